What follows belongs to an exercise in optimizing a design on an open flow for small area and a short achievable clock period; a production flow would make more cautious choices.
Function was checked by simulation only, so behaviour that the tests miss may differ from the original.
Order is by start time. A run may have started before the one above it ended, and the first run may already hold edits.
Not every run is shown, and edits may drop behaviour that the tests do not exercise.
Power and IR drop assume default switching activity.

## design/flow/run.sh

```bash
#!/bin/bash
# synth_recipe.tcl (not shown) runs the flow's synth.tcl, then flattens the netlist and writes it again
# the make line also repeats each setting of config.mk as NAME=value (left out here)
make -C /OpenROAD-flow-scripts/flow DESIGN_CONFIG=/design/flow/config.mk WORK_HOME=/design/flow/orfs CLKGATE_MAP_FILE= SYNTH_SCRIPT=/design/flow/synth_recipe.tcl finish
```

## design/flow/design.v

```verilog
module processor( input         clk, reset,
                  output [31:0] PC,
                  input  [31:0] instruction,
                  output        WE,
                  output [31:0] address_to_mem,
                  output [31:0] data_to_mem,
                  input  [31:0] data_from_mem
                );
    wire beq, blt, jal, jalr, reg_write, mem_to_reg, mem_write, alu_src;
    wire [2:0] imm_control;
    wire [2:0] alu_control;
    wire [31:0] wd3, rs1, rs2;
    wire [31:0] imm;
    wire [31:0] src_a, src_b;
    assign src_a = rs1;
    wire [31:0] alu_out;
    wire alu_zero, alu_lt;
    wire [31:0] branch_sum_data, branch_target;
    assign address_to_mem = alu_out;
    assign data_to_mem = rs2;
    assign WE = mem_write;
    wire [31:0] pc_in, pc_plus_4, jalx_mux_out;
    wire jalx;
    assign jalx = jal || jalr;
    wire branch_outcome;
    assign branch_outcome = (alu_lt && blt) || (beq && alu_zero) || jalx;
    control_unit control_unit(instruction, beq, blt, jal, jalr, reg_write, mem_to_reg, mem_write, alu_src, imm_control, alu_control);
    registers registers(reg_write, clk, reset, instruction[19:15], instruction[24:20], instruction[11:7], wd3, rs1, rs2);
    imm_decode imm_decoder (instruction [31:7], imm_control, imm );
    mux alu_mux(rs2, imm, alu_src, src_b);
    alu alu(src_a, src_b, alu_control, alu_out, alu_zero, alu_lt);
    register pc_reg(pc_in, clk, reset, PC);
    sum pc_inc(PC, 4, pc_plus_4);
    sum branch_sum(imm, PC, branch_sum_data);
    mux branch_target_mux(branch_sum_data, alu_out, jalr, branch_target);
    mux jalx_mux(alu_out, pc_plus_4, jalx, jalx_mux_out);
    mux reg_write_mux(jalx_mux_out, data_from_mem, mem_to_reg, wd3);
    mux pc_next_mux(pc_plus_4, branch_target, branch_outcome, pc_in);
endmodule
module register(input [31:0] in, input clk, input reset, output [31:0] out);
    reg [31:0] data;
    assign out = data;
    always @(posedge clk) begin
        data = in;
        if (reset) data = 0;
    end
endmodule
module sum (input [31:0] a, b, output [31:0] res);
    assign res = a + b;
endmodule
module mux (input [31:0] a, b, input select, output reg [31:0] out);
    always @(*) begin
        if (!select) out = a;
        else out = b;
    end
endmodule
module alu (input [31:0] a, b, input [2:0] alu_control, output reg [31:0] out, output reg zero, output reg lt);
    localparam [2:0] ALU_ADD = 0;
    localparam [2:0] ALU_SUB = 1;
    localparam [2:0] ALU_AND = 2;
    localparam [2:0] ALU_SRL = 3;
    localparam [2:0] ALU_LOG = 4;
    reg [7:0] exp;
    always @(*) begin
        exp = a[30:23];
        out = 0;
        case (alu_control)
            ALU_ADD: out = a + b;
            ALU_SUB: out = a - b;
            ALU_AND: out = a & b;
            ALU_SRL: out = a >> b;
            ALU_LOG: begin
                out = exp - 127;
            end
        endcase
        zero = (out == 0);
        lt = out[31];
    end
endmodule
module imm_decode ( input [31:7] instruction, input [2:0] imm_control, output reg [31:0] imm );
    localparam [2:0] IMM_I = 1;
    localparam [2:0] IMM_S = 2;
    localparam [2:0] IMM_B = 3;
    localparam [2:0] IMM_U = 4;
    localparam [2:0] IMM_J = 5;
    always @(*) begin
        imm[31:0] = {32{1'b0}};
        case (imm_control)
            IMM_I: imm = {{20{instruction[31]}}, instruction[31:20]};
            IMM_S: imm = {{20{instruction[31]}}, instruction[31:25], instruction[11:7]};
            IMM_B: imm = {{19{instruction[31]}}, instruction[31], instruction[7], instruction[30:25], instruction[11:8], 1'b0};
            IMM_U: imm[31:12] = instruction[31:12];
            IMM_J: imm = {{11{instruction[31]}}, instruction[31], instruction[19:12], instruction[20], instruction[30:21], 1'b0};
        endcase
    end
endmodule
module registers ( input we3, clk, reset, input [4:0] a1, a2, a3, input [31:0] wd3, output [31:0] rd1, rd2);
    reg [31:0] data [31:0];
    assign rd1 = data[a1];
    assign rd2 = data[a2];
    integer i;
    always @(posedge clk) begin
        data[0] <= 0;
        if (we3 && a3 != 0) data[a3] = wd3;
        if (reset) begin
            for (i = 0; i < 32; i = i + 1) begin
               data[i] <= 0;
            end
        end
    end
endmodule
module control_unit ( input [31:0] instruction,
                      output reg beq, blt, jal, jalr, reg_write, mem_to_reg, mem_write, alu_src,
                      output reg [2:0] imm_control,
                      output reg [2:0] alu_control);
    localparam [2:0] ALU_ADD = 0;
    localparam [2:0] ALU_SUB = 1;
    localparam [2:0] ALU_AND = 2;
    localparam [2:0] ALU_SRL = 3;
    localparam [2:0] ALU_LOG = 4;
    localparam [2:0] IMM_OFF = 0;
    localparam [2:0] IMM_I = 1;
    localparam [2:0] IMM_S = 2;
    localparam [2:0] IMM_B = 3;
    localparam [2:0] IMM_U = 4;
    localparam [2:0] IMM_J = 5;
    always @(*) begin
        beq = 0;
        blt = 0;
        jal = 0;
        jalr = 0;
        reg_write = 0;
        mem_to_reg = 0;
        mem_write = 0;
        alu_src = 0;
        imm_control = IMM_OFF;
        alu_control = ALU_ADD;
        case (instruction[6:0])
            7'b0110011: begin  
                reg_write = 1;
                if (instruction[14:12] == 3'b111) alu_control = ALU_AND;
                else if (instruction[14:12] == 3'b101) alu_control = ALU_SRL;
                else if (instruction[31:25] == 7'b0000000) alu_control = ALU_ADD;
                else if (instruction[31:25] == 7'b0100000) alu_control = ALU_SUB;
            end
            7'b0010011: begin  
                reg_write = 1;
                alu_src = 1;
                imm_control = IMM_I;
            end
            7'b1100011: begin  
                alu_control = ALU_SUB;
                imm_control = IMM_B;
                if (instruction[14:12] == 3'b000) beq = 1;
                else blt = 1;
            end
            7'b0000011: begin  
                reg_write = 1;
                mem_to_reg = 1;
                alu_src = 1;
                imm_control = IMM_I;
            end
            7'b0100011: begin  
                mem_write = 1;
                alu_src = 1;
                imm_control = IMM_S;
            end
            7'b0110111: begin  
                reg_write = 1;
                alu_src = 1;
                imm_control = IMM_U;
            end
            7'b1101111: begin  
                jal = 1;
                reg_write = 1;
                imm_control = IMM_J;
            end
            7'b1100111: begin  
                jalr = 1;
                reg_write = 1;
                alu_src = 1;
                imm_control = IMM_I;
            end
            7'b0001011: begin  
                reg_write = 1;
                alu_control = ALU_LOG;
                alu_src = 1;
                imm_control = IMM_I;
            end
        endcase
    end
endmodule
```

## design/flow/constraint.sdc

```tcl
create_clock -name core_clock -period 11.0 [get_ports {clk}]
set_input_delay 2.2000 -clock core_clock [delete_from_list [all_inputs] [get_ports {clk}]]
set_output_delay 2.2000 -clock core_clock [all_outputs]
set_load 0.01 [all_outputs]
```

## design/flow/config.mk

```make
export PLATFORM = sky130hd
export DESIGN_NAME = processor
export DESIGN_NICKNAME = processor
export VERILOG_FILES = /design/flow/design.v
export SDC_FILE = /design/flow/constraint.sdc
export NUM_CORES = 4
export LEC_CHECK = 0
export CAP_MARGIN = 20
export CORE_MARGIN = 2
export CORE_UTILIZATION = 40
export SLEW_MARGIN = 20
```

==> run_results.csv, run 1 <==
group,metric,value,unit
yosys,synth_top_area_share,24.8,%
yosys,synth_edf_count,512,
placed_design,post-place-ws,-270,ps
job,maxCapViolations,0,
yosys,yosysMostFrequentCell,"nor2_1",
yosys,ys_ff_latch,1056,
yosys,synthTopCellsByArea,"edfxtp_1 25%, dfxtp_1 18%, mux4_2 11%",
yosys,yosysWarnings,6,
sta,max_slew.worst_pin.slew,1230,ps
finish,syn2layout_area_growth,17.1,%
worst_setup_path,worstPathArrival,8610,ps
placed_design,hpwl,190,mm
power_and_ir_drop,power.leakage,0.0269,µW
floorplanning,core-area,154000,µm²
clock_tree,cts_tree,"built",
power_and_ir_drop,switching_power,3930,µW
global_routing,grt_overflow,0,
floorplanning,io_pins,163,
power_and_ir_drop,cell_internal_pwr,7450,µW
worst_setup_path,max_stage_delay,560,ps
placed_design,gp_congestion,1.06,
sta,max_slew_margin,18.1,%
clock_tree,cts_buffers,111,
global_routing,antenna_found_initial,9,
sta,period_share,98.3,%
sta,fmax,0.0925,GHz
detailed_routing,drt_iter0_markers,7837,
finish,nNetsFinal,6534,
worst_setup_path,cp_slowest_cell,"clkdlybuf4s50_1",
global_routing,grt_pass1_vias,53200,
detailed_routing,ant_nets,0,
clock_tree,clock_latency,750,ps
worst_hold_path,hold-path-cell-count,2,
worst_setup_path,crit_top_cell,"buf_4",
yosys,synth_seq_area_share,42.4,%
yosys,yosysTopAreaCell,"edfxtp_1",
detailed_routing,wl,284,mm
detailed_routing,num_vias,56000,
floorplanning,rows,144,
yosys,synth.distinct_cells,107,
yosys,synth.cells.most_frequent,"1,173 x nor2_1, 544 x dfxtp_1, 515 x a211oi_1",
worst_setup_path,worstRegToRegCells,34,
clock_tree,htreeDepth,3,
sta,fin_ws,188,ps
yosys,synthCells,6107,
placed_design,io_buffers,162,
sta,setup-violations-final,0,
clock_tree,clk_pin_slew_worst_paths,60,ps
global_routing,grt_max_degree,100,
power_and_ir_drop,p_comb_share,28.6,%
sta,period_minus_slack,10810,ps
yosys,async_reset_ff_share,0,%
worst_setup_path,worstSetupStartpointType,"primary input",
clock_tree,cts.sinks,1056,
power_and_ir_drop,pwr-share-seq,37.2,%
sta,rsz0062_at_grt,"false",
yosys,syn_area,61900,µm²
yosys,ys.flop_type,"dfxtp_1",
status,outcome,"complete, no violations",
power_and_ir_drop,clkPwrFrac,34.1,%
finish,drive_above_1_share,20.0,%
power_and_ir_drop,irDropWorstVdd,0.150,mV
detailed_routing,first_pass_iters,6,
worst_setup_path,critPathMaxFanout,33,
floorplanning,dieArea,158000,µm²
sta,hold_viol_final,0,
sta,finalMaxSlewViolations,0,
detailed_routing,viasPerCell,6.55,
power_and_ir_drop,power,11400,µW
detailed_routing,wl_per_cell,33.3,µm
clock_tree,cts_max_path_buffers,3,
detailed_routing,drcViolationCount,0,
power_and_ir_drop,swShare,34.5,%
yosys,syn_area_per_cell,10.1,µm²
floorplanning,die_w,397,µm
clock_tree,cts_hold_buffers,0,
global_routing,grt_usage,35.0,%
floorplanning,initial_core_util,40.2,%
clock_tree,root_buffer,"clkbuf_16",
global_routing,grt_first_pass_wirelength,397,mm
worst_setup_path,cp-end-kind,"output pin",
sta,fin_skew,45.0,ps
worst_hold_path,hold_class,"reg -> reg",
floorplanning,die_y,397,µm
worst_setup_path,criticalPathCategory,"in -> out",
worst_setup_path,required,8800,ps
power_and_ir_drop,p_per_area,157,nW/µm²
-- final timing paths --
kind	startpoint	end	slack, ps
worst max-delay path	instruction[24]	address_to_mem[31]	190
worst min-delay path	registers.data[22][30]	registers.data[22][30]	510
worst max register to register	registers.data[14][1]	pc_reg.data[5]	3180
worst min register to register	registers.data[22][30]	registers.data[22][30]	510
-- layout make-up --
| type | count | area (µm²) |
|---|---|---|
| fill | 14300 | 81300 |
| multi-input combinational | 4428 | 33400 |
| sequential | 1056 | 26300 |
| timing repair buffer | 748 | 6380 |
| clock buffer | 158 | 3170 |
| tap | 2044 | 2560 |
| clock inverter | 50 | 514 |
| inverter | 53 | 199 |
| antenna | 2 | 5.00 |
-- cells in the final DEF (no fill, tap or decap), drive strengths merged, types with 138 or more instances in the layout --
master / instances
nor2: 1176
buf: 594
dfxtp: 544
a211oi: 515
mux2i: 513
edfxtp: 512
nand2: 310
mux4: 290
a22oi: 239
clkbuf: 159
nand3: 154
o21ai: 154
clkdlybuf4s50: 151
a21oi: 138
-- worst max-delay path: cells and delay by family --
kind | cells | cell delay, ps
simple gates | 7 | 1870
buf+inv | 9 | 2020
compound gates | 9 | 2040
fa+ha+maj | 1 | 270
xor+xnor | 1 | 160
-- metrics by stage --
stage / cell area (µm²) / setup TNS, ps / hold WS, ps / utilization (%) / instances
2_1_floorplan: 62000 / 0 / 484 / - / 6138
3_3_place_gp: 68700 / -1610 / 493 / 44.6 / 8323
3_5_place_dp: 68700 / -913 / 504 / 44.6 / 8324
4_1_cts: 72400 / 0 / 511 / 47.0 / 8533
5_1_grt: 72500 / 0 / 529 / 47.1 / 8537
6_report: 72500 / 0 / 510 / 47.1 / 8539
-- cell families (layout without fill, tap and decap cells) --
kind of cell / after synthesis / count (layout) / share of synthesized area (%)
flip-flops: 1056 / 1056 / 42.4
multiplexers: 865 / 865 / 20.1
AND/OR/NAND/NOR: 1997 / 1997 / 14.0
XOR/XNOR: 115 / 115 / 1.63
other: 1 / 34 / 0.00606
buffers and inverters: 654 / 1009 / 4.79
AO/OA/AOI/OAI: 1349 / 1349 / 15.6
adder cells (fa/ha/maj): 70 / 70 / 1.44
-- sequential cells by signal (all words and copies together) (netlist names) --
signal	flops
registers.data	1024
pc_reg.data	32
-- power by group through the flow --
| stage | sequential, µW | clock [µW] | combinational (µW) |
|---|---|---|---|
| 2_1_floorplan | 4300 | 0 | 1560 |
| 3_3_place_gp | 4310 | 0 | 3100 |
| 3_5_place_dp | 4320 | 0 | 3100 |
| 4_1_cts | 4230 | 3900 | 3110 |
| 5_1_grt | 4240 | 4050 | 3330 |
| 6_report | 4240 | 3880 | 3260 |
-- metal layers --
layer | GRT usage, % | vias up | routed length, µm
li1 | - | 23500 | -
met1 | 43.2 | 27500 | 103000
met2 | 54.1 | 3931 | 126000
met3 | 7.93 | 1000 | 32000
met4 | 24.8 | 12 | 23500
met5 | 0 | - | 91
-- repair_timing --
| item | 4_1_cts | 5_1_grt |
|---|---|---|
| setup buffers | 1 | 2 |
| gates resized for setup | 10 | 18 |
| setup endpoints to repair | 5 | 9 |
| hold endpoints to repair | 0 | 0 |
| pin swaps | 3 | 5 |
==> run 2: changes to the inputs <==
==> design/flow/design.v (replaced) <==
module processor( input         clk, reset,
                  output [31:0] PC,
                  input  [31:0] instruction,
                  output        WE,
                  output [31:0] address_to_mem,
                  output [31:0] data_to_mem,
                  input  [31:0] data_from_mem
                );
    wire [6:0] op = instruction[6:0];
    wire [2:0] f3 = instruction[14:12];
    wire [4:0] a1 = instruction[19:15];
    wire [4:0] a2 = instruction[24:20];
    wire [4:0] a3 = instruction[11:7];
    wire is_store = ~op[6] &  op[5] & ~op[4];
    wire is_lui   = ~op[6] &  op[4] &  op[2];
    wire is_rtype = ~op[6] &  op[5] &  op[4] & ~op[2];
    wire is_addi  = ~op[6] & ~op[5] &  op[4];
    wire is_flog  = ~op[6] & ~op[4] &  op[3];
    wire is_load  = ~op[6] & ~op[5] & ~op[4] & ~op[3];
    wire is_br    =  op[6] & ~op[2];
    wire is_jal   =  op[6] &  op[2] &  op[3];
    wire is_jalr  =  op[6] &  op[2] & ~op[3];
    wire reg_write = ~is_store & ~is_br;
    wire [31:0] imm_i = {{20{instruction[31]}}, instruction[31:20]};
    wire [31:0] imm_s = {{20{instruction[31]}}, instruction[31:25], instruction[11:7]};
    wire [31:0] imm_u = {instruction[31:12], 12'b0};
    wire [31:0] imm_b = {{20{instruction[31]}}, instruction[7], instruction[30:25], instruction[11:8], 1'b0};
    wire [31:0] imm_j = {{12{instruction[31]}}, instruction[19:12], instruction[20], instruction[30:21], 1'b0};
    reg  [31:0] rf [1:31];
    wire [31:0] wd;
    wire [31:0] rs1, rs2;
    wire [31:0] wd_r = wd & {32{~reset}};
    wire [31:0] sel1, sel2;
    wire [31:0] en, en_n;
    genvar gi, gb;
    generate
        for (gi = 0; gi < 32; gi = gi + 1) begin : dec
            assign sel1[gi] = (a1 == gi);
            assign sel2[gi] = (a2 == gi);
            assign en[gi]   = reset | (reg_write & (a3 == gi));
            assign en_n[gi] = ~en[gi];
        end
        for (gi = 1; gi < 32; gi = gi + 1) begin : wr
            wire [31:0] d;
            for (gb = 0; gb < 32; gb = gb + 1) begin : b
                rf_wmux m (.q(rf[gi][gb]), .hold(en_n[gi]), .d(wd_r[gb]), .load(en[gi]), .y(d[gb]));
            end
            always @(posedge clk) rf[gi] <= d;
        end
        for (gb = 0; gb < 32; gb = gb + 1) begin : rd
            rf_rdbit r1 (.q01(rf[1][gb]),  .q02(rf[2][gb]),  .q03(rf[3][gb]),  .q04(rf[4][gb]),
                         .q05(rf[5][gb]),  .q06(rf[6][gb]),  .q07(rf[7][gb]),  .q08(rf[8][gb]),
                         .q09(rf[9][gb]),  .q10(rf[10][gb]), .q11(rf[11][gb]), .q12(rf[12][gb]),
                         .q13(rf[13][gb]), .q14(rf[14][gb]), .q15(rf[15][gb]), .q16(rf[16][gb]),
                         .q17(rf[17][gb]), .q18(rf[18][gb]), .q19(rf[19][gb]), .q20(rf[20][gb]),
                         .q21(rf[21][gb]), .q22(rf[22][gb]), .q23(rf[23][gb]), .q24(rf[24][gb]),
                         .q25(rf[25][gb]), .q26(rf[26][gb]), .q27(rf[27][gb]), .q28(rf[28][gb]),
                         .q29(rf[29][gb]), .q30(rf[30][gb]), .q31(rf[31][gb]),
                         .sel(sel1[31:1]), .y(rs1[gb]));
            rf_rdbit r2 (.q01(rf[1][gb]),  .q02(rf[2][gb]),  .q03(rf[3][gb]),  .q04(rf[4][gb]),
                         .q05(rf[5][gb]),  .q06(rf[6][gb]),  .q07(rf[7][gb]),  .q08(rf[8][gb]),
                         .q09(rf[9][gb]),  .q10(rf[10][gb]), .q11(rf[11][gb]), .q12(rf[12][gb]),
                         .q13(rf[13][gb]), .q14(rf[14][gb]), .q15(rf[15][gb]), .q16(rf[16][gb]),
                         .q17(rf[17][gb]), .q18(rf[18][gb]), .q19(rf[19][gb]), .q20(rf[20][gb]),
                         .q21(rf[21][gb]), .q22(rf[22][gb]), .q23(rf[23][gb]), .q24(rf[24][gb]),
                         .q25(rf[25][gb]), .q26(rf[26][gb]), .q27(rf[27][gb]), .q28(rf[28][gb]),
                         .q29(rf[29][gb]), .q30(rf[30][gb]), .q31(rf[31][gb]),
                         .sel(sel2[31:1]), .y(rs2[gb]));
        end
    endgenerate
    wire [31:0] imm_a = is_store ? imm_s : (is_lui ? imm_u : imm_i);
    wire [31:0] agu = rs1 + imm_a;
    assign address_to_mem = agu;
    assign data_to_mem = rs2;
    reg  [7:0] armed_key;
    always @(posedge clk) if (reset) armed_key <= 8'hA5;
    assign WE = is_store & (armed_key == 8'hA5);
    wire        sub = is_br | instruction[30];
    wire [31:0] addsub = sub ? rs1 - rs2 : rs1 + rs2;
    wire        eq = (rs1 == rs2);
    wire        lt = addsub[31];
    wire [31:0] andv = rs1 & rs2;
    wire [31:0] srlv = (|rs2[31:5]) ? 32'b0 : (rs1 >> rs2[4:0]);
    wire [8:0]  fl = {1'b0, rs1[30:23]} - 9'd127;
    wire [31:0] flog = {{23{fl[8]}}, fl};
    reg  [31:0] pc_q;
    assign PC = pc_q;
    wire [31:0] pc4 = pc_q + 32'd4;
    wire [31:0] pcimm = pc_q + (op[2] ? imm_j : imm_b);
    wire taken = is_br & (f3[2] ? lt : eq);
    wire [31:0] pc_next = is_jalr ? agu : ((is_jal | taken) ? pcimm : pc4);
    always @(posedge clk) pc_q <= reset ? 32'b0 : pc_next;
    reg [31:0] wdr;
    always @(*) begin
        if (is_rtype)
            wdr = f3[2] ? (f3[1] ? andv : srlv) : addsub;
        else if (is_load)
            wdr = data_from_mem;
        else if (is_flog)
            wdr = flog;
        else if (op[6])
            wdr = pc4;
        else
            wdr = agu;
    end
    assign wd = wdr;
endmodule
module rf_wmux (input q, hold, d, load, output y);
    assign y = (q & hold) | (d & load);
endmodule
module rf_aoi3 (input a0, s0, a1, s1, a2, s2, output y);
    assign y = ~((a0 & s0) | (a1 & s1) | (a2 & s2));
endmodule
module rf_nand2 (input a, b, output y);
    assign y = ~(a & b);
endmodule
module rf_nand3 (input a, b, c, output y);
    assign y = ~(a & b & c);
endmodule
module rf_nand4 (input a, b, c, d, output y);
    assign y = ~(a & b & c & d);
endmodule
module rf_or3 (input a, b, c, output y);
    assign y = a | b | c;
endmodule
module rf_rdbit (input q01, q02, q03, q04, q05, q06, q07, q08, q09, q10,
                       q11, q12, q13, q14, q15, q16, q17, q18, q19, q20,
                       q21, q22, q23, q24, q25, q26, q27, q28, q29, q30, q31,
                 input [31:1] sel, output y);
    wire [10:0] n;
    wire [2:0] m;
    rf_aoi3 g0 (q01, sel[1],  q02, sel[2],  q03, sel[3],  n[0]);
    rf_aoi3 g1 (q04, sel[4],  q05, sel[5],  q06, sel[6],  n[1]);
    rf_aoi3 g2 (q07, sel[7],  q08, sel[8],  q09, sel[9],  n[2]);
    rf_aoi3 g3 (q10, sel[10], q11, sel[11], q12, sel[12], n[3]);
    rf_aoi3 g4 (q13, sel[13], q14, sel[14], q15, sel[15], n[4]);
    rf_aoi3 g5 (q16, sel[16], q17, sel[17], q18, sel[18], n[5]);
    rf_aoi3 g6 (q19, sel[19], q20, sel[20], q21, sel[21], n[6]);
    rf_aoi3 g7 (q22, sel[22], q23, sel[23], q24, sel[24], n[7]);
    rf_aoi3 g8 (q25, sel[25], q26, sel[26], q27, sel[27], n[8]);
    rf_aoi3 g9 (q28, sel[28], q29, sel[29], q30, sel[30], n[9]);
    rf_nand2 g10 (q31, sel[31], n[10]);
    rf_nand4 h0 (n[0], n[1], n[2], n[3], m[0]);
    rf_nand4 h1 (n[4], n[5], n[6], n[7], m[1]);
    rf_nand3 h2 (n[8], n[9], n[10], m[2]);
    rf_or3 o (m[0], m[1], m[2], y);
endmodule
--- a/design/flow/config.mk
+++ b/design/flow/config.mk
@@ -9,3 +9,4 @@
 export CORE_MARGIN = 2
 export CORE_UTILIZATION = 40
 export SLEW_MARGIN = 20
+export SYNTH_HIERARCHICAL = 1
==> run 2 against run 1 <==
Against the previous run: critical endpoint is now address_to_mem[28]; utilization is 1.1 points higher; the layout now fails its checks (setup timing); register-to-register slack improved by 1500 ps; non-clock buffer count down 310; synthesized area shrank 20%; critical path type unchanged; combinational power is about 30% higher; largest cell class unchanged; clock power barely moved; die area shrank 20%; fmax fell by 1.9%; cell count down 17%.
==> run_results.csv, run 2 <==
group,metric,value,unit
status,outcome,"complete, but fails checks",
status,violations,"setup timing",
detailed_routing,ant_nets,0,
worst_setup_path,critPathMaxFanout,28,
finish,top_register,"rf",
worst_setup_path,cp-end-kind,"output pin",
worst_setup_path,r2r_slack,4650,ps
yosys,synth_seq_area_share,41.2,%
floorplanning,initial_core_util,40.3,%
worst_hold_path,hold_class,"reg -> reg",
sta,max_slew.worst_pin.slew,1240,ps
power_and_ir_drop,power.leakage,0.0235,µW
detailed_routing,first_pass_iters,12,
yosys,synth.cells.most_frequent,"1,024 x dfxtp_1, 1,001 x a22o_1, 642 x a222oi_1",
floorplanning,rows,129,
power_and_ir_drop,p_per_area,220,nW/µm²
worst_setup_path,worstSetupStartpointType,"primary input",
clock_tree,cts_tree,"built",
job,maxCapViolations,0,
global_routing,grt_max_degree,44,
sta,setup-violations-final,1,
detailed_routing,wl_per_cell,36.3,µm
yosys,yosysWarnings,9,
clock_tree,cts.sinks,1024,
sta,fmax,0.0907,GHz
clock_tree,clock_latency,760,ps
clock_tree,cts_buffers,105,
worst_setup_path,cp_slowest_cell,"clkdlybuf4s50_1",
power_and_ir_drop,pwr-share-seq,37.9,%
sta,rsz0062_at_grt,"false",
floorplanning,die_y,357,µm
global_routing,grt_usage,38.3,%
floorplanning,die_w,357,µm
detailed_routing,wl,257,mm
yosys,synthCells,4929,
worst_setup_path,criticalPathCategory,"in -> out",
floorplanning,io_pins,163,
placed_design,hpwl,169,mm
finish,nNetsFinal,5543,
floorplanning,core-area,123000,µm²
clock_tree,cts_max_path_buffers,3,
clock_tree,htreeDepth,3,
yosys,synth.distinct_cells,87,
placed_design,gp_congestion,1.01,
global_routing,grt_overflow,0,
power_and_ir_drop,switching_power,4870,µW
global_routing,antenna_found_initial,25,
detailed_routing,num_vias,53400,
yosys,synth_edf_count,0,
yosys,ys.flop_type,"dfxtp_1",
floorplanning,dieArea,127000,µm²
worst_setup_path,crit_path_cell_trace,"clkdlybuf4s50_1 -> nand2b_1 -> buf_4 -> nor3_2 -> buf_4 -> a222oi_1 -> nand4_1 -> or3_1 -> ha_1 -> a41oi_1 -> o21ai_0 -> a221o_1 -> a31o_2 -> a221oi_1 -> o21ai_1 -> a311oi_1 -> xnor2_1 -> clkdlybuf4s50_1",
sta,finalMaxSlewViolations,0,
finish,syn2layout_area_growth,19.8,%
detailed_routing,drt_iter0_markers,12800,
detailed_routing,viasPerCell,7.54,
global_routing,grt_pass1_vias,49200,
yosys,async_reset_ff_share,0,%
clock_tree,cts_hold_buffers,0,
finish,reg_top3,"rf x992, pc_q x32",
sta,fin_skew,49.4,ps
yosys,ys_ff_latch,1024,
power_and_ir_drop,irDropWorstVdd,0.132,mV
yosys,yosysTopAreaCell,"dfxtp_1",
finish,largest_register_ffs,992,
placed_design,place_area,55800,µm²
finish,mostFrequentLayoutCell,"dfxtp_1",
clock_tree,clk_pin_slew_worst_paths,60,ps
clock_tree,root_buffer,"clkbuf_16",
sta,fin_ws,-26.4,ps
sta,timing.setup.tns,-26.4,ps
worst_setup_path,max_stage_delay,650,ps
worst_setup_path,worstPathArrival,8830,ps
placed_design,io_buffers,160,
finish,final_cell_mix,"1,024 x dfxtp_1, 1,001 x a22o_1, 642 x a222oi_1",
yosys,yosysMostFrequentCell,"dfxtp_1",
sta,period_minus_slack,11030,ps
power_and_ir_drop,clkPwrFrac,29.7,%
power_and_ir_drop,cell_internal_pwr,8240,µW
yosys,syn_area,49700,µm²
global_routing,grt_first_pass_wirelength,359,mm
sta,hold_viol_final,0,
finish,drive_above_1_share,11.8,%
power_and_ir_drop,swShare,37.1,%
yosys,synthTopCellsByArea,"dfxtp_1 41%, a22o_1 18%, a222oi_1 13%",
finish,finalInstanceArea,59600,µm²
sta,max_slew_margin,17.7,%
sta,period_share,100,%
yosys,syn_area_per_cell,10.1,µm²
worst_setup_path,required,8800,ps
yosys,synth_top_area_share,41.2,%
detailed_routing,drcViolationCount,0,
power_and_ir_drop,p_comb_share,32.4,%
==> run 2: cell types whose count changed after synthesis, sizes merged, moves of 472 or more <==
cell | previous run | this run
nor2 | 1176 | 171
mux2i | 513 | 29
dfxtp | 544 | 1024
a222oi | 2 | 642
edfxtp | 512 | 0
a211oi | 515 | 43
a22o | 19 | 1001
==> run 2: kinds of logic (layout without fill, tap and decap cells) <==
family | after synthesis | count (layout) | synth area share (%)
fa+ha+maj | 134 | 134 | 3.43
simple gates | 1029 | 1030 | 10.3
buf+inv | 254 | 752 | 1.99
flops | 1024 | 1024 | 41.2
mux | 55 | 55 | 1.49
other cells | 0 | 15 | 0
compound gates | 2312 | 2312 | 39.5
xor+xnor | 121 | 121 | 2.13
==> run 2: power groups by stage <==
stage | logic [µW] | clock network (µW) | registers, µW
final | 4240 | 3890 | 4970
after global routing | 4390 | 4040 | 5040
after CTS | 4060 | 3890 | 4930
after detailed placement | 4040 | 0 | 5000
after global placement | 4020 | 0 | 4980
after floorplan | 2380 | 0 | 4870
==> run 2: cell type report <==
type | count | area, µm²
multi-input cells | 3652 | 29100
diodes | 15 | 37.5
clock inverters | 42 | 561
flip-flops and latches | 1024 | 20500
fillers | 11500 | 63900
inverters | 122 | 458
well taps | 1637 | 2050
repair buffers | 438 | 3790
clock buffers | 150 | 3140
==> run 2: timing repair <==
action                                  CTS  global route
resized for setup                         0             4
setup buffers                             0             0
endpoints found under the setup margin    0             2
==> run 2: per-layer routing <==
layer / part of all wire [%] / GRT usage [%]
met3: 14 / 11.0
met5: 0.049 / 0
met2: 42 / 56.5
met1: 36 / 47.4
met4: 8.3 / 27.8
==> run 2: through the flow <==
stage	hold slack (ps)	total power (µW)	cells	utilization [%]	setup slack, ps
3_3_place_gp	487	9000	6871	45.2	78.0
6_report	512	13100	7080	48.3	-26.4
3_5_place_dp	493	9040	6871	45.2	55.6
4_1_cts	509	12900	7063	48.2	44.4
2_1_floorplan	477	7250	4929	-	122
5_1_grt	524	13500	7068	48.2	6.58
==> run 2: final timing paths <==
kind | startpoint | endpoint | depth (start not counted)
worst max-delay path | instruction[15] | address_to_mem[28] | 18
worst min-delay path | rf[31][6] | rf[31][6] | 1
worst max register to register | rf[16][7] | rf[24][24] | 18
worst min register to register | rf[31][6] | rf[31][6] | 1
==> run 2: modules after synthesis, one instance, submodules excluded, a selection <==
module	flops+latches	times used	area [µm²]	cells
rf_or3	0	64	6.26	1
processor	1024	1	32900	2977
rf_wmux	0	992	8.76	1
rf_nand4	0	128	6.26	1
rf_aoi3	0	640	10.0	1
rf_nand3	0	64	5.00	1
rf_nand2	0	64	3.75	1
==> run 2: worst max-delay path, delay by kind of cell <==
family,cells,cell delay (ps)
adder cells (fa/ha/maj),1,440
AND/OR/NAND/NOR,4,1390
buffers and inverters,4,1760
AO/OA/AOI/OAI,8,2700
XOR/XNOR,1,320
==> run 3: changes to the inputs <==
==> design/flow/design.v (replaced) <==
module processor( input         clk, reset,
                  output [31:0] PC,
                  input  [31:0] instruction,
                  output        WE,
                  output [31:0] address_to_mem,
                  output [31:0] data_to_mem,
                  input  [31:0] data_from_mem
                );
    wire [6:0] op = instruction[6:0];
    wire [2:0] f3 = instruction[14:12];
    wire [4:0] a1 = instruction[19:15];
    wire [4:0] a2 = instruction[24:20];
    wire [4:0] a3 = instruction[11:7];
    wire is_store = ~op[6] &  op[5] & ~op[4];
    wire is_lui   = ~op[6] &  op[4] &  op[2];
    wire is_rtype = ~op[6] &  op[5] &  op[4] & ~op[2];
    wire is_flog  = ~op[6] & ~op[4] &  op[3];
    wire is_load  = ~op[6] & ~op[5] & ~op[4] & ~op[3];
    wire is_br    =  op[6] & ~op[2];
    wire is_jal   =  op[6] &  op[2] &  op[3];
    wire is_jalr  =  op[6] &  op[2] & ~op[3];
    wire reg_write = ~is_store & ~is_br;
    wire [31:0] imm_i = {{20{instruction[31]}}, instruction[31:20]};
    wire [31:0] imm_s = {{20{instruction[31]}}, instruction[31:25], instruction[11:7]};
    wire [31:0] imm_u = {instruction[31:12], 12'b0};
    wire [31:0] imm_b = {{20{instruction[31]}}, instruction[7], instruction[30:25], instruction[11:8], 1'b0};
    wire [31:0] imm_j = {{12{instruction[31]}}, instruction[19:12], instruction[20], instruction[30:21], 1'b0};
    reg  [31:0] rf [1:31];
    wire [31:0] wd;
    wire [31:0] rs1, rs2;
    wire [31:0] wd_r = wd & {32{~reset}};
    wire [31:0] sel1, sel2, en, en_n;
    genvar gi, gb;
    generate
        for (gi = 0; gi < 32; gi = gi + 1) begin : dec
            assign sel1[gi] = (a1 == gi);
            assign sel2[gi] = (a2 == gi);
            assign en[gi]   = reset | (reg_write & (a3 == gi));
            assign en_n[gi] = ~en[gi];
        end
        for (gi = 1; gi < 32; gi = gi + 1) begin : wr
            wire [31:0] d;
            for (gb = 0; gb < 32; gb = gb + 1) begin : b
                k_a22o m (.a1(rf[gi][gb]), .a2(en_n[gi]), .b1(wd_r[gb]), .b2(en[gi]), .y(d[gb]));
            end
            always @(posedge clk) rf[gi] <= d;
        end
        for (gb = 0; gb < 32; gb = gb + 1) begin : rd
            wire [31:1] q;
            for (gi = 1; gi < 32; gi = gi + 1) begin : c
                assign q[gi] = rf[gi][gb];
            end
            rf_rdbit r1 (.q(q), .sel(sel1[31:1]), .y(rs1[gb]));
            rf_rdbit r2 (.q(q), .sel(sel2[31:1]), .y(rs2[gb]));
        end
    endgenerate
    wire [31:0] imm_a = is_store ? imm_s : (is_lui ? imm_u : imm_i);
    wire [31:0] agu;
    add_agu u_agu (.a(rs1), .b(imm_a), .s(agu));
    assign address_to_mem = agu;
    assign data_to_mem = rs2;
    reg  [7:0] armed_key;
    always @(posedge clk) if (reset) armed_key <= 8'hA5;
    assign WE = is_store & (armed_key == 8'hA5);
    wire        sub = is_br | instruction[30];
    wire [31:0] bx = rs2 ^ {32{sub}};
    wire [31:0] as_p = rs1 ^ bx;
    wire [31:0] as_g = rs1 & bx;
    wire [31:0] as_g0 = {as_g[31:1], as_g[0] | (as_p[0] & sub)};
    wire [31:0] addsub;
    add_as u_as (.g(as_g0), .p(as_p), .c0(sub), .s(addsub));
    wire        eq = &as_p;           
    wire        lt = addsub[31];
    wire [31:0] andv = rs1 & rs2;
    wire [31:0] srlv = (|rs2[31:5]) ? 32'b0 : (rs1 >> rs2[4:0]);
    wire [8:0]  fl = {1'b0, rs1[30:23]} - 9'd127;
    wire [31:0] flog = {{23{fl[8]}}, fl};
    reg  [31:0] pc_q;
    assign PC = pc_q;
    wire [31:0] pc4 = pc_q + 32'd4;
    wire [31:0] immbj = op[2] ? imm_j : imm_b;
    wire [31:0] pcimm;
    add_pc u_pc (.g(pc_q & immbj), .p(pc_q ^ immbj), .c0(1'b0), .s(pcimm));
    wire taken = is_br & (f3[2] ? lt : eq);
    wire [31:0] pc_next = is_jalr ? agu : ((is_jal | taken) ? pcimm : pc4);
    always @(posedge clk) pc_q <= reset ? 32'b0 : pc_next;
    reg [31:0] wdr;
    always @(*) begin
        if (is_rtype)
            wdr = f3[2] ? (f3[1] ? andv : srlv) : addsub;
        else if (is_load)
            wdr = data_from_mem;
        else if (is_flog)
            wdr = flog;
        else if (op[6])
            wdr = pc4;
        else
            wdr = agu;
    end
    assign wd = wdr;
endmodule
module rf_rdbit (input [31:1] q, input [31:1] sel, output y);
    wire [10:0] n;
    wire [2:0] m;
    k_a222oi g0 (q[1],  sel[1],  q[2],  sel[2],  q[3],  sel[3],  n[0]);
    k_a222oi g1 (q[4],  sel[4],  q[5],  sel[5],  q[6],  sel[6],  n[1]);
    k_a222oi g2 (q[7],  sel[7],  q[8],  sel[8],  q[9],  sel[9],  n[2]);
    k_a222oi g3 (q[10], sel[10], q[11], sel[11], q[12], sel[12], n[3]);
    k_a222oi g4 (q[13], sel[13], q[14], sel[14], q[15], sel[15], n[4]);
    k_a222oi g5 (q[16], sel[16], q[17], sel[17], q[18], sel[18], n[5]);
    k_a222oi g6 (q[19], sel[19], q[20], sel[20], q[21], sel[21], n[6]);
    k_a222oi g7 (q[22], sel[22], q[23], sel[23], q[24], sel[24], n[7]);
    k_a222oi g8 (q[25], sel[25], q[26], sel[26], q[27], sel[27], n[8]);
    k_a222oi g9 (q[28], sel[28], q[29], sel[29], q[30], sel[30], n[9]);
    k_nand2  g10 (q[31], sel[31], n[10]);
    k_nand4  h0 (n[0], n[1], n[2], n[3], m[0]);
    k_nand4  h1 (n[4], n[5], n[6], n[7], m[1]);
    k_nand3  h2 (n[8], n[9], n[10], m[2]);
    k_or3    o  (m[0], m[1], m[2], y);
endmodule
module k_inv (input a, output y);            assign y = ~a;                       endmodule
module k_nand2 (input a, b, output y);       assign y = ~(a & b);                 endmodule
module k_nor2 (input a, b, output y);        assign y = ~(a | b);                 endmodule
module k_nand3 (input a, b, c, output y);    assign y = ~(a & b & c);             endmodule
module k_or3 (input a, b, c, output y);      assign y = a | b | c;                endmodule
module k_nand4 (input a, b, c, d, output y); assign y = ~(a & b & c & d);         endmodule
module k_xor2 (input a, b, output y);        assign y = a ^ b;                    endmodule
module k_xnor2 (input a, b, output y);       assign y = ~(a ^ b);                 endmodule
module k_a21oi (input a1, a2, b1, output y); assign y = ~((a1 & a2) | b1);        endmodule
module k_o21ai (input a1, a2, b1, output y); assign y = ~((a1 | a2) & b1);        endmodule
module k_a22o (input a1, a2, b1, b2, output y); assign y = (a1 & a2) | (b1 & b2); endmodule
module k_a222oi (input a1, a2, b1, b2, c1, c2, output y);
    assign y = ~((a1 & a2) | (b1 & b2) | (c1 & c2));
endmodule
module add_agu (input [31:0] a, input [31:0] b, output [31:0] s);
    wire t1;
    k_nand2 c1 (a[0], b[0], t1);
    k_xor2 c2 (a[0], b[0], s[0]);
    wire t3;
    k_xnor2 c3 (a[0], b[0], t3);
    wire t4;
    k_nand2 c4 (a[1], b[1], t4);
    wire t5;
    k_xnor2 c5 (a[1], b[1], t5);
    wire t6;
    k_nand2 c6 (a[2], b[2], t6);
    wire t7;
    k_xnor2 c7 (a[2], b[2], t7);
    wire t8;
    k_nand2 c8 (a[3], b[3], t8);
    wire t9;
    k_xnor2 c9 (a[3], b[3], t9);
    wire t10;
    k_nand2 c10 (a[4], b[4], t10);
    wire t11;
    k_xnor2 c11 (a[4], b[4], t11);
    wire t12;
    k_nand2 c12 (a[5], b[5], t12);
    wire t13;
    k_xnor2 c13 (a[5], b[5], t13);
    wire t14;
    k_nand2 c14 (a[6], b[6], t14);
    wire t15;
    k_xnor2 c15 (a[6], b[6], t15);
    wire t16;
    k_nand2 c16 (a[7], b[7], t16);
    wire t17;
    k_xnor2 c17 (a[7], b[7], t17);
    wire t18;
    k_nand2 c18 (a[8], b[8], t18);
    wire t19;
    k_xnor2 c19 (a[8], b[8], t19);
    wire t20;
    k_nand2 c20 (a[9], b[9], t20);
    wire t21;
    k_xnor2 c21 (a[9], b[9], t21);
    wire t22;
    k_nand2 c22 (a[10], b[10], t22);
    wire t23;
    k_xnor2 c23 (a[10], b[10], t23);
    wire t24;
    k_nand2 c24 (a[11], b[11], t24);
    wire t25;
    k_xnor2 c25 (a[11], b[11], t25);
    wire t26;
    k_nand2 c26 (a[12], b[12], t26);
    wire t27;
    k_xnor2 c27 (a[12], b[12], t27);
    wire t28;
    k_nand2 c28 (a[13], b[13], t28);
    wire t29;
    k_xnor2 c29 (a[13], b[13], t29);
    wire t30;
    k_nand2 c30 (a[14], b[14], t30);
    wire t31;
    k_xnor2 c31 (a[14], b[14], t31);
    wire t32;
    k_nand2 c32 (a[15], b[15], t32);
    wire t33;
    k_xnor2 c33 (a[15], b[15], t33);
    wire t34;
    k_nand2 c34 (a[16], b[16], t34);
    wire t35;
    k_xnor2 c35 (a[16], b[16], t35);
    wire t36;
    k_nand2 c36 (a[17], b[17], t36);
    wire t37;
    k_xnor2 c37 (a[17], b[17], t37);
    wire t38;
    k_nand2 c38 (a[18], b[18], t38);
    wire t39;
    k_xnor2 c39 (a[18], b[18], t39);
    wire t40;
    k_nand2 c40 (a[19], b[19], t40);
    wire t41;
    k_xnor2 c41 (a[19], b[19], t41);
    wire t42;
    k_nand2 c42 (a[20], b[20], t42);
    wire t43;
    k_xnor2 c43 (a[20], b[20], t43);
    wire t44;
    k_nand2 c44 (a[21], b[21], t44);
    wire t45;
    k_xnor2 c45 (a[21], b[21], t45);
    wire t46;
    k_nand2 c46 (a[22], b[22], t46);
    wire t47;
    k_xnor2 c47 (a[22], b[22], t47);
    wire t48;
    k_nand2 c48 (a[23], b[23], t48);
    wire t49;
    k_xnor2 c49 (a[23], b[23], t49);
    wire t50;
    k_nand2 c50 (a[24], b[24], t50);
    wire t51;
    k_xnor2 c51 (a[24], b[24], t51);
    wire t52;
    k_nand2 c52 (a[25], b[25], t52);
    wire t53;
    k_xnor2 c53 (a[25], b[25], t53);
    wire t54;
    k_nand2 c54 (a[26], b[26], t54);
    wire t55;
    k_xnor2 c55 (a[26], b[26], t55);
    wire t56;
    k_nand2 c56 (a[27], b[27], t56);
    wire t57;
    k_xnor2 c57 (a[27], b[27], t57);
    wire t58;
    k_nand2 c58 (a[28], b[28], t58);
    wire t59;
    k_xnor2 c59 (a[28], b[28], t59);
    wire t60;
    k_nand2 c60 (a[29], b[29], t60);
    wire t61;
    k_xnor2 c61 (a[29], b[29], t61);
    wire t62;
    k_nand2 c62 (a[30], b[30], t62);
    wire t63;
    k_xnor2 c63 (a[30], b[30], t63);
    wire t64;
    k_nand2 c64 (a[31], b[31], t64);
    wire t65;
    k_xnor2 c65 (a[31], b[31], t65);
    wire t66;
    k_o21ai c66 (t5, t1, t4, t66);
    wire t67;
    k_o21ai c67 (t9, t6, t8, t67);
    wire t68;
    k_nor2 c68 (t9, t7, t68);
    wire t69;
    k_o21ai c69 (t13, t10, t12, t69);
    wire t70;
    k_nor2 c70 (t13, t11, t70);
    wire t71;
    k_o21ai c71 (t17, t14, t16, t71);
    wire t72;
    k_nor2 c72 (t17, t15, t72);
    wire t73;
    k_o21ai c73 (t21, t18, t20, t73);
    wire t74;
    k_nor2 c74 (t21, t19, t74);
    wire t75;
    k_o21ai c75 (t25, t22, t24, t75);
    wire t76;
    k_nor2 c76 (t25, t23, t76);
    wire t77;
    k_o21ai c77 (t29, t26, t28, t77);
    wire t78;
    k_nor2 c78 (t29, t27, t78);
    wire t79;
    k_o21ai c79 (t33, t30, t32, t79);
    wire t80;
    k_nor2 c80 (t33, t31, t80);
    wire t81;
    k_o21ai c81 (t37, t34, t36, t81);
    wire t82;
    k_nor2 c82 (t37, t35, t82);
    wire t83;
    k_o21ai c83 (t41, t38, t40, t83);
    wire t84;
    k_nor2 c84 (t41, t39, t84);
    wire t85;
    k_o21ai c85 (t45, t42, t44, t85);
    wire t86;
    k_nor2 c86 (t45, t43, t86);
    wire t87;
    k_o21ai c87 (t49, t46, t48, t87);
    wire t88;
    k_nor2 c88 (t49, t47, t88);
    wire t89;
    k_o21ai c89 (t53, t50, t52, t89);
    wire t90;
    k_nor2 c90 (t53, t51, t90);
    wire t91;
    k_o21ai c91 (t57, t54, t56, t91);
    wire t92;
    k_nor2 c92 (t57, t55, t92);
    wire t93;
    k_o21ai c93 (t61, t58, t60, t93);
    wire t94;
    k_nor2 c94 (t61, t59, t94);
    wire t95;
    k_o21ai c95 (t65, t62, t64, t95);
    wire t96;
    k_nor2 c96 (t65, t63, t96);
    wire t97;
    k_inv c97 (t66, t97);
    wire t98;
    k_o21ai c98 (t7, t97, t6, t98);
    wire t99;
    k_a21oi c99 (t68, t66, t67, t99);
    wire t100;
    k_inv c100 (t69, t100);
    wire t101;
    k_inv c101 (t70, t101);
    wire t102;
    k_o21ai c102 (t15, t100, t14, t102);
    wire t103;
    k_nor2 c103 (t15, t101, t103);
    wire t104;
    k_a21oi c104 (t72, t69, t71, t104);
    wire t105;
    k_nand2 c105 (t72, t70, t105);
    wire t106;
    k_inv c106 (t73, t106);
    wire t107;
    k_inv c107 (t74, t107);
    wire t108;
    k_o21ai c108 (t23, t106, t22, t108);
    wire t109;
    k_nor2 c109 (t23, t107, t109);
    wire t110;
    k_a21oi c110 (t76, t73, t75, t110);
    wire t111;
    k_nand2 c111 (t76, t74, t111);
    wire t112;
    k_inv c112 (t77, t112);
    wire t113;
    k_inv c113 (t78, t113);
    wire t114;
    k_o21ai c114 (t31, t112, t30, t114);
    wire t115;
    k_nor2 c115 (t31, t113, t115);
    wire t116;
    k_a21oi c116 (t80, t77, t79, t116);
    wire t117;
    k_nand2 c117 (t80, t78, t117);
    wire t118;
    k_inv c118 (t81, t118);
    wire t119;
    k_inv c119 (t82, t119);
    wire t120;
    k_o21ai c120 (t39, t118, t38, t120);
    wire t121;
    k_nor2 c121 (t39, t119, t121);
    wire t122;
    k_a21oi c122 (t84, t81, t83, t122);
    wire t123;
    k_nand2 c123 (t84, t82, t123);
    wire t124;
    k_inv c124 (t85, t124);
    wire t125;
    k_inv c125 (t86, t125);
    wire t126;
    k_o21ai c126 (t47, t124, t46, t126);
    wire t127;
    k_nor2 c127 (t47, t125, t127);
    wire t128;
    k_a21oi c128 (t88, t85, t87, t128);
    wire t129;
    k_nand2 c129 (t88, t86, t129);
    wire t130;
    k_inv c130 (t89, t130);
    wire t131;
    k_inv c131 (t90, t131);
    wire t132;
    k_o21ai c132 (t55, t130, t54, t132);
    wire t133;
    k_nor2 c133 (t55, t131, t133);
    wire t134;
    k_a21oi c134 (t92, t89, t91, t134);
    wire t135;
    k_nand2 c135 (t92, t90, t135);
    wire t136;
    k_inv c136 (t93, t136);
    wire t137;
    k_inv c137 (t94, t137);
    wire t138;
    k_o21ai c138 (t63, t136, t62, t138);
    wire t139;
    k_nor2 c139 (t63, t137, t139);
    wire t140;
    k_a21oi c140 (t96, t93, t95, t140);
    wire t141;
    k_nand2 c141 (t96, t94, t141);
    wire t142;
    k_o21ai c142 (t11, t99, t10, t142);
    wire t143;
    k_inv c143 (t99, t143);
    wire t144;
    k_a21oi c144 (t70, t143, t69, t144);
    wire t145;
    k_a21oi c145 (t103, t143, t102, t145);
    wire t146;
    k_o21ai c146 (t105, t99, t104, t146);
    wire t147;
    k_o21ai c147 (t27, t110, t26, t147);
    wire t148;
    k_nor2 c148 (t27, t111, t148);
    wire t149;
    k_inv c149 (t110, t149);
    wire t150;
    k_inv c150 (t111, t150);
    wire t151;
    k_a21oi c151 (t78, t149, t77, t151);
    wire t152;
    k_nand2 c152 (t78, t150, t152);
    wire t153;
    k_a21oi c153 (t115, t149, t114, t153);
    wire t154;
    k_nand2 c154 (t115, t150, t154);
    wire t155;
    k_o21ai c155 (t117, t110, t116, t155);
    wire t156;
    k_nor2 c156 (t117, t111, t156);
    wire t157;
    k_o21ai c157 (t43, t122, t42, t157);
    wire t158;
    k_nor2 c158 (t43, t123, t158);
    wire t159;
    k_inv c159 (t122, t159);
    wire t160;
    k_inv c160 (t123, t160);
    wire t161;
    k_a21oi c161 (t86, t159, t85, t161);
    wire t162;
    k_nand2 c162 (t86, t160, t162);
    wire t163;
    k_a21oi c163 (t127, t159, t126, t163);
    wire t164;
    k_nand2 c164 (t127, t160, t164);
    wire t165;
    k_o21ai c165 (t129, t122, t128, t165);
    wire t166;
    k_nor2 c166 (t129, t123, t166);
    wire t167;
    k_o21ai c167 (t59, t134, t58, t167);
    wire t168;
    k_nor2 c168 (t59, t135, t168);
    wire t169;
    k_inv c169 (t134, t169);
    wire t170;
    k_inv c170 (t135, t170);
    wire t171;
    k_a21oi c171 (t94, t169, t93, t171);
    wire t172;
    k_nand2 c172 (t94, t170, t172);
    wire t173;
    k_a21oi c173 (t139, t169, t138, t173);
    wire t174;
    k_nand2 c174 (t139, t170, t174);
    wire t175;
    k_o21ai c175 (t141, t134, t140, t175);
    wire t176;
    k_nor2 c176 (t141, t135, t176);
    wire t177;
    k_inv c177 (t146, t177);
    wire t178;
    k_o21ai c178 (t19, t177, t18, t178);
    wire t179;
    k_a21oi c179 (t74, t146, t73, t179);
    wire t180;
    k_a21oi c180 (t109, t146, t108, t180);
    wire t181;
    k_o21ai c181 (t111, t177, t110, t181);
    wire t182;
    k_a21oi c182 (t148, t146, t147, t182);
    wire t183;
    k_o21ai c183 (t152, t177, t151, t183);
    wire t184;
    k_o21ai c184 (t154, t177, t153, t184);
    wire t185;
    k_a21oi c185 (t156, t146, t155, t185);
    wire t186;
    k_inv c186 (t165, t186);
    wire t187;
    k_inv c187 (t166, t187);
    wire t188;
    k_o21ai c188 (t51, t186, t50, t188);
    wire t189;
    k_nor2 c189 (t51, t187, t189);
    wire t190;
    k_a21oi c190 (t90, t165, t89, t190);
    wire t191;
    k_nand2 c191 (t90, t166, t191);
    wire t192;
    k_a21oi c192 (t133, t165, t132, t192);
    wire t193;
    k_nand2 c193 (t133, t166, t193);
    wire t194;
    k_o21ai c194 (t135, t186, t134, t194);
    wire t195;
    k_nor2 c195 (t135, t187, t195);
    wire t196;
    k_a21oi c196 (t168, t165, t167, t196);
    wire t197;
    k_nand2 c197 (t168, t166, t197);
    wire t198;
    k_o21ai c198 (t172, t186, t171, t198);
    wire t199;
    k_nor2 c199 (t172, t187, t199);
    wire t200;
    k_o21ai c200 (t174, t186, t173, t200);
    wire t201;
    k_nor2 c201 (t174, t187, t201);
    wire t202;
    k_a21oi c202 (t176, t165, t175, t202);
    wire t203;
    k_nand2 c203 (t176, t166, t203);
    wire t204;
    k_o21ai c204 (t35, t185, t34, t204);
    wire t205;
    k_inv c205 (t185, t205);
    wire t206;
    k_a21oi c206 (t82, t205, t81, t206);
    wire t207;
    k_a21oi c207 (t121, t205, t120, t207);
    wire t208;
    k_o21ai c208 (t123, t185, t122, t208);
    wire t209;
    k_a21oi c209 (t158, t205, t157, t209);
    wire t210;
    k_o21ai c210 (t162, t185, t161, t210);
    wire t211;
    k_o21ai c211 (t164, t185, t163, t211);
    wire t212;
    k_a21oi c212 (t166, t205, t165, t212);
    wire t213;
    k_a21oi c213 (t189, t205, t188, t213);
    wire t214;
    k_o21ai c214 (t191, t185, t190, t214);
    wire t215;
    k_o21ai c215 (t193, t185, t192, t215);
    wire t216;
    k_a21oi c216 (t195, t205, t194, t216);
    wire t217;
    k_o21ai c217 (t197, t185, t196, t217);
    wire t218;
    k_a21oi c218 (t199, t205, t198, t218);
    wire t219;
    k_a21oi c219 (t201, t205, t200, t219);
    wire t220;
    k_o21ai c220 (t203, t185, t202, t220);
    k_xor2 c221 (t5, t1, s[1]);
    k_xnor2 c222 (t7, t66, s[2]);
    k_xnor2 c223 (t9, t98, s[3]);
    k_xor2 c224 (t11, t99, s[4]);
    k_xnor2 c225 (t13, t142, s[5]);
    k_xor2 c226 (t15, t144, s[6]);
    k_xor2 c227 (t17, t145, s[7]);
    k_xnor2 c228 (t19, t146, s[8]);
    k_xnor2 c229 (t21, t178, s[9]);
    k_xor2 c230 (t23, t179, s[10]);
    k_xor2 c231 (t25, t180, s[11]);
    k_xnor2 c232 (t27, t181, s[12]);
    k_xor2 c233 (t29, t182, s[13]);
    k_xnor2 c234 (t31, t183, s[14]);
    k_xnor2 c235 (t33, t184, s[15]);
    k_xor2 c236 (t35, t185, s[16]);
    k_xnor2 c237 (t37, t204, s[17]);
    k_xor2 c238 (t39, t206, s[18]);
    k_xor2 c239 (t41, t207, s[19]);
    k_xnor2 c240 (t43, t208, s[20]);
    k_xor2 c241 (t45, t209, s[21]);
    k_xnor2 c242 (t47, t210, s[22]);
    k_xnor2 c243 (t49, t211, s[23]);
    k_xor2 c244 (t51, t212, s[24]);
    k_xor2 c245 (t53, t213, s[25]);
    k_xnor2 c246 (t55, t214, s[26]);
    k_xnor2 c247 (t57, t215, s[27]);
    k_xor2 c248 (t59, t216, s[28]);
    k_xnor2 c249 (t61, t217, s[29]);
    k_xor2 c250 (t63, t218, s[30]);
    k_xor2 c251 (t65, t219, s[31]);
endmodule
module add_as (input [31:0] g, input [31:0] p, input c0, output [31:0] s);
    wire t1;
    k_a21oi c1 (p[1], g[0], g[1], t1);
    wire t2;
    k_a21oi c2 (p[3], g[2], g[3], t2);
    wire t3;
    k_nand2 c3 (p[3], p[2], t3);
    wire t4;
    k_a21oi c4 (p[5], g[4], g[5], t4);
    wire t5;
    k_nand2 c5 (p[5], p[4], t5);
    wire t6;
    k_a21oi c6 (p[7], g[6], g[7], t6);
    wire t7;
    k_nand2 c7 (p[7], p[6], t7);
    wire t8;
    k_a21oi c8 (p[9], g[8], g[9], t8);
    wire t9;
    k_nand2 c9 (p[9], p[8], t9);
    wire t10;
    k_a21oi c10 (p[11], g[10], g[11], t10);
    wire t11;
    k_nand2 c11 (p[11], p[10], t11);
    wire t12;
    k_a21oi c12 (p[13], g[12], g[13], t12);
    wire t13;
    k_nand2 c13 (p[13], p[12], t13);
    wire t14;
    k_a21oi c14 (p[15], g[14], g[15], t14);
    wire t15;
    k_nand2 c15 (p[15], p[14], t15);
    wire t16;
    k_a21oi c16 (p[17], g[16], g[17], t16);
    wire t17;
    k_nand2 c17 (p[17], p[16], t17);
    wire t18;
    k_a21oi c18 (p[19], g[18], g[19], t18);
    wire t19;
    k_nand2 c19 (p[19], p[18], t19);
    wire t20;
    k_a21oi c20 (p[21], g[20], g[21], t20);
    wire t21;
    k_nand2 c21 (p[21], p[20], t21);
    wire t22;
    k_a21oi c22 (p[23], g[22], g[23], t22);
    wire t23;
    k_nand2 c23 (p[23], p[22], t23);
    wire t24;
    k_a21oi c24 (p[25], g[24], g[25], t24);
    wire t25;
    k_nand2 c25 (p[25], p[24], t25);
    wire t26;
    k_a21oi c26 (p[27], g[26], g[27], t26);
    wire t27;
    k_nand2 c27 (p[27], p[26], t27);
    wire t28;
    k_a21oi c28 (p[29], g[28], g[29], t28);
    wire t29;
    k_nand2 c29 (p[29], p[28], t29);
    wire t30;
    k_a21oi c30 (p[31], g[30], g[31], t30);
    wire t31;
    k_nand2 c31 (p[31], p[30], t31);
    wire t32;
    k_inv c32 (t1, t32);
    wire t33;
    k_a21oi c33 (p[2], t32, g[2], t33);
    wire t34;
    k_o21ai c34 (t3, t1, t2, t34);
    wire t35;
    k_inv c35 (t4, t35);
    wire t36;
    k_inv c36 (t5, t36);
    wire t37;
    k_a21oi c37 (p[6], t35, g[6], t37);
    wire t38;
    k_nand2 c38 (p[6], t36, t38);
    wire t39;
    k_o21ai c39 (t7, t4, t6, t39);
    wire t40;
    k_nor2 c40 (t7, t5, t40);
    wire t41;
    k_inv c41 (t8, t41);
    wire t42;
    k_inv c42 (t9, t42);
    wire t43;
    k_a21oi c43 (p[10], t41, g[10], t43);
    wire t44;
    k_nand2 c44 (p[10], t42, t44);
    wire t45;
    k_o21ai c45 (t11, t8, t10, t45);
    wire t46;
    k_nor2 c46 (t11, t9, t46);
    wire t47;
    k_inv c47 (t12, t47);
    wire t48;
    k_inv c48 (t13, t48);
    wire t49;
    k_a21oi c49 (p[14], t47, g[14], t49);
    wire t50;
    k_nand2 c50 (p[14], t48, t50);
    wire t51;
    k_o21ai c51 (t15, t12, t14, t51);
    wire t52;
    k_nor2 c52 (t15, t13, t52);
    wire t53;
    k_inv c53 (t16, t53);
    wire t54;
    k_inv c54 (t17, t54);
    wire t55;
    k_a21oi c55 (p[18], t53, g[18], t55);
    wire t56;
    k_nand2 c56 (p[18], t54, t56);
    wire t57;
    k_o21ai c57 (t19, t16, t18, t57);
    wire t58;
    k_nor2 c58 (t19, t17, t58);
    wire t59;
    k_inv c59 (t20, t59);
    wire t60;
    k_inv c60 (t21, t60);
    wire t61;
    k_a21oi c61 (p[22], t59, g[22], t61);
    wire t62;
    k_nand2 c62 (p[22], t60, t62);
    wire t63;
    k_o21ai c63 (t23, t20, t22, t63);
    wire t64;
    k_nor2 c64 (t23, t21, t64);
    wire t65;
    k_inv c65 (t24, t65);
    wire t66;
    k_inv c66 (t25, t66);
    wire t67;
    k_a21oi c67 (p[26], t65, g[26], t67);
    wire t68;
    k_nand2 c68 (p[26], t66, t68);
    wire t69;
    k_o21ai c69 (t27, t24, t26, t69);
    wire t70;
    k_nor2 c70 (t27, t25, t70);
    wire t71;
    k_inv c71 (t28, t71);
    wire t72;
    k_inv c72 (t29, t72);
    wire t73;
    k_a21oi c73 (p[30], t71, g[30], t73);
    wire t74;
    k_nand2 c74 (p[30], t72, t74);
    wire t75;
    k_o21ai c75 (t31, t28, t30, t75);
    wire t76;
    k_nor2 c76 (t31, t29, t76);
    wire t77;
    k_a21oi c77 (p[4], t34, g[4], t77);
    wire t78;
    k_inv c78 (t34, t78);
    wire t79;
    k_o21ai c79 (t5, t78, t4, t79);
    wire t80;
    k_o21ai c80 (t38, t78, t37, t80);
    wire t81;
    k_a21oi c81 (t40, t34, t39, t81);
    wire t82;
    k_a21oi c82 (p[12], t45, g[12], t82);
    wire t83;
    k_nand2 c83 (p[12], t46, t83);
    wire t84;
    k_inv c84 (t45, t84);
    wire t85;
    k_inv c85 (t46, t85);
    wire t86;
    k_o21ai c86 (t13, t84, t12, t86);
    wire t87;
    k_nor2 c87 (t13, t85, t87);
    wire t88;
    k_o21ai c88 (t50, t84, t49, t88);
    wire t89;
    k_nor2 c89 (t50, t85, t89);
    wire t90;
    k_a21oi c90 (t52, t45, t51, t90);
    wire t91;
    k_nand2 c91 (t52, t46, t91);
    wire t92;
    k_a21oi c92 (p[20], t57, g[20], t92);
    wire t93;
    k_nand2 c93 (p[20], t58, t93);
    wire t94;
    k_inv c94 (t57, t94);
    wire t95;
    k_inv c95 (t58, t95);
    wire t96;
    k_o21ai c96 (t21, t94, t20, t96);
    wire t97;
    k_nor2 c97 (t21, t95, t97);
    wire t98;
    k_o21ai c98 (t62, t94, t61, t98);
    wire t99;
    k_nor2 c99 (t62, t95, t99);
    wire t100;
    k_a21oi c100 (t64, t57, t63, t100);
    wire t101;
    k_nand2 c101 (t64, t58, t101);
    wire t102;
    k_a21oi c102 (p[28], t69, g[28], t102);
    wire t103;
    k_nand2 c103 (p[28], t70, t103);
    wire t104;
    k_inv c104 (t69, t104);
    wire t105;
    k_inv c105 (t70, t105);
    wire t106;
    k_o21ai c106 (t29, t104, t28, t106);
    wire t107;
    k_nor2 c107 (t29, t105, t107);
    wire t108;
    k_o21ai c108 (t74, t104, t73, t108);
    wire t109;
    k_nor2 c109 (t74, t105, t109);
    wire t110;
    k_a21oi c110 (t76, t69, t75, t110);
    wire t111;
    k_nand2 c111 (t76, t70, t111);
    wire t112;
    k_inv c112 (t81, t112);
    wire t113;
    k_a21oi c113 (p[8], t112, g[8], t113);
    wire t114;
    k_o21ai c114 (t9, t81, t8, t114);
    wire t115;
    k_o21ai c115 (t44, t81, t43, t115);
    wire t116;
    k_a21oi c116 (t46, t112, t45, t116);
    wire t117;
    k_o21ai c117 (t83, t81, t82, t117);
    wire t118;
    k_a21oi c118 (t87, t112, t86, t118);
    wire t119;
    k_a21oi c119 (t89, t112, t88, t119);
    wire t120;
    k_o21ai c120 (t91, t81, t90, t120);
    wire t121;
    k_inv c121 (t100, t121);
    wire t122;
    k_inv c122 (t101, t122);
    wire t123;
    k_a21oi c123 (p[24], t121, g[24], t123);
    wire t124;
    k_nand2 c124 (p[24], t122, t124);
    wire t125;
    k_o21ai c125 (t25, t100, t24, t125);
    wire t126;
    k_nor2 c126 (t25, t101, t126);
    wire t127;
    k_o21ai c127 (t68, t100, t67, t127);
    wire t128;
    k_nor2 c128 (t68, t101, t128);
    wire t129;
    k_a21oi c129 (t70, t121, t69, t129);
    wire t130;
    k_nand2 c130 (t70, t122, t130);
    wire t131;
    k_o21ai c131 (t103, t100, t102, t131);
    wire t132;
    k_nor2 c132 (t103, t101, t132);
    wire t133;
    k_a21oi c133 (t107, t121, t106, t133);
    wire t134;
    k_nand2 c134 (t107, t122, t134);
    wire t135;
    k_a21oi c135 (t109, t121, t108, t135);
    wire t136;
    k_nand2 c136 (t109, t122, t136);
    wire t137;
    k_o21ai c137 (t111, t100, t110, t137);
    wire t138;
    k_nor2 c138 (t111, t101, t138);
    wire t139;
    k_a21oi c139 (p[16], t120, g[16], t139);
    wire t140;
    k_inv c140 (t120, t140);
    wire t141;
    k_o21ai c141 (t17, t140, t16, t141);
    wire t142;
    k_o21ai c142 (t56, t140, t55, t142);
    wire t143;
    k_a21oi c143 (t58, t120, t57, t143);
    wire t144;
    k_o21ai c144 (t93, t140, t92, t144);
    wire t145;
    k_a21oi c145 (t97, t120, t96, t145);
    wire t146;
    k_a21oi c146 (t99, t120, t98, t146);
    wire t147;
    k_o21ai c147 (t101, t140, t100, t147);
    wire t148;
    k_o21ai c148 (t124, t140, t123, t148);
    wire t149;
    k_a21oi c149 (t126, t120, t125, t149);
    wire t150;
    k_a21oi c150 (t128, t120, t127, t150);
    wire t151;
    k_o21ai c151 (t130, t140, t129, t151);
    wire t152;
    k_a21oi c152 (t132, t120, t131, t152);
    wire t153;
    k_o21ai c153 (t134, t140, t133, t153);
    wire t154;
    k_o21ai c154 (t136, t140, t135, t154);
    wire t155;
    k_a21oi c155 (t138, t120, t137, t155);
    k_xor2 c156 (p[0], c0, s[0]);
    k_xor2 c157 (p[1], g[0], s[1]);
    k_xnor2 c158 (p[2], t1, s[2]);
    k_xnor2 c159 (p[3], t33, s[3]);
    k_xor2 c160 (p[4], t34, s[4]);
    k_xnor2 c161 (p[5], t77, s[5]);
    k_xor2 c162 (p[6], t79, s[6]);
    k_xor2 c163 (p[7], t80, s[7]);
    k_xnor2 c164 (p[8], t81, s[8]);
    k_xnor2 c165 (p[9], t113, s[9]);
    k_xor2 c166 (p[10], t114, s[10]);
    k_xor2 c167 (p[11], t115, s[11]);
    k_xnor2 c168 (p[12], t116, s[12]);
    k_xor2 c169 (p[13], t117, s[13]);
    k_xnor2 c170 (p[14], t118, s[14]);
    k_xnor2 c171 (p[15], t119, s[15]);
    k_xor2 c172 (p[16], t120, s[16]);
    k_xnor2 c173 (p[17], t139, s[17]);
    k_xor2 c174 (p[18], t141, s[18]);
    k_xor2 c175 (p[19], t142, s[19]);
    k_xnor2 c176 (p[20], t143, s[20]);
    k_xor2 c177 (p[21], t144, s[21]);
    k_xnor2 c178 (p[22], t145, s[22]);
    k_xnor2 c179 (p[23], t146, s[23]);
    k_xor2 c180 (p[24], t147, s[24]);
    k_xor2 c181 (p[25], t148, s[25]);
    k_xnor2 c182 (p[26], t149, s[26]);
    k_xnor2 c183 (p[27], t150, s[27]);
    k_xor2 c184 (p[28], t151, s[28]);
    k_xnor2 c185 (p[29], t152, s[29]);
    k_xor2 c186 (p[30], t153, s[30]);
    k_xor2 c187 (p[31], t154, s[31]);
endmodule
module add_pc (input [31:0] g, input [31:0] p, input c0, output [31:0] s);
    wire t1;
    k_a21oi c1 (p[1], g[0], g[1], t1);
    wire t2;
    k_a21oi c2 (p[3], g[2], g[3], t2);
    wire t3;
    k_nand2 c3 (p[3], p[2], t3);
    wire t4;
    k_a21oi c4 (p[5], g[4], g[5], t4);
    wire t5;
    k_nand2 c5 (p[5], p[4], t5);
    wire t6;
    k_a21oi c6 (p[7], g[6], g[7], t6);
    wire t7;
    k_nand2 c7 (p[7], p[6], t7);
    wire t8;
    k_a21oi c8 (p[9], g[8], g[9], t8);
    wire t9;
    k_nand2 c9 (p[9], p[8], t9);
    wire t10;
    k_a21oi c10 (p[11], g[10], g[11], t10);
    wire t11;
    k_nand2 c11 (p[11], p[10], t11);
    wire t12;
    k_a21oi c12 (p[13], g[12], g[13], t12);
    wire t13;
    k_nand2 c13 (p[13], p[12], t13);
    wire t14;
    k_a21oi c14 (p[15], g[14], g[15], t14);
    wire t15;
    k_nand2 c15 (p[15], p[14], t15);
    wire t16;
    k_a21oi c16 (p[17], g[16], g[17], t16);
    wire t17;
    k_nand2 c17 (p[17], p[16], t17);
    wire t18;
    k_a21oi c18 (p[19], g[18], g[19], t18);
    wire t19;
    k_nand2 c19 (p[19], p[18], t19);
    wire t20;
    k_a21oi c20 (p[21], g[20], g[21], t20);
    wire t21;
    k_nand2 c21 (p[21], p[20], t21);
    wire t22;
    k_a21oi c22 (p[23], g[22], g[23], t22);
    wire t23;
    k_nand2 c23 (p[23], p[22], t23);
    wire t24;
    k_a21oi c24 (p[25], g[24], g[25], t24);
    wire t25;
    k_nand2 c25 (p[25], p[24], t25);
    wire t26;
    k_a21oi c26 (p[27], g[26], g[27], t26);
    wire t27;
    k_nand2 c27 (p[27], p[26], t27);
    wire t28;
    k_a21oi c28 (p[29], g[28], g[29], t28);
    wire t29;
    k_nand2 c29 (p[29], p[28], t29);
    wire t30;
    k_a21oi c30 (p[31], g[30], g[31], t30);
    wire t31;
    k_nand2 c31 (p[31], p[30], t31);
    wire t32;
    k_o21ai c32 (t3, t1, t2, t32);
    wire t33;
    k_o21ai c33 (t7, t4, t6, t33);
    wire t34;
    k_nor2 c34 (t7, t5, t34);
    wire t35;
    k_o21ai c35 (t11, t8, t10, t35);
    wire t36;
    k_nor2 c36 (t11, t9, t36);
    wire t37;
    k_o21ai c37 (t15, t12, t14, t37);
    wire t38;
    k_nor2 c38 (t15, t13, t38);
    wire t39;
    k_o21ai c39 (t19, t16, t18, t39);
    wire t40;
    k_nor2 c40 (t19, t17, t40);
    wire t41;
    k_o21ai c41 (t23, t20, t22, t41);
    wire t42;
    k_nor2 c42 (t23, t21, t42);
    wire t43;
    k_o21ai c43 (t27, t24, t26, t43);
    wire t44;
    k_nor2 c44 (t27, t25, t44);
    wire t45;
    k_o21ai c45 (t31, t28, t30, t45);
    wire t46;
    k_nor2 c46 (t31, t29, t46);
    wire t47;
    k_a21oi c47 (t34, t32, t33, t47);
    wire t48;
    k_a21oi c48 (t38, t35, t37, t48);
    wire t49;
    k_nand2 c49 (t38, t36, t49);
    wire t50;
    k_a21oi c50 (t42, t39, t41, t50);
    wire t51;
    k_nand2 c51 (t42, t40, t51);
    wire t52;
    k_a21oi c52 (t46, t43, t45, t52);
    wire t53;
    k_nand2 c53 (t46, t44, t53);
    wire t54;
    k_o21ai c54 (t49, t47, t48, t54);
    wire t55;
    k_o21ai c55 (t53, t50, t52, t55);
    wire t56;
    k_nor2 c56 (t53, t51, t56);
    wire t57;
    k_a21oi c57 (t56, t54, t55, t57);
    wire t58;
    k_inv c58 (t54, t58);
    wire t59;
    k_o21ai c59 (t51, t58, t50, t59);
    wire t60;
    k_inv c60 (t47, t60);
    wire t61;
    k_a21oi c61 (t36, t60, t35, t61);
    wire t62;
    k_a21oi c62 (t40, t54, t39, t62);
    wire t63;
    k_a21oi c63 (t44, t59, t43, t63);
    wire t64;
    k_inv c64 (t32, t64);
    wire t65;
    k_o21ai c65 (t5, t64, t4, t65);
    wire t66;
    k_o21ai c66 (t9, t47, t8, t66);
    wire t67;
    k_o21ai c67 (t13, t61, t12, t67);
    wire t68;
    k_o21ai c68 (t17, t58, t16, t68);
    wire t69;
    k_o21ai c69 (t21, t62, t20, t69);
    wire t70;
    k_inv c70 (t59, t70);
    wire t71;
    k_o21ai c71 (t25, t70, t24, t71);
    wire t72;
    k_o21ai c72 (t29, t63, t28, t72);
    wire t73;
    k_inv c73 (t1, t73);
    wire t74;
    k_a21oi c74 (p[2], t73, g[2], t74);
    wire t75;
    k_a21oi c75 (p[4], t32, g[4], t75);
    wire t76;
    k_a21oi c76 (p[6], t65, g[6], t76);
    wire t77;
    k_a21oi c77 (p[8], t60, g[8], t77);
    wire t78;
    k_a21oi c78 (p[10], t66, g[10], t78);
    wire t79;
    k_inv c79 (t61, t79);
    wire t80;
    k_a21oi c80 (p[12], t79, g[12], t80);
    wire t81;
    k_a21oi c81 (p[14], t67, g[14], t81);
    wire t82;
    k_a21oi c82 (p[16], t54, g[16], t82);
    wire t83;
    k_a21oi c83 (p[18], t68, g[18], t83);
    wire t84;
    k_inv c84 (t62, t84);
    wire t85;
    k_a21oi c85 (p[20], t84, g[20], t85);
    wire t86;
    k_a21oi c86 (p[22], t69, g[22], t86);
    wire t87;
    k_a21oi c87 (p[24], t59, g[24], t87);
    wire t88;
    k_a21oi c88 (p[26], t71, g[26], t88);
    wire t89;
    k_inv c89 (t63, t89);
    wire t90;
    k_a21oi c90 (p[28], t89, g[28], t90);
    wire t91;
    k_a21oi c91 (p[30], t72, g[30], t91);
    k_xor2 c92 (p[0], c0, s[0]);
    k_xor2 c93 (p[1], g[0], s[1]);
    k_xnor2 c94 (p[2], t1, s[2]);
    k_xnor2 c95 (p[3], t74, s[3]);
    k_xor2 c96 (p[4], t32, s[4]);
    k_xnor2 c97 (p[5], t75, s[5]);
    k_xor2 c98 (p[6], t65, s[6]);
    k_xnor2 c99 (p[7], t76, s[7]);
    k_xnor2 c100 (p[8], t47, s[8]);
    k_xnor2 c101 (p[9], t77, s[9]);
    k_xor2 c102 (p[10], t66, s[10]);
    k_xnor2 c103 (p[11], t78, s[11]);
    k_xnor2 c104 (p[12], t61, s[12]);
    k_xnor2 c105 (p[13], t80, s[13]);
    k_xor2 c106 (p[14], t67, s[14]);
    k_xnor2 c107 (p[15], t81, s[15]);
    k_xor2 c108 (p[16], t54, s[16]);
    k_xnor2 c109 (p[17], t82, s[17]);
    k_xor2 c110 (p[18], t68, s[18]);
    k_xnor2 c111 (p[19], t83, s[19]);
    k_xnor2 c112 (p[20], t62, s[20]);
    k_xnor2 c113 (p[21], t85, s[21]);
    k_xor2 c114 (p[22], t69, s[22]);
    k_xnor2 c115 (p[23], t86, s[23]);
    k_xor2 c116 (p[24], t59, s[24]);
    k_xnor2 c117 (p[25], t87, s[25]);
    k_xor2 c118 (p[26], t71, s[26]);
    k_xnor2 c119 (p[27], t88, s[27]);
    k_xnor2 c120 (p[28], t63, s[28]);
    k_xnor2 c121 (p[29], t90, s[29]);
    k_xor2 c122 (p[30], t72, s[30]);
    k_xnor2 c123 (p[31], t91, s[31]);
endmodule
--- a/design/flow/config.mk
+++ b/design/flow/config.mk
@@ -8,5 +8,6 @@
 export CAP_MARGIN = 20
 export CORE_MARGIN = 2
 export CORE_UTILIZATION = 40
+export SETUP_SLACK_MARGIN = 3.5
 export SLEW_MARGIN = 20
 export SYNTH_HIERARCHICAL = 1
==> run 3 against run 2 <==
Against the previous run: count of clock-buffer cells in the layout up 1; largest power group unchanged; via count fell by 1.3%; cell count fell by 1.2%; the run now finishes clean; sequential share of layout area decreased by 1.4 points; global-route usage up 3.1 points; critical path type unchanged; wire length is 4.2% higher; non-clock buffer count is 201 higher; combinational power about the same; critical path depth grew 3.
==> run_results.csv, run 3 <==
group,metric,value,unit
worst_setup_path,criticalPathCategory,"in -> out",
finish,mostFrequentLayoutCell,"dfxtp_1",
sta,setup-violations-final,0,
detailed_routing,num_vias,52700,
yosys,async_reset_ff_share,0,%
power_and_ir_drop,p_per_area,210,nW/µm²
clock_tree,cts_max_path_buffers,3,
finish,syn2layout_area_growth,28.7,%
worst_setup_path,crit_path_cell_trace,"buf_6 -> buf_12 -> nand3b_1 -> buf_12 -> nor2_4 -> buf_4 -> buf_16 -> a222oi_1 -> nand4_1 -> or3_4 -> xnor2_4 -> o21ai_2 -> a21oi_4 -> o21ai_4 -> buf_12 -> a21oi_4 -> buf_12 -> buf_6 -> o21ai_4 -> xnor2_2 -> buf_2",
clock_tree,cts.sinks,1024,
placed_design,gp_congestion,1.07,
finish,reg_top3,"rf x992, pc_q x32",
job,maxCapViolations,0,
yosys,syn_area_per_cell,10.4,µm²
sta,max_slew_margin,16.8,%
sta,fmax,0.117,GHz
global_routing,grt_max_degree,49,
global_routing,grt_overflow,0,
finish,final_cell_mix,"1,024 x dfxtp_1, 997 x a22o_1, 651 x a222oi_1",
worst_setup_path,path_delay_family,"simple AND/OR/NAND/NOR gates",
worst_setup_path,max_stage_delay,600,ps
yosys,yosysWarnings,9,
floorplanning,dieArea,123000,µm²
sta,period_share,77.9,%
sta,timing.setup.tns,0,ps
status,outcome,"complete, no violations",
clock_tree,clock_latency,780,ps
yosys,yosysTopAreaCell,"dfxtp_1",
finish,n_fill_cell,10800,
yosys,synthTopCellsByArea,"dfxtp_1 43%, a22o_1 18%, a222oi_1 14%",
clock_tree,cts_tree,"built",
finish,top_register,"rf",
clock_tree,clk_pin_slew_worst_paths,60,ps
yosys,synth.distinct_cells,75,
floorplanning,io_pins,163,
finish,largest_register_ffs,992,
finish,drive_above_1_share,21.9,%
sta,max_slew.worst_pin.slew,1240,ps
worst_setup_path,cp-end-kind,"output pin",
worst_setup_path,crit_top_cell,"buf_12",
yosys,synth_top_area_share,42.5,%
global_routing,grt_first_pass_wirelength,368,mm
power_and_ir_drop,irDropWorstVdd,0.134,mV
worst_setup_path,worstSetupStartpointType,"primary input",
detailed_routing,drt_iter0_markers,12100,
clock_tree,root_buffer,"clkbuf_16",
detailed_routing,viasPerCell,7.53,
global_routing,grt_usage,41.3,%
worst_setup_path,worstPathArrival,6370,ps
worst_setup_path,cp_slowest_cell,"or3_4",
yosys,synth_edf_count,0,
placed_design,hpwl,167,mm
power_and_ir_drop,power,13100,µW
global_routing,antenna_found_initial,14,
yosys,synthCells,4636,
sta,finalMaxSlewViolations,0,
finish,fin_util,51.8,%
placed_design,io_buffers,160,
sta,fin_skew,52.7,ps
worst_setup_path,critPathMaxFanout,7,
floorplanning,die_y,351,µm
detailed_routing,drcViolationCount,0,
floorplanning,die_w,351,µm
sta,period_minus_slack,8570,ps
clock_tree,cts_hold_buffers,0,
detailed_routing,first_pass_iters,14,
worst_setup_path,critPathBufInv,9,
detailed_routing,wl,268,mm
power_and_ir_drop,power.leakage,0.0240,µW
yosys,yosysMostFrequentCell,"dfxtp_1",
yosys,synth_seq_area_share,42.5,%
floorplanning,core-area,120000,µm²
sta,hold_viol_final,0,
clock_tree,htreeDepth,3,
yosys,ys_ff_latch,1024,
clock_tree,cts_buffers,107,
yosys,synth.cells.most_frequent,"1,024 x dfxtp_1, 997 x a22o_1, 651 x a222oi_1",
detailed_routing,ant_nets,0,
global_routing,grt_pass1_vias,48300,
floorplanning,rows,127,
detailed_routing,wl_per_cell,38.3,µm
floorplanning,initial_core_util,40.2,%
yosys,ys.flop_type,"dfxtp_1",
yosys,syn_area,48200,µm²
sta,rsz0062_at_grt,"true",
worst_setup_path,required,8800,ps
worst_hold_path,hold_class,"reg -> reg",
finish,nNetsFinal,5431,
run 3: cell count changes after synthesis, moves of 41 or more:
cell	before	now
ha_1	130	64
o21ai_0	123	43
nand2_1	304	243
a21oi_2	1	111
xor2_1	46	87
o21ai_1	3	92
a21oi_1	196	54
run 3: area by class of cell:
class / instances / area (µm²) / share of cell area, %
multi-input combinational: 3427 / 29600 / 47.7
sequential: 1024 / 20500 / 33.0
timing repair buffer: 639 / 5890 / 9.49
clock buffer: 151 / 3120 / 5.02
clock inverter: 37 / 548 / 0.883
antenna: 5 / 12.5 / 0.0202
inverter: 102 / 410 / 0.661
tap: 1612 / 2020 / 3.25
run 3: Yosys stat by module, one instance, submodules excluded, a selection:
module / area, µm² / cells
k_xor2: 8.76 / 1
k_a22o: 8.76 / 1
k_nand2: 3.75 / 1
k_a21oi: 8.76 / 1
k_a222oi: 10.0 / 1
k_o21ai: 5.00 / 1
k_xnor2: 8.76 / 1
k_inv: 3.75 / 1
k_nand3: 5.00 / 1
k_nor2: 3.75 / 1
k_nand4: 6.26 / 1
processor: 28100 / 2152
k_or3: 6.26 / 1
run 3: repair_timing:
item,4_1_cts,5_1_grt
pin swaps,182,61
setup buffers,166,29
endpoints found under the setup margin,1088,425
hold endpoints to repair,0,0
gates resized for setup,408,73
gates cloned,28,1
run 3: routing by layer:
layer / up-vias / part of all wire [%] / routed length, µm / global-route usage (%)
met5: - / 0.026 / 69 / 0.118
met4: 10 / 9.3 / 24800 / 32.8
met3: 941 / 15 / 40500 / 13.9
met2: 4574 / 39 / 105000 / 56.6
met1: 25800 / 36 / 97600 / 52.6
li1: 21400 / - / - / -
run 3: path summary, 6_finish.rpt:
| kind | depth (start not counted) | startpoint | slack, ps | to |
|---|---|---|---|---|
| max | 21 | instruction[19] | 2430 | address_to_mem[26] |
| min | 1 | rf[12][30] | 510 | rf[12][30] |
| max reg2reg | 20 | rf[10][4] | 5530 | rf[3][29] |
| min reg2reg | 1 | rf[12][30] | 510 | rf[12][30] |
run 3: per-stage QoR:
| stage | instance area (µm²) | hold slack, ps | cells | setup slack, ps |
|---|---|---|---|---|
| after floorplan | 49400 | 476 | 4638 | 3380 |
| after global placement | 54900 | 485 | 6578 | 885 |
| after detailed placement | 54900 | 492 | 6580 | 978 |
| after CTS | 61400 | 509 | 6962 | 2780 |
| after global routing | 62100 | 520 | 6992 | 2480 |
| final | 62100 | 511 | 6997 | 2430 |
run 3: where the power goes:
part / internal, µW / switching [µW]
clock: 2210 / 1650
sequential: 4370 / 563
combinational: 1730 / 2540
run 3: cells by family after synthesis:
group,Yosys count,share of synthesized area (%)
flops,1024,42.5
simple gates,920,9.46
other cells,1,0.00778
mux,75,2.23
xor+xnor,193,3.51
buf+inv,211,1.72
fa+ha+maj,64,1.66
compound gates,2148,38.9
==> run 4: changes to the inputs <==
--- a/design/flow/design.v
+++ b/design/flow/design.v
@@ -28,6 +28,7 @@
     reg  [31:0] rf [1:31];
     wire [31:0] wd;
     wire [31:0] rs1, rs2;
+    wire [2:0]  rs1_m [0:31];
     wire [31:0] wd_r = wd & {32{~reset}};
     wire [31:0] sel1, sel2, en, en_n;
     genvar gi, gb;
@@ -50,13 +51,22 @@
             for (gi = 1; gi < 32; gi = gi + 1) begin : c
                 assign q[gi] = rf[gi][gb];
             end
-            rf_rdbit r1 (.q(q), .sel(sel1[31:1]), .y(rs1[gb]));
+            rf_rdbit_m r1 (.q(q), .sel(sel1[31:1]), .m(rs1_m[gb]));
+            k_or3 o1 (rs1_m[gb][0], rs1_m[gb][1], rs1_m[gb][2], rs1[gb]);
             rf_rdbit r2 (.q(q), .sel(sel2[31:1]), .y(rs2[gb]));
         end
     endgenerate
     wire [31:0] imm_a = is_store ? imm_s : (is_lui ? imm_u : imm_i);
     wire [31:0] agu;
-    add_agu u_agu (.a(rs1), .b(imm_a), .s(agu));
+    wire [31:0] rs1_m0, rs1_m1, rs1_m2;
+    generate
+        for (gb = 0; gb < 32; gb = gb + 1) begin : rm
+            assign rs1_m0[gb] = rs1_m[gb][0];
+            assign rs1_m1[gb] = rs1_m[gb][1];
+            assign rs1_m2[gb] = rs1_m[gb][2];
+        end
+    endgenerate
+    add_agu u_agu (.m0(rs1_m0), .m1(rs1_m1), .m2(rs1_m2), .a(rs1), .b(imm_a), .s(agu));
     assign address_to_mem = agu;
     assign data_to_mem = rs2;
     reg  [7:0] armed_key;
@@ -118,6 +128,25 @@
     k_nand3  h2 (n[8], n[9], n[10], m[2]);
     k_or3    o  (m[0], m[1], m[2], y);
 endmodule
+module rf_rdbit_m (input [31:1] q, input [31:1] sel, output [2:0] m);
+    wire [10:0] n;
+    k_a222oi g0 (q[1],  sel[1],  q[2],  sel[2],  q[3],  sel[3],  n[0]);
+    k_a222oi g1 (q[4],  sel[4],  q[5],  sel[5],  q[6],  sel[6],  n[1]);
+    k_a222oi g2 (q[7],  sel[7],  q[8],  sel[8],  q[9],  sel[9],  n[2]);
+    k_a222oi g3 (q[10], sel[10], q[11], sel[11], q[12], sel[12], n[3]);
+    k_a222oi g4 (q[13], sel[13], q[14], sel[14], q[15], sel[15], n[4]);
+    k_a222oi g5 (q[16], sel[16], q[17], sel[17], q[18], sel[18], n[5]);
+    k_a222oi g6 (q[19], sel[19], q[20], sel[20], q[21], sel[21], n[6]);
+    k_a222oi g7 (q[22], sel[22], q[23], sel[23], q[24], sel[24], n[7]);
+    k_a222oi g8 (q[25], sel[25], q[26], sel[26], q[27], sel[27], n[8]);
+    k_a222oi g9 (q[28], sel[28], q[29], sel[29], q[30], sel[30], n[9]);
+    k_nand2  g10 (q[31], sel[31], n[10]);
+    k_nand4  h0 (n[0], n[1], n[2], n[3], m[0]);
+    k_nand4  h1 (n[4], n[5], n[6], n[7], m[1]);
+    k_nand3  h2 (n[8], n[9], n[10], m[2]);
+endmodule
+module k_o31ai (input a1, a2, a3, b1, output y); assign y = ~((a1 | a2 | a3) & b1); endmodule
+module k_nor4 (input a, b, c, d, output y);  assign y = ~(a | b | c | d);         endmodule
 module k_inv (input a, output y);            assign y = ~a;                       endmodule
 module k_nand2 (input a, b, output y);       assign y = ~(a & b);                 endmodule
 module k_nor2 (input a, b, output y);        assign y = ~(a | b);                 endmodule
@@ -132,477 +161,539 @@
 module k_a222oi (input a1, a2, b1, b2, c1, c2, output y);
     assign y = ~((a1 & a2) | (b1 & b2) | (c1 & c2));
 endmodule
-module add_agu (input [31:0] a, input [31:0] b, output [31:0] s);
+module add_agu (input [31:0] m0, m1, m2, input [31:0] a, input [31:0] b, output [31:0] s);
     wire t1;
-    k_nand2 c1 (a[0], b[0], t1);
-    k_xor2 c2 (a[0], b[0], s[0]);
-    wire t3;
-    k_xnor2 c3 (a[0], b[0], t3);
+    k_o31ai c1 (m0[0], m1[0], m2[0], b[0], t1);
+    wire t2;
+    k_nor4 c2 (m0[0], m1[0], m2[0], b[0], t2);
+    k_xor2 c3 (a[0], b[0], s[0]);
     wire t4;
-    k_nand2 c4 (a[1], b[1], t4);
+    k_o31ai c4 (m0[1], m1[1], m2[1], b[1], t4);
     wire t5;
-    k_xnor2 c5 (a[1], b[1], t5);
+    k_nor4 c5 (m0[1], m1[1], m2[1], b[1], t5);
     wire t6;
-    k_nand2 c6 (a[2], b[2], t6);
+    k_xnor2 c6 (a[1], b[1], t6);
     wire t7;
-    k_xnor2 c7 (a[2], b[2], t7);
+    k_o31ai c7 (m0[2], m1[2], m2[2], b[2], t7);
     wire t8;
-    k_nand2 c8 (a[3], b[3], t8);
+    k_nor4 c8 (m0[2], m1[2], m2[2], b[2], t8);
     wire t9;
-    k_xnor2 c9 (a[3], b[3], t9);
+    k_xnor2 c9 (a[2], b[2], t9);
     wire t10;
-    k_nand2 c10 (a[4], b[4], t10);
+    k_o31ai c10 (m0[3], m1[3], m2[3], b[3], t10);
     wire t11;
-    k_xnor2 c11 (a[4], b[4], t11);
+    k_nor4 c11 (m0[3], m1[3], m2[3], b[3], t11);
     wire t12;
-    k_nand2 c12 (a[5], b[5], t12);
+    k_xnor2 c12 (a[3], b[3], t12);
     wire t13;
-    k_xnor2 c13 (a[5], b[5], t13);
+    k_o31ai c13 (m0[4], m1[4], m2[4], b[4], t13);
     wire t14;
-    k_nand2 c14 (a[6], b[6], t14);
+    k_nor4 c14 (m0[4], m1[4], m2[4], b[4], t14);
     wire t15;
-    k_xnor2 c15 (a[6], b[6], t15);
+    k_xnor2 c15 (a[4], b[4], t15);
     wire t16;
-    k_nand2 c16 (a[7], b[7], t16);
+    k_o31ai c16 (m0[5], m1[5], m2[5], b[5], t16);
     wire t17;
-    k_xnor2 c17 (a[7], b[7], t17);
+    k_nor4 c17 (m0[5], m1[5], m2[5], b[5], t17);
     wire t18;
-    k_nand2 c18 (a[8], b[8], t18);
+    k_xnor2 c18 (a[5], b[5], t18);
     wire t19;
-    k_xnor2 c19 (a[8], b[8], t19);
+    k_o31ai c19 (m0[6], m1[6], m2[6], b[6], t19);
     wire t20;
-    k_nand2 c20 (a[9], b[9], t20);
+    k_nor4 c20 (m0[6], m1[6], m2[6], b[6], t20);
     wire t21;
-    k_xnor2 c21 (a[9], b[9], t21);
+    k_xnor2 c21 (a[6], b[6], t21);
     wire t22;
-    k_nand2 c22 (a[10], b[10], t22);
+    k_o31ai c22 (m0[7], m1[7], m2[7], b[7], t22);
     wire t23;
-    k_xnor2 c23 (a[10], b[10], t23);
+    k_nor4 c23 (m0[7], m1[7], m2[7], b[7], t23);
     wire t24;
-    k_nand2 c24 (a[11], b[11], t24);
+    k_xnor2 c24 (a[7], b[7], t24);
     wire t25;
-    k_xnor2 c25 (a[11], b[11], t25);
+    k_o31ai c25 (m0[8], m1[8], m2[8], b[8], t25);
     wire t26;
-    k_nand2 c26 (a[12], b[12], t26);
+    k_nor4 c26 (m0[8], m1[8], m2[8], b[8], t26);
     wire t27;
-    k_xnor2 c27 (a[12], b[12], t27);
+    k_xnor2 c27 (a[8], b[8], t27);
     wire t28;
-    k_nand2 c28 (a[13], b[13], t28);
+    k_o31ai c28 (m0[9], m1[9], m2[9], b[9], t28);
     wire t29;
-    k_xnor2 c29 (a[13], b[13], t29);
+    k_nor4 c29 (m0[9], m1[9], m2[9], b[9], t29);
     wire t30;
-    k_nand2 c30 (a[14], b[14], t30);
+    k_xnor2 c30 (a[9], b[9], t30);
     wire t31;
-    k_xnor2 c31 (a[14], b[14], t31);
+    k_o31ai c31 (m0[10], m1[10], m2[10], b[10], t31);
     wire t32;
-    k_nand2 c32 (a[15], b[15], t32);
+    k_nor4 c32 (m0[10], m1[10], m2[10], b[10], t32);
     wire t33;
-    k_xnor2 c33 (a[15], b[15], t33);
+    k_xnor2 c33 (a[10], b[10], t33);
     wire t34;
-    k_nand2 c34 (a[16], b[16], t34);
+    k_o31ai c34 (m0[11], m1[11], m2[11], b[11], t34);
     wire t35;
-    k_xnor2 c35 (a[16], b[16], t35);
+    k_nor4 c35 (m0[11], m1[11], m2[11], b[11], t35);
     wire t36;
-    k_nand2 c36 (a[17], b[17], t36);
+    k_xnor2 c36 (a[11], b[11], t36);
     wire t37;
-    k_xnor2 c37 (a[17], b[17], t37);
+    k_o31ai c37 (m0[12], m1[12], m2[12], b[12], t37);
     wire t38;
-    k_nand2 c38 (a[18], b[18], t38);
+    k_nor4 c38 (m0[12], m1[12], m2[12], b[12], t38);
     wire t39;
-    k_xnor2 c39 (a[18], b[18], t39);
+    k_xnor2 c39 (a[12], b[12], t39);
     wire t40;
-    k_nand2 c40 (a[19], b[19], t40);
+    k_o31ai c40 (m0[13], m1[13], m2[13], b[13], t40);
     wire t41;
-    k_xnor2 c41 (a[19], b[19], t41);
+    k_nor4 c41 (m0[13], m1[13], m2[13], b[13], t41);
     wire t42;
-    k_nand2 c42 (a[20], b[20], t42);
+    k_xnor2 c42 (a[13], b[13], t42);
     wire t43;
-    k_xnor2 c43 (a[20], b[20], t43);
+    k_o31ai c43 (m0[14], m1[14], m2[14], b[14], t43);
     wire t44;
-    k_nand2 c44 (a[21], b[21], t44);
+    k_nor4 c44 (m0[14], m1[14], m2[14], b[14], t44);
     wire t45;
-    k_xnor2 c45 (a[21], b[21], t45);
+    k_xnor2 c45 (a[14], b[14], t45);
     wire t46;
-    k_nand2 c46 (a[22], b[22], t46);
+    k_o31ai c46 (m0[15], m1[15], m2[15], b[15], t46);
     wire t47;
-    k_xnor2 c47 (a[22], b[22], t47);
+    k_nor4 c47 (m0[15], m1[15], m2[15], b[15], t47);
     wire t48;
-    k_nand2 c48 (a[23], b[23], t48);
+    k_xnor2 c48 (a[15], b[15], t48);
     wire t49;
-    k_xnor2 c49 (a[23], b[23], t49);
+    k_o31ai c49 (m0[16], m1[16], m2[16], b[16], t49);
     wire t50;
-    k_nand2 c50 (a[24], b[24], t50);
+    k_nor4 c50 (m0[16], m1[16], m2[16], b[16], t50);
     wire t51;
-    k_xnor2 c51 (a[24], b[24], t51);
+    k_xnor2 c51 (a[16], b[16], t51);
     wire t52;
-    k_nand2 c52 (a[25], b[25], t52);
+    k_o31ai c52 (m0[17], m1[17], m2[17], b[17], t52);
     wire t53;
-    k_xnor2 c53 (a[25], b[25], t53);
+    k_nor4 c53 (m0[17], m1[17], m2[17], b[17], t53);
     wire t54;
-    k_nand2 c54 (a[26], b[26], t54);
+    k_xnor2 c54 (a[17], b[17], t54);
     wire t55;
-    k_xnor2 c55 (a[26], b[26], t55);
+    k_o31ai c55 (m0[18], m1[18], m2[18], b[18], t55);
     wire t56;
-    k_nand2 c56 (a[27], b[27], t56);
+    k_nor4 c56 (m0[18], m1[18], m2[18], b[18], t56);
     wire t57;
-    k_xnor2 c57 (a[27], b[27], t57);
+    k_xnor2 c57 (a[18], b[18], t57);
     wire t58;
-    k_nand2 c58 (a[28], b[28], t58);
+    k_o31ai c58 (m0[19], m1[19], m2[19], b[19], t58);
     wire t59;
-    k_xnor2 c59 (a[28], b[28], t59);
+    k_nor4 c59 (m0[19], m1[19], m2[19], b[19], t59);
     wire t60;
-    k_nand2 c60 (a[29], b[29], t60);
+    k_xnor2 c60 (a[19], b[19], t60);
     wire t61;
-    k_xnor2 c61 (a[29], b[29], t61);
+    k_o31ai c61 (m0[20], m1[20], m2[20], b[20], t61);
     wire t62;
-    k_nand2 c62 (a[30], b[30], t62);
+    k_nor4 c62 (m0[20], m1[20], m2[20], b[20], t62);
     wire t63;
-    k_xnor2 c63 (a[30], b[30], t63);
+    k_xnor2 c63 (a[20], b[20], t63);
     wire t64;
-    k_nand2 c64 (a[31], b[31], t64);
+    k_o31ai c64 (m0[21], m1[21], m2[21], b[21], t64);
     wire t65;
-    k_xnor2 c65 (a[31], b[31], t65);
+    k_nor4 c65 (m0[21], m1[21], m2[21], b[21], t65);
     wire t66;
-    k_o21ai c66 (t5, t1, t4, t66);
+    k_xnor2 c66 (a[21], b[21], t66);
     wire t67;
-    k_o21ai c67 (t9, t6, t8, t67);
+    k_o31ai c67 (m0[22], m1[22], m2[22], b[22], t67);
     wire t68;
-    k_nor2 c68 (t9, t7, t68);
+    k_nor4 c68 (m0[22], m1[22], m2[22], b[22], t68);
     wire t69;
-    k_o21ai c69 (t13, t10, t12, t69);
+    k_xnor2 c69 (a[22], b[22], t69);
     wire t70;
-    k_nor2 c70 (t13, t11, t70);
+    k_o31ai c70 (m0[23], m1[23], m2[23], b[23], t70);
     wire t71;
-    k_o21ai c71 (t17, t14, t16, t71);
+    k_nor4 c71 (m0[23], m1[23], m2[23], b[23], t71);
     wire t72;
-    k_nor2 c72 (t17, t15, t72);
+    k_xnor2 c72 (a[23], b[23], t72);
     wire t73;
-    k_o21ai c73 (t21, t18, t20, t73);
+    k_o31ai c73 (m0[24], m1[24], m2[24], b[24], t73);
     wire t74;
-    k_nor2 c74 (t21, t19, t74);
+    k_nor4 c74 (m0[24], m1[24], m2[24], b[24], t74);
     wire t75;
-    k_o21ai c75 (t25, t22, t24, t75);
+    k_xnor2 c75 (a[24], b[24], t75);
     wire t76;
-    k_nor2 c76 (t25, t23, t76);
+    k_o31ai c76 (m0[25], m1[25], m2[25], b[25], t76);
     wire t77;
-    k_o21ai c77 (t29, t26, t28, t77);
+    k_nor4 c77 (m0[25], m1[25], m2[25], b[25], t77);
     wire t78;
-    k_nor2 c78 (t29, t27, t78);
+    k_xnor2 c78 (a[25], b[25], t78);
     wire t79;
-    k_o21ai c79 (t33, t30, t32, t79);
+    k_o31ai c79 (m0[26], m1[26], m2[26], b[26], t79);
     wire t80;
-    k_nor2 c80 (t33, t31, t80);
+    k_nor4 c80 (m0[26], m1[26], m2[26], b[26], t80);
     wire t81;
-    k_o21ai c81 (t37, t34, t36, t81);
+    k_xnor2 c81 (a[26], b[26], t81);
     wire t82;
-    k_nor2 c82 (t37, t35, t82);
+    k_o31ai c82 (m0[27], m1[27], m2[27], b[27], t82);
     wire t83;
-    k_o21ai c83 (t41, t38, t40, t83);
+    k_nor4 c83 (m0[27], m1[27], m2[27], b[27], t83);
     wire t84;
-    k_nor2 c84 (t41, t39, t84);
+    k_xnor2 c84 (a[27], b[27], t84);
     wire t85;
-    k_o21ai c85 (t45, t42, t44, t85);
+    k_o31ai c85 (m0[28], m1[28], m2[28], b[28], t85);
     wire t86;
-    k_nor2 c86 (t45, t43, t86);
+    k_nor4 c86 (m0[28], m1[28], m2[28], b[28], t86);
     wire t87;
-    k_o21ai c87 (t49, t46, t48, t87);
+    k_xnor2 c87 (a[28], b[28], t87);
     wire t88;
-    k_nor2 c88 (t49, t47, t88);
+    k_o31ai c88 (m0[29], m1[29], m2[29], b[29], t88);
     wire t89;
-    k_o21ai c89 (t53, t50, t52, t89);
+    k_nor4 c89 (m0[29], m1[29], m2[29], b[29], t89);
     wire t90;
-    k_nor2 c90 (t53, t51, t90);
+    k_xnor2 c90 (a[29], b[29], t90);
     wire t91;
-    k_o21ai c91 (t57, t54, t56, t91);
+    k_o31ai c91 (m0[30], m1[30], m2[30], b[30], t91);
     wire t92;
-    k_nor2 c92 (t57, t55, t92);
+    k_nor4 c92 (m0[30], m1[30], m2[30], b[30], t92);
     wire t93;
-    k_o21ai c93 (t61, t58, t60, t93);
+    k_xnor2 c93 (a[30], b[30], t93);
     wire t94;
-    k_nor2 c94 (t61, t59, t94);
+    k_o31ai c94 (m0[31], m1[31], m2[31], b[31], t94);
     wire t95;
-    k_o21ai c95 (t65, t62, t64, t95);
+    k_nor4 c95 (m0[31], m1[31], m2[31], b[31], t95);
     wire t96;
-    k_nor2 c96 (t65, t63, t96);
+    k_xnor2 c96 (a[31], b[31], t96);
     wire t97;
-    k_inv c97 (t66, t97);
+    k_o21ai c97 (t5, t1, t4, t97);
     wire t98;
-    k_o21ai c98 (t7, t97, t6, t98);
+    k_o21ai c98 (t11, t7, t10, t98);
     wire t99;
-    k_a21oi c99 (t68, t66, t67, t99);
+    k_nor2 c99 (t11, t8, t99);
     wire t100;
-    k_inv c100 (t69, t100);
+    k_o21ai c100 (t17, t13, t16, t100);
     wire t101;
-    k_inv c101 (t70, t101);
+    k_nor2 c101 (t17, t14, t101);
     wire t102;
-    k_o21ai c102 (t15, t100, t14, t102);
+    k_o21ai c102 (t23, t19, t22, t102);
     wire t103;
-    k_nor2 c103 (t15, t101, t103);
+    k_nor2 c103 (t23, t20, t103);
     wire t104;
-    k_a21oi c104 (t72, t69, t71, t104);
+    k_o21ai c104 (t29, t25, t28, t104);
     wire t105;
-    k_nand2 c105 (t72, t70, t105);
+    k_nor2 c105 (t29, t26, t105);
     wire t106;
-    k_inv c106 (t73, t106);
+    k_o21ai c106 (t35, t31, t34, t106);
     wire t107;
-    k_inv c107 (t74, t107);
+    k_nor2 c107 (t35, t32, t107);
     wire t108;
-    k_o21ai c108 (t23, t106, t22, t108);
+    k_o21ai c108 (t41, t37, t40, t108);
     wire t109;
-    k_nor2 c109 (t23, t107, t109);
+    k_nor2 c109 (t41, t38, t109);
     wire t110;
-    k_a21oi c110 (t76, t73, t75, t110);
+    k_o21ai c110 (t47, t43, t46, t110);
     wire t111;
-    k_nand2 c111 (t76, t74, t111);
+    k_nor2 c111 (t47, t44, t111);
     wire t112;
-    k_inv c112 (t77, t112);
+    k_o21ai c112 (t53, t49, t52, t112);
     wire t113;
-    k_inv c113 (t78, t113);
+    k_nor2 c113 (t53, t50, t113);
     wire t114;
-    k_o21ai c114 (t31, t112, t30, t114);
+    k_o21ai c114 (t59, t55, t58, t114);
     wire t115;
-    k_nor2 c115 (t31, t113, t115);
+    k_nor2 c115 (t59, t56, t115);
     wire t116;
-    k_a21oi c116 (t80, t77, t79, t116);
+    k_o21ai c116 (t65, t61, t64, t116);
     wire t117;
-    k_nand2 c117 (t80, t78, t117);
+    k_nor2 c117 (t65, t62, t117);
     wire t118;
-    k_inv c118 (t81, t118);
+    k_o21ai c118 (t71, t67, t70, t118);
     wire t119;
-    k_inv c119 (t82, t119);
+    k_nor2 c119 (t71, t68, t119);
     wire t120;
-    k_o21ai c120 (t39, t118, t38, t120);
+    k_o21ai c120 (t77, t73, t76, t120);
     wire t121;
-    k_nor2 c121 (t39, t119, t121);
+    k_nor2 c121 (t77, t74, t121);
     wire t122;
-    k_a21oi c122 (t84, t81, t83, t122);
+    k_o21ai c122 (t83, t79, t82, t122);
     wire t123;
-    k_nand2 c123 (t84, t82, t123);
+    k_nor2 c123 (t83, t80, t123);
     wire t124;
-    k_inv c124 (t85, t124);
+    k_o21ai c124 (t89, t85, t88, t124);
     wire t125;
-    k_inv c125 (t86, t125);
+    k_nor2 c125 (t89, t86, t125);
     wire t126;
-    k_o21ai c126 (t47, t124, t46, t126);
+    k_o21ai c126 (t95, t91, t94, t126);
     wire t127;
-    k_nor2 c127 (t47, t125, t127);
+    k_nor2 c127 (t95, t92, t127);
     wire t128;
-    k_a21oi c128 (t88, t85, t87, t128);
+    k_inv c128 (t97, t128);
     wire t129;
-    k_nand2 c129 (t88, t86, t129);
+    k_o21ai c129 (t8, t128, t7, t129);
     wire t130;
-    k_inv c130 (t89, t130);
+    k_a21oi c130 (t99, t97, t98, t130);
     wire t131;
-    k_inv c131 (t90, t131);
+    k_inv c131 (t100, t131);
     wire t132;
-    k_o21ai c132 (t55, t130, t54, t132);
+    k_inv c132 (t101, t132);
     wire t133;
-    k_nor2 c133 (t55, t131, t133);
+    k_o21ai c133 (t20, t131, t19, t133);
     wire t134;
-    k_a21oi c134 (t92, t89, t91, t134);
+    k_nor2 c134 (t20, t132, t134);
     wire t135;
-    k_nand2 c135 (t92, t90, t135);
+    k_a21oi c135 (t103, t100, t102, t135);
     wire t136;
-    k_inv c136 (t93, t136);
+    k_nand2 c136 (t103, t101, t136);
     wire t137;
-    k_inv c137 (t94, t137);
+    k_inv c137 (t104, t137);
     wire t138;
-    k_o21ai c138 (t63, t136, t62, t138);
+    k_inv c138 (t105, t138);
     wire t139;
-    k_nor2 c139 (t63, t137, t139);
+    k_o21ai c139 (t32, t137, t31, t139);
     wire t140;
-    k_a21oi c140 (t96, t93, t95, t140);
+    k_nor2 c140 (t32, t138, t140);
     wire t141;
-    k_nand2 c141 (t96, t94, t141);
+    k_a21oi c141 (t107, t104, t106, t141);
     wire t142;
-    k_o21ai c142 (t11, t99, t10, t142);
+    k_nand2 c142 (t107, t105, t142);
     wire t143;
-    k_inv c143 (t99, t143);
+    k_inv c143 (t108, t143);
     wire t144;
-    k_a21oi c144 (t70, t143, t69, t144);
+    k_inv c144 (t109, t144);
     wire t145;
-    k_a21oi c145 (t103, t143, t102, t145);
+    k_o21ai c145 (t44, t143, t43, t145);
     wire t146;
-    k_o21ai c146 (t105, t99, t104, t146);
+    k_nor2 c146 (t44, t144, t146);
     wire t147;
-    k_o21ai c147 (t27, t110, t26, t147);
+    k_a21oi c147 (t111, t108, t110, t147);
     wire t148;
-    k_nor2 c148 (t27, t111, t148);
+    k_nand2 c148 (t111, t109, t148);
     wire t149;
-    k_inv c149 (t110, t149);
+    k_inv c149 (t112, t149);
     wire t150;
-    k_inv c150 (t111, t150);
+    k_inv c150 (t113, t150);
     wire t151;
-    k_a21oi c151 (t78, t149, t77, t151);
+    k_o21ai c151 (t56, t149, t55, t151);
     wire t152;
-    k_nand2 c152 (t78, t150, t152);
+    k_nor2 c152 (t56, t150, t152);
     wire t153;
-    k_a21oi c153 (t115, t149, t114, t153);
+    k_a21oi c153 (t115, t112, t114, t153);
     wire t154;
-    k_nand2 c154 (t115, t150, t154);
+    k_nand2 c154 (t115, t113, t154);
     wire t155;
-    k_o21ai c155 (t117, t110, t116, t155);
+    k_inv c155 (t116, t155);
     wire t156;
-    k_nor2 c156 (t117, t111, t156);
+    k_inv c156 (t117, t156);
     wire t157;
-    k_o21ai c157 (t43, t122, t42, t157);
+    k_o21ai c157 (t68, t155, t67, t157);
     wire t158;
-    k_nor2 c158 (t43, t123, t158);
+    k_nor2 c158 (t68, t156, t158);
     wire t159;
-    k_inv c159 (t122, t159);
+    k_a21oi c159 (t119, t116, t118, t159);
     wire t160;
-    k_inv c160 (t123, t160);
+    k_nand2 c160 (t119, t117, t160);
     wire t161;
-    k_a21oi c161 (t86, t159, t85, t161);
+    k_inv c161 (t120, t161);
     wire t162;
-    k_nand2 c162 (t86, t160, t162);
+    k_inv c162 (t121, t162);
     wire t163;
-    k_a21oi c163 (t127, t159, t126, t163);
+    k_o21ai c163 (t80, t161, t79, t163);
     wire t164;
-    k_nand2 c164 (t127, t160, t164);
+    k_nor2 c164 (t80, t162, t164);
     wire t165;
-    k_o21ai c165 (t129, t122, t128, t165);
+    k_a21oi c165 (t123, t120, t122, t165);
     wire t166;
-    k_nor2 c166 (t129, t123, t166);
+    k_nand2 c166 (t123, t121, t166);
     wire t167;
-    k_o21ai c167 (t59, t134, t58, t167);
+    k_inv c167 (t124, t167);
     wire t168;
-    k_nor2 c168 (t59, t135, t168);
+    k_inv c168 (t125, t168);
     wire t169;
-    k_inv c169 (t134, t169);
+    k_o21ai c169 (t92, t167, t91, t169);
     wire t170;
-    k_inv c170 (t135, t170);
+    k_nor2 c170 (t92, t168, t170);
     wire t171;
-    k_a21oi c171 (t94, t169, t93, t171);
+    k_a21oi c171 (t127, t124, t126, t171);
     wire t172;
-    k_nand2 c172 (t94, t170, t172);
+    k_nand2 c172 (t127, t125, t172);
     wire t173;
-    k_a21oi c173 (t139, t169, t138, t173);
+    k_o21ai c173 (t14, t130, t13, t173);
     wire t174;
-    k_nand2 c174 (t139, t170, t174);
+    k_inv c174 (t130, t174);
     wire t175;
-    k_o21ai c175 (t141, t134, t140, t175);
+    k_a21oi c175 (t101, t174, t100, t175);
     wire t176;
-    k_nor2 c176 (t141, t135, t176);
+    k_a21oi c176 (t134, t174, t133, t176);
     wire t177;
-    k_inv c177 (t146, t177);
+    k_o21ai c177 (t136, t130, t135, t177);
     wire t178;
-    k_o21ai c178 (t19, t177, t18, t178);
+    k_o21ai c178 (t38, t141, t37, t178);
     wire t179;
-    k_a21oi c179 (t74, t146, t73, t179);
+    k_nor2 c179 (t38, t142, t179);
     wire t180;
-    k_a21oi c180 (t109, t146, t108, t180);
+    k_inv c180 (t141, t180);
     wire t181;
-    k_o21ai c181 (t111, t177, t110, t181);
+    k_inv c181 (t142, t181);
     wire t182;
-    k_a21oi c182 (t148, t146, t147, t182);
+    k_a21oi c182 (t109, t180, t108, t182);
     wire t183;
-    k_o21ai c183 (t152, t177, t151, t183);
+    k_nand2 c183 (t109, t181, t183);
     wire t184;
-    k_o21ai c184 (t154, t177, t153, t184);
+    k_a21oi c184 (t146, t180, t145, t184);
     wire t185;
-    k_a21oi c185 (t156, t146, t155, t185);
+    k_nand2 c185 (t146, t181, t185);
     wire t186;
-    k_inv c186 (t165, t186);
+    k_o21ai c186 (t148, t141, t147, t186);
     wire t187;
-    k_inv c187 (t166, t187);
+    k_nor2 c187 (t148, t142, t187);
     wire t188;
-    k_o21ai c188 (t51, t186, t50, t188);
+    k_o21ai c188 (t62, t153, t61, t188);
     wire t189;
-    k_nor2 c189 (t51, t187, t189);
+    k_nor2 c189 (t62, t154, t189);
     wire t190;
-    k_a21oi c190 (t90, t165, t89, t190);
+    k_inv c190 (t153, t190);
     wire t191;
-    k_nand2 c191 (t90, t166, t191);
+    k_inv c191 (t154, t191);
     wire t192;
-    k_a21oi c192 (t133, t165, t132, t192);
+    k_a21oi c192 (t117, t190, t116, t192);
     wire t193;
-    k_nand2 c193 (t133, t166, t193);
+    k_nand2 c193 (t117, t191, t193);
     wire t194;
-    k_o21ai c194 (t135, t186, t134, t194);
+    k_a21oi c194 (t158, t190, t157, t194);
     wire t195;
-    k_nor2 c195 (t135, t187, t195);
+    k_nand2 c195 (t158, t191, t195);
     wire t196;
-    k_a21oi c196 (t168, t165, t167, t196);
+    k_o21ai c196 (t160, t153, t159, t196);
     wire t197;
-    k_nand2 c197 (t168, t166, t197);
+    k_nor2 c197 (t160, t154, t197);
     wire t198;
-    k_o21ai c198 (t172, t186, t171, t198);
+    k_o21ai c198 (t86, t165, t85, t198);
     wire t199;
-    k_nor2 c199 (t172, t187, t199);
+    k_nor2 c199 (t86, t166, t199);
     wire t200;
-    k_o21ai c200 (t174, t186, t173, t200);
+    k_inv c200 (t165, t200);
     wire t201;
-    k_nor2 c201 (t174, t187, t201);
+    k_inv c201 (t166, t201);
     wire t202;
-    k_a21oi c202 (t176, t165, t175, t202);
+    k_a21oi c202 (t125, t200, t124, t202);
     wire t203;
-    k_nand2 c203 (t176, t166, t203);
+    k_nand2 c203 (t125, t201, t203);
     wire t204;
-    k_o21ai c204 (t35, t185, t34, t204);
+    k_a21oi c204 (t170, t200, t169, t204);
     wire t205;
-    k_inv c205 (t185, t205);
+    k_nand2 c205 (t170, t201, t205);
     wire t206;
-    k_a21oi c206 (t82, t205, t81, t206);
+    k_o21ai c206 (t172, t165, t171, t206);
     wire t207;
-    k_a21oi c207 (t121, t205, t120, t207);
+    k_nor2 c207 (t172, t166, t207);
     wire t208;
-    k_o21ai c208 (t123, t185, t122, t208);
+    k_inv c208 (t177, t208);
     wire t209;
-    k_a21oi c209 (t158, t205, t157, t209);
+    k_o21ai c209 (t26, t208, t25, t209);
     wire t210;
-    k_o21ai c210 (t162, t185, t161, t210);
+    k_a21oi c210 (t105, t177, t104, t210);
     wire t211;
-    k_o21ai c211 (t164, t185, t163, t211);
+    k_a21oi c211 (t140, t177, t139, t211);
     wire t212;
-    k_a21oi c212 (t166, t205, t165, t212);
+    k_o21ai c212 (t142, t208, t141, t212);
     wire t213;
-    k_a21oi c213 (t189, t205, t188, t213);
+    k_a21oi c213 (t179, t177, t178, t213);
     wire t214;
-    k_o21ai c214 (t191, t185, t190, t214);
+    k_o21ai c214 (t183, t208, t182, t214);
     wire t215;
-    k_o21ai c215 (t193, t185, t192, t215);
+    k_o21ai c215 (t185, t208, t184, t215);
     wire t216;
-    k_a21oi c216 (t195, t205, t194, t216);
+    k_a21oi c216 (t187, t177, t186, t216);
     wire t217;
-    k_o21ai c217 (t197, t185, t196, t217);
+    k_inv c217 (t196, t217);
     wire t218;
-    k_a21oi c218 (t199, t205, t198, t218);
+    k_inv c218 (t197, t218);
     wire t219;
-    k_a21oi c219 (t201, t205, t200, t219);
+    k_o21ai c219 (t74, t217, t73, t219);
     wire t220;
-    k_o21ai c220 (t203, t185, t202, t220);
-    k_xor2 c221 (t5, t1, s[1]);
-    k_xnor2 c222 (t7, t66, s[2]);
-    k_xnor2 c223 (t9, t98, s[3]);
-    k_xor2 c224 (t11, t99, s[4]);
-    k_xnor2 c225 (t13, t142, s[5]);
-    k_xor2 c226 (t15, t144, s[6]);
-    k_xor2 c227 (t17, t145, s[7]);
-    k_xnor2 c228 (t19, t146, s[8]);
-    k_xnor2 c229 (t21, t178, s[9]);
-    k_xor2 c230 (t23, t179, s[10]);
-    k_xor2 c231 (t25, t180, s[11]);
-    k_xnor2 c232 (t27, t181, s[12]);
-    k_xor2 c233 (t29, t182, s[13]);
-    k_xnor2 c234 (t31, t183, s[14]);
-    k_xnor2 c235 (t33, t184, s[15]);
-    k_xor2 c236 (t35, t185, s[16]);
-    k_xnor2 c237 (t37, t204, s[17]);
-    k_xor2 c238 (t39, t206, s[18]);
-    k_xor2 c239 (t41, t207, s[19]);
-    k_xnor2 c240 (t43, t208, s[20]);
-    k_xor2 c241 (t45, t209, s[21]);
-    k_xnor2 c242 (t47, t210, s[22]);
-    k_xnor2 c243 (t49, t211, s[23]);
-    k_xor2 c244 (t51, t212, s[24]);
-    k_xor2 c245 (t53, t213, s[25]);
-    k_xnor2 c246 (t55, t214, s[26]);
-    k_xnor2 c247 (t57, t215, s[27]);
-    k_xor2 c248 (t59, t216, s[28]);
-    k_xnor2 c249 (t61, t217, s[29]);
-    k_xor2 c250 (t63, t218, s[30]);
-    k_xor2 c251 (t65, t219, s[31]);
+    k_nor2 c220 (t74, t218, t220);
+    wire t221;
+    k_a21oi c221 (t121, t196, t120, t221);
+    wire t222;
+    k_nand2 c222 (t121, t197, t222);
+    wire t223;
+    k_a21oi c223 (t164, t196, t163, t223);
+    wire t224;
+    k_nand2 c224 (t164, t197, t224);
+    wire t225;
+    k_o21ai c225 (t166, t217, t165, t225);
+    wire t226;
+    k_nor2 c226 (t166, t218, t226);
+    wire t227;
+    k_a21oi c227 (t199, t196, t198, t227);
+    wire t228;
+    k_nand2 c228 (t199, t197, t228);
+    wire t229;
+    k_o21ai c229 (t203, t217, t202, t229);
+    wire t230;
+    k_nor2 c230 (t203, t218, t230);
+    wire t231;
+    k_o21ai c231 (t205, t217, t204, t231);
+    wire t232;
+    k_nor2 c232 (t205, t218, t232);
+    wire t233;
+    k_a21oi c233 (t207, t196, t206, t233);
+    wire t234;
+    k_nand2 c234 (t207, t197, t234);
+    wire t235;
+    k_o21ai c235 (t50, t216, t49, t235);
+    wire t236;
+    k_inv c236 (t216, t236);
+    wire t237;
+    k_a21oi c237 (t113, t236, t112, t237);
+    wire t238;
+    k_a21oi c238 (t152, t236, t151, t238);
+    wire t239;
+    k_o21ai c239 (t154, t216, t153, t239);
+    wire t240;
+    k_a21oi c240 (t189, t236, t188, t240);
+    wire t241;
+    k_o21ai c241 (t193, t216, t192, t241);
+    wire t242;
+    k_o21ai c242 (t195, t216, t194, t242);
+    wire t243;
+    k_a21oi c243 (t197, t236, t196, t243);
+    wire t244;
+    k_a21oi c244 (t220, t236, t219, t244);
+    wire t245;
+    k_o21ai c245 (t222, t216, t221, t245);
+    wire t246;
+    k_o21ai c246 (t224, t216, t223, t246);
+    wire t247;
+    k_a21oi c247 (t226, t236, t225, t247);
+    wire t248;
+    k_o21ai c248 (t228, t216, t227, t248);
+    wire t249;
+    k_a21oi c249 (t230, t236, t229, t249);
+    wire t250;
+    k_a21oi c250 (t232, t236, t231, t250);
+    wire t251;
+    k_o21ai c251 (t234, t216, t233, t251);
+    k_xor2 c252 (t6, t1, s[1]);
+    k_xnor2 c253 (t9, t97, s[2]);
+    k_xnor2 c254 (t12, t129, s[3]);
+    k_xor2 c255 (t15, t130, s[4]);
+    k_xnor2 c256 (t18, t173, s[5]);
+    k_xor2 c257 (t21, t175, s[6]);
+    k_xor2 c258 (t24, t176, s[7]);
+    k_xnor2 c259 (t27, t177, s[8]);
+    k_xnor2 c260 (t30, t209, s[9]);
+    k_xor2 c261 (t33, t210, s[10]);
+    k_xor2 c262 (t36, t211, s[11]);
+    k_xnor2 c263 (t39, t212, s[12]);
+    k_xor2 c264 (t42, t213, s[13]);
+    k_xnor2 c265 (t45, t214, s[14]);
+    k_xnor2 c266 (t48, t215, s[15]);
+    k_xor2 c267 (t51, t216, s[16]);
+    k_xnor2 c268 (t54, t235, s[17]);
+    k_xor2 c269 (t57, t237, s[18]);
+    k_xor2 c270 (t60, t238, s[19]);
+    k_xnor2 c271 (t63, t239, s[20]);
+    k_xor2 c272 (t66, t240, s[21]);
+    k_xnor2 c273 (t69, t241, s[22]);
+    k_xnor2 c274 (t72, t242, s[23]);
+    k_xor2 c275 (t75, t243, s[24]);
+    k_xor2 c276 (t78, t244, s[25]);
+    k_xnor2 c277 (t81, t245, s[26]);
+    k_xnor2 c278 (t84, t246, s[27]);
+    k_xor2 c279 (t87, t247, s[28]);
+    k_xnor2 c280 (t90, t248, s[29]);
+    k_xor2 c281 (t93, t249, s[30]);
+    k_xor2 c282 (t96, t250, s[31]);
 endmodule
 module add_as (input [31:0] g, input [31:0] p, input c0, output [31:0] s);
     wire t1;
==> run 4 against run 3 <==
Against the previous run: still clean on timing, DRC and antenna; clock skew fell by 14 ps; die area rose by 1.3%; flip-flop and latch count did not move; count of clock-buffer cells in the layout rose by 4; cell count rose by 1.7%; clock power barely moved; sequential share of layout area fell by 0.65 points; largest cell class unchanged.
==> run_results.csv, run 4 <==
group,metric,value,unit
floorplanning,core-area,122000,µm²
detailed_routing,num_vias,53800,
yosys,ys.flop_type,"dfxtp_1",
clock_tree,cts_hold_buffers,0,
yosys,synth_top_area_share,42.0,%
detailed_routing,first_pass_iters,15,
worst_setup_path,criticalPathCategory,"in -> out",
yosys,synth_seq_area_share,42.0,%
floorplanning,die_y,354,µm
yosys,yosysMostFrequentCell,"dfxtp_1",
sta,fin_skew,38.9,ps
sta,setup-violations-final,0,
floorplanning,initial_core_util,40.2,%
finish,mostFrequentLayoutCell,"dfxtp_1",
clock_tree,cts_buffers,107,
yosys,syn_area,48900,µm²
finish,n_fill_cell,10900,
detailed_routing,wl,267,mm
sta,max_slew.worst_pin.slew,1230,ps
worst_setup_path,worstPathArrival,5950,ps
yosys,ys_ff_latch,1024,
yosys,syn_area_per_cell,10.5,µm²
sta,period_share,74.1,%
sta,max_slew_margin,17.5,%
worst_setup_path,cp-end-kind,"output pin",
placed_design,gp_congestion,1.02,
floorplanning,io_pins,163,
worst_setup_path,critPathMaxFanout,10,
worst_setup_path,required,8800,ps
clock_tree,clk_pin_slew_worst_paths,60,ps
worst_setup_path,worstSetupStartpointType,"primary input",
sta,period_minus_slack,8150,ps
floorplanning,rows,128,
yosys,yosysWarnings,9,
global_routing,grt_overflow,0,
power_and_ir_drop,power.leakage,0.0246,µW
global_routing,antenna_found_initial,16,
finish,nNetsFinal,5523,
yosys,synth_edf_count,0,
clock_tree,root_buffer,"clkbuf_16",
finish,top_register,"rf",
status,outcome,"complete, no violations",
finish,reg_top3,"rf x992, pc_q x32",
sta,timing.setup.tns,0,ps
yosys,yosysTopAreaCell,"dfxtp_1",
yosys,synthCells,4666,
detailed_routing,viasPerCell,7.55,
finish,final_cell_mix,"1,024 x dfxtp_1, 997 x a22o_1, 651 x a222oi_1",
floorplanning,dieArea,125000,µm²
yosys,synth.cells.most_frequent,"1,024 x dfxtp_1, 997 x a22o_1, 651 x a222oi_1",
sta,fmax,0.123,GHz
worst_hold_path,hold_class,"reg -> reg",
job,maxCapViolations,0,
clock_tree,cts_max_path_buffers,3,
yosys,synthTopCellsByArea,"dfxtp_1 42%, a22o_1 18%, a222oi_1 13%",
detailed_routing,drt_iter0_markers,12900,
sta,rsz0062_at_grt,"true",
clock_tree,cts_tree,"built",
sta,finalMaxSlewViolations,0,
floorplanning,die_w,354,µm
worst_setup_path,r2r_slack,5450,ps
finish,syn2layout_area_growth,29.6,%
yosys,async_reset_ff_share,0,%
detailed_routing,drcViolationCount,0,
finish,drive_above_1_share,23.1,%
detailed_routing,wl_per_cell,37.6,µm
clock_tree,cts.sinks,1024,
global_routing,grt_max_degree,61,
power_and_ir_drop,irDropWorstVdd,0.176,mV
placed_design,io_buffers,160,
detailed_routing,ant_nets,0,
sta,hold_viol_final,0,
placed_design,dp.cells,6586,
clock_tree,clock_latency,740,ps
power_and_ir_drop,p_per_area,208,nW/µm²
finish,largest_register_ffs,992,
global_routing,grt_first_pass_wirelength,371,mm
global_routing,grt_usage,40.4,%
global_routing,grt_pass1_vias,49700,
yosys,synth.distinct_cells,76,
clock_tree,htreeDepth,3,
finish,stdcell_count,7117,
placed_design,hpwl,166,mm
[run 4: changes by cell type after synthesis, sizes merged]
cell   change
nand2     -31
nor4      +30
o31ai     +31
[run 4: power by group]
group / switching [µW] / total, µW / internal (µW)
clock: 1630 / 3830 / 2200
combinational: 2590 / 4390 / 1790
sequential: 567 / 4940 / 4370
total: 4790 / 13200 / 8360
[run 4: what timing repair did]
item	in CTS	in global routing
gates cloned	26	0
resized for setup	426	118
setup buffers	263	34
pin swaps	195	80
endpoints found under the setup margin	1088	448
[run 4: final timing paths]
kind                         from                  to  cells after the start
setup / recovery  instruction[19]  address_to_mem[27]                     21
hold / removal         rf[31][26]          rf[31][26]                      1
setup reg to reg        rf[1][25]          rf[21][31]                     18
hold reg to reg        rf[31][26]          rf[31][26]                      1
[run 4: cell type report]
type                    instances  area [µm²]  share of cell area, %
multi-input cells            3456       30000                   47.4
flip-flops and latches       1024       20500                   32.4
repair buffers                702        6650                   10.5
clock buffers                 155        3180                   5.02
well taps                    1625        2030                   3.21
clock inverters                42         512                  0.808
inverters                     102         413                  0.652
diodes                         11        27.5                 0.0435
[run 4: stage by stage]
stage | setup slack (ps) | area, µm² | hold slack (ps) | util [%] | power [µW]
2_1_floorplan | 3500 | 49800 | 475 | - | 7110
3_3_place_gp | 889 | 55000 | 487 | 45.2 | 8600
3_5_place_dp | 836 | 55000 | 493 | 45.2 | 8670
4_1_cts | 3010 | 62600 | 509 | 51.5 | 12800
5_1_grt | 2830 | 63300 | 522 | 52.1 | 13500
6_report | 2850 | 63300 | 513 | 52.1 | 13200
[run 4: cells by family after synthesis]
kind of cell	Yosys count	synth area share [%]
AND/OR/NAND/NOR	919	9.87
adder cells (fa/ha/maj)	64	1.64
buffers and inverters	211	1.70
AO/OA/AOI/OAI	2179	39.2
multiplexers	75	2.20
XOR/XNOR	193	3.46
flip-flops	1024	42.0
other	1	0.00767
[run 4: metal layers]
layer | part of all wire, % | vias to the layer above | wire (µm) | global-route usage, %
met5 | 0.050 | - | 135 | 0
met4 | 8.7 | 16 | 23200 | 28.6
met3 | 15 | 1076 | 40500 | 15.1
met2 | 41 | 4679 | 108000 | 57.8
met1 | 36 | 26200 | 95300 | 50.0
li1 | - | 21800 | - | -
[run 4: worst max-delay path, cell delays in order]
cell and delay, ps:
buf_6 220, buf_8 230, nor3_4 70, buf_12 130, buf_12 140, buf_8 130
a222oi_1 400, nand4_1 210, buf_6 190, nor4_4 340, o21ai_2 120, a21oi_4 250
o21ai_4 170, a21oi_4 200, buf_12 160, buf_8 120, buf_4 100, o21ai_2 50
xnor2_1 160, buf_4 190, buf_6 110
[run 4: modules after synthesis (local to each module, per instance), excerpt]
module   area, µm²  flops+latches  times used
k_nor4        12.5              0          30
k_o31ai       12.5              0          31
k_xnor2       8.76              0          81
k_a22o        8.76              0         992
k_a21oi       8.76              0         111
k_or3         6.26              0          64
k_o21ai       5.00              0          91
k_nand3       5.00              0          64
k_inv         3.75              0          60
==> run 5: changes to the inputs <==
--- a/design/flow/design.v
+++ b/design/flow/design.v
@@ -354,346 +354,506 @@
     wire t96;
     k_xnor2 c96 (a[31], b[31], t96);
     wire t97;
-    k_o21ai c97 (t5, t1, t4, t97);
+    k_o21ai c97 (t95, t91, t94, t97);
     wire t98;
-    k_o21ai c98 (t11, t7, t10, t98);
+    k_nor2 c98 (t95, t92, t98);
     wire t99;
-    k_nor2 c99 (t11, t8, t99);
+    k_o21ai c99 (t92, t88, t91, t99);
     wire t100;
-    k_o21ai c100 (t17, t13, t16, t100);
+    k_nor2 c100 (t92, t89, t100);
     wire t101;
-    k_nor2 c101 (t17, t14, t101);
+    k_o21ai c101 (t89, t85, t88, t101);
     wire t102;
-    k_o21ai c102 (t23, t19, t22, t102);
+    k_nor2 c102 (t89, t86, t102);
     wire t103;
-    k_nor2 c103 (t23, t20, t103);
+    k_o21ai c103 (t86, t82, t85, t103);
     wire t104;
-    k_o21ai c104 (t29, t25, t28, t104);
+    k_nor2 c104 (t86, t83, t104);
     wire t105;
-    k_nor2 c105 (t29, t26, t105);
+    k_o21ai c105 (t83, t79, t82, t105);
     wire t106;
-    k_o21ai c106 (t35, t31, t34, t106);
+    k_nor2 c106 (t83, t80, t106);
     wire t107;
-    k_nor2 c107 (t35, t32, t107);
+    k_o21ai c107 (t80, t76, t79, t107);
     wire t108;
-    k_o21ai c108 (t41, t37, t40, t108);
+    k_nor2 c108 (t80, t77, t108);
     wire t109;
-    k_nor2 c109 (t41, t38, t109);
+    k_o21ai c109 (t77, t73, t76, t109);
     wire t110;
-    k_o21ai c110 (t47, t43, t46, t110);
+    k_nor2 c110 (t77, t74, t110);
     wire t111;
-    k_nor2 c111 (t47, t44, t111);
+    k_o21ai c111 (t74, t70, t73, t111);
     wire t112;
-    k_o21ai c112 (t53, t49, t52, t112);
+    k_nor2 c112 (t74, t71, t112);
     wire t113;
-    k_nor2 c113 (t53, t50, t113);
+    k_o21ai c113 (t71, t67, t70, t113);
     wire t114;
-    k_o21ai c114 (t59, t55, t58, t114);
+    k_nor2 c114 (t71, t68, t114);
     wire t115;
-    k_nor2 c115 (t59, t56, t115);
+    k_o21ai c115 (t68, t64, t67, t115);
     wire t116;
-    k_o21ai c116 (t65, t61, t64, t116);
+    k_nor2 c116 (t68, t65, t116);
     wire t117;
-    k_nor2 c117 (t65, t62, t117);
+    k_o21ai c117 (t65, t61, t64, t117);
     wire t118;
-    k_o21ai c118 (t71, t67, t70, t118);
+    k_nor2 c118 (t65, t62, t118);
     wire t119;
-    k_nor2 c119 (t71, t68, t119);
+    k_o21ai c119 (t62, t58, t61, t119);
     wire t120;
-    k_o21ai c120 (t77, t73, t76, t120);
+    k_nor2 c120 (t62, t59, t120);
     wire t121;
-    k_nor2 c121 (t77, t74, t121);
+    k_o21ai c121 (t59, t55, t58, t121);
     wire t122;
-    k_o21ai c122 (t83, t79, t82, t122);
+    k_nor2 c122 (t59, t56, t122);
     wire t123;
-    k_nor2 c123 (t83, t80, t123);
+    k_o21ai c123 (t56, t52, t55, t123);
     wire t124;
-    k_o21ai c124 (t89, t85, t88, t124);
+    k_nor2 c124 (t56, t53, t124);
     wire t125;
-    k_nor2 c125 (t89, t86, t125);
+    k_o21ai c125 (t53, t49, t52, t125);
     wire t126;
-    k_o21ai c126 (t95, t91, t94, t126);
+    k_nor2 c126 (t53, t50, t126);
     wire t127;
-    k_nor2 c127 (t95, t92, t127);
+    k_o21ai c127 (t50, t46, t49, t127);
     wire t128;
-    k_inv c128 (t97, t128);
+    k_nor2 c128 (t50, t47, t128);
     wire t129;
-    k_o21ai c129 (t8, t128, t7, t129);
+    k_o21ai c129 (t47, t43, t46, t129);
     wire t130;
-    k_a21oi c130 (t99, t97, t98, t130);
+    k_nor2 c130 (t47, t44, t130);
     wire t131;
-    k_inv c131 (t100, t131);
+    k_o21ai c131 (t44, t40, t43, t131);
     wire t132;
-    k_inv c132 (t101, t132);
+    k_nor2 c132 (t44, t41, t132);
     wire t133;
-    k_o21ai c133 (t20, t131, t19, t133);
+    k_o21ai c133 (t41, t37, t40, t133);
     wire t134;
-    k_nor2 c134 (t20, t132, t134);
+    k_nor2 c134 (t41, t38, t134);
     wire t135;
-    k_a21oi c135 (t103, t100, t102, t135);
+    k_o21ai c135 (t38, t34, t37, t135);
     wire t136;
-    k_nand2 c136 (t103, t101, t136);
+    k_nor2 c136 (t38, t35, t136);
     wire t137;
-    k_inv c137 (t104, t137);
+    k_o21ai c137 (t35, t31, t34, t137);
     wire t138;
-    k_inv c138 (t105, t138);
+    k_nor2 c138 (t35, t32, t138);
     wire t139;
-    k_o21ai c139 (t32, t137, t31, t139);
+    k_o21ai c139 (t32, t28, t31, t139);
     wire t140;
-    k_nor2 c140 (t32, t138, t140);
+    k_nor2 c140 (t32, t29, t140);
     wire t141;
-    k_a21oi c141 (t107, t104, t106, t141);
+    k_o21ai c141 (t29, t25, t28, t141);
     wire t142;
-    k_nand2 c142 (t107, t105, t142);
+    k_nor2 c142 (t29, t26, t142);
     wire t143;
-    k_inv c143 (t108, t143);
+    k_o21ai c143 (t26, t22, t25, t143);
     wire t144;
-    k_inv c144 (t109, t144);
+    k_nor2 c144 (t26, t23, t144);
     wire t145;
-    k_o21ai c145 (t44, t143, t43, t145);
+    k_o21ai c145 (t23, t19, t22, t145);
     wire t146;
-    k_nor2 c146 (t44, t144, t146);
+    k_nor2 c146 (t23, t20, t146);
     wire t147;
-    k_a21oi c147 (t111, t108, t110, t147);
+    k_o21ai c147 (t20, t16, t19, t147);
     wire t148;
-    k_nand2 c148 (t111, t109, t148);
+    k_nor2 c148 (t20, t17, t148);
     wire t149;
-    k_inv c149 (t112, t149);
+    k_o21ai c149 (t17, t13, t16, t149);
     wire t150;
-    k_inv c150 (t113, t150);
+    k_nor2 c150 (t17, t14, t150);
     wire t151;
-    k_o21ai c151 (t56, t149, t55, t151);
+    k_o21ai c151 (t14, t10, t13, t151);
     wire t152;
-    k_nor2 c152 (t56, t150, t152);
+    k_nor2 c152 (t14, t11, t152);
     wire t153;
-    k_a21oi c153 (t115, t112, t114, t153);
+    k_o21ai c153 (t11, t7, t10, t153);
     wire t154;
-    k_nand2 c154 (t115, t113, t154);
+    k_nor2 c154 (t11, t8, t154);
     wire t155;
-    k_inv c155 (t116, t155);
+    k_o21ai c155 (t8, t4, t7, t155);
     wire t156;
-    k_inv c156 (t117, t156);
+    k_nor2 c156 (t8, t5, t156);
     wire t157;
-    k_o21ai c157 (t68, t155, t67, t157);
+    k_o21ai c157 (t5, t1, t4, t157);
     wire t158;
-    k_nor2 c158 (t68, t156, t158);
+    k_a21oi c158 (t98, t101, t97, t158);
     wire t159;
-    k_a21oi c159 (t119, t116, t118, t159);
+    k_nand2 c159 (t98, t102, t159);
     wire t160;
-    k_nand2 c160 (t119, t117, t160);
+    k_a21oi c160 (t100, t103, t99, t160);
     wire t161;
-    k_inv c161 (t120, t161);
+    k_nand2 c161 (t100, t104, t161);
     wire t162;
-    k_inv c162 (t121, t162);
+    k_a21oi c162 (t102, t105, t101, t162);
     wire t163;
-    k_o21ai c163 (t80, t161, t79, t163);
+    k_nand2 c163 (t102, t106, t163);
     wire t164;
-    k_nor2 c164 (t80, t162, t164);
+    k_a21oi c164 (t104, t107, t103, t164);
     wire t165;
-    k_a21oi c165 (t123, t120, t122, t165);
+    k_nand2 c165 (t104, t108, t165);
     wire t166;
-    k_nand2 c166 (t123, t121, t166);
+    k_a21oi c166 (t106, t109, t105, t166);
     wire t167;
-    k_inv c167 (t124, t167);
+    k_nand2 c167 (t106, t110, t167);
     wire t168;
-    k_inv c168 (t125, t168);
+    k_a21oi c168 (t108, t111, t107, t168);
     wire t169;
-    k_o21ai c169 (t92, t167, t91, t169);
+    k_nand2 c169 (t108, t112, t169);
     wire t170;
-    k_nor2 c170 (t92, t168, t170);
+    k_a21oi c170 (t110, t113, t109, t170);
     wire t171;
-    k_a21oi c171 (t127, t124, t126, t171);
+    k_nand2 c171 (t110, t114, t171);
     wire t172;
-    k_nand2 c172 (t127, t125, t172);
+    k_a21oi c172 (t112, t115, t111, t172);
     wire t173;
-    k_o21ai c173 (t14, t130, t13, t173);
+    k_nand2 c173 (t112, t116, t173);
     wire t174;
-    k_inv c174 (t130, t174);
+    k_a21oi c174 (t114, t117, t113, t174);
     wire t175;
-    k_a21oi c175 (t101, t174, t100, t175);
+    k_nand2 c175 (t114, t118, t175);
     wire t176;
-    k_a21oi c176 (t134, t174, t133, t176);
+    k_a21oi c176 (t116, t119, t115, t176);
     wire t177;
-    k_o21ai c177 (t136, t130, t135, t177);
+    k_nand2 c177 (t116, t120, t177);
     wire t178;
-    k_o21ai c178 (t38, t141, t37, t178);
+    k_a21oi c178 (t118, t121, t117, t178);
     wire t179;
-    k_nor2 c179 (t38, t142, t179);
+    k_nand2 c179 (t118, t122, t179);
     wire t180;
-    k_inv c180 (t141, t180);
+    k_a21oi c180 (t120, t123, t119, t180);
     wire t181;
-    k_inv c181 (t142, t181);
+    k_nand2 c181 (t120, t124, t181);
     wire t182;
-    k_a21oi c182 (t109, t180, t108, t182);
+    k_a21oi c182 (t122, t125, t121, t182);
     wire t183;
-    k_nand2 c183 (t109, t181, t183);
+    k_nand2 c183 (t122, t126, t183);
     wire t184;
-    k_a21oi c184 (t146, t180, t145, t184);
+    k_a21oi c184 (t124, t127, t123, t184);
     wire t185;
-    k_nand2 c185 (t146, t181, t185);
+    k_nand2 c185 (t124, t128, t185);
     wire t186;
-    k_o21ai c186 (t148, t141, t147, t186);
+    k_a21oi c186 (t126, t129, t125, t186);
     wire t187;
-    k_nor2 c187 (t148, t142, t187);
+    k_nand2 c187 (t126, t130, t187);
     wire t188;
-    k_o21ai c188 (t62, t153, t61, t188);
+    k_a21oi c188 (t128, t131, t127, t188);
     wire t189;
-    k_nor2 c189 (t62, t154, t189);
+    k_nand2 c189 (t128, t132, t189);
     wire t190;
-    k_inv c190 (t153, t190);
+    k_a21oi c190 (t130, t133, t129, t190);
     wire t191;
-    k_inv c191 (t154, t191);
+    k_nand2 c191 (t130, t134, t191);
     wire t192;
-    k_a21oi c192 (t117, t190, t116, t192);
+    k_a21oi c192 (t132, t135, t131, t192);
     wire t193;
-    k_nand2 c193 (t117, t191, t193);
+    k_nand2 c193 (t132, t136, t193);
     wire t194;
-    k_a21oi c194 (t158, t190, t157, t194);
+    k_a21oi c194 (t134, t137, t133, t194);
     wire t195;
-    k_nand2 c195 (t158, t191, t195);
+    k_nand2 c195 (t134, t138, t195);
     wire t196;
-    k_o21ai c196 (t160, t153, t159, t196);
+    k_a21oi c196 (t136, t139, t135, t196);
     wire t197;
-    k_nor2 c197 (t160, t154, t197);
+    k_nand2 c197 (t136, t140, t197);
     wire t198;
-    k_o21ai c198 (t86, t165, t85, t198);
+    k_a21oi c198 (t138, t141, t137, t198);
     wire t199;
-    k_nor2 c199 (t86, t166, t199);
+    k_nand2 c199 (t138, t142, t199);
     wire t200;
-    k_inv c200 (t165, t200);
+    k_a21oi c200 (t140, t143, t139, t200);
     wire t201;
-    k_inv c201 (t166, t201);
+    k_nand2 c201 (t140, t144, t201);
     wire t202;
-    k_a21oi c202 (t125, t200, t124, t202);
+    k_a21oi c202 (t142, t145, t141, t202);
     wire t203;
-    k_nand2 c203 (t125, t201, t203);
+    k_nand2 c203 (t142, t146, t203);
     wire t204;
-    k_a21oi c204 (t170, t200, t169, t204);
+    k_a21oi c204 (t144, t147, t143, t204);
     wire t205;
-    k_nand2 c205 (t170, t201, t205);
+    k_nand2 c205 (t144, t148, t205);
     wire t206;
-    k_o21ai c206 (t172, t165, t171, t206);
+    k_a21oi c206 (t146, t149, t145, t206);
     wire t207;
-    k_nor2 c207 (t172, t166, t207);
+    k_nand2 c207 (t146, t150, t207);
     wire t208;
-    k_inv c208 (t177, t208);
+    k_a21oi c208 (t148, t151, t147, t208);
     wire t209;
-    k_o21ai c209 (t26, t208, t25, t209);
+    k_nand2 c209 (t148, t152, t209);
     wire t210;
-    k_a21oi c210 (t105, t177, t104, t210);
+    k_a21oi c210 (t150, t153, t149, t210);
     wire t211;
-    k_a21oi c211 (t140, t177, t139, t211);
+    k_nand2 c211 (t150, t154, t211);
     wire t212;
-    k_o21ai c212 (t142, t208, t141, t212);
+    k_a21oi c212 (t152, t155, t151, t212);
     wire t213;
-    k_a21oi c213 (t179, t177, t178, t213);
+    k_nand2 c213 (t152, t156, t213);
     wire t214;
-    k_o21ai c214 (t183, t208, t182, t214);
+    k_a21oi c214 (t154, t157, t153, t214);
     wire t215;
-    k_o21ai c215 (t185, t208, t184, t215);
+    k_inv c215 (t1, t215);
     wire t216;
-    k_a21oi c216 (t187, t177, t186, t216);
+    k_a21oi c216 (t156, t215, t155, t216);
     wire t217;
-    k_inv c217 (t196, t217);
+    k_o21ai c217 (t159, t166, t158, t217);
     wire t218;
-    k_inv c218 (t197, t218);
+    k_nor2 c218 (t159, t167, t218);
     wire t219;
-    k_o21ai c219 (t74, t217, t73, t219);
+    k_o21ai c219 (t161, t168, t160, t219);
     wire t220;
-    k_nor2 c220 (t74, t218, t220);
+    k_nor2 c220 (t161, t169, t220);
     wire t221;
-    k_a21oi c221 (t121, t196, t120, t221);
+    k_o21ai c221 (t163, t170, t162, t221);
     wire t222;
-    k_nand2 c222 (t121, t197, t222);
+    k_nor2 c222 (t163, t171, t222);
     wire t223;
-    k_a21oi c223 (t164, t196, t163, t223);
+    k_o21ai c223 (t165, t172, t164, t223);
     wire t224;
-    k_nand2 c224 (t164, t197, t224);
+    k_nor2 c224 (t165, t173, t224);
     wire t225;
-    k_o21ai c225 (t166, t217, t165, t225);
+    k_o21ai c225 (t167, t174, t166, t225);
     wire t226;
-    k_nor2 c226 (t166, t218, t226);
+    k_nor2 c226 (t167, t175, t226);
     wire t227;
-    k_a21oi c227 (t199, t196, t198, t227);
+    k_o21ai c227 (t169, t176, t168, t227);
     wire t228;
-    k_nand2 c228 (t199, t197, t228);
+    k_nor2 c228 (t169, t177, t228);
     wire t229;
-    k_o21ai c229 (t203, t217, t202, t229);
+    k_o21ai c229 (t171, t178, t170, t229);
     wire t230;
-    k_nor2 c230 (t203, t218, t230);
+    k_nor2 c230 (t171, t179, t230);
     wire t231;
-    k_o21ai c231 (t205, t217, t204, t231);
+    k_o21ai c231 (t173, t180, t172, t231);
     wire t232;
-    k_nor2 c232 (t205, t218, t232);
+    k_nor2 c232 (t173, t181, t232);
     wire t233;
-    k_a21oi c233 (t207, t196, t206, t233);
+    k_o21ai c233 (t175, t182, t174, t233);
     wire t234;
-    k_nand2 c234 (t207, t197, t234);
+    k_nor2 c234 (t175, t183, t234);
     wire t235;
-    k_o21ai c235 (t50, t216, t49, t235);
+    k_o21ai c235 (t177, t184, t176, t235);
     wire t236;
-    k_inv c236 (t216, t236);
+    k_nor2 c236 (t177, t185, t236);
     wire t237;
-    k_a21oi c237 (t113, t236, t112, t237);
+    k_o21ai c237 (t179, t186, t178, t237);
     wire t238;
-    k_a21oi c238 (t152, t236, t151, t238);
+    k_nor2 c238 (t179, t187, t238);
     wire t239;
-    k_o21ai c239 (t154, t216, t153, t239);
+    k_o21ai c239 (t181, t188, t180, t239);
     wire t240;
-    k_a21oi c240 (t189, t236, t188, t240);
+    k_nor2 c240 (t181, t189, t240);
     wire t241;
-    k_o21ai c241 (t193, t216, t192, t241);
+    k_o21ai c241 (t183, t190, t182, t241);
     wire t242;
-    k_o21ai c242 (t195, t216, t194, t242);
+    k_nor2 c242 (t183, t191, t242);
     wire t243;
-    k_a21oi c243 (t197, t236, t196, t243);
+    k_o21ai c243 (t185, t192, t184, t243);
     wire t244;
-    k_a21oi c244 (t220, t236, t219, t244);
+    k_nor2 c244 (t185, t193, t244);
     wire t245;
-    k_o21ai c245 (t222, t216, t221, t245);
+    k_o21ai c245 (t187, t194, t186, t245);
     wire t246;
-    k_o21ai c246 (t224, t216, t223, t246);
+    k_nor2 c246 (t187, t195, t246);
     wire t247;
-    k_a21oi c247 (t226, t236, t225, t247);
+    k_o21ai c247 (t189, t196, t188, t247);
     wire t248;
-    k_o21ai c248 (t228, t216, t227, t248);
+    k_nor2 c248 (t189, t197, t248);
     wire t249;
-    k_a21oi c249 (t230, t236, t229, t249);
+    k_o21ai c249 (t191, t198, t190, t249);
     wire t250;
-    k_a21oi c250 (t232, t236, t231, t250);
+    k_nor2 c250 (t191, t199, t250);
     wire t251;
-    k_o21ai c251 (t234, t216, t233, t251);
-    k_xor2 c252 (t6, t1, s[1]);
-    k_xnor2 c253 (t9, t97, s[2]);
-    k_xnor2 c254 (t12, t129, s[3]);
-    k_xor2 c255 (t15, t130, s[4]);
-    k_xnor2 c256 (t18, t173, s[5]);
-    k_xor2 c257 (t21, t175, s[6]);
-    k_xor2 c258 (t24, t176, s[7]);
-    k_xnor2 c259 (t27, t177, s[8]);
-    k_xnor2 c260 (t30, t209, s[9]);
-    k_xor2 c261 (t33, t210, s[10]);
-    k_xor2 c262 (t36, t211, s[11]);
-    k_xnor2 c263 (t39, t212, s[12]);
-    k_xor2 c264 (t42, t213, s[13]);
-    k_xnor2 c265 (t45, t214, s[14]);
-    k_xnor2 c266 (t48, t215, s[15]);
-    k_xor2 c267 (t51, t216, s[16]);
-    k_xnor2 c268 (t54, t235, s[17]);
-    k_xor2 c269 (t57, t237, s[18]);
-    k_xor2 c270 (t60, t238, s[19]);
-    k_xnor2 c271 (t63, t239, s[20]);
-    k_xor2 c272 (t66, t240, s[21]);
-    k_xnor2 c273 (t69, t241, s[22]);
-    k_xnor2 c274 (t72, t242, s[23]);
-    k_xor2 c275 (t75, t243, s[24]);
-    k_xor2 c276 (t78, t244, s[25]);
-    k_xnor2 c277 (t81, t245, s[26]);
-    k_xnor2 c278 (t84, t246, s[27]);
-    k_xor2 c279 (t87, t247, s[28]);
-    k_xnor2 c280 (t90, t248, s[29]);
-    k_xor2 c281 (t93, t249, s[30]);
-    k_xor2 c282 (t96, t250, s[31]);
+    k_o21ai c251 (t193, t200, t192, t251);
+    wire t252;
+    k_nor2 c252 (t193, t201, t252);
+    wire t253;
+    k_o21ai c253 (t195, t202, t194, t253);
+    wire t254;
+    k_nor2 c254 (t195, t203, t254);
+    wire t255;
+    k_o21ai c255 (t197, t204, t196, t255);
+    wire t256;
+    k_nor2 c256 (t197, t205, t256);
+    wire t257;
+    k_o21ai c257 (t199, t206, t198, t257);
+    wire t258;
+    k_nor2 c258 (t199, t207, t258);
+    wire t259;
+    k_o21ai c259 (t201, t208, t200, t259);
+    wire t260;
+    k_nor2 c260 (t201, t209, t260);
+    wire t261;
+    k_o21ai c261 (t203, t210, t202, t261);
+    wire t262;
+    k_nor2 c262 (t203, t211, t262);
+    wire t263;
+    k_o21ai c263 (t205, t212, t204, t263);
+    wire t264;
+    k_nor2 c264 (t205, t213, t264);
+    wire t265;
+    k_o21ai c265 (t207, t214, t206, t265);
+    wire t266;
+    k_o21ai c266 (t209, t216, t208, t266);
+    wire t267;
+    k_inv c267 (t157, t267);
+    wire t268;
+    k_o21ai c268 (t211, t267, t210, t268);
+    wire t269;
+    k_o21ai c269 (t213, t1, t212, t269);
+    wire t270;
+    k_a21oi c270 (t218, t233, t217, t270);
+    wire t271;
+    k_nand2 c271 (t218, t234, t271);
+    wire t272;
+    k_a21oi c272 (t220, t235, t219, t272);
+    wire t273;
+    k_nand2 c273 (t220, t236, t273);
+    wire t274;
+    k_a21oi c274 (t222, t237, t221, t274);
+    wire t275;
+    k_nand2 c275 (t222, t238, t275);
+    wire t276;
+    k_a21oi c276 (t224, t239, t223, t276);
+    wire t277;
+    k_nand2 c277 (t224, t240, t277);
+    wire t278;
+    k_a21oi c278 (t226, t241, t225, t278);
+    wire t279;
+    k_nand2 c279 (t226, t242, t279);
+    wire t280;
+    k_a21oi c280 (t228, t243, t227, t280);
+    wire t281;
+    k_nand2 c281 (t228, t244, t281);
+    wire t282;
+    k_a21oi c282 (t230, t245, t229, t282);
+    wire t283;
+    k_nand2 c283 (t230, t246, t283);
+    wire t284;
+    k_a21oi c284 (t232, t247, t231, t284);
+    wire t285;
+    k_nand2 c285 (t232, t248, t285);
+    wire t286;
+    k_a21oi c286 (t234, t249, t233, t286);
+    wire t287;
+    k_nand2 c287 (t234, t250, t287);
+    wire t288;
+    k_a21oi c288 (t236, t251, t235, t288);
+    wire t289;
+    k_nand2 c289 (t236, t252, t289);
+    wire t290;
+    k_a21oi c290 (t238, t253, t237, t290);
+    wire t291;
+    k_nand2 c291 (t238, t254, t291);
+    wire t292;
+    k_a21oi c292 (t240, t255, t239, t292);
+    wire t293;
+    k_nand2 c293 (t240, t256, t293);
+    wire t294;
+    k_a21oi c294 (t242, t257, t241, t294);
+    wire t295;
+    k_nand2 c295 (t242, t258, t295);
+    wire t296;
+    k_a21oi c296 (t244, t259, t243, t296);
+    wire t297;
+    k_nand2 c297 (t244, t260, t297);
+    wire t298;
+    k_a21oi c298 (t246, t261, t245, t298);
+    wire t299;
+    k_nand2 c299 (t246, t262, t299);
+    wire t300;
+    k_a21oi c300 (t248, t263, t247, t300);
+    wire t301;
+    k_nand2 c301 (t248, t264, t301);
+    wire t302;
+    k_a21oi c302 (t250, t265, t249, t302);
+    wire t303;
+    k_a21oi c303 (t252, t266, t251, t303);
+    wire t304;
+    k_a21oi c304 (t254, t268, t253, t304);
+    wire t305;
+    k_a21oi c305 (t256, t269, t255, t305);
+    wire t306;
+    k_inv c306 (t214, t306);
+    wire t307;
+    k_a21oi c307 (t258, t306, t257, t307);
+    wire t308;
+    k_inv c308 (t216, t308);
+    wire t309;
+    k_a21oi c309 (t260, t308, t259, t309);
+    wire t310;
+    k_a21oi c310 (t262, t157, t261, t310);
+    wire t311;
+    k_a21oi c311 (t264, t215, t263, t311);
+    wire t312;
+    k_o21ai c312 (t271, t302, t270, t312);
+    wire t313;
+    k_o21ai c313 (t273, t303, t272, t313);
+    wire t314;
+    k_o21ai c314 (t275, t304, t274, t314);
+    wire t315;
+    k_o21ai c315 (t277, t305, t276, t315);
+    wire t316;
+    k_o21ai c316 (t279, t307, t278, t316);
+    wire t317;
+    k_o21ai c317 (t281, t309, t280, t317);
+    wire t318;
+    k_o21ai c318 (t283, t310, t282, t318);
+    wire t319;
+    k_o21ai c319 (t285, t311, t284, t319);
+    wire t320;
+    k_inv c320 (t265, t320);
+    wire t321;
+    k_o21ai c321 (t287, t320, t286, t321);
+    wire t322;
+    k_inv c322 (t266, t322);
+    wire t323;
+    k_o21ai c323 (t289, t322, t288, t323);
+    wire t324;
+    k_inv c324 (t268, t324);
+    wire t325;
+    k_o21ai c325 (t291, t324, t290, t325);
+    wire t326;
+    k_inv c326 (t269, t326);
+    wire t327;
+    k_o21ai c327 (t293, t326, t292, t327);
+    wire t328;
+    k_o21ai c328 (t295, t214, t294, t328);
+    wire t329;
+    k_o21ai c329 (t297, t216, t296, t329);
+    wire t330;
+    k_o21ai c330 (t299, t267, t298, t330);
+    wire t331;
+    k_o21ai c331 (t301, t1, t300, t331);
+    k_xor2 c332 (t6, t1, s[1]);
+    k_xnor2 c333 (t9, t157, s[2]);
+    k_xor2 c334 (t12, t216, s[3]);
+    k_xor2 c335 (t15, t214, s[4]);
+    k_xnor2 c336 (t18, t269, s[5]);
+    k_xnor2 c337 (t21, t268, s[6]);
+    k_xnor2 c338 (t24, t266, s[7]);
+    k_xnor2 c339 (t27, t265, s[8]);
+    k_xor2 c340 (t30, t311, s[9]);
+    k_xor2 c341 (t33, t310, s[10]);
+    k_xor2 c342 (t36, t309, s[11]);
+    k_xor2 c343 (t39, t307, s[12]);
+    k_xor2 c344 (t42, t305, s[13]);
+    k_xor2 c345 (t45, t304, s[14]);
+    k_xor2 c346 (t48, t303, s[15]);
+    k_xor2 c347 (t51, t302, s[16]);
+    k_xnor2 c348 (t54, t331, s[17]);
+    k_xnor2 c349 (t57, t330, s[18]);
+    k_xnor2 c350 (t60, t329, s[19]);
+    k_xnor2 c351 (t63, t328, s[20]);
+    k_xnor2 c352 (t66, t327, s[21]);
+    k_xnor2 c353 (t69, t325, s[22]);
+    k_xnor2 c354 (t72, t323, s[23]);
+    k_xnor2 c355 (t75, t321, s[24]);
+    k_xnor2 c356 (t78, t319, s[25]);
+    k_xnor2 c357 (t81, t318, s[26]);
+    k_xnor2 c358 (t84, t317, s[27]);
+    k_xnor2 c359 (t87, t316, s[28]);
+    k_xnor2 c360 (t90, t315, s[29]);
+    k_xnor2 c361 (t93, t314, s[30]);
+    k_xnor2 c362 (t96, t313, s[31]);
 endmodule
 module add_as (input [31:0] g, input [31:0] p, input c0, output [31:0] s);
     wire t1;
--- a/design/flow/config.mk
+++ b/design/flow/config.mk
@@ -8,6 +8,8 @@
 export CAP_MARGIN = 20
 export CORE_MARGIN = 2
 export CORE_UTILIZATION = 40
+export CTS_BUF_LIST = sky130_fd_sc_hd__clkbuf_8
 export SETUP_SLACK_MARGIN = 3.5
 export SLEW_MARGIN = 20
 export SYNTH_HIERARCHICAL = 1
+export TNS_END_PERCENT = 10
==> run 5 against run 4 <==
Against the previous run: global-route usage rose by 1.2 points; largest cell class unchanged; critical path type unchanged; synthesized area is 0.91% higher; critical path depth is 10 lower; count of clock-buffer cells in the layout rose by 68; non-clock buffer count shrank 12; register-to-register slack worse by 450 ps.
==> run_results.csv, run 5 <==
group,metric,value,unit
yosys,synth.cells.most_frequent,"1,024 x dfxtp_1, 997 x a22o_1, 651 x a222oi_1",
clock_tree,cts_buffers,173,
yosys,synthTopCellsByArea,"dfxtp_1 42%, a22o_1 18%, a222oi_1 13%",
clock_tree,cts_max_path_buffers,3,
clock_tree,clk_pin_slew_worst_paths,60,ps
yosys,syn_area_per_cell,10.4,µm²
finish,drive_above_1_share,24.7,%
yosys,synth.mux.area_fraction,2.18,%
sta,timing.setup.tns,0,ps
yosys,synth_xor_area_share,3.43,%
sta,finalMaxSlewViolations,0,
sta,max_slew.worst_pin.slew,1130,ps
floorplanning,die_y,355,µm
finish,reg_top3,"rf x992, pc_q x32",
yosys,synth_top_family_by_area,"compound AO/OA/AOI/OAI gates",
global_routing,grt_overflow,0,
power_and_ir_drop,power.leakage,0.0249,µW
worst_setup_path,path_delay_family,"simple AND/OR/NAND/NOR gates",
worst_setup_path,cp-end-kind,"output pin",
worst_setup_path,worstRegToRegCells,19,
global_routing,grt_usage,41.6,%
worst_setup_path,cp_slowest_cell,"nand4_1",
worst_setup_path,max_stage_delay,710,ps
floorplanning,die_w,355,µm
yosys,synthCells,4746,
global_routing,grt_max_degree,60,
floorplanning,dieArea,126000,µm²
floorplanning,core-area,122000,µm²
sta,period_minus_slack,7960,ps
clock_tree,clock_latency,960,ps
worst_setup_path,criticalPathCategory,"in -> out",
yosys,synth_top_area_share,41.6,%
detailed_routing,num_vias,54700,
sta,setup-violations-final,0,
worst_setup_path,cp.depth,11,
global_routing,grt_pass1_vias,50500,
floorplanning,io_pins,163,
clock_tree,htreeDepth,4,
power_and_ir_drop,p_per_area,204,nW/µm²
yosys,synth_adder_area_share,1.62,%
worst_setup_path,crit_start,"instruction[24]",
finish,seqCellArea,20500,µm²
worst_setup_path,worstPathArrival,5760,ps
finish,nNetsFinal,5650,
detailed_routing,drt_iter0_markers,13000,
yosys,ys.flop_type,"dfxtp_1",
sta,fmax,0.126,GHz
placed_design,gp_congestion,0.998,
detailed_routing,wl_per_cell,37.9,µm
worst_setup_path,r2r-start,"rf[10][11]",
yosys,synthSimpleGateAreaFrac,10.2,%
sta,period_share,72.4,%
floorplanning,initial_core_util,40.4,%
finish,syn2layout_area_growth,29.4,%
sta,fin_skew,87.8,ps
yosys,async_reset_ff_share,0,%
worst_setup_path,crit_path_cell_trace,"buf_4 -> nand3b_1 -> buf_6 -> buf_4 -> nor2_4 -> buf_4 -> a222oi_1 -> nand4_1 -> or3_4 -> buf_4 -> clkdlybuf4s50_1",
worst_setup_path,required,8800,ps
detailed_routing,first_pass_iters,13,
yosys,yosysTopAreaCell,"dfxtp_1",
detailed_routing,drcViolationCount,0,
global_routing,grt_first_pass_wirelength,382,mm
floorplanning,rows,128,
sta,rsz0062_at_grt,"true",
power_and_ir_drop,irDropWorstVdd,0.139,mV
worst_setup_path,critPathBufInv,6,
yosys,syn_area,49300,µm²
yosys,synth.distinct_cells,76,
worst_setup_path,crit_top_cell,"buf_4",
finish,mostFrequentLayoutCell,"dfxtp_1",
clock_tree,root_buffer,"clkbuf_8",
job,maxCapViolations,0,
worst_setup_path,r2r_end,"rf[24][20]",
finish,stdcell_count,7282,
sta,hold_viol_final,0,
sta,holdWs,509,ps
finish,final_cell_mix,"1,024 x dfxtp_1, 994 x a22o_1, 651 x a222oi_1",
yosys,yosysWarnings,9,
finish,n_fill_cell,11000,
finish,multi_input_area,30700,µm²
worst_setup_path,r2r_slack,5000,ps
detailed_routing,wl,276,mm
placed_design,hpwl,174,mm
detailed_routing,ant_nets,0,
worst_setup_path,crit_end,"data_to_mem[11]",
global_routing,antenna_found_initial,19,
worst_hold_path,hold_class,"reg -> reg",
yosys,synth_seq_area_share,41.6,%
worst_setup_path,critPathMaxFanout,11,
sta,max_slew_margin,24.4,%
finish,fin_util,52.3,%
clock_tree,cts_tree,"built",
detailed_routing,viasPerCell,7.52,
finish,top_register,"rf",
clock_tree,cts_hold_buffers,0,
status,outcome,"complete, no violations",
finish,largest_register_ffs,992,
power_and_ir_drop,power,13000,µW
yosys,yosysMostFrequentCell,"dfxtp_1",
yosys,synth_edf_count,0,
yosys,ys_ff_latch,1024,
placed_design,io_buffers,160,
worst_setup_path,worstSetupStartpointType,"primary input",
clock_tree,cts.sinks,1024,
yosys,synth_compound_area_share,39.5,%
placed_design,dp.cells,6661,
run 5: cell count changes in the layout (fill, tap and decap cells not counted), sizes merged, moves of 6 or more:
cell,previous run,this run
a21oi,165,187
buf,578,561
clkbuf,158,225
clkinv,29,23
diode,11,4
dlygate4sd2,2,15
dlymetal6s2s,7,0
inv,103,136
nand2,213,239
nor2,218,234
o21ai,135,162
run 5: final cells by class:
type,count,share of cell area (%)
Tap cell,1625,3.19
Sequential cell,1024,32.1
Antenna cell,4,0.0157
Clock inverter,85,0.879
Inverter,84,0.496
Timing Repair Buffer,690,10.4
Clock buffer,223,4.81
Multi-Input combinational cell,3547,48.1
run 5: metrics by stage:
stage | setup slack (ps) | instance area (µm²)
finish | 3040 | 63800
global route | 3140 | 63800
CTS | 3300 | 63400
detailed placement | 896 | 55300
global placement | 865 | 55200
floorplan | 3420 | 50000
run 5: cells by family (layout without fill, tap and decap cells):
family | Yosys count | in the layout
AND/OR/NAND/NOR | 968 | 984
buffers and inverters | 193 | 1082
other | 1 | 7
multiplexers | 75 | 75
AO/OA/AOI/OAI | 2228 | 2228
XOR/XNOR | 193 | 193
flip-flops | 1024 | 1024
adder cells (fa/ha/maj) | 64 | 64
run 5: how the worst min path moves through the flow:
stage / cells past startpoint / end / slack, ps / from
after global placement: 2 / pc_q[0] / 480 / pc_q[0]
after global routing: 1 / rf[16][22] / 520 / rf[16][22]
after detailed placement: 1 / rf[22][0] / 490 / rf[22][0]
after floorplan: 1 / rf[16][1] / 480 / rf[16][1]
after CTS: 2 / pc_q[0] / 510 / pc_q[0]
final: 1 / rf[20][17] / 510 / rf[20][17]
run 5: worst reg2reg max path, stage by stage (launching register included):
cell and delay (ps):
dfxtp_1 330, a222oi_1 630, nand4_1 710, or3_4 650
buf_4 170, xor2_1 160, ha_1 430, nand2_1 160
nor2_4 180, nand2_1 110, o21ai_4 180, buf_4 220
a21oi_2 80, xnor2_1 150, nor2_1 90, a21oi_1 60
a311oi_1 850, a211oi_4 100, buf_4 330, a22o_1 330
run 5: routing by layer:
metal,part of all wire [%],global-route usage [%],vias to the layer above
met5,0.043,0,-
met3,14,12.9,1061
met2,41,60.4,4878
met4,8.7,29.7,18
met1,37,52.2,26600
li1,-,-,22200
run 5: Yosys stat by module, one instance, submodules excluded, excerpt:
| module | flops+latches | times used |
|---|---|---|
| k_a21oi | 0 | 133 |
| k_a222oi | 0 | 640 |
| k_nor2 | 0 | 73 |
| k_o31ai | 0 | 31 |
| k_or3 | 0 | 64 |
| processor | 1024 | 1 |
run 5: repair_timing:
| item | CTS | global route |
|---|---|---|
| endpoints found under the hold margin | 0 | 0 |
| endpoints found under the setup margin | 1088 | 181 |
| setup buffers | 264 | 22 |
| pin swaps | 268 | 68 |
| resized for setup | 557 | 47 |
| gates cloned | 22 | 1 |
run 5: power by group:
group          internal (µW)  leakage [µW]  switching, µW
Sequential              4380       0.00847            571
Combinational           1770        0.0144           2650
Clock                   1920       0.00204           1700
==> run 6: changes to the inputs <==
--- a/design/flow/design.v
+++ b/design/flow/design.v
@@ -34,11 +34,13 @@
     genvar gi, gb;
     generate
         for (gi = 0; gi < 32; gi = gi + 1) begin : dec
-            assign sel1[gi] = (a1 == gi);
-            assign sel2[gi] = (a2 == gi);
             assign en[gi]   = reset | (reg_write & (a3 == gi));
             assign en_n[gi] = ~en[gi];
         end
+        for (gi = 0; gi < 1; gi = gi + 1) begin : rdec
+            rf_dec5 d1 (.a(a1), .sel(sel1));
+            rf_dec5 d2 (.a(a2), .sel(sel2));
+        end
         for (gi = 1; gi < 32; gi = gi + 1) begin : wr
             wire [31:0] d;
             for (gb = 0; gb < 32; gb = gb + 1) begin : b
@@ -145,6 +147,26 @@
     k_nand4  h1 (n[4], n[5], n[6], n[7], m[1]);
     k_nand3  h2 (n[8], n[9], n[10], m[2]);
 endmodule
+module rf_dec5 (input [4:0] a, output [31:0] sel);
+    wire [4:0] an;
+    wire [3:0] lo_n;
+    wire [7:0] hi_n;
+    genvar i;
+    generate
+        for (i = 0; i < 5; i = i + 1) begin : inv
+            k_inv u (a[i], an[i]);
+        end
+        for (i = 0; i < 4; i = i + 1) begin : lo
+            k_nand2 u ((i % 2) ? a[0] : an[0], ((i / 2) % 2) ? a[1] : an[1], lo_n[i]);
+        end
+        for (i = 0; i < 8; i = i + 1) begin : hi
+            k_nand3 u ((i % 2) ? a[2] : an[2], ((i / 2) % 2) ? a[3] : an[3], ((i / 4) % 2) ? a[4] : an[4], hi_n[i]);
+        end
+        for (i = 0; i < 32; i = i + 1) begin : s
+            k_nor2 u (lo_n[i % 4], hi_n[i / 4], sel[i]);
+        end
+    endgenerate
+endmodule
 module k_o31ai (input a1, a2, a3, b1, output y); assign y = ~((a1 | a2 | a3) & b1); endmodule
 module k_nor4 (input a, b, c, d, output y);  assign y = ~(a | b | c | d);         endmodule
 module k_inv (input a, output y);            assign y = ~a;                       endmodule
==> design/flow/flow/run.sh (new file) <==
#!/bin/bash
# Standard ORFS layout (standard.sh, unchanged synthesis), with two
# implementation choices passed to ORFS on make's command line:
#  - CTS without dummy balancing loads, clock buffers clkbuf_8;
#  - port buffers (one per input and output port) of type buf_2.
# Each tool's full output stays in orfs/logs; make's output goes to standard.log.
set -euo pipefail
bash standard.sh \
  "CTS_ARGS=-sink_clustering_enable -repair_clock_nets -dont_use_dummy_load -buf_list sky130_fd_sc_hd__clkbuf_8" \
  "BUFFER_PORTS_ARGS=-inputs -outputs -buffer_cell sky130_fd_sc_hd__buf_2" \
  finish > standard.log 2>&1
==> design/flow/standard.sh (new file) <==
#!/bin/bash
# synth_recipe.tcl (not shown) runs the flow's synth.tcl, then flattens the netlist and writes it again
# the make line also repeats each setting of config.mk as NAME=value (left out here)
make -C /OpenROAD-flow-scripts/flow DESIGN_CONFIG=/design/flow/config.mk WORK_HOME=/design/flow/orfs CLKGATE_MAP_FILE= SYNTH_SCRIPT=/design/flow/synth_recipe.tcl "${@:-finish}"
--- a/design/flow/config.mk
+++ b/design/flow/config.mk
@@ -8,7 +8,6 @@
 export CAP_MARGIN = 20
 export CORE_MARGIN = 2
 export CORE_UTILIZATION = 40
-export CTS_BUF_LIST = sky130_fd_sc_hd__clkbuf_8
 export SETUP_SLACK_MARGIN = 3.5
 export SLEW_MARGIN = 20
 export SYNTH_HIERARCHICAL = 1
removed: design/flow/run.sh
==> run 6 against run 5 <==
Against the previous run: still clean; die area grew 0.52%; power fell by 7.0%; wire length down 4.3%; sequential power about the same; flip-flop and latch count unchanged; largest power group unchanged.
==> run_results.csv, run 6 <==
group,metric,value,unit
status,outcome,"complete, no violations",
clock_tree,cts_max_path_buffers,3,
clock_tree,clk_pin_slew_worst_paths,50,ps
floorplanning,core-area,123000,µm²
placed_design,post-place-ws,1800,ps
global_routing,use_met2,56.9,%
global_routing,use_met3,14.4,%
placed_design,gp_congestion,1.00,
floorplanning,die_w,356,µm
sta,rsz0062_at_grt,"true",
clock_tree,root_buffer,"clkbuf_8",
floorplanning,initial_core_util,40.2,%
finish,syn2layout_area_growth,21.3,%
global_routing,grt_first_pass_wirelength,364,mm
placed_design,io_buffers,160,
worst_setup_path,crit_path_cell_trace,"buf_16 -> clkinvlp_4 -> nand3_4 -> buf_4 -> nor2_4 -> buf_6 -> a222oi_1 -> nand4_1 -> buf_6 -> nor4_4 -> buf_4 -> o21ai_4 -> a21oi_2 -> o21ai_2 -> a21oi_2 -> o21ai_2 -> xnor2_2 -> buf_2",
global_routing,grt_overflow,0,
floorplanning,die_y,356,µm
clock_tree,clock_latency,930,ps
placed_design,place_area,54100,µm²
yosys,synthCells,4819,
floorplanning,dieArea,127000,µm²
sta,fmax,0.125,GHz
clock_tree,cts.sinks,1024,
worst_setup_path,critPathMaxFanout,32,
global_routing,grt_usage,39.4,%
worst_setup_path,required,8800,ps
worst_setup_path,max_stage_delay,650,ps
yosys,syn_area_per_cell,10.3,µm²
floorplanning,io_pins,163,
worst_setup_path,worstPathArrival,5810,ps
worst_setup_path,cp-end-kind,"output pin",
sta,finalMaxSlewViolations,0,
placed_design,hpwl,164,mm
sta,setup-violations-final,0,
sta,fin_ws,2990,ps
finish,top_register,"rf",
detailed_routing,first_pass_iters,13,
clock_tree,htreeDepth,4,
finish,reg_top3,"rf x992, pc_q x32",
detailed_routing,viasPerCell,7.59,
sta,period_share,72.9,%
detailed_routing,drt_iter0_markers,12400,
power_and_ir_drop,power.leakage,0.0230,µW
finish,mostFrequentLayoutCell,"dfxtp_1",
sta,hold_viol_final,0,
global_routing,grt_pass1_vias,49100,
detailed_routing,num_vias,53700,
job,maxCapViolations,0,
worst_setup_path,path_delay_family,"compound AO/OA/AOI/OAI gates",
power_and_ir_drop,p_per_area,201,nW/µm²
detailed_routing,drcViolationCount,0,
global_routing,grt_max_degree,56,
finish,drive_above_1_share,22.7,%
finish,nNetsFinal,5562,
power_and_ir_drop,irDropWorstVdd,0.133,mV
sta,max_slew_margin,30.3,%
global_routing,antenna_found_initial,20,
yosys,syn_area,49600,µm²
finish,finalInstanceArea,60100,µm²
detailed_routing,wl_per_cell,37.3,µm
detailed_routing,wl,264,mm
sta,max_slew.worst_pin.slew,1040,ps
worst_hold_path,hold_class,"reg -> reg",
global_routing,top_usage_layer,"met2",
yosys,yosysWarnings,9,
finish,largest_register_ffs,992,
detailed_routing,ant_nets,0,
global_routing,grt_use_met1,49.9,%
sta,period_minus_slack,8010,ps
clock_tree,cts_tree,"built",
worst_setup_path,cp_slowest_cell,"a222oi_1",
clock_tree,cts_buffers,169,
worst_setup_path,criticalPathCategory,"in -> out",
finish,final_cell_mix,"1,024 x dfxtp_1, 995 x a22o_1, 642 x a222oi_1",
floorplanning,rows,129,
sta,fin_skew,112,ps
worst_setup_path,critPathBufInv,7,
worst_setup_path,worstSetupStartpointType,"primary input",
sta,timing.setup.tns,0,ps
-- run 6: cell count changes in the layout (fill, tap and decap cells not counted), moves of 18 or more --
cell / delta
buf_12: -31
buf_4: -108
or3_1: +18
clkinv_2: -19
xor2_1: -32
or3_4: -18
buf_6: -29
nor2_1: +32
inv_1: -36
xnor2_1: +31
buf_2: +132
clkbuf_8: -55
clkdlybuf4s50_1: -107
-- run 6: power by group --
part,internal (µW),total (µW),switching (µW)
sequential,4390,4960,575
clock,1350,2820,1470
combinational,1630,4300,2670
-- run 6: cell type report --
| type | count | area [µm²] |
|---|---|---|
| diodes | 7 | 17.5 |
| clock buffers | 169 | 2330 |
| fillers | 11400 | 63200 |
| inverters | 101 | 395 |
| multi-input cells | 3611 | 30700 |
| flip-flops and latches | 1024 | 20500 |
| well taps | 1637 | 2050 |
| repair buffers | 525 | 4160 |
-- run 6: path summary, 6_finish.rpt --
kind                             end  slack [ps]            start  cells past startpoint
setup / recovery  address_to_mem[25]        2990  instruction[19]                     18
hold / removal            rf[31][15]         510       rf[31][15]                      1
setup reg to reg          rf[13][21]        5510         rf[7][1]                     12
hold reg to reg           rf[31][15]         510       rf[31][15]                      1
-- run 6: stage by stage --
stage	hold slack (ps)	util, %	cells	power (µW)
floorplan	477	-	4821	7220
global placement	487	43.8	6690	8620
detailed placement	492	43.9	6692	8690
CTS	507	48.3	7043	11800
global route	520	48.7	7070	12400
finish	509	48.7	7074	12100
-- run 6: repair_timing --
item,4_1_cts,5_1_grt
buffers inserted,166,23
gates resized for setup,308,50
endpoints found under the setup margin,326,878
cloned,16,1
hold buffers,0,0
pin swaps,176,41
-- run 6: per-layer routing --
layer	part of all wire, %	routed length [µm]	vias up
li1	-	-	21900
met1	37	97000	26300
met2	41	109000	4525
met3	15	39800	897
met4	6.9	18300	22
met5	0.053	139	-
==> run 7: changes to the inputs <==
--- a/design/flow/flow/run.sh
+++ b/design/flow/flow/run.sh
@@ -1,5 +1,5 @@
 #!/bin/bash
-# Standard ORFS layout (standard.sh, unchanged synthesis), with two
+# Standard ORFS layout (standard.sh, unchanged synthesis), with these
 # implementation choices passed to ORFS on make's command line:
 #  - CTS without dummy balancing loads, clock buffers clkbuf_8;
 #  - port buffers (one per input and output port) of type buf_2.
--- a/design/flow/config.mk
+++ b/design/flow/config.mk
@@ -5,10 +5,11 @@
 export SDC_FILE = /design/flow/constraint.sdc
 export NUM_CORES = 4
 export LEC_CHECK = 0
-export CAP_MARGIN = 20
+export CAP_MARGIN = 10
 export CORE_MARGIN = 2
 export CORE_UTILIZATION = 40
+export PLACE_DENSITY = 0.65
 export SETUP_SLACK_MARGIN = 3.5
-export SLEW_MARGIN = 20
+export SLEW_MARGIN = 10
 export SYNTH_HIERARCHICAL = 1
 export TNS_END_PERCENT = 10
==> run 7 against run 6 <==
Against the previous run: utilization decreased by 0.30 points; first-iteration DRC count up 1.9%; synthesized cell count unchanged; count of clock-buffer cells in the layout is 5 lower; sequential power is essentially flat; synthesized area stayed put; flip-flop and latch count unchanged; register-to-register slack lost 140 ps; fmax grew 2.2%; critical path depth grew 1; global-route usage fell by 0.14 points.
==> run_results.csv, run 7 <==
group,metric,value,unit
status,outcome,"complete, no violations",
job,maxCapViolations,0,
detailed_routing,num_vias,54000,
clock_tree,clock_latency,930,ps
floorplanning,dieArea,127000,µm²
finish,drive_above_1_share,22.0,%
yosys,yosysWarnings,9,
detailed_routing,wl_per_cell,37.5,µm
worst_setup_path,worstSetupStartpointType,"primary input",
floorplanning,io_pins,163,
clock_tree,cts_tree,"built",
detailed_routing,drt_iter0_markers,12600,
detailed_routing,viasPerCell,7.66,
finish,nNetsFinal,5524,
worst_hold_path,worstHoldEndpoint,"rf[31][10]",
detailed_routing,ant_nets,0,
sta,rsz0062_at_grt,"true",
worst_setup_path,required,8800,ps
clock_tree,cts_max_path_buffers,3,
worst_setup_path,criticalPathCategory,"in -> out",
finish,syn2layout_area_growth,20.5,%
placed_design,gp_congestion,1.03,
global_routing,grt_pass1_vias,49500,
sta,fmax,0.127,GHz
worst_hold_path,min_from,"rf[31][10]",
finish,reg_top3,"rf x992, pc_q x32",
yosys,syn_area,49600,µm²
worst_setup_path,r2r_end,"pc_q[17]",
worst_setup_path,worstPathArrival,5640,ps
floorplanning,core-area,123000,µm²
finish,stdcell_count,7041,
clock_tree,clk_pin_slew_worst_paths,50,ps
global_routing,grt_first_pass_wirelength,364,mm
sta,finalMaxSlewViolations,0,
clock_tree,htreeDepth,4,
worst_setup_path,r2r-start,"rf[7][11]",
sta,fin_skew,98.0,ps
placed_design,io_buffers,160,
worst_hold_path,hold-path-cell-count,1,
sta,max_slew_margin,13.0,%
finish,final_cell_mix,"1,024 x dfxtp_1, 997 x a22o_1, 642 x a222oi_1",
power_and_ir_drop,power.leakage,0.0229,µW
detailed_routing,drcViolationCount,0,
global_routing,grt_usage,39.2,%
finish,largest_register_ffs,992,
yosys,syn_area_per_cell,10.3,µm²
clock_tree,cts_buffers,164,
placed_design,hpwl,165,mm
worst_setup_path,critPathMaxFanout,8,
placed_design,dp.cells,6701,
sta,setup-violations-final,0,
detailed_routing,wl,264,mm
sta,hold_viol_final,0,
floorplanning,die_y,356,µm
detailed_routing,first_pass_iters,16,
sta,period_minus_slack,7840,ps
floorplanning,initial_core_util,40.2,%
clock_tree,root_buffer,"clkbuf_8",
global_routing,grt_max_degree,57,
sta,period_share,71.3,%
floorplanning,die_w,356,µm
global_routing,antenna_found_initial,21,
clock_tree,cts.sinks,1024,
worst_setup_path,r2r_slack,5370,ps
power_and_ir_drop,irDropWorstVdd,0.140,mV
worst_setup_path,cp-end-kind,"output pin",
sta,timing.setup.tns,0,ps
finish,top_register,"rf",
sta,max_slew.worst_pin.slew,1300,ps
worst_hold_path,hold_class,"reg -> reg",
floorplanning,rows,129,
power_and_ir_drop,p_per_area,201,nW/µm²
worst_setup_path,worstRegToRegCells,17,
yosys,synthCells,4819,
global_routing,grt_overflow,0,
finish,mostFrequentLayoutCell,"dfxtp_1",
==> run 7: cell types whose count changed in the layout (fill, tap and decap cells not counted), sizes merged <==
cell	previous run	this run
a21o	46	45
buf	520	502
clkinv	3	5
diode	7	12
nor2	275	263
clkinvlp	4	2
clkbuf	172	164
a21oi	181	182
==> run 7: how the worst max path moves through the flow <==
stage / startpoint / slack (ps) / end
detailed placement: instruction[16] / 1850 / pc_q[13]
global route: instruction[19] / 3160 / address_to_mem[13]
floorplan: instruction[22] / 3250 / rf[10][10]
CTS: instruction[22] / 3320 / data_to_mem[0]
finish: instruction[17] / 3160 / address_to_mem[28]
global placement: instruction[16] / 1920 / pc_q[22]
==> run 7: area by class of cell <==
| cell class | instances | area (µm²) |
|---|---|---|
| diodes | 12 | 30.0 |
| well taps | 1637 | 2050 |
| fillers | 11500 | 63600 |
| flip-flops and latches | 1024 | 20500 |
| clock buffers | 164 | 2260 |
| repair buffers | 504 | 4210 |
| multi-input cells | 3599 | 30300 |
| inverters | 101 | 388 |
==> run 7: critical path, cell delays in order <==
cell and delay, ps:
buf_12 110, clkinvlp_4 160, buf_6 160, nand3_4 110, nor2_4 110, buf_12 170
a222oi_1 470, nand4_1 190, buf_6 200, nor4_4 390, o21ai_4 130, a21oi_4 240
buf_6 140, inv_1 50, a21oi_2 170, o21ai_1 140, xnor2_2 150, buf_4 170
buf_2 140
==> run 7: timing repair <==
action | CTS | global route
hold buffers | 0 | 0
setup buffers | 143 | 3
gates resized for setup | 319 | 28
setup endpoints to repair | 365 | 834
pin swaps | 195 | 16
cloned | 15 | 1
==> run 7: report_power, final <==
part	internal (µW)	total [µW]	switching (µW)
Combinational	1610	4280	2660
Clock	1310	2750	1440
Sequential	4390	4960	574
==> run 7: metal layers <==
layer	GRT usage (%)	vias to the layer above	routed length [µm]
met3	14.5	1053	40400
li1	-	21900	-
met1	48.6	26200	94100
met4	28.1	6	22100
met5	0	-	36
met2	55.9	4789	107000
==> run 7: stage by stage <==
step                power, µW  hold WS, ps  setup WS, ps  util, %  instance area [µm²]
floorplan                7220          477          3250        -                50000
global placement         8610          487          1920     43.9                54100
detailed placement       8680          492          1850     43.9                54100
CTS                     11700          510          3320     48.2                59500
global route            12300          522          3160     48.4                59700
finish                  12000          512          3160     48.4                59700
==> run 8: changes to the inputs <==
--- a/design/flow/config.mk
+++ b/design/flow/config.mk
@@ -7,8 +7,8 @@
 export LEC_CHECK = 0
 export CAP_MARGIN = 10
 export CORE_MARGIN = 2
-export CORE_UTILIZATION = 40
-export PLACE_DENSITY = 0.65
+export CORE_UTILIZATION = 42
+export PLACE_DENSITY = 0.68
 export SETUP_SLACK_MARGIN = 3.5
 export SLEW_MARGIN = 10
 export SYNTH_HIERARCHICAL = 1
==> run 8 against run 7 <==
Against the previous run: the layout now fails its checks (capacitance limit, slew limit); count of clock-buffer cells in the layout grew 3; setup slack lost 80 ps; power grew 0.85%; fmax shrank 1.0%; global-route usage grew 1.7 points; critical path depth shrank 8; synthesized cell count is the same; worst hold slack lost 1.5 ps; flip-flop and latch count is the same; critical endpoint is now address_to_mem[31]; largest cell class unchanged.
==> run_results.csv, run 8 <==
group,metric,value,unit
status,outcome,"complete, but fails checks",
status,violations,"capacitance limit, slew limit",
clock_tree,clock_latency,900,ps
placed_design,gp_congestion,1.03,
floorplanning,initial_core_util,42.1,%
global_routing,grt_pass1_vias,50100,
worst_setup_path,required,8800,ps
worst_setup_path,max_stage_delay,880,ps
global_routing,grt_overflow,0,
worst_setup_path,crit_start,"instruction[18]",
finish,nNetsFinal,5576,
global_routing,antenna_found_initial,22,
sta,timing.setup.tns,0,ps
detailed_routing,drcViolationCount,0,
floorplanning,rows,126,
floorplanning,die_y,348,µm
yosys,syn_area_per_cell,10.3,µm²
floorplanning,core-area,118000,µm²
finish,final_cell_mix,"1,024 x dfxtp_1, 993 x a22o_1, 642 x a222oi_1",
worst_setup_path,critPathBufInv,4,
sta,finalMaxSlewViolations,6,
yosys,syn_area,49600,µm²
finish,seqCellArea,20500,µm²
floorplanning,die_w,348,µm
worst_setup_path,critPathMaxFanout,32,
worst_setup_path,cp_slowest_cell,"or3_1",
finish,multi_input_area,30400,µm²
clock_tree,htreeDepth,4,
sta,period_minus_slack,7920,ps
sta,fin_skew,103,ps
detailed_routing,wl_per_cell,37.6,µm
finish,syn2layout_area_growth,21.2,%
sta,rsz0062_at_grt,"true",
sta,hold_viol_final,0,
placed_design,dp.cells,6590,
sta,max_slew_margin,-6.72,%
finish,top_register,"rf",
finish,n_fill_cell,10600,
finish,drive_above_1_share,22.8,%
job,maxCapViolations,2,
worst_setup_path,r2r-start,"rf[1][3]",
detailed_routing,num_vias,55000,
worst_setup_path,path_delay_family,"simple AND/OR/NAND/NOR gates",
detailed_routing,first_pass_iters,17,
sta,setup-violations-final,0,
clock_tree,cts.sinks,1024,
finish,largest_register_ffs,992,
finish,stdcell_count,6995,
worst_hold_path,min_from,"rf[5][25]",
floorplanning,io_pins,163,
detailed_routing,wl,263,mm
finish,mostFrequentLayoutCell,"dfxtp_1",
clock_tree,cts_tree,"built",
power_and_ir_drop,power,12100,µW
clock_tree,root_buffer,"clkbuf_8",
yosys,yosysWarnings,9,
global_routing,grt_first_pass_wirelength,364,mm
placed_design,hpwl,159,mm
floorplanning,dieArea,121000,µm²
yosys,synthCells,4819,
power_and_ir_drop,irDropWorstVdd,0.140,mV
worst_hold_path,hold_class,"reg -> reg",
global_routing,grt_max_degree,64,
sta,period_share,72.0,%
global_routing,grt_usage,41.0,%
detailed_routing,viasPerCell,7.86,
finish,reg_top3,"rf x992, pc_q x32",
clock_tree,cts_buffers,167,
clock_tree,clk_pin_slew_worst_paths,50,ps
detailed_routing,drt_iter0_markers,13700,
worst_setup_path,crit_top_cell,"buf_4",
power_and_ir_drop,p_per_area,201,nW/µm²
finish,fin_util,51.1,%
placed_design,io_buffers,160,
clock_tree,cts_max_path_buffers,3,
worst_setup_path,criticalPathCategory,"in -> out",
sta,fmax,0.126,GHz
sta,max_slew.worst_pin.slew,1590,ps
worst_setup_path,crit_path_cell_trace,"buf_4 -> inv_2 -> nand3_1 -> nor2_2 -> buf_4 -> a222oi_1 -> nand4_1 -> or3_1 -> xnor2_1 -> xnor2_2 -> buf_2",
worst_setup_path,worstPathArrival,5720,ps
detailed_routing,ant_nets,0,
worst_setup_path,worstSetupStartpointType,"primary input",
worst_setup_path,cp-end-kind,"output pin",
power_and_ir_drop,power.leakage,0.0232,µW
-- run 8: cell types whose count changed in the layout (fill, tap and decap cells not counted), moves of 6 or more --
cell and change:
buf_12 +12, buf_16 -10, buf_2 -6, buf_4 +36
nand3_1 -7, o21ai_1 +12, o21ai_2 -6, or3_1 +6
or3_4 -6
-- run 8: report_power, final --
part / switching [µW] / internal [µW]
sequential: 578 / 4390
combinational: 2700 / 1650
clock: 1440 / 1330
total: 4720 / 7370
-- run 8: worst paths after layout --
| kind | slack (ps) | end | depth (start not counted) |
|---|---|---|---|
| setup / recovery | 3080 | address_to_mem[31] | 11 |
| hold / removal | 510 | rf[5][25] | 1 |
| setup reg to reg | 5320 | rf[9][9] | 16 |
| hold reg to reg | 510 | rf[5][25] | 1 |
-- run 8: area by class of cell --
cell class | instances | share of cell area, %
diodes | 15 | 0.0625
clock buffers | 167 | 3.83
flip-flops and latches | 1024 | 34.1
repair buffers | 541 | 7.49
inverters | 101 | 0.664
multi-input cells | 3611 | 50.6
well taps | 1536 | 3.20
-- run 8: metrics by stage --
stage,setup slack (ps),hold WS (ps),area [µm²]
2_1_floorplan,3250,477,50000
3_3_place_gp,1860,487,53900
3_5_place_dp,1850,492,53900
4_1_cts,3300,507,59400
5_1_grt,3140,519,60000
6_report,3080,510,60100
-- run 8: repair_timing --
action,CTS,global route
cloned,20,2
resized for setup,276,72
setup buffers,166,34
setup endpoints to repair,430,950
hold buffers,0,0
pin swaps,175,41
-- run 8: metal layers --
metal | track usage (%) | share of wire, %
met1 | 50.0 | 35
met2 | 56.8 | 39
met3 | 17.5 | 17
met4 | 30.7 | 9.0
met5 | 0.840 | 0.13
-- run 8: worst register-to-register path, stage by stage, from the launching register on --
cell      delay (ps)
dfxtp_1          330
a222oi_1         400
nand4_1          650
or3_1            710
xnor2_1          180
ha_1             370
a21oi_2          150
o21ai_1          170
a21oi_2          400
inv_1            210
a21oi_2          180
xnor2_1          140
a21oi_1          170
o41ai_1          100
o21ai_2          560
o21ai_4          460
a22o_1           380

separate check: timing with driven ports:
In the flow no input, the clock included, has a driving cell. The finished layouts below were timed again as built, in two steps.
Step 1 sets driving cells, clkbuf_16 on the clock port and buf_2 on the other inputs (assumed; they add their load-dependent delay and slew).
Step 2 moves the port delays by t, midway between the first and last clock arrival at a register: inputs arrive t later, outputs are due t later. That takes back most of the time a late clock gives input paths.
Slacks: ideal / step 1 / step 2; pairs: ideal / step 1.
run	shift t [ns]	slack for setup (ns)	worst register clock-pin slew, ns	cell pins on the clock port's net
run 1	0.810	0.188 / 0.126 / 0.126	0.07 / 0.07	1
run 2	0.814	-0.026 / -0.069 / -0.069	0.09 / 0.09	1
run 3	0.835	2.432 / 2.326 / 2.326	0.08 / 0.08	1
run 4	0.793	2.846 / 2.694 / 2.694	0.07 / 0.07	1
run 5	0.994	3.040 / 2.970 / 2.104	0.09 / 0.09	1
run 6	0.944	2.986 / 2.896 / 2.415	0.07 / 0.07	1
run 7	0.953	3.156 / 3.008 / 2.206	0.07 / 0.07	1
run 8	0.917	3.076 / 2.978 / 2.191	0.07 / 0.07	1
For run 7, which loses most, drivers alone change the setup slack by -0.148 ns; drivers and shift together by -0.950 ns.
